Background: an optimization exercise with open tools, aiming at a short achievable clock period and few clock cycles. Do not read the settings as production practice. RTL that was checked went through simulation tests only; none was proved equivalent to the original. The runs stand in the order in which they began. Some may have run side by side, so a run need not build on the results above it, and the first need not be the original design. Not every run is shown, and edits may drop behaviour that the tests do not exercise. Function not checked in runs 3 and 4: the RTL went through the layout flow alone. No activity file was given, so power comes from the tool's default toggle rates.

==> flow/design.v <==
module sign_extend(in, out);
  input [15:0] in;
  output [31:0] out;
  assign out = {{16{in[15]}}, in};
endmodule
module shl_2(in, out);
  input [31:0] in;
  output [31:0] out;
  assign out = {in[29:0], 2'b00};
endmodule
module adder(a, b, out);
  input [31:0] a, b;
  output [31:0] out;
  assign out = a + b;
endmodule
module mux2_32(d0, d1, a, out);
  input [31:0] d0, d1;
  input a;
  output [31:0] out;
  assign out = a ? d1 : d0;
endmodule
module mux2_5(d0, d1, a, out);
  input [4:0] d0, d1;
  input a;
  output [4:0] out;
  assign out = a ? d1 : d0;
endmodule
module register_file(clk, we3, a1, a2, a3, wd3, rd1, rd2);
  input clk, we3;
  input [4:0] a1, a2, a3;
  input [31:0] wd3;
  output [31:0] rd1, rd2;
  reg [31:0] mem[0:31];
  assign rd1 = mem[a1];
  assign rd2 = mem[a2];
  always @ (posedge clk) begin
    if (we3) mem[a3] <= wd3;
  end
endmodule
module d_flop(d, clk, rst, q);
  input [31:0] d;
  input clk;
  input rst;
  output reg [31:0] q;
  always @ (posedge clk)
    if (rst) q <= 32'b0;
    else q <= d;
endmodule
module control_unit(opc, fun, MRT, MWT, BNT, BET, AST, RDT, RWT, ACT, JPT, JLT, JRT);
input wire [5:0] opc, fun;
output wire MRT, MWT, BNT, BET, AST, RDT, RWT, JPT, JLT, JRT;
output reg [2:0] ACT;
reg mr, mw, bn, be, as, rd, rw, jp, jl, jr;
reg [1:0] ALUop;
reg a, c, d, e, f, na, nc, nd, ne, nf;
always @* begin
a = opc[5]; na = ~a;
c = opc[3]; nc = ~c;
d = opc[2]; nd = ~d;
e = opc[1]; ne = ~e;
f = opc[0]; nf = ~f;
rw = na & ne & nf & (nd | c & d) | e & f & nc & nd;
rd = na & nc & nd & ne & nf;
as = a & nd & e & f | na & c & ne & nf;
mr = a & nc & nd & e & f;
jl = na & nc & nd & e & f;
bn = na & nc & d & ne & f;
be = na & nc & d & ne & nf;
mw = a & c & nd & e & f;
jp = na & nc & nd & e;
ALUop[1] = na & nc & nd & e | na & ne & nf & (nc & nd | c & d);
ALUop[0] = na & d & ne & (nc | c & nf);
jr = 0;
ACT = 3'b010;
if (ALUop == 2'b10)
begin
  case (fun)
  6'b100000: begin ACT = 3'b010; end
  6'b100010: begin ACT = 3'b110; end
  6'b100100: begin ACT = 3'b000; end
  6'b100101: begin ACT = 3'b001; end
  6'b101010: begin ACT = 3'b111; end
  6'b001000: begin if (rd) begin jr = 1; rw = 0; end end
  endcase
end else begin
  ACT[2] = (~ALUop[1]) & ALUop[0];
  ACT[1] = ~ALUop[1];
  ACT[0] = 0;
end
end
assign MRT = mr; assign MWT = mw;
assign RDT = rd; assign RWT = rw;
assign BNT = bn; assign BET = be;
assign AST = as;
assign JPT = jp;
assign JLT = jl;
assign JRT = jr; 
endmodule
module mips_cpu(clk, pc, pc_new, instruction_memory_a, instruction_memory_rd, data_memory_a, data_memory_rd, data_memory_we, data_memory_wd,
                register_a1, register_a2, register_a3, register_we3, register_wd3, register_rd1, register_rd2);
  input clk;
  input [31:0] pc;
  output [31:0] pc_new;
  output data_memory_we;
  output [31:0] instruction_memory_a, data_memory_a, data_memory_wd;
  input [31:0] instruction_memory_rd, data_memory_rd;
  output register_we3;
  output [4:0] register_a1, register_a2, register_a3;
  output [31:0] register_wd3;
  input [31:0] register_rd1, register_rd2;
  wire [5:0] opcode = instruction_memory_rd[31:26], funct = instruction_memory_rd[5:0];
  wire [4:0] rs = instruction_memory_rd[25:21], rt = instruction_memory_rd[20:16], rd = instruction_memory_rd[15:11];
  wire [15:0] imm16 = instruction_memory_rd[15:0];
  wire [25:0] jumpAddr = instruction_memory_rd[25:0];
  wire MemtoReg, MemtoWrite, BN, BE, src, RegDst, Jump, Jal, Jr;
  wire [2:0] ctrl;
  wire [4:0] tempRegWrite;
  wire [31:0] imm32, reg2, res, value, pc0, pc1, tempPc1, tempPc2, tempJump, jmp, chetire;
  wire [31:0] reg1 = register_rd1;
  wire fobos, lol, kek, BranchChoose, notnol, rnol, PCSrc;
  control_unit CU(opcode, funct, MemtoReg, MemtoWrite, BN, BE, src, RegDst, register_we3, ctrl, Jump, Jal, Jr);
  mux2_5 mux243826342(rt, rd, RegDst, tempRegWrite);
  mux2_5 mux328423432(tempRegWrite, 5'b11111, Jal, register_a3);
  mux2_32 mux38273423(.d0(register_rd2), .d1(imm32), .a(src), .out(reg2));
  alu alu347242394322(reg1, reg2, ctrl, res, fobos);
  mux2_32 mux24382341(res, data_memory_rd, MemtoReg, value);
  mux2_32 mux38121921(value, pc0, Jal, register_wd3);
  shl_2 shl9474293231(imm32, chetire);
  alu alu929020002931(pc, 4, 3'b010, pc0, lol);
  alu alu192993476824(pc0, chetire, 3'b010, pc1, kek);
  mux2_1 mux923429213(BN, BE, fobos, BranchChoose);
  mux2_1 mux248919832(notnol, fobos, BE, rnol);
  and_gate and2382917(BranchChoose, rnol, PCSrc);
  mux2_32 mux92100646(pc0, pc1, PCSrc, tempPc1);
  shl_2 shl1287477777(tempJump, jmp);
  mux2_32 mux92347546(tempPc1, jmp, Jump, tempPc2);
  mux2_32 mux32742736(tempPc2, reg1, Jr, pc_new);
  assign tempJump = {6'b000000, jumpAddr};
  assign imm32 = {{16{imm16[15]}}, imm16};
  assign instruction_memory_a = pc;
  assign register_a1 = rs;
  assign register_a2 = rt;
  assign data_memory_a = res;
  assign data_memory_wd = register_rd2;
  assign data_memory_we = MemtoWrite;
  assign notnol = !fobos;
endmodule
module mux2_1(d0, d1, a, out);
  input d0, d1, a;
  output out;
  assign out = a ? d1 : d0;
endmodule
module and_gate(a, b, out);
  input a, b;
  output reg out;
  always @* begin
  out = a && b;
  end
endmodule
module alu(a, b, control, res, f);
  input signed [31:0] a, b;
  input [2:0] control;
  output reg [31:0] res;
  output reg f;
  reg [31:0] bb;
  always @* begin
    bb = (control[2] == 0) ? b : ~b;
    case (control[1:0])
      2'b00: res = a & bb;
      2'b01: res = a | bb;
      2'b10: res = a + bb + control[2];
      2'b11: begin
        if (control[2] == 1) begin
          if (a < b) res = 1;
          else res = 0;
        end else res = 0;
      end
    endcase
    f = (res == 0);
  end
endmodule
module mips_top(clk, rst, imem_addr, imem_rdata, dmem_addr, dmem_wdata, dmem_we, dmem_rdata);
  input clk;
  input rst;
  output [31:0] imem_addr;
  input [31:0] imem_rdata;
  output [31:0] dmem_addr, dmem_wdata;
  output dmem_we;
  input [31:0] dmem_rdata;
  wire [31:0] pc, pc_new;
  wire register_we3;
  wire [4:0] register_a1, register_a2, register_a3;
  wire [31:0] register_rd1, register_rd2, register_wd3;
  d_flop program_counter(.d(pc_new), .clk(clk), .rst(rst), .q(pc));
  register_file cpu_register(.clk(clk),
                             .we3(register_we3),
                             .a1(register_a1),
                             .a2(register_a2),
                             .a3(register_a3),
                             .wd3(register_wd3),
                             .rd1(register_rd1),
                             .rd2(register_rd2));
  mips_cpu cpu(.clk(clk),
               .pc(pc),
               .pc_new(pc_new),
               .instruction_memory_a(imem_addr),
               .instruction_memory_rd(imem_rdata),
               .data_memory_a(dmem_addr),
               .data_memory_rd(dmem_rdata),
               .data_memory_we(dmem_we),
               .data_memory_wd(dmem_wdata),
               .register_a1(register_a1),
               .register_a2(register_a2),
               .register_a3(register_a3),
               .register_we3(register_we3),
               .register_wd3(register_wd3),
               .register_rd1(register_rd1),
               .register_rd2(register_rd2));
endmodule
==> flow/run.sh <==
#!/bin/bash
# synth_recipe.tcl (not shown) runs the flow's synth.tcl, then flattens the netlist and writes it again
# the make line also repeats each setting of config.mk as NAME=value (left out here)
make -C /OpenROAD-flow-scripts/flow DESIGN_CONFIG=/design/flow/config.mk WORK_HOME=/design/flow/orfs CLKGATE_MAP_FILE= SYNTH_SCRIPT=/design/flow/synth_recipe.tcl finish
==> flow/config.mk <==
export PLATFORM = sky130hd
export DESIGN_NAME = mips_top
export DESIGN_NICKNAME = mips_top
export VERILOG_FILES = /design/flow/design.v
export SDC_FILE = /design/flow/constraint.sdc
export NUM_CORES = 4
export LEC_CHECK = 0
export CAP_MARGIN = 20
export CORE_MARGIN = 2
export CORE_UTILIZATION = 40
export SLEW_MARGIN = 20
==> flow/constraint.sdc <==
create_clock -name core_clock -period 11.0 [get_ports {clk}]
set_input_delay 2.2000 -clock core_clock [delete_from_list [all_inputs] [get_ports {clk}]]
set_output_delay 2.2000 -clock core_clock [all_outputs]
set_load 0.01 [all_outputs]
==> results of run 1 <==
## sequential cells by signal, summed over array words and instances (netlist names)
signal             cells
program_counter.q     32
cpu_register.mem    1024
## where the power goes
part           total, mW  leakage [nW]  switching (mW)  internal (mW)
sequential          5.15          9.47          0.0155           5.14
clock               3.93          1.84            1.62           2.31
combinational       2.73          9.85            1.80          0.925
total               11.8          21.2            3.44           8.37
## logic make-up (layout without fill, tap and decap cells)
logic type               count (synthesis)  count (layout)
AO/OA/AOI/OAI                          431             431
XOR/XNOR                               103             103
adder cells (fa/ha/maj)                128             128
buffers and inverters                  337             653
flip-flops                            1056            1056
multiplexers                           733             733
AND/OR/NAND/NOR                        465             465
## cell usage after synthesis (all sizes together), types with 14 or more instances
cell,number,area [um^2]
a21o,37,277.8
a211oi,14,110.1
mux2,54,608.1
a21oi,101,513.0
nand4,42,262.8
o21ai,87,435.4
xnor2,72,630.6
clkbuf,117,439.2
inv,116,435.4
edfxtp,1024,30750
ha,126,1577
mux2i,47,470.5
nand2,118,445.4
mux4,632,14230
o22ai,18,112.6
dfxtp,32,640.6
or3,14,87.58
nor2,133,499.2
nor3,27,151.4
a22oi,25,192.7
buf,104,440.4
xor2,31,271.5
o211ai,37,282.8
nand3,53,265.3
## worst min path at each step
stage,cells past startpoint,start,to
after CTS,2,program_counter.q[0],program_counter.q[0]
after global placement,2,program_counter.q[0],program_counter.q[0]
after floorplan,2,program_counter.q[0],program_counter.q[0]
final,2,program_counter.q[0],program_counter.q[0]
after global routing,2,program_counter.q[0],program_counter.q[0]
after detailed placement,2,program_counter.q[0],program_counter.q[0]
## layer usage
layer	global-route usage, %	vias up
li1	-	14100
met1	36.17	18610
met2	40.38	1752
met3	4.056	289
met4	8.340	2
met5	0	-
## worst register-to-register path: stages (launching register included)
cell and delay [ps]:
edfxtp_1 390, mux4_2 480, mux4_2 460, mux2_2 380, o21ai_0 490, xnor2_1 170, ha_1 420, nand2_1 130
o21a_1 230, o21ai_0 220, a31oi_1 220, nand3_1 130, o21ai_0 80, a22oi_1 160, nand3_1 390, or4_1 760
nor4_2 430, and4_1 340, a31oi_1 100, buf_4 220, nor2_1 350, buf_4 340, o211ai_1 160
## area by class of cell
type                    count  area, um^2  area share, %
inverters                 116       435.4         0.6762
flip-flops and latches   1056       31390          48.75
clock inverters            74       957.2          1.486
well taps                1794        2245          3.486
repair buffers            337        3153          4.896
clock buffers             126        2821          4.381
multi-input cells        1860       23390          36.33
## metrics by stage
stage,std cells,instance area [um^2]
after global routing,5363,64400
after CTS,5363,64390
after floorplan,3253,55720
after detailed placement,5163,60610
after global placement,5163,60600
final,5363,64400
==> impl_metrics.toml, run 1 <==
[hold_path]
hp-class = "flip-flop to flip-flop"

[layout]
final_common_cell = "edfxtp_1"
n_fill_cell = 11690
diodes = 0
drive_above_1_share_pct = 31.77
post-route-util_pct = 46.72
nets = 3672
areaGrowthSynthToFinish_pct = 15.56
final_cell_mix = "1024 x edfxtp_1, 632 x mux4_2, 161 x buf_4"

[synth]
syn_area_per_cell_um2 = 17.13
synth-simple-area-share_pct = 4.089
synth_top_family_by_area = "multiplexers"
yosys_warnings = 5
synthMuxAreaShare_pct = 27.48
ys_ff_latch = 1056
synth_xor_area_share_pct = 1.619
synth_cell_type_count = 85
synth_compound_area_share_pct = 5.220
syn_inst = 3253
synthFlopType = "edfxtp_1"
synth_edf_count = 1024
ys_seq_area_share_pct = 56.33
synth-adder-area-share_pct = 2.901
async_flop_share_pct = 0
syn_area_um2 = 55720

[critical_path]
endpoint = "dmem_addr[30]"
path_cells = "buf_8, buf_12, mux4_2, mux4_2, mux2_2, mux2i_1, xnor2_1, inv_1, fa_1, nor2b_1, o31a_1, o31ai_1, a21o_1, a21o_1, o31a_1, o21a_1, a21oi_1, a21oi_1, xnor2_1, a21oi_1, buf_4, inv_1, clkdlybuf4s50_1"
setup.worst_path.end_class = "output port"
worst_r2r_startpoint = "cpu_register.mem[16][15]"
critPathKind = "input port to output port"
path_buf_inv = 6
critPathRequiredTime_ps = 8800
critical_path_arrival_ps = 8240
slowest_delay_ps = 580
start_kind = "input port"
r2r_cells = 22
r2r_slack_ps = 3830
crit_family = "compound AO/OA/AOI/OAI gates"
crit_slowest_cell = "clkdlybuf4s50_1"
crit_cells = 23
crit_start = "imem_rdata[16]"
crit_top_cell = "a21oi_1"
r2r-end = "program_counter.q[19]"
crit_path_max_fanout = 26

[placed_design]
gp_congestion = 0.9729
port_buffers = 161
place_ws_ps = 640.9
hpwl_um = 117200

[floorplanning]
die_h_um = 377.2
fp.coreArea_um2 = 137800
io-pin-count = 163
start_util_pct = 40.43
die_area_um2 = 142300
rows = 136
die_w_um = 377.2

[routing]
viasPerCell = 6.480
wl_met2_um = 85310
drc_errors = 0
drt-wirelength-per-cell_um = 33.87
ant_nets = 0
route.top_layer_used = "met5"
wl_met3_um = 15850
firstDrtPassIters = 5
vias = 34750
drt-initial-drc-count = 4216
wl_met1_um = 74780
wl_um = 181700

[global_route]
track_usage_pct = 25.50
grt_pass1_vias = 34000
grt_pass1_wl_um = 255000
antenna_found_initial = 7
grt_start_max_net_pins = 57
gr-total-overflow = 0

[sta]
final.setup.worst_slack_ps = 561.1
hold_ws_ps = 524.5
finalHoldViolations = 0
clock_skew_ps = 33.04
relSlewSlack_pct = 24.71
fin_setup_tns_ps = 0
period_share_pct = 94.90
setup_viol_count_final = 0
rsz0062_at_grt = "no"
min_period_ps = 10440
fmax_mhz = 95.80
tightest_slew_ps = 1127
drv_slew = 0

[clocking]
ctsResizeCount = 0
clock_path_buffers = 3
cts_buffers = 107
cts_setup_buffers = 0
htreeDepth = 3
cts_tree = "built"
hold_buffers = 0
clk_pin_slew_worst_paths_ps = 70
cts.sinks = 1056
cts_root_buffer = "clkbuf_16"
clkLatencyLatePin_ps = 740

[pwr]
irDropWorstVdd_mv = 0.1212
p_total_mw = 11.81
cellPowerDensity_nw_per_um2 = 183.4
leakage_nw = 21.16

[flow_run]
cap_violations = 0

[outcome]
status = "no timing/DRC/antenna violations"
Testbench counts, summed over its fixed seeds: cycles 40,654.
==> run 2: changes to the inputs <==
==> flow/design.v (replaced) <==
module en_reg(clk, rst, en, d, q);
  parameter W = 32;
  input clk, rst, en;
  input [W-1:0] d;
  output reg [W-1:0] q;
  always @(posedge clk)
    if (rst) q <= {W{1'b0}};
    else if (en) q <= d;
endmodule
module register_file(clk, we3, a1, a2, a3, wd3, rd1, rd2);
  input clk, we3;
  input [4:0] a1, a2, a3;
  input [31:0] wd3;
  output [31:0] rd1, rd2;
  reg [31:0] mem[0:31];
  assign rd1 = mem[a1];
  assign rd2 = mem[a2];
  always @(posedge clk)
    if (we3) mem[a3] <= wd3;
endmodule
module d_flop(d, clk, rst, en, q);
  input [31:0] d;
  input clk;
  input rst;
  input en;
  output reg [31:0] q;
  always @(posedge clk)
    if (rst) q <= 32'b0;
    else if (en) q <= d;
endmodule
module mips_cpu(clk, rst, imem_addr, imem_rdata, dmem_addr, dmem_rdata, dmem_we, dmem_wdata,
                rf_ra1, rf_ra2, rf_rd1, rf_rd2, rf_we, rf_wa, rf_wd);
  input clk, rst;
  output [31:0] imem_addr;
  input [31:0] imem_rdata;
  output [31:0] dmem_addr, dmem_wdata;
  output dmem_we;
  input [31:0] dmem_rdata;
  output [4:0] rf_ra1, rf_ra2;
  input [31:0] rf_rd1, rf_rd2;
  output rf_we;
  output [4:0] rf_wa;
  output [31:0] rf_wd;
  wire [31:0] pc;
  wire [31:0] pc4 = pc + 32'd4;
  wire [31:0] ins = imem_rdata;
  wire [5:0] op = ins[31:26], fn = ins[5:0];
  wire [4:0] rs = ins[25:21], rt = ins[20:16], rd = ins[15:11];
  wire [15:0] imm = ins[15:0];
  wire [31:0] simm = {{16{imm[15]}}, imm};
  wire f_rtype = (op == 6'b000000);
  wire f_jr    = f_rtype & (fn == 6'b001000);
  wire f_addi  = (op == 6'b001000);
  wire f_andi  = (op == 6'b001100);
  wire f_lw    = (op == 6'b100011);
  wire f_sw    = (op == 6'b101011);
  wire f_beq   = (op == 6'b000100);
  wire f_bne   = (op == 6'b000101);
  wire f_j     = (op == 6'b000010);
  wire f_jal   = (op == 6'b000011);
  wire f_br    = f_beq | f_bne;
  wire f_wen   = (f_rtype & ~f_jr) | f_addi | f_andi | f_lw | f_jal;
  wire [4:0] f_dest = f_jal ? 5'd31 : (f_rtype ? rd : rt);
  wire f_use_rs = ~(f_j | f_jal);
  wire f_use_rt = f_rtype | f_sw | f_br;
  wire f_sub  = f_rtype & (fn == 6'b100010);
  wire f_and  = (f_rtype & (fn == 6'b100100)) | f_andi;
  wire f_or   = f_rtype & (fn == 6'b100101);
  wire f_slt  = f_rtype & (fn == 6'b101010);
  wire f_uimm = f_addi | f_andi | f_lw | f_sw;
  wire f_ptaken = f_br & (imm[15] | (f_beq & (rs == rt)) | (f_bne & (rs != rt)));
  wire [31:0] f_btarget = pc4 + {simm[29:0], 2'b00};
  wire [31:0] link;
  wire [31:0] f_pnpc = (f_j | f_jal) ? {4'b0000, ins[25:0], 2'b00} :
                       f_jr ? link :
                       f_ptaken ? f_btarget : pc4;
  reg e_valid, e_wen, e_lw, e_sw, e_beq, e_bne, e_jr, e_jal;
  reg e_sub, e_and, e_or, e_slt, e_uimm, e_fa, e_fb, e_ptaken, e_off0;
  reg [4:0] e_dest;
  reg [31:0] e_a, e_b, e_imm, e_pc4, e_btarget, e_pnpc;
  reg m_wen, m_lw, m_sw;
  reg [4:0] m_dest;
  reg [31:0] m_res, m_wdata;
  assign rf_ra1 = rs;
  assign rf_ra2 = rt;
  wire [31:0] f_a = (m_wen & (m_dest == rs)) ? rf_wd : rf_rd1;
  wire [31:0] f_b = (m_wen & (m_dest == rt)) ? rf_wd : rf_rd2;
  wire stall = e_valid & e_lw & ((f_use_rs & (rs == e_dest)) | (f_use_rt & (rt == e_dest)));
  wire [31:0] a = e_fa ? m_res : e_a;
  wire [31:0] b = e_fb ? m_res : e_b;
  wire [31:0] bi = e_uimm ? e_imm : b;
  wire [31:0] sum = a + bi;
  wire [31:0] diff = a - b;
  wire lt = (a[31] != b[31]) ? a[31] : diff[31];
  wire [31:0] res = e_jal ? e_pc4 :
                    e_and ? (a & bi) :
                    e_or  ? (a | bi) :
                    e_slt ? {31'b0, lt} :
                    e_sub ? diff : sum;
  wire eq = (a == b);
  wire taken = e_beq ? eq : ~eq;
  wire br_miss = (e_beq | e_bne) & ~e_off0 & (taken != e_ptaken);
  wire jr_miss = e_jr & (a != e_pnpc);
  wire redirect = e_valid & (br_miss | jr_miss);
  wire [31:0] rtarget = e_jr ? a : (taken ? e_btarget : e_pc4);
  wire [31:0] npc = redirect ? rtarget : f_pnpc;
  d_flop program_counter(.d(npc), .clk(clk), .rst(rst), .en(redirect | ~stall), .q(pc));
  en_reg link_reg(.clk(clk), .rst(rst), .en(f_jal & ~redirect), .d(pc4), .q(link));
  assign imem_addr = pc;
  always @(posedge clk) begin
    if (rst) begin
      e_valid <= 1'b0;
      m_wen <= 1'b0;
      m_sw <= 1'b0;
    end else begin
      e_valid <= ~redirect & ~stall;
      m_wen <= e_valid & e_wen;
      m_sw <= e_valid & e_sw;
    end
    e_wen <= f_wen;
    e_lw <= f_lw;
    e_sw <= f_sw;
    e_beq <= f_beq;
    e_bne <= f_bne;
    e_jr <= f_jr;
    e_jal <= f_jal;
    e_sub <= f_sub;
    e_and <= f_and;
    e_or <= f_or;
    e_slt <= f_slt;
    e_uimm <= f_uimm;
    e_dest <= f_dest;
    e_fa <= e_valid & e_wen & (e_dest == rs);
    e_fb <= e_valid & e_wen & (e_dest == rt);
    e_a <= f_a;
    e_b <= f_b;
    e_imm <= simm;
    e_pc4 <= pc4;
    e_btarget <= f_btarget;
    e_pnpc <= link;
    e_ptaken <= f_ptaken;
    e_off0 <= (imm == 16'b0);
    m_lw <= e_lw;
    m_dest <= e_dest;
    m_res <= res;
    m_wdata <= b;
  end
  assign dmem_addr = m_res;
  assign dmem_wdata = m_wdata;
  assign dmem_we = m_sw;
  assign rf_we = m_wen;
  assign rf_wa = m_dest;
  assign rf_wd = m_lw ? dmem_rdata : m_res;
endmodule
module mips_top(clk, rst, imem_addr, imem_rdata, dmem_addr, dmem_wdata, dmem_we, dmem_rdata);
  input clk;
  input rst;
  output [31:0] imem_addr;
  input [31:0] imem_rdata;
  output [31:0] dmem_addr, dmem_wdata;
  output dmem_we;
  input [31:0] dmem_rdata;
  wire [4:0] ra1, ra2, wa;
  wire [31:0] rd1, rd2, wd;
  wire we;
  register_file cpu_register(.clk(clk), .we3(we), .a1(ra1), .a2(ra2), .a3(wa),
                             .wd3(wd), .rd1(rd1), .rd2(rd2));
  mips_cpu cpu(.clk(clk), .rst(rst),
               .imem_addr(imem_addr), .imem_rdata(imem_rdata),
               .dmem_addr(dmem_addr), .dmem_rdata(dmem_rdata),
               .dmem_we(dmem_we), .dmem_wdata(dmem_wdata),
               .rf_ra1(ra1), .rf_ra2(ra2), .rf_rd1(rd1), .rf_rd2(rd2),
               .rf_we(we), .rf_wa(wa), .rf_wd(wd));
endmodule
==> run 2 against run 1 <==
Against the previous run:
- die area rose by 16%
- clock power grew 18%
- combinational power is 8.1% lower
- final area grew 14%
- register-to-register slack lost 1000 ps
- total power rose by 14%
- synthesized cell count is 35% higher
- non-clock buffer count decreased by 50
- maximum frequency increased by 28%
- critical endpoint is now cpu.m_res[31]
- highest routed layer unchanged
==> impl_metrics.toml, run 2 <==
[synth]
async_flop_share_pct = 0
yosys_warnings = 4
synth_most_common_cell = "edfxtp_1"
syn_inst = 4405
synth_top_area_share_pct = 47.62
syn_area_um2 = 64570
yosysTopAreaCell = "edfxtp_1"
syn_area_per_cell_um2 = 14.66
synth_cell_type_count = 80
synthFlopType = "edfxtp_1"
ys_seq_area_share_pct = 56.24
synth_edf_count = 1024
ys_ff_latch = 1302
synth_top_cells_by_count = "1024 x edfxtp_1, 485 x mux4_2, 334 x mux2i_1, 278 x dfxtp_1, 245 x nor2_1"
synthTopCellsByArea = "edfxtp_1 48%, mux4_2 17%, dfxtp_1 8.6%"

[pwr]
leakage_nw = 25.72
cellPowerDensity_nw_per_um2 = 182.4
p_total_mw = 13.42
irDropWorstVdd_mv = 0.1677

[critical_path]
setup.worst_path.end_class = "flip-flop"
critPathRequiredTime_ps = 11720
r2r-end = "cpu.m_res[31]"
crit_top_cell = "nor2_1"
crit_slowest_cell = "dfxtp_4"
critPathKind = "flip-flop to flip-flop"
crit_path_max_fanout = 118
r2r_cells = 23
slowest_delay_ps = 990
critical_path_arrival_ps = 8900
start_kind = "flip-flop"
path_buf_inv = 2
crit_family = "compound AO/OA/AOI/OAI gates"
r2r_slack_ps = 2820
path_cells = "buf_12, mux4_2, nor2_1, nor2_1, o221ai_1, nor2_1, a21oi_1, inv_1, ha_1, nor2b_1, o21a_1, o21ai_0, a21oi_1, o211ai_1, a31oi_1, nand4b_1, a211o_1, a31oi_1, nor2_1, a211oi_1, fa_1, or3b_2, nand3_1"

[floorplanning]
fp.coreArea_um2 = 160400
die_area_um2 = 164700
io-pin-count = 163
die_h_um = 405.8
die_w_um = 405.8
rows = 147
start_util_pct = 40.26

[sta]
fin_setup_tns_ps = 0
final.setup.worst_slack_ps = 2819
rsz0062_at_grt = "no"
drv_slew = 0
tightest_slew_ps = 1136
relSlewSlack_pct = 24.27
finalHoldViolations = 0
clock_skew_ps = 37.28
hold_ws_ps = 363.4
fmax_mhz = 122.2
period_share_pct = 74.38
setup_viol_count_final = 0
min_period_ps = 8181

[routing]
drc_errors = 0
drt-wirelength-per-cell_um = 34.42
ant_nets = 0
firstDrtPassIters = 7
drt-initial-drc-count = 5637
vias = 43560
viasPerCell = 6.376
wl_um = 235200

[layout]
final_common_cell = "edfxtp_1"
n_fill_cell = 13970
nets = 4763
top_register = "cpu_register.mem"
areaGrowthSynthToFinish_pct = 13.94
regArea_um2 = 36350
drive_above_1_share_pct = 20.29
multi_input_area_um2 = 26820
diodes = 0
largest_register_ffs = 1024
fin_cells = 6833
final_cell_mix = "1024 x edfxtp_1, 485 x mux4_2, 333 x mux2i_1"

[clocking]
cts_root_buffer = "clkbuf_16"
cts.sinks = 1302
clock_path_buffers = 3
cts_buffers = 138
htreeDepth = 4
cts_setup_buffers = 0
cts_tree = "built"
ctsResizeCount = 0
clk_pin_slew_worst_paths_ps = 60
hold_buffers = 0
clkLatencyLatePin_ps = 790

[global_route]
antenna_found_initial = 15
grt_start_max_net_pins = 119
grt_pass1_wl_um = 328100
grt_pass1_vias = 42490
gr-total-overflow = 0
track_usage_pct = 28.37

[placed_design]
place_ws_ps = 3028
gp_congestion = 1.031
placedCellCount = 6588
hpwl_um = 150000
port_buffers = 162

[outcome]
status = "no timing/DRC/antenna violations"

[hold_path]
holdPathEnd = "cpu.e_pnpc[20]"
hold_start = "cpu.link_reg.q[20]"
hold_path_depth = 0
hp-class = "flip-flop to flip-flop"

[flow_run]
cap_violations = 0
[run 2: cell types whose count changed in the layout (fill, tap and decap cells not counted), sizes merged, moves of 39 or more]
| cell | before | now |
|---|---|---|
| a21oi | 101 | 208 |
| nand3 | 53 | 93 |
| inv | 120 | 163 |
| dfxtp | 32 | 278 |
| mux2i | 47 | 334 |
| xor2 | 31 | 79 |
| buf | 186 | 127 |
| clkbuf | 126 | 165 |
| nand2 | 118 | 185 |
| a22oi | 25 | 116 |
| mux4 | 632 | 485 |
| nor2 | 133 | 247 |
[run 2: per-stage QoR]
step / area, um^2 / utilization, %
2_1_floorplan: 64570 / -
3_3_place_gp: 69130 / 43.10
3_5_place_dp: 69150 / 43.11
4_1_cts: 73570 / 45.87
5_1_grt: 73570 / 45.87
6_report: 73570 / 45.87
[run 2: cell families after synthesis]
group	Yosys count	share of synthesized area (%)
multiplexers	871	23.00
flip-flops	1302	56.24
XOR/XNOR	185	2.509
adder cells (fa/ha/maj)	129	2.546
AND/OR/NAND/NOR	751	5.476
buffers and inverters	424	2.691
AO/OA/AOI/OAI	743	7.536
[run 2: routing by layer]
layer / routed length, um / part of all wire (%) / up-vias / GRT usage [%]
met1: 90110 / 38 / 22610 / 36.93
met2: 108100 / 46 / 2532 / 44.68
met5: 88 / 0.037 / - / 0
li1: - / - / 17810 / -
met4: 14240 / 6.1 / 14 / 14.86
met3: 22660 / 9.6 / 598 / 6.103
[run 2: how the worst max path moves through the flow]
| stage | startpoint | end | slack [ps] | cells after the start |
|---|---|---|---|---|
| 4_1_cts | flip-flop | cpu.m_res[31] | 2980 | 23 |
| 2_1_floorplan | flip-flop | cpu.m_res[31] | 4730 | 24 |
| 3_5_place_dp | flip-flop | cpu.m_res[31] | 3030 | 23 |
| 5_1_grt | flip-flop | cpu.m_res[31] | 2420 | 23 |
| 6_report | flip-flop | cpu.m_res[31] | 2820 | 23 |
| 3_3_place_gp | flip-flop | cpu.m_res[31] | 2990 | 23 |
[run 2: report_power, final]
group	internal [mW]	total [mW]	switching, mW
clock	2.66	4.65	1.99
sequential	5.98	6.26	0.279
combinational	0.881	2.51	1.63
total	9.52	13.4	3.90
[run 2: final cells by class]
cell class	instances	share of cell area, %
sequential	1302	49.41
tap	2160	3.673
clock inverter	80	0.9745
timing repair buffer	287	3.636
clock buffer	165	5.030
inverter	160	0.8163
multi-input combinational	2679	36.46
Testbench counts for the RTL of run 2, summed over its fixed seeds: cycles 42,763.
==> run 3: changes to the inputs <==
--- a/flow/design.v
+++ b/flow/design.v
@@ -6,6 +6,33 @@
   always @(posedge clk)
     if (rst) q <= {W{1'b0}};
     else if (en) q <= d;
+endmodule
+module ks_add(a, b, cin, s);
+  parameter W = 32;
+  input [W-1:0] a, b;
+  input cin;
+  output [W-1:0] s;
+  localparam L = $clog2(W);
+  wire [W-1:0] g [0:L];
+  wire [W-1:0] p [0:L];
+  assign g[0] = (a & b) | {{(W-1){1'b0}}, cin & (a[0] ^ b[0])};
+  assign p[0] = a ^ b;
+  genvar i, k;
+  generate
+    for (k = 0; k < L; k = k + 1) begin : lvl
+      for (i = 0; i < W; i = i + 1) begin : bitk
+        if (i >= (1 << k)) begin : comb
+          assign g[k+1][i] = g[k][i] | (p[k][i] & g[k][i - (1 << k)]);
+          assign p[k+1][i] = p[k][i] & p[k][i - (1 << k)];
+        end else begin : pass
+          assign g[k+1][i] = g[k][i];
+          assign p[k+1][i] = p[k][i];
+        end
+      end
+    end
+  endgenerate
+  wire [W-1:0] c = {g[L][W-2:0], cin};
+  assign s = p[0] ^ c;
 endmodule
 module register_file(clk, we3, a1, a2, a3, wd3, rd1, rd2);
   input clk, we3;
@@ -42,7 +69,9 @@
   output [4:0] rf_wa;
   output [31:0] rf_wd;
   wire [31:0] pc;
-  wire [31:0] pc4 = pc + 32'd4;
+  wire [31:0] pc4;
+  ks_add #(30) pc_inc(.a(pc[31:2]), .b(30'd1), .cin(1'b0), .s(pc4[31:2]));
+  assign pc4[1:0] = pc[1:0];
   wire [31:0] ins = imem_rdata;
   wire [5:0] op = ins[31:26], fn = ins[5:0];
   wire [4:0] rs = ins[25:21], rt = ins[20:16], rd = ins[15:11];
@@ -69,7 +98,9 @@
   wire f_slt  = f_rtype & (fn == 6'b101010);
   wire f_uimm = f_addi | f_andi | f_lw | f_sw;
   wire f_ptaken = f_br & (imm[15] | (f_beq & (rs == rt)) | (f_bne & (rs != rt)));
-  wire [31:0] f_btarget = pc4 + {simm[29:0], 2'b00};
+  wire [31:0] f_btarget;
+  ks_add #(30) br_add(.a(pc4[31:2]), .b(simm[29:0]), .cin(1'b0), .s(f_btarget[31:2]));
+  assign f_btarget[1:0] = pc4[1:0];
   wire [31:0] link;
   wire [31:0] f_pnpc = (f_j | f_jal) ? {4'b0000, ins[25:0], 2'b00} :
                        f_jr ? link :
@@ -89,8 +120,9 @@
   wire [31:0] a = e_fa ? m_res : e_a;
   wire [31:0] b = e_fb ? m_res : e_b;
   wire [31:0] bi = e_uimm ? e_imm : b;
-  wire [31:0] sum = a + bi;
-  wire [31:0] diff = a - b;
+  wire [31:0] sum, diff;
+  ks_add #(32) alu_add(.a(a), .b(bi), .cin(1'b0), .s(sum));
+  ks_add #(32) alu_sub(.a(a), .b(~b), .cin(1'b1), .s(diff));
   wire lt = (a[31] != b[31]) ? a[31] : diff[31];
   wire [31:0] res = e_jal ? e_pc4 :
                     e_and ? (a & bi) :
--- a/flow/config.mk
+++ b/flow/config.mk
@@ -8,4 +8,5 @@
 export CAP_MARGIN = 20
 export CORE_MARGIN = 2
 export CORE_UTILIZATION = 40
+export SETUP_SLACK_MARGIN = 5
 export SLEW_MARGIN = 20
==> run 3 against run 2 <==
Against the previous run:
- maximum frequency grew 37%
- worst setup slack better by 2200 ps
- register-to-register slack improved by 2200 ps
- wire length rose by 6.1%
- total power grew 5.9%
- clock skew rose by 8.5 ps
- final area grew 6.2%
- critical path type unchanged
- highest routed layer unchanged
==> impl_metrics.toml, run 3 <==
[critical_path]
setup.worst_path.end_class = "flip-flop"
start_kind = "flip-flop"
r2r-end = "cpu.program_counter.q[19]"
critical_path_arrival_ps = 6680
r2r_cells = 21
crit_path_max_fanout = 8
r2r_slack_ps = 5020
critPathKind = "flip-flop to flip-flop"
critPathRequiredTime_ps = 11700

[global_route]
antenna_found_initial = 7
gr-total-overflow = 0
grt_pass1_vias = 44760
grt_start_max_net_pins = 68
track_usage_pct = 29.22
grt_pass1_wl_um = 344500

[layout]
n_fill_cell = 13800
final_common_cell = "edfxtp_1"
post-route-util_pct = 48.17
areaGrowthSynthToFinish_pct = 19.88
top_register = "cpu_register.mem"
drive_above_1_share_pct = 25.85
stdcell_area_um2 = 78140
nets = 5043
final_cell_mix = "1024 x edfxtp_1, 469 x mux4_2, 263 x dfxtp_1"
largest_register_ffs = 1024

[synth]
async_flop_share_pct = 0
syn_inst = 4526
synth_most_common_cell = "edfxtp_1"
synth_top_cells_by_count = "1024 x edfxtp_1, 469 x mux4_2, 286 x mux2i_1, 278 x dfxtp_1, 239 x nor2_1"
yosysTopAreaCell = "edfxtp_1"
yosys_warnings = 6
synth_edf_count = 1024
synth_top_area_share_pct = 47.17
synthFlopType = "edfxtp_1"
syn_area_um2 = 65190
syn_area_per_cell_um2 = 14.40
synthTopCellsByArea = "edfxtp_1 47%, mux4_2 16%, dfxtp_1 8.5%"
ys_seq_area_share_pct = 55.71
synth_cell_type_count = 85
ys_ff_latch = 1302

[routing]
drt-initial-drc-count = 6690
vias = 46490
firstDrtPassIters = 6
drc_errors = 0
viasPerCell = 6.512
ant_nets = 0
drt-wirelength-per-cell_um = 34.97
wl_um = 249600

[pwr]
irDropWorstVdd_mv = 0.1833
cellPowerDensity_nw_per_um2 = 181.8
leakage_nw = 27.18

[sta]
hold_ws_ps = 361.5
relSlewSlack_pct = 20.82
tightest_slew_ps = 1185
fin_setup_tns_ps = 0
rsz0062_at_grt = "yes"
drv_slew = 0
fmax_mhz = 167.1
clock_skew_ps = 45.79
finalHoldViolations = 0
min_period_ps = 5984
setup_viol_count_final = 0
period_share_pct = 54.40

[floorplanning]
io-pin-count = 163
rows = 148
die_area_um2 = 166200
start_util_pct = 40.18
die_h_um = 407.7
fp.coreArea_um2 = 162200
die_w_um = 407.7

[clocking]
cts.sinks = 1302
cts_root_buffer = "clkbuf_16"
cts_tree = "built"
htreeDepth = 4
clk_pin_slew_worst_paths_ps = 60
clkLatencyLatePin_ps = 810
cts_buffers = 140
clock_path_buffers = 3

[flow_run]
cap_violations = 0

[hold_path]
holdPathEnd = "cpu.m_lw"
hold_start = "cpu.e_lw"
hold_path_depth = 0
hp-class = "flip-flop to flip-flop"

[placed_design]
gp_congestion = 0.9854
port_buffers = 162
hpwl_um = 151200
placed_area_um2 = 69410

[outcome]
status = "no timing/DRC/antenna violations"
run 3: logic make-up (layout without fill, tap and decap cells):
logic type | after synthesis | in the layout | share of synthesized area (%)
xor+xnor | 176 | 176 | 2.365
flops | 1302 | 1302 | 55.71
simple gates | 797 | 801 | 5.881
compound gates | 836 | 837 | 8.572
buf+inv | 451 | 879 | 2.966
mux | 835 | 835 | 21.98
fa+ha+maj | 129 | 129 | 2.522
other cells | 0 | 4 | 0
run 3: through the flow:
stage	worst slack (ps)	std cells	total power, mW
finish	5016	7138	14.21
global route	4945	7134	14.61
CTS	4968	7083	14.07
detailed placement	2636	6678	8.990
global placement	2696	6678	8.963
floorplan	5179	4526	7.820
run 3: timing repair:
action	in CTS	in global routing
setup endpoints to repair	90	73
cloned	25	9
setup buffers	127	42
endpoints found under the hold margin	0	0
resized for setup	230	84
pin swaps	29	15
hold buffers	0	0
run 3: routing by layer:
| metal | routed length [um] | vias up | global-route usage (%) | share of wire, % |
|---|---|---|---|---|
| met1 | 92420 | 23780 | 37.93 | 37 |
| met3 | 28310 | 736 | 7.097 | 11 |
| met4 | 15920 | 2 | 15.49 | 6.4 |
| met5 | 13 | - | 0 | 0.0052 |
| li1 | - | 18740 | - | - |
| met2 | 113000 | 3230 | 45.38 | 45 |
run 3: worst max path at each step:
| stage | endpoint | start | slack (ps) | cells after the start |
|---|---|---|---|---|
| finish | cpu.program_counter.q[19] | flip-flop | 5020 | 21 |
| global route | cpu.m_res[30] | flip-flop | 4940 | 21 |
| CTS | cpu.m_res[0] | flip-flop | 4970 | 27 |
| detailed placement | cpu.link_reg.q[5] | flip-flop | 2640 | 21 |
| global placement | cpu.link_reg.q[4] | flip-flop | 2700 | 19 |
| floorplan | cpu.program_counter.q[28] | flip-flop | 5180 | 22 |
run 3: final cells by class:
class / count / area (um^2) / area share, %
multi-input cells: 2778 / 28420 / 36.36
well taps: 2175 / 2721 / 3.482
clock inverters: 76 / 988.4 / 1.265
flip-flops and latches: 1302 / 36360 / 46.52
inverters: 163 / 616.8 / 0.7894
diodes: 4 / 10.01 / 0.01281
clock buffers: 177 / 3784 / 4.842
repair buffers: 463 / 5251 / 6.720
run 3: critical path: stages (launching register included):
cell and delay (ps):
dfxtp_4 380, buf_4 230, nor2b_4 350, buf_4 290
buf_4 230, a22oi_1 90, nand3_1 120, nand4_1 100
buf_4 200, mux2_2 310, ha_1 390, nand4_1 200
or4_4 580, or3_4 410, or4_1 410, o2111a_2 300
and2_4 210, buf_4 150, mux2_1 310, nor2_1 190
a2111oi_4 80, a221o_1 290
run 3: power breakdown:
group / internal, mW / switching (mW)
registers: 6.01 / 0.373
clock network: 2.84 / 2.07
logic: 1.11 / 1.80
==> run 4: changes to the inputs <==
==> flow/flow/run.sh (new file) <==
#!/bin/bash
set -euo pipefail
bash standard.sh SETUP_SLACK_MARGIN=7.5 finish > make_finish.log 2>&1
==> flow/standard.sh (new file) <==
#!/bin/bash
# synth_recipe.tcl (not shown) runs the flow's synth.tcl, then flattens the netlist and writes it again
# the make line also repeats each setting of config.mk as NAME=value (left out here)
make -C /OpenROAD-flow-scripts/flow DESIGN_CONFIG=/design/flow/config.mk WORK_HOME=/design/flow/orfs CLKGATE_MAP_FILE= SYNTH_SCRIPT=/design/flow/synth_recipe.tcl "${@:-finish}"
--- a/flow/config.mk
+++ b/flow/config.mk
@@ -8,5 +8,4 @@
 export CAP_MARGIN = 20
 export CORE_MARGIN = 2
 export CORE_UTILIZATION = 40
-export SETUP_SLACK_MARGIN = 5
 export SLEW_MARGIN = 20
removed: flow/run.sh
==> run 4 against run 3 <==
Against the previous run:
- clock power shrank 2%
- non-clock buffer count grew 194
- maximum frequency grew 1.7%
- sequential power shrank 3%
- hold slack lost 9.5 ps
- critical path depth shrank 1
- sequential cell count is the same
- largest cell class unchanged
==> impl_metrics.toml, run 4 <==
[synth]
async_flop_share_pct = 0
synthTopCellsByArea = "edfxtp_1 47%, mux4_2 16%, dfxtp_1 8.5%"
yosysTopAreaCell = "edfxtp_1"
yosys_warnings = 6
syn_inst = 4526
synth_cell_type_count = 85
syn_area_um2 = 65190
ys_ff_latch = 1302
synth_top_area_share_pct = 47.17
synth_top_cells_by_count = "1024 x edfxtp_1, 469 x mux4_2, 286 x mux2i_1, 278 x dfxtp_1, 239 x nor2_1"
ys_seq_area_share_pct = 55.71
synth_most_common_cell = "edfxtp_1"
synth_edf_count = 1024
syn_area_per_cell_um2 = 14.40
synthFlopType = "edfxtp_1"

[routing]
vias = 47400
wl_um = 254400
viasPerCell = 6.460
drc_errors = 0
drt-initial-drc-count = 6569
route.top_layer_used = "met5"
drt-wirelength-per-cell_um = 34.67
firstDrtPassIters = 8
wl_met2_um = 113800
wl_met1_um = 96010
wl_met3_um = 29870
ant_nets = 0

[layout]
nets = 5242
largest_register_ffs = 1024
areaGrowthSynthToFinish_pct = 25.99
final_common_cell = "edfxtp_1"
top_register = "cpu_register.mem"
stdcell_area_um2 = 82120
final_cell_mix = "1024 x edfxtp_1, 469 x mux4_2, 306 x buf_4"
post-route-util_pct = 50.63
drive_above_1_share_pct = 36.44

[sta]
relSlewSlack_pct = 28.74
setup_viol_count_final = 0
min_period_ps = 5887
tightest_slew_ps = 1066
fmax_mhz = 169.9
final.setup.worst_slack_ps = 5113
drv_slew = 0
clock_skew_ps = 47.93
period_share_pct = 53.52
rsz0062_at_grt = "yes"
finalHoldViolations = 0
fin_setup_tns_ps = 0

[critical_path]
slowest_delay_ps = 440
critical_path_arrival_ps = 6580
crit_path_max_fanout = 28
critPathRequiredTime_ps = 11690
r2r_cells = 20
r2r_slack_ps = 5110
path_cells = "buf_12, buf_4, bufbuf_16, mux4_2, a22oi_1, nand4_1, mux2i_4, inv_1, ha_1, and4_4, nand4bb_4, or3_4, or4_1, o2111a_2, and2_4, buf_12, mux2_1, nor2_1, a2111oi_2, a211o_1"
crit_slowest_cell = "or3_4"
start_kind = "flip-flop"
r2r-end = "cpu.program_counter.q[10]"
setup.worst_path.end_class = "flip-flop"
crit_top_cell = "buf_12"
critPathKind = "flip-flop to flip-flop"

[floorplanning]
rows = 148
die_w_um = 407.7
die_h_um = 407.7
io-pin-count = 163
die_area_um2 = 166200
start_util_pct = 40.18
fp.coreArea_um2 = 162200

[placed_design]
gp_congestion = 0.9652
hpwl_um = 145900
port_buffers = 162
placed_area_um2 = 70080
place_ws_ps = 3379

[global_route]
antenna_found_initial = 8
grt_start_max_net_pins = 72
grt_pass1_vias = 45750
gr-total-overflow = 0
track_usage_pct = 29.67
grt_pass1_wl_um = 350200

[clocking]
hold_buffers = 0
clkLatencyLatePin_ps = 810
cts.sinks = 1302
cts_root_buffer = "clkbuf_16"
cts_buffers = 144
cts_tree = "built"
htreeDepth = 4
clk_pin_slew_worst_paths_ps = 60
clock_path_buffers = 3

[pwr]
p_total_mw = 14.88
irDropWorstVdd_mv = 0.1843
leakage_nw = 29.01
cellPowerDensity_nw_per_um2 = 181.2

[outcome]
status = "no timing/DRC/antenna violations"

[hold_path]
hold_path_depth = 0
holdPathEnd = "cpu.m_lw"
hp-class = "flip-flop to flip-flop"
hold_start = "cpu.e_lw"

[flow_run]
cap_violations = 0
## run 4: cell counts after synthesis
No cell type changed its count.
## run 4: where the power goes
| part | internal, mW | total (mW) | switching, mW |
|---|---|---|---|
| logic | 1.59 | 3.83 | 2.24 |
| clock network | 2.71 | 4.83 | 2.12 |
| registers | 6.05 | 6.22 | 0.177 |
## run 4: worst max-delay path, delay by kind of cell, from the launching register on
kind,cells,cell delay (ps)
adder cells (fa/ha/maj),1,420
buffers and inverters,5,1060
multiplexers,3,1060
AND/OR/NAND/NOR,7,2030
AO/OA/AOI/OAI,4,750
flip-flops,1,390
## run 4: timing repair
action / 4_1_cts / 5_1_grt
endpoints found under the setup margin: 248 / 183
pin swaps: 105 / 112
setup buffers: 286 / 69
gates cloned: 35 / 9
gates resized for setup: 1039 / 236
## run 4: per-stage QoR
stage / std cells / hold WS [ps]
6_report: 7338 / 352.0
5_1_grt: 7332 / 371.8
4_1_cts: 7253 / 348.1
3_5_place_dp: 6676 / 339.9
3_3_place_gp: 6676 / 343.7
2_1_floorplan: 4526 / 323.6
## run 4: area by class of cell
type,instances,area (um^2)
inverters,163,634.4
well taps,2175,2721
fillers,13610,80090
multi-input cells,2779,30040
clock inverters,71,810.8
clock buffers,185,3904
repair buffers,657,7416
diodes,6,15.01
flip-flops and latches,1302,36580
## run 4: logic make-up (layout without fill, tap and decap cells)
group,count (synthesis),in the layout,share of synthesized area [%]
DFF,1302,1302,55.71
AOI/OAI and AO/OA,836,836,8.572
muxes,835,835,21.98
and+or+nand+nor,797,803,5.881
buffers and inverters,451,1076,2.966
xor gates and xnor gates,176,176,2.365
adders and majority gates,129,129,2.522
other,0,6,0
## run 4: worst max-delay path by stage
stage / cells past startpoint / to / slack [ps]
6_report: 20 / cpu.program_counter.q[10] / 5110
3_3_place_gp: 19 / cpu.link_reg.q[10] / 3390
3_5_place_dp: 19 / cpu.link_reg.q[27] / 3380
4_1_cts: 20 / cpu.program_counter.q[27] / 5230
5_1_grt: 24 / cpu.program_counter.q[13] / 5050
2_1_floorplan: 22 / cpu.program_counter.q[28] / 5700
## run 4: layer usage
metal	vias up	track usage (%)
met5	-	0
met4	4	14.66
li1	19130	-
met3	671	7.591
met2	3310	45.29
met1	24290	39.40
==> run 5: changes to the inputs <==
==> flow/design.v (replaced) <==
module en_reg(clk, rst, en, d, q);
  parameter W = 32;
  input clk, rst, en;
  input [W-1:0] d;
  output reg [W-1:0] q;
  always @(posedge clk)
    if (rst) q <= {W{1'b0}};
    else if (en) q <= d;
endmodule
module ks_add(a, b, cin, s);
  parameter W = 32;
  input [W-1:0] a, b;
  input cin;
  output [W-1:0] s;
  localparam L = (W > 32) ? 6 : (W > 16) ? 5 : (W > 8) ? 4 : (W > 4) ? 3 : (W > 2) ? 2 : 1;
  wire [W-1:0] g [0:L];
  wire [W-1:0] p [0:L];
  assign g[0] = (a & b) | {{(W-1){1'b0}}, cin & (a[0] ^ b[0])};
  assign p[0] = a ^ b;
  genvar i, k;
  generate
    for (k = 0; k < L; k = k + 1) begin : lvl
      for (i = 0; i < W; i = i + 1) begin : bitk
        if (i >= (1 << k)) begin : comb
          assign g[k+1][i] = g[k][i] | (p[k][i] & g[k][i - (1 << k)]);
          assign p[k+1][i] = p[k][i] & p[k][i - (1 << k)];
        end else begin : pass
          assign g[k+1][i] = g[k][i];
          assign p[k+1][i] = p[k][i];
        end
      end
    end
  endgenerate
  wire [W-1:0] c = {g[L][W-2:0], cin};
  assign s = p[0] ^ c;
endmodule
module register_file(clk, we3, a1, a2, a3, wd3, rd1, rd2);
  input clk, we3;
  input [4:0] a1, a2, a3;
  input [31:0] wd3;
  output [31:0] rd1, rd2;
  reg [1023:0] regs;
  wire [31:0] sel1, sel2;
  genvar i;
  generate
    for (i = 0; i < 32; i = i + 1) begin : word
      always @(posedge clk)
        if (we3 & (a3 == i)) regs[i*32 +: 32] <= wd3;
      assign sel1[i] = (a1 == i);
      assign sel2[i] = (a2 == i);
    end
  endgenerate
  reg [31:0] r1, r2;
  integer k;
  always @* begin
    r1 = 32'b0;
    r2 = 32'b0;
    for (k = 0; k < 32; k = k + 1) begin
      r1 = r1 | (regs[k*32 +: 32] & {32{sel1[k]}});
      r2 = r2 | (regs[k*32 +: 32] & {32{sel2[k]}});
    end
  end
  assign rd1 = r1;
  assign rd2 = r2;
endmodule
module d_flop(d, clk, rst, en, q);
  input [31:0] d;
  input clk;
  input rst;
  input en;
  output reg [31:0] q;
  always @(posedge clk)
    if (rst) q <= 32'b0;
    else if (en) q <= d;
endmodule
module mips_cpu(clk, rst, imem_addr, imem_rdata, dmem_addr, dmem_rdata, dmem_we, dmem_wdata,
                rf_ra1, rf_ra2, rf_rd1, rf_rd2, rf_we, rf_wa, rf_wd);
  input clk, rst;
  output [31:0] imem_addr;
  input [31:0] imem_rdata;
  output [31:0] dmem_addr, dmem_wdata;
  output dmem_we;
  input [31:0] dmem_rdata;
  output [4:0] rf_ra1, rf_ra2;
  input [31:0] rf_rd1, rf_rd2;
  output rf_we;
  output [4:0] rf_wa;
  output [31:0] rf_wd;
  reg d_valid, d_ptaken, d_ptok;
  reg [31:0] d_ins, d_pc4, d_pnpc;
  reg e_valid, e_wen, e_lw, e_sw, e_beq, e_bne, e_jr, e_fl, e_ptaken, e_ptok, e_off0;
  reg e_s_sum, e_s_diff, e_s_and, e_s_or, e_s_slt, e_s_link;
  reg [4:0] e_dest;
  reg [31:0] e_a, e_b, e_bi, e_imm, e_pc4, e_pnpc;
  reg m_wen, m_lw, m_sw;
  reg [4:0] m_dest;
  reg [31:0] m_res, m_wdata;
  wire redirect, stall;
  wire [31:0] pc;
  wire [31:0] pc4;
  ks_add #(30) pc_inc(.a(pc[31:2]), .b(30'd1), .cin(1'b0), .s(pc4[31:2]));
  assign pc4[1:0] = pc[1:0];
  wire [31:0] ins = imem_rdata;
  wire [5:0] op = ins[31:26];
  wire [4:0] rs = ins[25:21], rt = ins[20:16];
  wire [15:0] imm = ins[15:0];
  wire f_jr    = (op == 6'b000000) & (ins[5:0] == 6'b001000);
  wire f_beq   = (op == 6'b000100);
  wire f_bne   = (op == 6'b000101);
  wire f_jal   = (op == 6'b000011);
  wire f_j     = (op == 6'b000010) | f_jal;
  wire f_ptaken = (f_beq | f_bne) & (imm[15] | (f_beq & (rs == rt)) | (f_bne & (rs != rt)));
  wire [10:0] bt_lo;
  ks_add #(11) lo_add(.a({1'b0, pc[11:2]}), .b({1'b0, imm[9:0]}), .cin(1'b1), .s(bt_lo));
  wire f_tgt_ok = ((imm[15:10] == 6'h00) & ~bt_lo[10]) | ((imm[15:10] == 6'h3f) & bt_lo[10]);
  wire [31:0] f_bpred = {pc[31:12], bt_lo[9:0], pc[1:0]};
  wire [31:0] link;
  wire [31:0] f_pnpc = f_j ? {4'b0000, ins[25:0], 2'b00} :
                       f_jr ? link :
                       f_ptaken ? f_bpred : pc4;
  wire [5:0] dop = d_ins[31:26], fn = d_ins[5:0];
  wire [4:0] drs = d_ins[25:21], drt = d_ins[20:16], drd = d_ins[15:11];
  wire [15:0] dimm = d_ins[15:0];
  wire [31:0] simm = {{16{dimm[15]}}, dimm};
  wire d_rtype = (dop == 6'b000000);
  wire d_jr    = d_rtype & (fn == 6'b001000);
  wire d_addi  = (dop == 6'b001000);
  wire d_andi  = (dop == 6'b001100);
  wire d_lw    = (dop == 6'b100011);
  wire d_sw    = (dop == 6'b101011);
  wire d_beq   = (dop == 6'b000100);
  wire d_bne   = (dop == 6'b000101);
  wire d_j     = (dop == 6'b000010);
  wire d_jal   = (dop == 6'b000011);
  wire d_br    = d_beq | d_bne;
  wire d_wen   = (d_rtype & ~d_jr) | d_addi | d_andi | d_lw | d_jal;
  wire [4:0] d_dest = d_jal ? 5'd31 : (d_rtype ? drd : drt);
  wire d_use_rs = ~(d_j | d_jal);
  wire d_use_rt = d_rtype | d_sw | d_br;
  wire d_s_diff = d_rtype & (fn == 6'b100010);
  wire d_s_and  = (d_rtype & (fn == 6'b100100)) | d_andi;
  wire d_s_or   = d_rtype & (fn == 6'b100101);
  wire d_s_slt  = d_rtype & (fn == 6'b101010);
  wire d_s_link = d_jal;
  wire d_s_sum  = ~(d_s_diff | d_s_and | d_s_or | d_s_slt | d_s_link);
  wire d_uimm   = d_addi | d_andi | d_lw | d_sw;
  assign rf_ra1 = drs;
  assign rf_ra2 = drt;
  wire e_fwd = e_valid & e_wen & ~e_lw;
  wire fa_e = e_fwd & (e_dest == drs);
  wire fb_e = e_fwd & (e_dest == drt);
  wire fa_m = m_wen & (m_dest == drs);
  wire fb_m = m_wen & (m_dest == drt);
  wire [31:0] res;
  wire [31:0] d_a_rf = fa_m ? rf_wd : rf_rd1;
  wire [31:0] d_b_rf = fb_m ? rf_wd : rf_rd2;
  wire [31:0] d_a = fa_e ? res : d_a_rf;
  wire [31:0] d_b = fb_e ? res : d_b_rf;
  wire [31:0] d_bi = (fb_e & ~d_uimm) ? res : (d_uimm ? simm : d_b_rf);
  wire d_sw_ld = d_sw & (drt == e_dest) & (drs != e_dest);
  assign stall = d_valid & e_valid & e_lw &
                 ((d_use_rs & (drs == e_dest)) | (d_use_rt & (drt == e_dest) & ~d_sw_ld));
  wire [31:0] sum, diff;
  ks_add #(32) alu_add(.a(e_a), .b(e_bi), .cin(1'b0), .s(sum));
  ks_add #(32) alu_sub(.a(e_a), .b(~e_b), .cin(1'b1), .s(diff));
  wire lt = (e_a[31] != e_b[31]) ? e_a[31] : diff[31];
  assign res = ({32{e_s_sum}} & sum) |
               ({32{e_s_diff}} & diff) |
               ({32{e_s_and}} & (e_a & e_bi)) |
               ({32{e_s_or}} & (e_a | e_bi)) |
               {31'b0, e_s_slt & lt} |
               ({32{e_s_link}} & e_pc4);
  wire [31:0] btarget;
  ks_add #(30) bt_add(.a(e_pc4[31:2]), .b(e_imm[29:0]), .cin(1'b0), .s(btarget[31:2]));
  assign btarget[1:0] = e_pc4[1:0];
  wire eq = (e_a == e_b);
  wire taken = e_beq ? eq : ~eq;
  wire br_miss = (e_beq | e_bne) & ~e_off0 & (taken ? ~e_ptok : e_ptaken);
  wire jr_miss = e_jr & (e_a != e_pnpc);
  assign redirect = e_valid & (br_miss | jr_miss);
  wire [31:0] rtarget = e_jr ? e_a : (taken ? btarget : e_pc4);
  wire [31:0] npc = redirect ? rtarget : f_pnpc;
  d_flop program_counter(.d(npc), .clk(clk), .rst(rst), .en(redirect | ~stall), .q(pc));
  en_reg link_reg(.clk(clk), .rst(rst), .en(f_jal & ~redirect & ~stall), .d(pc4), .q(link));
  assign imem_addr = pc;
  always @(posedge clk) begin
    if (rst) begin
      d_valid <= 1'b0;
      e_valid <= 1'b0;
      m_wen <= 1'b0;
      m_sw <= 1'b0;
    end else begin
      if (redirect | ~stall) d_valid <= ~redirect;
      e_valid <= d_valid & ~redirect & ~stall;
      m_wen <= e_valid & e_wen;
      m_sw <= e_valid & e_sw;
    end
    if (~stall) begin
      d_ins <= ins;
      d_pc4 <= pc4;
      d_pnpc <= link;
      d_ptaken <= f_ptaken;
      d_ptok <= f_ptaken & f_tgt_ok;
    end
    e_wen <= d_wen;
    e_lw <= d_lw;
    e_sw <= d_sw;
    e_beq <= d_beq;
    e_bne <= d_bne;
    e_jr <= d_jr;
    e_s_sum <= d_s_sum;
    e_s_diff <= d_s_diff;
    e_s_and <= d_s_and;
    e_s_or <= d_s_or;
    e_s_slt <= d_s_slt;
    e_s_link <= d_s_link;
    e_dest <= d_dest;
    e_fl <= e_valid & e_lw & d_sw_ld;
    e_a <= d_a;
    e_b <= d_b;
    e_bi <= d_bi;
    e_imm <= simm;
    e_pc4 <= d_pc4;
    e_pnpc <= d_pnpc;
    e_ptaken <= d_ptaken;
    e_ptok <= d_ptok;
    e_off0 <= (dimm == 16'b0);
    m_lw <= e_lw;
    m_dest <= e_dest;
    m_res <= res;
    m_wdata <= e_fl ? dmem_rdata : e_b;
  end
  assign dmem_addr = m_res;
  assign dmem_wdata = m_wdata;
  assign dmem_we = m_sw;
  assign rf_we = m_wen;
  assign rf_wa = m_dest;
  assign rf_wd = m_lw ? dmem_rdata : m_res;
endmodule
module mips_top(clk, rst, imem_addr, imem_rdata, dmem_addr, dmem_wdata, dmem_we, dmem_rdata);
  input clk;
  input rst;
  output [31:0] imem_addr;
  input [31:0] imem_rdata;
  output [31:0] dmem_addr, dmem_wdata;
  output dmem_we;
  input [31:0] dmem_rdata;
  wire [4:0] ra1, ra2, wa;
  wire [31:0] rd1, rd2, wd;
  wire we;
  register_file cpu_register(.clk(clk), .we3(we), .a1(ra1), .a2(ra2), .a3(wa),
                             .wd3(wd), .rd1(rd1), .rd2(rd2));
  mips_cpu cpu(.clk(clk), .rst(rst),
               .imem_addr(imem_addr), .imem_rdata(imem_rdata),
               .dmem_addr(dmem_addr), .dmem_rdata(dmem_rdata),
               .dmem_we(dmem_we), .dmem_wdata(dmem_wdata),
               .rf_ra1(ra1), .rf_ra2(ra2), .rf_rd1(rd1), .rf_rd2(rd2),
               .rf_we(we), .rf_wa(wa), .rf_wd(wd));
endmodule
==> flow/flow/run.sh (replaced) <==
#!/bin/bash
set -euo pipefail
bash standard.sh SETUP_SLACK_MARGIN=7.5 ADDER_MAP_FILE= finish > make_finish.log 2>&1
--- a/flow/config.mk
+++ b/flow/config.mk
@@ -8,4 +8,7 @@
 export CAP_MARGIN = 20
 export CORE_MARGIN = 2
 export CORE_UTILIZATION = 40
+export SETUP_SLACK_MARGIN = 5
 export SLEW_MARGIN = 20
+export SYNTH_HIERARCHICAL = 1
+export SYNTH_MINIMUM_KEEP_SIZE = 0
==> run 5 against run 4 <==
Against the previous run:
- sequential cell count rose by 155
- combinational power grew 52%
- utilization is 2.3 points lower
- critical path depth down 10
- synthesized cell count increased by 37%
- critical path type unchanged
- via count grew 33%
- sequential power up 21%
- clock power grew 12%
- final cell count grew 23%
- die area grew 12%
- worst setup slack better by 2200 ps
- count of clock-buffer cells in the layout up 29
==> impl_metrics.toml, run 5 <==
[outcome]
status = "no timing/DRC/antenna violations"

[synth]
synth_edf_count = 1122
synth_most_common_cell = "edfxtp_1"
async_flop_share_pct = 0
synth_top_cells_by_count = "1122 x edfxtp_1, 700 x a22oi_1, 335 x dfxtp_1, 309 x nor2_1, 298 x nand2_1"
ys_seq_area_share_pct = 55.39
synth_cell_type_count = 109
yosysTopAreaCell = "edfxtp_1"
syn_area_um2 = 72940
syn_inst = 6198
syn_area_per_cell_um2 = 11.77
synthTopCellsByArea = "edfxtp_1 46%, dfxtp_1 9.2%, a22oi_1 7.2%"
synth_top_area_share_pct = 46.19
yosys_warnings = 13
synthFlopType = "edfxtp_1"
ys_ff_latch = 1457

[flow_run]
cap_violations = 0

[pwr]
cellPowerDensity_nw_per_um2 = 214.8
p_sw_share_pct = 35.72
leakage_nw = 30.73
p_total_mw = 18.78
p_sw_mw = 6.707
pwr-share-seq_pct = 40.0
internal_power_mw = 12.07
p_clk_share_pct = 28.8
irDropWorstVdd_mv = 0.1461
pwr-share-comb_pct = 31.1

[sta]
fmax_mhz = 273.7
period_share_pct = 33.21
setup_viol_count_final = 0
min_period_ps = 3653
fin_setup_tns_ps = 0
rsz0062_at_grt = "yes"
final.setup.worst_slack_ps = 7347
finalHoldViolations = 0
clock_skew_ps = 60.09
hold_ws_ps = 319.2
drv_slew = 0
relSlewSlack_pct = 7.721
tightest_slew_ps = 1379

[floorplanning]
die_area_um2 = 185800
rows = 156
io-pin-count = 163
fp.coreArea_um2 = 180900
die_h_um = 431.0
start_util_pct = 40.31
die_w_um = 431.0

[layout]
top_register = "cpu_register.regs"
drive_above_1_share_pct = 22.05
stdcell_area_um2 = 87410
n_fill_cell = 16060
nets = 6580
largest_register_ffs = 1024
areaGrowthSynthToFinish_pct = 19.85
final_common_cell = "edfxtp_1"
final_cell_mix = "1122 x edfxtp_1, 691 x a22oi_1, 294 x nand2_1"

[critical_path]
crit_start = "cpu.d_ins[21]"
setup.worst_path.end_class = "flip-flop"
r2r_cells = 10
crit_path_max_fanout = 26
critPathKind = "flip-flop to flip-flop"
critical_path_arrival_ps = 4370
r2r_slack_ps = 7350
worst_r2r_startpoint = "cpu.d_ins[21]"
endpoint = "cpu.e_a[29]"
r2r-end = "cpu.e_a[29]"
start_kind = "flip-flop"
critPathRequiredTime_ps = 11720

[global_route]
grt_pass1_vias = 58360
antenna_found_initial = 22
track_usage_pct = 35.72
grt_pass1_wl_um = 464100
gr-total-overflow = 0
grt_start_max_net_pins = 99

[routing]
drt-wirelength-per-cell_um = 38.65
drt-initial-drc-count = 10860
firstDrtPassIters = 13
wl_um = 349300
drc_errors = 0
vias = 62970
ant_nets = 0
viasPerCell = 6.966

[clocking]
cts.sinks = 1457
clk_pin_slew_worst_paths_ps = 70
clock_path_buffers = 3
cts_root_buffer = "clkbuf_16"
cts_tree = "built"
clkLatencyLatePin_ps = 860
cts_buffers = 158
htreeDepth = 4

[placed_design]
place_ws_ps = 5211
gp_congestion = 0.9690
port_buffers = 162
placed_area_um2 = 77490
hpwl_um = 211400

[hold_path]
hp-class = "flip-flop to flip-flop"
==> run 5: cell count changes after synthesis, moves of 70 or more <==
cell      previous run  this run
a22oi_1            147       700
mux4_2             469         1
and3_1              17       264
nand2_1            153       298
xnor2_1            107       246
ha_1               125         0
clkbuf_1           162       286
mux2i_1            286       178
edfxtp_1          1024      1122
nand4_1             46       129
nor2_1             239       309
==> run 5: through the flow <==
stage                     util (%)  cells
after floorplan                  -   6301
after CTS                    47.24   8935
final                        48.31   9039
after global placement       42.83   8541
after global routing         48.28   9017
after detailed placement     42.83   8541
==> run 5: area by class of cell <==
type,instances,area [um^2],area share [%]
Antenna cell,24,60.06,0.06871
Timing Repair inverter,1,7.507,0.008588
Sequential cell,1457,40670,46.53
Multi-Input combinational cell,4293,32770,37.49
Inverter,97,386.6,0.4423
Clock inverter,77,803.3,0.9190
Tap cell,2370,2965,3.392
Timing Repair Buffer,506,5381,6.156
Clock buffer,214,4359,4.987
==> run 5: power groups by stage <==
stage	clock, mW	combinational (mW)	sequential (mW)
6_report	5.41	5.84	7.52
2_1_floorplan	0	3.15	7.30
5_1_grt	5.63	6.07	7.53
3_3_place_gp	0	4.99	7.63
3_5_place_dp	0	5.02	7.63
4_1_cts	5.41	5.43	7.50
==> run 5: modules after synthesis (local to each module, per instance), excerpt <==
module         cells inside  copies in the design  flip-flops and latches
d_flop                  103                     1                      32
mips_cpu               1515                     1                     369
register_file          3038                     1                    1024
en_reg                  103                     1                      32
==> run 5: critical path, cell delays in order (launching register included) <==
cell,delay [ps]
edfxtp_1,450
buf_12,180
buf_16,160
nand2_4,240
nor2_4,70
buf_4,400
a2111oi_1,770
nand4_1,160
or4_1,690
o211ai_1,260
o21ai_0,100
==> run 5: per-layer routing <==
layer	routed length, um	track usage [%]	vias to the layer above
met1	119800	42.40	30870
met2	152300	54.50	5498
met5	326	0	-
met3	48110	13.00	1561
li1	-	-	25030
met4	28830	23.38	14
==> run 5: how the worst min path moves through the flow <==
| stage | startpoint | end | slack, ps | cells after the start |
|---|---|---|---|---|
| 2_1_floorplan | cpu.d_pc4[0] | cpu.e_pc4[0] | 320 | 0 |
| 3_3_place_gp | cpu.d_pc4[14] | cpu.e_pc4[14] | 330 | 0 |
| 3_5_place_dp | cpu.d_pc4[14] | cpu.e_pc4[14] | 330 | 0 |
| 4_1_cts | cpu.d_ptaken | cpu.e_ptaken | 320 | 0 |
| 5_1_grt | cpu.d_ptaken | cpu.e_ptaken | 330 | 0 |
| 6_report | cpu.d_pc4[24] | cpu.e_pc4[24] | 320 | 0 |
==> run 5: cell families after synthesis <==
kind of cell	Yosys count	share of synthesized area [%]
AO/OA/AOI/OAI	1780	18.62
AND/OR/NAND/NOR	1643	12.15
flip-flops	1457	55.39
buffers and inverters	557	3.573
XOR/XNOR	369	4.472
multiplexers	335	5.006
adder cells (fa/ha/maj)	55	0.7737
other	2	0.01030
==> run 5: what timing repair did <==
item / CTS / global route
pin swaps: 36 / 68
gates resized for setup: 1087 / 256
setup buffers: 86 / 67
gates cloned: 17 / 13
endpoints found under the setup margin: 379 / 253
hold buffers: 0 / 0
Testbench counts for the RTL of run 5, summed over its fixed seeds: cycles 43,448.
==> run 6: changes to the inputs <==
--- a/flow/design.v
+++ b/flow/design.v
@@ -6,6 +6,12 @@
   always @(posedge clk)
     if (rst) q <= {W{1'b0}};
     else if (en) q <= d;
+endmodule
+module pg_dot(gh, ph, gl, pl, g, p);
+  input gh, ph, gl, pl;
+  output g, p;
+  assign g = gh | (ph & gl);
+  assign p = ph & pl;
 endmodule
 module ks_add(a, b, cin, s);
   parameter W = 32;
@@ -22,8 +28,8 @@
     for (k = 0; k < L; k = k + 1) begin : lvl
       for (i = 0; i < W; i = i + 1) begin : bitk
         if (i >= (1 << k)) begin : comb
-          assign g[k+1][i] = g[k][i] | (p[k][i] & g[k][i - (1 << k)]);
-          assign p[k+1][i] = p[k][i] & p[k][i - (1 << k)];
+          pg_dot dot(.gh(g[k][i]), .ph(p[k][i]), .gl(g[k][i - (1 << k)]), .pl(p[k][i - (1 << k)]),
+                     .g(g[k+1][i]), .p(p[k+1][i]));
         end else begin : pass
           assign g[k+1][i] = g[k][i];
           assign p[k+1][i] = p[k][i];
@@ -33,6 +39,41 @@
   endgenerate
   wire [W-1:0] c = {g[L][W-2:0], cin};
   assign s = p[0] ^ c;
+endmodule
+module next_pc(ins, pc_n, link, rst, redirect, rtarget, stall, pc_d, pc4, jal, ptaken, ptok);
+  input [31:0] ins, pc_n, link, rtarget;
+  input rst, redirect, stall;
+  output [31:0] pc_d, pc4;
+  output jal, ptaken, ptok;
+  wire [31:0] pc = ~pc_n;
+  ks_add #(30) pc_inc(.a(pc[31:2]), .b(30'd1), .cin(1'b0), .s(pc4[31:2]));
+  assign pc4[1:0] = pc[1:0];
+  wire [5:0] op = ins[31:26];
+  wire [4:0] rs = ins[25:21], rt = ins[20:16];
+  wire [15:0] imm = ins[15:0];
+  wire is_jr  = (op == 6'b000000) & (ins[5:0] == 6'b001000);
+  wire is_beq = (op == 6'b000100);
+  wire is_bne = (op == 6'b000101);
+  assign jal  = (op == 6'b000011);
+  wire is_j   = (op == 6'b000010) | jal;
+  assign ptaken = (is_beq | is_bne) & (imm[15] | (is_beq & (rs == rt)) | (is_bne & (rs != rt)));
+  wire [10:0] bt_lo;
+  ks_add #(11) lo_add(.a({1'b0, pc[11:2]}), .b({1'b0, imm[9:0]}), .cin(1'b1), .s(bt_lo));
+  assign ptok = ptaken & (((imm[15:10] == 6'h00) & ~bt_lo[10]) | ((imm[15:10] == 6'h3f) & bt_lo[10]));
+  wire [31:0] bpred = {pc[31:12], bt_lo[9:0], pc[1:0]};
+  wire go = ~rst & ~redirect & ~stall;
+  wire s_j  = go & is_j;
+  wire s_jr = go & ~is_j & is_jr;
+  wire s_bt = go & ~is_j & ~is_jr & ptaken;
+  wire s_p4 = go & ~is_j & ~is_jr & ~ptaken;
+  wire s_rd = ~rst & redirect;
+  wire s_hd = ~rst & ~redirect & stall;
+  assign pc_d = ({32{s_bt}} & bpred) |
+                ({32{s_j}}  & {4'b0000, ins[25:0], 2'b00}) |
+                ({32{s_jr}} & link) |
+                ({32{s_p4}} & pc4) |
+                ({32{s_rd}} & rtarget) |
+                ({32{s_hd}} & pc);
 endmodule
 module register_file(clk, we3, a1, a2, a3, wd3, rd1, rd2);
   input clk, we3;
@@ -63,15 +104,12 @@
   assign rd1 = r1;
   assign rd2 = r2;
 endmodule
-module d_flop(d, clk, rst, en, q);
+module d_flop(d, clk, q);
   input [31:0] d;
   input clk;
-  input rst;
-  input en;
   output reg [31:0] q;
   always @(posedge clk)
-    if (rst) q <= 32'b0;
-    else if (en) q <= d;
+    q <= d;
 endmodule
 module mips_cpu(clk, rst, imem_addr, imem_rdata, dmem_addr, dmem_rdata, dmem_we, dmem_wdata,
                 rf_ra1, rf_ra2, rf_rd1, rf_rd2, rf_we, rf_wa, rf_wd);
@@ -94,30 +132,32 @@
   reg [31:0] e_a, e_b, e_bi, e_imm, e_pc4, e_pnpc;
   reg m_wen, m_lw, m_sw;
   reg [4:0] m_dest;
-  reg [31:0] m_res, m_wdata;
+  reg [31:0] m_res, m_addr, m_wdata;
   wire redirect, stall;
-  wire [31:0] pc;
-  wire [31:0] pc4;
-  ks_add #(30) pc_inc(.a(pc[31:2]), .b(30'd1), .cin(1'b0), .s(pc4[31:2]));
-  assign pc4[1:0] = pc[1:0];
+  wire [31:0] pc, pc_n;
+  wire [31:0] pc_d, pc4, link;
   wire [31:0] ins = imem_rdata;
-  wire [5:0] op = ins[31:26];
-  wire [4:0] rs = ins[25:21], rt = ins[20:16];
-  wire [15:0] imm = ins[15:0];
-  wire f_jr    = (op == 6'b000000) & (ins[5:0] == 6'b001000);
-  wire f_beq   = (op == 6'b000100);
-  wire f_bne   = (op == 6'b000101);
-  wire f_jal   = (op == 6'b000011);
-  wire f_j     = (op == 6'b000010) | f_jal;
-  wire f_ptaken = (f_beq | f_bne) & (imm[15] | (f_beq & (rs == rt)) | (f_bne & (rs != rt)));
-  wire [10:0] bt_lo;
-  ks_add #(11) lo_add(.a({1'b0, pc[11:2]}), .b({1'b0, imm[9:0]}), .cin(1'b1), .s(bt_lo));
-  wire f_tgt_ok = ((imm[15:10] == 6'h00) & ~bt_lo[10]) | ((imm[15:10] == 6'h3f) & bt_lo[10]);
-  wire [31:0] f_bpred = {pc[31:12], bt_lo[9:0], pc[1:0]};
-  wire [31:0] link;
-  wire [31:0] f_pnpc = f_j ? {4'b0000, ins[25:0], 2'b00} :
-                       f_jr ? link :
-                       f_ptaken ? f_bpred : pc4;
+  wire f_jal, f_ptaken, f_ptok;
+  wire [31:0] rtarget;
+  wire [31:0] pc_d0, pc_d1, pc_d2, pc_d3, pc4_1, pc4_2, pc4_3;
+  wire jal_1, jal_2, jal_3, ptaken_1, ptaken_2, ptaken_3, ptok_1, ptok_2, ptok_3;
+  next_pc fetch0(.ins(ins), .pc_n(pc_n), .link(link), .rst(rst), .redirect(redirect),
+                 .rtarget(rtarget), .stall(stall), .pc_d(pc_d0), .pc4(pc4),
+                 .jal(f_jal), .ptaken(f_ptaken), .ptok(f_ptok));
+  next_pc fetch1(.ins(ins), .pc_n(pc_n), .link(link), .rst(rst), .redirect(redirect),
+                 .rtarget(rtarget), .stall(stall), .pc_d(pc_d1), .pc4(pc4_1),
+                 .jal(jal_1), .ptaken(ptaken_1), .ptok(ptok_1));
+  next_pc fetch2(.ins(ins), .pc_n(pc_n), .link(link), .rst(rst), .redirect(redirect),
+                 .rtarget(rtarget), .stall(stall), .pc_d(pc_d2), .pc4(pc4_2),
+                 .jal(jal_2), .ptaken(ptaken_2), .ptok(ptok_2));
+  next_pc fetch3(.ins(ins), .pc_n(pc_n), .link(link), .rst(rst), .redirect(redirect),
+                 .rtarget(rtarget), .stall(stall), .pc_d(pc_d3), .pc4(pc4_3),
+                 .jal(jal_3), .ptaken(ptaken_3), .ptok(ptok_3));
+  assign pc_d = {pc_d3[31:24], pc_d2[23:16], pc_d1[15:8], pc_d0[7:0]};
+  d_flop program_counter(.d(pc_d), .clk(clk), .q(pc));
+  d_flop program_counter_n(.d(~pc_d), .clk(clk), .q(pc_n));
+  en_reg link_reg(.clk(clk), .rst(rst), .en(f_jal & ~redirect & ~stall), .d(pc4), .q(link));
+  assign imem_addr = pc;
   wire [5:0] dop = d_ins[31:26], fn = d_ins[5:0];
   wire [4:0] drs = d_ins[25:21], drt = d_ins[20:16], drd = d_ins[15:11];
   wire [15:0] dimm = d_ins[15:0];
@@ -178,11 +218,7 @@
   wire br_miss = (e_beq | e_bne) & ~e_off0 & (taken ? ~e_ptok : e_ptaken);
   wire jr_miss = e_jr & (e_a != e_pnpc);
   assign redirect = e_valid & (br_miss | jr_miss);
-  wire [31:0] rtarget = e_jr ? e_a : (taken ? btarget : e_pc4);
-  wire [31:0] npc = redirect ? rtarget : f_pnpc;
-  d_flop program_counter(.d(npc), .clk(clk), .rst(rst), .en(redirect | ~stall), .q(pc));
-  en_reg link_reg(.clk(clk), .rst(rst), .en(f_jal & ~redirect & ~stall), .d(pc4), .q(link));
-  assign imem_addr = pc;
+  assign rtarget = e_jr ? e_a : (taken ? btarget : e_pc4);
   always @(posedge clk) begin
     if (rst) begin
       d_valid <= 1'b0;
@@ -200,7 +236,7 @@
       d_pc4 <= pc4;
       d_pnpc <= link;
       d_ptaken <= f_ptaken;
-      d_ptok <= f_ptaken & f_tgt_ok;
+      d_ptok <= f_ptok;
     end
     e_wen <= d_wen;
     e_lw <= d_lw;
@@ -227,10 +263,11 @@
     e_off0 <= (dimm == 16'b0);
     m_lw <= e_lw;
     m_dest <= e_dest;
-    m_res <= res;
+    if (e_valid & e_wen) m_res <= res;
+    m_addr <= res;
     m_wdata <= e_fl ? dmem_rdata : e_b;
   end
-  assign dmem_addr = m_res;
+  assign dmem_addr = m_addr;
   assign dmem_wdata = m_wdata;
   assign dmem_we = m_sw;
   assign rf_we = m_wen;
==> flow/flow/run.sh (replaced) <==
#!/bin/bash
set -euo pipefail
bash standard.sh SETUP_SLACK_MARGIN=7.5 ADDER_MAP_FILE= MATCH_CELL_FOOTPRINT=0 finish > make_finish.log 2>&1
==> run 6 against run 5 <==
Against the previous run:
- sequential cell count up 64
- critical endpoint is now cpu.e_bi[16]
- maximum frequency down 1.0%
- highest routed layer unchanged
- still clean
- sequential share of layout area down 1.2 points
==> impl_metrics.toml, run 6 <==
[floorplanning]
die_w_um = 449.1
io-pin-count = 163
die_area_um2 = 201700
die_h_um = 449.1
fp.coreArea_um2 = 197000
start_util_pct = 40.22
rows = 163

[synth]
syn_area_um2 = 79240
yosys_warnings = 13
syn_inst = 6895
syn_area_per_cell_um2 = 11.49

[pwr]
cellPowerDensity_nw_per_um2 = 197.9
pwr-share-seq_pct = 39.5
internal_power_mw = 11.90
irDropWorstVdd_mv = 0.1515
p_sw_share_pct = 35.34
p_clk_share_pct = 30.9
leakage_nw = 38.87
pwr-share-comb_pct = 29.6
p_sw_mw = 6.504

[placed_design]
hpwl_um = 239000
placedCellCount = 9593
port_buffers = 162
gp_congestion = 1.002

[clocking]
clkLatencyLatePin_ps = 860
cts.sinks = 1521
cts_root_buffer = "clkbuf_16"
cts_tree = "built"
hold_buffers = 0
htreeDepth = 4
clock_path_buffers = 3
cts_buffers = 165
clk_pin_slew_worst_paths_ps = 70

[critical_path]
crit_path_max_fanout = 46
critical_path_arrival_ps = 4450
critPathKind = "flip-flop to flip-flop"
setup.worst_path.end_class = "flip-flop"
crit_start = "cpu.d_ins[20]"
critPathRequiredTime_ps = 11760
worst_r2r_startpoint = "cpu.d_ins[20]"
start_kind = "flip-flop"

[hold_path]
hold_start = "cpu.d_pc4[23]"
hp-class = "flip-flop to flip-flop"

[sta]
fmax_mhz = 270.9
period_share_pct = 33.56
drv_slew = 0
min_period_ps = 3692
rsz0062_at_grt = "yes"
tightest_slew_ps = 1225
setup_viol_count_final = 0
clock_skew_ps = 54.27
finalHoldViolations = 0
fin_setup_tns_ps = 0
relSlewSlack_pct = 18.12

[global_route]
antenna_found_initial = 27
grt_start_max_net_pins = 71
grt_pass1_vias = 62140
gr-total-overflow = 0
track_usage_pct = 35.01
grt_pass1_wl_um = 494400

[outcome]
status = "no timing/DRC/antenna violations"

[routing]
drc_errors = 0
firstDrtPassIters = 10
vias = 66240
ant_nets = 0
viasPerCell = 6.621
wl_um = 369300
drt-wirelength-per-cell_um = 36.92
drt-initial-drc-count = 12490

[layout]
post-route-util_pct = 47.20
final_cell_mix = "1154 x edfxtp_1, 756 x a21o_1, 741 x and2_1"
top_register = "cpu_register.regs"
fin_cells = 10010
final_common_cell = "edfxtp_1"
largest_register_ffs = 1024
nets = 7280
areaGrowthSynthToFinish_pct = 17.35
drive_above_1_share_pct = 17.19

[flow_run]
cap_violations = 0
## run 6: area by class of cell
class	instances	area [um^2]
multi-input cells	4911	37110
diodes	17	42.54
repair buffers	407	4066
inverters	207	793.3
clock buffers	214	4523
repair inverters	1	8.758
clock inverters	87	944.7
flip-flops and latches	1521	42200
fillers	17940	104000
well taps	2640	3303
## run 6: power groups by stage
| stage | registers, mW | logic, mW | clock network, mW |
|---|---|---|---|
| final | 7.26 | 5.45 | 5.70 |
| after global routing | 7.25 | 5.72 | 5.91 |
| after CTS | 7.21 | 5.12 | 5.69 |
| after detailed placement | 7.28 | 5.03 | 0 |
| after global placement | 7.29 | 5.04 | 0 |
| after floorplan | 6.96 | 3.15 | 0 |
## run 6: worst max-delay path, cell delays in order (launching register included)
cell      delay [ps]
edfxtp_1         400
buf_6            220
nor2b_4          160
buf_8            450
and2_4           950
a22oi_1          270
and4_1           210
nand4_1          190
mux2i_1          190
mux2i_1          350
o21ba_1          170
## run 6: stage by stage
| stage | power (mW) | setup slack, ps | cell area (um^2) | hold WS (ps) |
|---|---|---|---|---|
| floorplan | 10.10 | 7262 | 80200 | 323.3 |
| global placement | 12.33 | 5901 | 84600 | 325.4 |
| detailed placement | 12.31 | 5839 | 84630 | 326.9 |
| CTS | 18.02 | 7428 | 91760 | 330.2 |
| global route | 18.89 | 7444 | 92950 | 333.2 |
| finish | 18.40 | 7308 | 92990 | 333.6 |
## run 6: final timing paths
path / depth (start not counted) / endpoint / slack, ps
worst min-delay path: 0 / cpu.e_pc4[23] / 330
worst max register to register: 10 / cpu.e_bi[16] / 7310
worst min register to register: 0 / cpu.e_pc4[23] / 330
worst max-delay path: 10 / cpu.e_bi[16] / 7310
## run 6: layer usage
metal	wire (um)	up-vias	global-route usage, %	share of wire [%]
li1	-	26710	-	-
met1	139200	32360	46.91	38
met2	149800	5823	49.37	41
met3	54620	1327	11.96	15
met4	25600	24	19.19	6.9
met5	190	-	0	0.051
## run 6: repair_timing
| item | 4_1_cts | 5_1_grt |
|---|---|---|
| gates cloned | 7 | 6 |
| pin swaps | 26 | 31 |
| setup buffers | 44 | 37 |
| endpoints found under the setup margin | 402 | 254 |
| gates resized for setup | 754 | 175 |
Testbench counts for the RTL of run 6, summed over its fixed seeds: cycles 43,448.
==> run 7: changes to the inputs <==
--- a/flow/design.v
+++ b/flow/design.v
@@ -61,34 +61,31 @@
   ks_add #(11) lo_add(.a({1'b0, pc[11:2]}), .b({1'b0, imm[9:0]}), .cin(1'b1), .s(bt_lo));
   assign ptok = ptaken & (((imm[15:10] == 6'h00) & ~bt_lo[10]) | ((imm[15:10] == 6'h3f) & bt_lo[10]));
   wire [31:0] bpred = {pc[31:12], bt_lo[9:0], pc[1:0]};
-  wire go = ~rst & ~redirect & ~stall;
+  wire go = ~rst & ~stall;
   wire s_j  = go & is_j;
   wire s_jr = go & ~is_j & is_jr;
   wire s_bt = go & ~is_j & ~is_jr & ptaken;
   wire s_p4 = go & ~is_j & ~is_jr & ~ptaken;
-  wire s_rd = ~rst & redirect;
-  wire s_hd = ~rst & ~redirect & stall;
-  assign pc_d = ({32{s_bt}} & bpred) |
-                ({32{s_j}}  & {4'b0000, ins[25:0], 2'b00}) |
-                ({32{s_jr}} & link) |
-                ({32{s_p4}} & pc4) |
-                ({32{s_rd}} & rtarget) |
-                ({32{s_hd}} & pc);
-endmodule
-module register_file(clk, we3, a1, a2, a3, wd3, rd1, rd2);
+  wire s_hd = ~rst & stall;
+  wire [31:0] pred = ({32{s_bt}} & bpred) |
+                     ({32{s_j}}  & {4'b0000, ins[25:0], 2'b00}) |
+                     ({32{s_jr}} & link) |
+                     ({32{s_p4}} & pc4) |
+                     ({32{s_hd}} & pc);
+  assign pc_d = (redirect & ~rst) ? rtarget : pred;
+endmodule
+module register_file(clk, we3, s1, s2, a3, wd3, rd1, rd2);
   input clk, we3;
-  input [4:0] a1, a2, a3;
+  input [31:0] s1, s2;
+  input [4:0] a3;
   input [31:0] wd3;
   output [31:0] rd1, rd2;
   reg [1023:0] regs;
-  wire [31:0] sel1, sel2;
   genvar i;
   generate
     for (i = 0; i < 32; i = i + 1) begin : word
       always @(posedge clk)
         if (we3 & (a3 == i)) regs[i*32 +: 32] <= wd3;
-      assign sel1[i] = (a1 == i);
-      assign sel2[i] = (a2 == i);
     end
   endgenerate
   reg [31:0] r1, r2;
@@ -97,8 +94,8 @@
     r1 = 32'b0;
     r2 = 32'b0;
     for (k = 0; k < 32; k = k + 1) begin
-      r1 = r1 | (regs[k*32 +: 32] & {32{sel1[k]}});
-      r2 = r2 | (regs[k*32 +: 32] & {32{sel2[k]}});
+      r1 = r1 | (regs[k*32 +: 32] & {32{s1[k]}});
+      r2 = r2 | (regs[k*32 +: 32] & {32{s2[k]}});
     end
   end
   assign rd1 = r1;
@@ -112,20 +109,20 @@
     q <= d;
 endmodule
 module mips_cpu(clk, rst, imem_addr, imem_rdata, dmem_addr, dmem_rdata, dmem_we, dmem_wdata,
-                rf_ra1, rf_ra2, rf_rd1, rf_rd2, rf_we, rf_wa, rf_wd);
+                rf_rs1, rf_rs2, rf_rd1, rf_rd2, rf_we, rf_wa, rf_wd);
   input clk, rst;
   output [31:0] imem_addr;
   input [31:0] imem_rdata;
   output [31:0] dmem_addr, dmem_wdata;
   output dmem_we;
   input [31:0] dmem_rdata;
-  output [4:0] rf_ra1, rf_ra2;
+  output [31:0] rf_rs1, rf_rs2;
   input [31:0] rf_rd1, rf_rd2;
   output rf_we;
   output [4:0] rf_wa;
   output [31:0] rf_wd;
   reg d_valid, d_ptaken, d_ptok;
-  reg [31:0] d_ins, d_pc4, d_pnpc;
+  reg [31:0] d_ins, d_pc4, d_pnpc, d_sel1, d_sel2;
   reg e_valid, e_wen, e_lw, e_sw, e_beq, e_bne, e_jr, e_fl, e_ptaken, e_ptok, e_off0;
   reg e_s_sum, e_s_diff, e_s_and, e_s_or, e_s_slt, e_s_link;
   reg [4:0] e_dest;
@@ -184,8 +181,8 @@
   wire d_s_link = d_jal;
   wire d_s_sum  = ~(d_s_diff | d_s_and | d_s_or | d_s_slt | d_s_link);
   wire d_uimm   = d_addi | d_andi | d_lw | d_sw;
-  assign rf_ra1 = drs;
-  assign rf_ra2 = drt;
+  assign rf_rs1 = d_sel1;
+  assign rf_rs2 = d_sel2;
   wire e_fwd = e_valid & e_wen & ~e_lw;
   wire fa_e = e_fwd & (e_dest == drs);
   wire fb_e = e_fwd & (e_dest == drt);
@@ -233,6 +230,8 @@
     end
     if (~stall) begin
       d_ins <= ins;
+      d_sel1 <= 32'b1 << ins[25:21];
+      d_sel2 <= 32'b1 << ins[20:16];
       d_pc4 <= pc4;
       d_pnpc <= link;
       d_ptaken <= f_ptaken;
@@ -282,15 +281,16 @@
   output [31:0] dmem_addr, dmem_wdata;
   output dmem_we;
   input [31:0] dmem_rdata;
-  wire [4:0] ra1, ra2, wa;
+  wire [31:0] rs1, rs2;
+  wire [4:0] wa;
   wire [31:0] rd1, rd2, wd;
   wire we;
-  register_file cpu_register(.clk(clk), .we3(we), .a1(ra1), .a2(ra2), .a3(wa),
+  register_file cpu_register(.clk(clk), .we3(we), .s1(rs1), .s2(rs2), .a3(wa),
                              .wd3(wd), .rd1(rd1), .rd2(rd2));
   mips_cpu cpu(.clk(clk), .rst(rst),
                .imem_addr(imem_addr), .imem_rdata(imem_rdata),
                .dmem_addr(dmem_addr), .dmem_rdata(dmem_rdata),
                .dmem_we(dmem_we), .dmem_wdata(dmem_wdata),
-               .rf_ra1(ra1), .rf_ra2(ra2), .rf_rd1(rd1), .rf_rd2(rd2),
+               .rf_rs1(rs1), .rf_rs2(rs2), .rf_rd1(rd1), .rf_rd2(rd2),
                .rf_we(we), .rf_wa(wa), .rf_wd(wd));
 endmodule
==> run 7 against run 6 <==
Against the previous run:
- global-route usage is 4.5 points lower
- via count fell by 6.7%
- non-clock buffer count down 82
- sequential power rose by 3.3%
- sequential cell count up 64
- count of clock-buffer cells in the layout unchanged
- final area down 2.1%
- combinational power increased by 3%
- wire length shrank 14%
- die area decreased by 0.25%
- critical path depth down 9
==> impl_metrics.toml, run 7 <==
[outcome]
status = "no timing/DRC/antenna violations"

[pwr]
leakage_nw = 36.75
cellPowerDensity_nw_per_um2 = 206.6
irDropWorstVdd_mv = 0.1603
p_total_mw = 18.81

[critical_path]
crit_family = "flip-flops"
critical_path_arrival_ps = 1370
critPathRequiredTime_ps = 8800
path_buf_inv = 1
setup.worst_path.end_class = "output port"
start_kind = "flip-flop"
slowest_delay_ps = 420
crit_path_max_fanout = 1
crit_slowest_cell = "dfxtp_4"
critPathKind = "flip-flop to output port"
path_cells = "buf_6"

[layout]
largest_register_ffs = 1024
areaGrowthSynthToFinish_pct = 15.18
top_register = "cpu_register.regs"
drive_above_1_share_pct = 12.95
n_fill_cell = 17920
final_common_cell = "edfxtp_1"
final_cell_mix = "1218 x edfxtp_1, 1087 x a22oi_1, 752 x a21o_1"
nets = 7094

[clocking]
cts_root_buffer = "clkbuf_16"
hold_buffers = 0
clkLatencyLatePin_ps = 850
cts_buffers = 165
htreeDepth = 4
clk_pin_slew_worst_paths_ps = 60
cts.sinks = 1585
clock_path_buffers = 3
cts_tree = "built"

[routing]
drt-initial-drc-count = 8839
drt-wirelength-per-cell_um = 32.42
ant_nets = 0
firstDrtPassIters = 7
drc_errors = 0
vias = 61820
wl_um = 318100
viasPerCell = 6.301

[global_route]
gr-total-overflow = 0
grt_start_max_net_pins = 76
grt_pass1_vias = 59050
track_usage_pct = 30.47
antenna_found_initial = 17
grt_pass1_wl_um = 439800

[sta]
fin_setup_tns_ps = 0
clock_skew_ps = 69.77
drv_slew = 0
rsz0062_at_grt = "yes"
period_share_pct = 32.42
min_period_ps = 3566
setup_viol_count_final = 0
tightest_slew_ps = 1091
finalHoldViolations = 0
fmax_mhz = 280.4
relSlewSlack_pct = 27.27

[floorplanning]
fp.coreArea_um2 = 196800
start_util_pct = 40.16
die_h_um = 448.5
die_w_um = 448.5
rows = 163
io-pin-count = 163
die_area_um2 = 201200

[placed_design]
hpwl_um = 206900
gp_congestion = 0.9622
port_buffers = 162

[synth]
syn_area_per_cell_um2 = 11.68
yosys_warnings = 13
syn_inst = 6768
syn_area_um2 = 79040

[hold_path]
hp-class = "flip-flop to flip-flop"

[flow_run]
cap_violations = 0
==> run 7: routing by layer <==
layer / track usage [%] / vias up / wire (um)
li1: - / 26170 / -
met1: 42.62 / 30450 / 129700
met2: 42.77 / 4343 / 129000
met3: 8.673 / 838 / 40460
met4: 15.49 / 14 / 18810
met5: 0 / - / 92
==> run 7: layout make-up <==
type                       count  area, um^2  share of cell area, %
antenna                        6       15.01                0.01649
clock buffer                 214        4488                  4.930
clock inverter                90        1001                  1.100
inverter                     207       799.5                 0.8782
multi-input combinational   4744       34460                  37.85
sequential                  1585       44120                  48.46
tap                         2640        3303                  3.628
timing repair buffer         325        2849                  3.130
==> run 7: path summary, 6_finish.rpt <==
kind	slack [ps]	cells after the start	end	from
setup reg to reg	7500	13	cpu.program_counter_n.q[23]	cpu.e_pc4[18]
setup / recovery	7430	1	dmem_addr[20]	cpu.m_addr[20]
hold / removal	320	0	cpu.e_pc4[3]	cpu.d_pc4[3]
hold reg to reg	320	0	cpu.e_pc4[3]	cpu.d_pc4[3]
==> run 7: timing repair <==
action	in CTS	in global routing
pin swaps	11	36
buffers inserted	17	16
gates resized for setup	566	197
gates cloned	1	3
endpoints found under the setup margin	245	135
==> run 7: power by group <==
part / leakage [nW] / switching, mW / internal [mW]
sequential: 14.5 / 0.639 / 6.87
clock: 2.65 / 2.44 / 3.25
combinational: 19.6 / 3.46 / 2.15
==> run 7: through the flow <==
stage	hold slack, ps	worst slack [ps]	std cells	area, um^2	utilization, %
3_3_place_gp	325.0	5781	9463	83750	42.56
2_1_floorplan	323.3	6688	6959	79810	-
5_1_grt	330.6	7421	9806	91020	46.25
6_report	322.9	7434	9811	91040	46.26
3_5_place_dp	326.9	5773	9464	83770	42.56
4_1_cts	325.0	7385	9786	89990	45.73
Testbench counts for the RTL of run 7, summed over its fixed seeds: cycles 43,448.
==> run 8: changes to the inputs <==
--- a/flow/design.v
+++ b/flow/design.v
@@ -123,6 +123,7 @@
   output [31:0] rf_wd;
   reg d_valid, d_ptaken, d_ptok;
   reg [31:0] d_ins, d_pc4, d_pnpc, d_sel1, d_sel2;
+  reg [4:0] d_rs, d_rt;
   reg e_valid, e_wen, e_lw, e_sw, e_beq, e_bne, e_jr, e_fl, e_ptaken, e_ptok, e_off0;
   reg e_s_sum, e_s_diff, e_s_and, e_s_or, e_s_slt, e_s_link;
   reg [4:0] e_dest;
@@ -156,7 +157,7 @@
   en_reg link_reg(.clk(clk), .rst(rst), .en(f_jal & ~redirect & ~stall), .d(pc4), .q(link));
   assign imem_addr = pc;
   wire [5:0] dop = d_ins[31:26], fn = d_ins[5:0];
-  wire [4:0] drs = d_ins[25:21], drt = d_ins[20:16], drd = d_ins[15:11];
+  wire [4:0] drs = d_rs, drt = d_rt, drd = d_ins[15:11];
   wire [15:0] dimm = d_ins[15:0];
   wire [31:0] simm = {{16{dimm[15]}}, dimm};
   wire d_rtype = (dop == 6'b000000);
@@ -230,13 +231,15 @@
     end
     if (~stall) begin
       d_ins <= ins;
-      d_sel1 <= 32'b1 << ins[25:21];
-      d_sel2 <= 32'b1 << ins[20:16];
       d_pc4 <= pc4;
       d_pnpc <= link;
       d_ptaken <= f_ptaken;
       d_ptok <= f_ptok;
     end
+    d_rs <= stall ? d_ins[25:21] : ins[25:21];
+    d_rt <= stall ? d_ins[20:16] : ins[20:16];
+    d_sel1 <= 32'b1 << (stall ? d_ins[25:21] : ins[25:21]);
+    d_sel2 <= 32'b1 << (stall ? d_ins[20:16] : ins[20:16]);
     e_wen <= d_wen;
     e_lw <= d_lw;
     e_sw <= d_sw;
==> run 8 against run 7 <==
Against the previous run:
- register-to-register slack worse by 90 ps
- synthesized cell count increased by 1.8%
- synthesized area rose by 0.40%
- sequential share of layout area shrank 0.67 points
- still clean
- wire length grew 1.6%
- total power up 0.33%
- combinational power is 0.9% higher
- largest power group unchanged
- hold slack improved by 0.97 ps
- final cell count grew 1.1%
- count of clock-buffer cells in the layout down 4
==> impl_metrics.toml, run 8 <==
[outcome]
status = "no timing/DRC/antenna violations"

[hold_path]
hp-class = "flip-flop to flip-flop"

[placed_design]
gp_congestion = 0.9987
hpwl_um = 208400
port_buffers = 162

[global_route]
gr-total-overflow = 0
grt_pass1_vias = 60060
antenna_found_initial = 22
track_usage_pct = 30.86
grt_pass1_wl_um = 447300
grt_start_max_net_pins = 69

[clocking]
clkLatencyLatePin_ps = 860
hold_buffers = 0
cts_tree = "built"
clk_pin_slew_worst_paths_ps = 70
clock_path_buffers = 3
htreeDepth = 4
cts.sinks = 1595
cts_buffers = 164
cts_root_buffer = "clkbuf_16"

[sta]
fin_setup_tns_ps = 0
setup_viol_count_final = 0
tightest_slew_ps = 1243
period_share_pct = 32.66
drv_slew = 0
clock_skew_ps = 81.95
fmax_mhz = 278.4
hold_ws_ps = 323.8
finalHoldViolations = 0
min_period_ps = 3592
rsz0062_at_grt = "yes"
relSlewSlack_pct = 16.24

[floorplanning]
die_area_um2 = 202000
fp.coreArea_um2 = 197200
rows = 163
io-pin-count = 163
die_w_um = 449.4
die_h_um = 449.4
start_util_pct = 40.24

[routing]
firstDrtPassIters = 6
wl_um = 323200
viasPerCell = 6.339
ant_nets = 0
drc_errors = 0
vias = 62900
drt-initial-drc-count = 9676
drt-wirelength-per-cell_um = 32.57

[layout]
top_register = "cpu_register.regs"
drive_above_1_share_pct = 13.72
final_cell_mix = "1154 x edfxtp_1, 1086 x a22oi_1, 754 x a21o_1"
largest_register_ffs = 1024
nets = 7205
post-route-util_pct = 46.40
n_fill_cell = 17970
areaGrowthSynthToFinish_pct = 15.32
final_common_cell = "edfxtp_1"

[synth]
syn_area_per_cell_um2 = 11.52
yosys_warnings = 13
syn_area_um2 = 79350
syn_inst = 6889

[flow_run]
cap_violations = 0

[pwr]
p_total_mw = 18.87
irDropWorstVdd_mv = 0.1293
p_sw_share_pct = 35.33
cellPowerDensity_nw_per_um2 = 206.2
pwr-share-seq_pct = 40.1
pwr-share-comb_pct = 30.0
p_sw_mw = 6.668
leakage_nw = 36.88
internal_power_mw = 12.21
p_clk_share_pct = 29.9

[critical_path]
crit_path_max_fanout = 30
critPathRequiredTime_ps = 11720
setup.worst_path.end_class = "flip-flop"
critical_path_arrival_ps = 4310
critPathKind = "flip-flop to flip-flop"
start_kind = "flip-flop"
run 8: worst paths after layout:
check / from / end / slack, ps / cells past startpoint
worst min register to register: cpu.d_pc4[13] / cpu.e_pc4[13] / 320 / 0
worst max-delay path: cpu.e_a[8] / cpu.program_counter_n.q[30] / 7410 / 12
worst min-delay path: cpu.d_pc4[13] / cpu.e_pc4[13] / 320 / 0
worst max register to register: cpu.e_a[8] / cpu.program_counter_n.q[30] / 7410 / 12
run 8: metal layers:
| metal | vias to the layer above | wire length, um | track usage [%] |
|---|---|---|---|
| li1 | 26590 | - | - |
| met1 | 30780 | 125600 | 41.17 |
| met2 | 4577 | 132700 | 43.55 |
| met3 | 942 | 44410 | 10.51 |
| met4 | 14 | 20220 | 17.25 |
| met5 | - | 229 | 0.6155 |
run 8: critical path, stage by stage (launching register included):
cell and delay, ps:
dfxtp_2 530, xor2_1 610, nor4_1 120, and4_1 270
nand3_1 90, buf_4 400, nand3_1 380, a31oi_4 410
o21ai_0 160, a211oi_1 240, o21ai_1 100, nand3b_1 120
inv_1 50
run 8: stage by stage:
stage	cells	setup WS, ps	instance area (um^2)
2_1_floorplan	7080	7177	80170
3_3_place_gp	9564	5966	84080
4_1_cts	9891	7381	90650
3_5_place_dp	9564	5938	84090
6_report	9923	7408	91510
5_1_grt	9913	7408	91480
run 8: what timing repair did:
item | CTS | global route
pin swaps | 10 | 27
setup endpoints to repair | 249 | 153
gates cloned | 5 | 5
setup buffers | 22 | 15
resized for setup | 617 | 162
run 8: power groups by stage:
stage	Clock [mW]	Sequential, mW	Combinational [mW]
floorplan	0	7.25	3.14
global placement	0	7.58	5.01
detailed placement	0	7.57	5.01
CTS	5.67	7.51	5.24
global route	5.90	7.58	5.99
finish	5.64	7.57	5.66
run 8: final cells by class:
cell class	count	area, um^2	area share, %
diodes	10	25.02	0.02735
clock inverters	90	915.9	1.001
repair buffers	334	2978	3.254
clock buffers	210	4483	4.899
flip-flops and latches	1595	43740	47.80
well taps	2640	3303	3.610
inverters	208	814.5	0.8901
multi-input cells	4836	35250	38.52
Testbench counts for the RTL of run 8, summed over its fixed seeds: cycles 43,448.
==> run 9: changes to the inputs <==
--- a/flow/design.v
+++ b/flow/design.v
@@ -127,7 +127,7 @@
   reg e_valid, e_wen, e_lw, e_sw, e_beq, e_bne, e_jr, e_fl, e_ptaken, e_ptok, e_off0;
   reg e_s_sum, e_s_diff, e_s_and, e_s_or, e_s_slt, e_s_link;
   reg [4:0] e_dest;
-  reg [31:0] e_a, e_b, e_bi, e_imm, e_pc4, e_pnpc;
+  reg [31:0] e_a, e_b, e_bi, e_pc4, e_pnpc, e_btarget;
   reg m_wen, m_lw, m_sw;
   reg [4:0] m_dest;
   reg [31:0] m_res, m_addr, m_wdata;
@@ -182,6 +182,9 @@
   wire d_s_link = d_jal;
   wire d_s_sum  = ~(d_s_diff | d_s_and | d_s_or | d_s_slt | d_s_link);
   wire d_uimm   = d_addi | d_andi | d_lw | d_sw;
+  wire [31:0] d_btarget;
+  ks_add #(30) bt_add(.a(d_pc4[31:2]), .b(simm[29:0]), .cin(1'b0), .s(d_btarget[31:2]));
+  assign d_btarget[1:0] = d_pc4[1:0];
   assign rf_rs1 = d_sel1;
   assign rf_rs2 = d_sel2;
   wire e_fwd = e_valid & e_wen & ~e_lw;
@@ -208,15 +211,13 @@
                ({32{e_s_or}} & (e_a | e_bi)) |
                {31'b0, e_s_slt & lt} |
                ({32{e_s_link}} & e_pc4);
-  wire [31:0] btarget;
-  ks_add #(30) bt_add(.a(e_pc4[31:2]), .b(e_imm[29:0]), .cin(1'b0), .s(btarget[31:2]));
-  assign btarget[1:0] = e_pc4[1:0];
   wire eq = (e_a == e_b);
   wire taken = e_beq ? eq : ~eq;
-  wire br_miss = (e_beq | e_bne) & ~e_off0 & (taken ? ~e_ptok : e_ptaken);
+  wire br_miss = (e_beq | e_bne) &
+                 ((e_ptaken & ~e_ptok) | (~e_off0 & (taken ? ~e_ptaken : e_ptaken)));
   wire jr_miss = e_jr & (e_a != e_pnpc);
   assign redirect = e_valid & (br_miss | jr_miss);
-  assign rtarget = e_jr ? e_a : (taken ? btarget : e_pc4);
+  assign rtarget = e_jr ? e_a : (taken ? e_btarget : e_pc4);
   always @(posedge clk) begin
     if (rst) begin
       d_valid <= 1'b0;
@@ -257,8 +258,8 @@
     e_a <= d_a;
     e_b <= d_b;
     e_bi <= d_bi;
-    e_imm <= simm;
     e_pc4 <= d_pc4;
+    e_btarget <= d_btarget;
     e_pnpc <= d_pnpc;
     e_ptaken <= d_ptaken;
     e_ptok <= d_ptok;
==> flow/flow/run.sh (replaced) <==
#!/bin/bash
set -euo pipefail
bash standard.sh SETUP_SLACK_MARGIN=7.5 ADDER_MAP_FILE= MATCH_CELL_FOOTPRINT=0 \
  "BUFFER_PORTS_ARGS=-buffer_cell sky130_fd_sc_hd__buf_4" finish > make_finish.log 2>&1
==> run 9 against run 8 <==
Against the previous run:
- synthesized cell count up 0.70%
- sequential power down 0.5%
- still clean
- sequential share of layout area up 0.28 points
- clock skew down 26 ps
- count of clock-buffer cells in the layout up 17
==> impl_metrics.toml, run 9 <==
[outcome]
status = "no timing/DRC/antenna violations"

[routing]
wl_met2_um = 133000
wl_met3_um = 40580
firstDrtPassIters = 7
wl_met1_um = 128500
route.top_layer_used = "met5"
drc_errors = 0
ant_nets = 0
vias = 63560
drt-initial-drc-count = 9110
viasPerCell = 6.375
wl_um = 322400
drt-wirelength-per-cell_um = 32.33

[clocking]
cts_buffers = 169
hold_buffers = 0
clk_pin_slew_worst_paths_ps = 60
clock_path_buffers = 3
htreeDepth = 4
clkLatencyLatePin_ps = 870
cts.sinks = 1609
cts_tree = "built"
cts_root_buffer = "clkbuf_16"

[floorplanning]
die_w_um = 450.5
die_area_um2 = 202900
die_h_um = 450.5
io-pin-count = 163
rows = 163
fp.coreArea_um2 = 197600
start_util_pct = 40.35

[layout]
largest_register_ffs = 1024
top_register = "cpu_register.regs"
nets = 7245
drive_above_1_share_pct = 14.19
final_cell_mix = "1154 x edfxtp_1, 1084 x a22oi_1, 756 x a21o_1"
final_common_cell = "edfxtp_1"
areaGrowthSynthToFinish_pct = 14.76

[global_route]
gr-total-overflow = 0
grt_pass1_vias = 60240
grt_start_max_net_pins = 83
track_usage_pct = 30.64
antenna_found_initial = 19
grt_pass1_wl_um = 446400

[sta]
drv_slew = 0
tightest_slew_ps = 1059
rsz0062_at_grt = "yes"
relSlewSlack_pct = 28.79
min_period_ps = 3579
setup_viol_count_final = 0
final.setup.worst_slack_ps = 7421
fin_setup_tns_ps = 0
finalHoldViolations = 0
clock_skew_ps = 55.87
hold_ws_ps = 303.9
period_share_pct = 32.53
fmax_mhz = 279.4

[critical_path]
slowest_delay_ps = 410
critical_path_arrival_ps = 1380
path_buf_inv = 1
crit_slowest_cell = "dfxtp_4"
path_cells = "buf_6"
start_kind = "flip-flop"
crit_start = "cpu.m_addr[21]"
worst_r2r_startpoint = "cpu.e_a[29]"
critPathKind = "flip-flop to output port"
crit_family = "flip-flops"
critPathRequiredTime_ps = 8800
crit_path_max_fanout = 1
setup.worst_path.end_class = "output port"

[placed_design]
gp_congestion = 0.9797
port_buffers = 162
place_ws_ps = 6139
hpwl_um = 208700

[pwr]
cellPowerDensity_nw_per_um2 = 201.3
p_sw_share_pct = 33.63
p_sw_mw = 6.195
pwr-share-seq_pct = 40.9
p_clk_share_pct = 31.0
irDropWorstVdd_mv = 0.1863
pwr-share-comb_pct = 28.2
internal_power_mw = 12.22
leakage_nw = 36.79

[flow_run]
cap_violations = 0

[hold_path]
hold_start = "cpu.d_pnpc[2]"
hp-class = "flip-flop to flip-flop"

[synth]
syn_area_um2 = 79740
syn_area_per_cell_um2 = 11.49
yosys_warnings = 13
syn_inst = 6937
run 9: cell types whose count changed in the layout (fill, tap and decap cells not counted), moves of 28 or more:
cell / previous run / this run
buf_6: 60 / 95
buf_4: 155 / 228
nand3_1: 93 / 141
clkdlybuf4s50_1: 37 / 0
dfxtp_2: 93 / 154
o21ai_1: 56 / 28
o21ai_0: 185 / 213
buf_2: 30 / 0
run 9: area by class of cell:
type / instances / area [um^2]
Clock buffer: 227 / 4633
Multi-Input combinational cell: 4855 / 34880
Inverter: 210 / 814.5
Antenna cell: 16 / 40.04
Timing Repair Buffer: 334 / 3002
Sequential cell: 1609 / 43990
Fill cell: 17980 / 106100
Clock inverter: 80 / 840.8
Tap cell: 2640 / 3303
run 9: power groups by stage:
stage	Clock, mW	Sequential [mW]	Combinational, mW
floorplan	0	7.38	3.05
global placement	0	7.57	4.69
detailed placement	0	7.57	4.70
CTS	5.75	7.50	4.89
global route	5.98	7.56	5.52
finish	5.70	7.53	5.19
run 9: what timing repair did:
item	4_1_cts	5_1_grt
gates resized for setup	276	107
buffers inserted	17	20
pin swaps	11	17
endpoints found under the setup margin	236	184
gates cloned	1	3
run 9: final timing paths:
check | to | slack [ps] | depth (start not counted)
worst min register to register | cpu.e_pnpc[2] | 300 | 0
worst min-delay path | cpu.e_pnpc[2] | 300 | 0
worst max register to register | cpu.program_counter.q[10] | 7500 | 13
worst max-delay path | dmem_addr[21] | 7420 | 1
run 9: stage by stage:
step | utilization, % | std cells | total power, mW | instance area (um^2)
floorplan | - | 7128 | 10.43 | 80540
global placement | 42.59 | 9607 | 12.26 | 84170
detailed placement | 42.59 | 9607 | 12.27 | 84180
CTS | 45.94 | 9932 | 18.14 | 90780
global route | 46.29 | 9956 | 19.06 | 91470
finish | 46.30 | 9971 | 18.42 | 91510
run 9: per-layer routing:
layer,vias up,global-route usage [%]
li1,26830,-
met1,31230,41.25
met2,4559,43.63
met3,938,9.397
met4,6,17.02
met5,-,0.1894
Testbench counts for the RTL of run 9, summed over its fixed seeds: cycles 43,448.
==> run 10: changes to the inputs <==
--- a/flow/design.v
+++ b/flow/design.v
@@ -123,11 +123,10 @@
   output [31:0] rf_wd;
   reg d_valid, d_ptaken, d_ptok;
   reg [31:0] d_ins, d_pc4, d_pnpc, d_sel1, d_sel2;
-  reg [4:0] d_rs, d_rt;
   reg e_valid, e_wen, e_lw, e_sw, e_beq, e_bne, e_jr, e_fl, e_ptaken, e_ptok, e_off0;
   reg e_s_sum, e_s_diff, e_s_and, e_s_or, e_s_slt, e_s_link;
   reg [4:0] e_dest;
-  reg [31:0] e_a, e_b, e_bi, e_pc4, e_pnpc, e_btarget;
+  reg [31:0] e_a, e_b, e_bi, e_imm, e_pc4, e_pnpc;
   reg m_wen, m_lw, m_sw;
   reg [4:0] m_dest;
   reg [31:0] m_res, m_addr, m_wdata;
@@ -157,7 +156,7 @@
   en_reg link_reg(.clk(clk), .rst(rst), .en(f_jal & ~redirect & ~stall), .d(pc4), .q(link));
   assign imem_addr = pc;
   wire [5:0] dop = d_ins[31:26], fn = d_ins[5:0];
-  wire [4:0] drs = d_rs, drt = d_rt, drd = d_ins[15:11];
+  wire [4:0] drs = d_ins[25:21], drt = d_ins[20:16], drd = d_ins[15:11];
   wire [15:0] dimm = d_ins[15:0];
   wire [31:0] simm = {{16{dimm[15]}}, dimm};
   wire d_rtype = (dop == 6'b000000);
@@ -182,9 +181,6 @@
   wire d_s_link = d_jal;
   wire d_s_sum  = ~(d_s_diff | d_s_and | d_s_or | d_s_slt | d_s_link);
   wire d_uimm   = d_addi | d_andi | d_lw | d_sw;
-  wire [31:0] d_btarget;
-  ks_add #(30) bt_add(.a(d_pc4[31:2]), .b(simm[29:0]), .cin(1'b0), .s(d_btarget[31:2]));
-  assign d_btarget[1:0] = d_pc4[1:0];
   assign rf_rs1 = d_sel1;
   assign rf_rs2 = d_sel2;
   wire e_fwd = e_valid & e_wen & ~e_lw;
@@ -211,13 +207,16 @@
                ({32{e_s_or}} & (e_a | e_bi)) |
                {31'b0, e_s_slt & lt} |
                ({32{e_s_link}} & e_pc4);
+  wire [31:0] btarget;
+  ks_add #(30) bt_add(.a(e_pc4[31:2]), .b(e_imm[29:0]), .cin(1'b0), .s(btarget[31:2]));
+  assign btarget[1:0] = e_pc4[1:0];
   wire eq = (e_a == e_b);
   wire taken = e_beq ? eq : ~eq;
   wire br_miss = (e_beq | e_bne) &
                  ((e_ptaken & ~e_ptok) | (~e_off0 & (taken ? ~e_ptaken : e_ptaken)));
   wire jr_miss = e_jr & (e_a != e_pnpc);
   assign redirect = e_valid & (br_miss | jr_miss);
-  assign rtarget = e_jr ? e_a : (taken ? e_btarget : e_pc4);
+  assign rtarget = e_jr ? e_a : (taken ? btarget : e_pc4);
   always @(posedge clk) begin
     if (rst) begin
       d_valid <= 1'b0;
@@ -232,15 +231,13 @@
     end
     if (~stall) begin
       d_ins <= ins;
+      d_sel1 <= 32'b1 << ins[25:21];
+      d_sel2 <= 32'b1 << ins[20:16];
       d_pc4 <= pc4;
       d_pnpc <= link;
       d_ptaken <= f_ptaken;
       d_ptok <= f_ptok;
     end
-    d_rs <= stall ? d_ins[25:21] : ins[25:21];
-    d_rt <= stall ? d_ins[20:16] : ins[20:16];
-    d_sel1 <= 32'b1 << (stall ? d_ins[25:21] : ins[25:21]);
-    d_sel2 <= 32'b1 << (stall ? d_ins[20:16] : ins[20:16]);
     e_wen <= d_wen;
     e_lw <= d_lw;
     e_sw <= d_sw;
@@ -258,8 +255,8 @@
     e_a <= d_a;
     e_b <= d_b;
     e_bi <= d_bi;
+    e_imm <= simm;
     e_pc4 <= d_pc4;
-    e_btarget <= d_btarget;
     e_pnpc <= d_pnpc;
     e_ptaken <= d_ptaken;
     e_ptok <= d_ptok;
==> flow/flow/run.sh (replaced) <==
#!/bin/bash
set -euo pipefail
bash standard.sh SETUP_SLACK_MARGIN=7.5 ADDER_MAP_FILE= MATCH_CELL_FOOTPRINT=0 finish > make_finish.log 2>&1
==> run 10 against run 9 <==
Against the previous run:
- maximum frequency is essentially flat
- largest cell class unchanged
- critical endpoint is now dmem_addr[19]
- global-route usage is 0.40 points lower
- via count shrank 2.9%
- highest routed layer unchanged
- worst setup slack got worse by 3.5 ps
- still clean
==> impl_metrics.toml, run 10 <==
[critical_path]
slowest_delay_ps = 420
critical_path_arrival_ps = 1380
critPathKind = "flip-flop to output port"
crit_path_max_fanout = 1
crit_slowest_cell = "dfxtp_4"
path_cells = "buf_6"
start_kind = "flip-flop"
crit_family = "flip-flops"
critPathRequiredTime_ps = 8800
path_buf_inv = 1
setup.worst_path.end_class = "output port"

[sta]
rsz0062_at_grt = "yes"
clock_skew_ps = 69.60
drv_slew = 0
min_period_ps = 3582
relSlewSlack_pct = 30.93
period_share_pct = 32.56
tightest_slew_ps = 1036
hold_ws_ps = 327.3
setup_viol_count_final = 0
fin_setup_tns_ps = 0
finalHoldViolations = 0
fmax_mhz = 279.2

[synth]
syn_area_per_cell_um2 = 11.65
syn_inst = 6779
yosys_warnings = 13
syn_area_um2 = 78980

[pwr]
leakage_nw = 36.66
p_total_mw = 18.62
cellPowerDensity_nw_per_um2 = 205.3
irDropWorstVdd_mv = 0.1696

[layout]
drive_above_1_share_pct = 12.71
largest_register_ffs = 1024
top_register = "cpu_register.regs"
nets = 7099
final_cell_mix = "1218 x edfxtp_1, 1087 x a22oi_1, 754 x a21o_1"
areaGrowthSynthToFinish_pct = 14.87
fin_cells = 9817
final_common_cell = "edfxtp_1"

[global_route]
grt_pass1_vias = 58850
top_usage_layer = "met2"
grt_start_max_net_pins = 76
track_usage_pct = 30.24
antenna_found_initial = 20
met2_usage_pct = 44.62
grt_use_met1_pct = 41.62
grt_pass1_wl_um = 433700
gr-total-overflow = 0
grt_util_met3_pct = 7.754

[clocking]
clk_pin_slew_worst_paths_ps = 60
clock_path_buffers = 3
cts.sinks = 1585
cts_tree = "built"
cts_root_buffer = "clkbuf_16"
htreeDepth = 4
clkLatencyLatePin_ps = 870
hold_buffers = 0
cts_buffers = 167

[routing]
firstDrtPassIters = 6
vias = 61740
ant_nets = 0
wl_um = 312100
viasPerCell = 6.289
drt-initial-drc-count = 9440
drt-wirelength-per-cell_um = 31.79
drc_errors = 0

[floorplanning]
die_w_um = 448.4
io-pin-count = 163
fp.coreArea_um2 = 196800
die_h_um = 448.4
rows = 163
die_area_um2 = 201000
start_util_pct = 40.13

[placed_design]
port_buffers = 162
placedCellCount = 9470
gp_congestion = 0.9599
hpwl_um = 204300

[flow_run]
cap_violations = 0

[hold_path]
hp-class = "flip-flop to flip-flop"

[outcome]
status = "no timing/DRC/antenna violations"
[run 10: what timing repair did]
action | 4_1_cts | 5_1_grt
gates cloned | 1 | 3
endpoints found under the setup margin | 371 | 162
pin swaps | 11 | 11
setup buffers | 14 | 15
gates resized for setup | 563 | 134
[run 10: report_power, final]
group / switching (mW) / leakage [nW] / internal, mW
logic: 3.35 / 19.5 / 2.05
clock network: 2.54 / 2.71 / 3.27
registers: 0.530 / 14.5 / 6.90
total: 6.41 / 36.7 / 12.2
[run 10: worst paths after layout]
| check | depth (start not counted) | slack [ps] | endpoint | start |
|---|---|---|---|---|
| max reg2reg | 10 | 7440 | cpu.program_counter_n.q[6] | cpu.program_counter_n.q[2] |
| min | 0 | 330 | cpu.e_pnpc[27] | cpu.d_pnpc[27] |
| max | 1 | 7420 | dmem_addr[19] | cpu.m_addr[19] |
| min reg2reg | 0 | 330 | cpu.e_pnpc[27] | cpu.d_pnpc[27] |
[run 10: per-stage QoR]
stage | setup slack, ps | instance area, um^2 | utilization [%]
2_1_floorplan | 7157 | 79760 | -
3_3_place_gp | 5677 | 83770 | 42.57
3_5_place_dp | 5609 | 83770 | 42.57
4_1_cts | 7375 | 90060 | 45.76
5_1_grt | 7390 | 90720 | 46.09
6_report | 7418 | 90720 | 46.10
[run 10: final cells by class]
class / instances / area (um^2)
fillers: 17820 / 106100
flip-flops and latches: 1585 / 44100
multi-input cells: 4754 / 34240
clock buffers: 206 / 4417
well taps: 2640 / 3303
repair buffers: 319 / 2683
clock inverters: 104 / 1194
inverters: 206 / 784.5
diodes: 3 / 7.507
[run 10: routing by layer]
metal	vias up	wire length [um]
li1	26200	-
met1	30550	126400
met2	4179	133600
met4	16	15460
met3	804	36390
met5	-	264
Testbench counts for the RTL of run 10, summed over its fixed seeds: cycles 43,448.
==> run 11: changes to the inputs <==
--- a/flow/design.v
+++ b/flow/design.v
@@ -40,10 +40,10 @@
   wire [W-1:0] c = {g[L][W-2:0], cin};
   assign s = p[0] ^ c;
 endmodule
-module next_pc(ins, pc_n, link, rst, redirect, rtarget, stall, pc_d, pc4, jal, ptaken, ptok);
+module next_pc(ins, pc_n, link, rst, redirect, rtarget, stall, pc_d, pc_dn, pc4, jal, ptaken, ptok);
   input [31:0] ins, pc_n, link, rtarget;
   input rst, redirect, stall;
-  output [31:0] pc_d, pc4;
+  output [31:0] pc_d, pc_dn, pc4;
   output jal, ptaken, ptok;
   wire [31:0] pc = ~pc_n;
   ks_add #(30) pc_inc(.a(pc[31:2]), .b(30'd1), .cin(1'b0), .s(pc4[31:2]));
@@ -67,12 +67,14 @@
   wire s_bt = go & ~is_j & ~is_jr & ptaken;
   wire s_p4 = go & ~is_j & ~is_jr & ~ptaken;
   wire s_hd = ~rst & stall;
-  wire [31:0] pred = ({32{s_bt}} & bpred) |
-                     ({32{s_j}}  & {4'b0000, ins[25:0], 2'b00}) |
-                     ({32{s_jr}} & link) |
-                     ({32{s_p4}} & pc4) |
-                     ({32{s_hd}} & pc);
-  assign pc_d = (redirect & ~rst) ? rtarget : pred;
+  wire [31:0] pred_other = ({32{s_j}}  & {4'b0000, ins[25:0], 2'b00}) |
+                           ({32{s_jr}} & link) |
+                           ({32{s_p4}} & pc4) |
+                           ({32{s_hd}} & pc);
+  wire [31:0] pred = ({32{s_bt}} & bpred) | pred_other;
+  wire rd = redirect & ~rst;
+  assign pc_d = rd ? rtarget : pred;
+  assign pc_dn = rd ? ~rtarget : ~pred;
 endmodule
 module register_file(clk, we3, s1, s2, a3, wd3, rd1, rd2);
   input clk, we3;
@@ -123,10 +125,11 @@
   output [31:0] rf_wd;
   reg d_valid, d_ptaken, d_ptok;
   reg [31:0] d_ins, d_pc4, d_pnpc, d_sel1, d_sel2;
+  reg [4:0] d_rs, d_rt;
   reg e_valid, e_wen, e_lw, e_sw, e_beq, e_bne, e_jr, e_fl, e_ptaken, e_ptok, e_off0;
   reg e_s_sum, e_s_diff, e_s_and, e_s_or, e_s_slt, e_s_link;
   reg [4:0] e_dest;
-  reg [31:0] e_a, e_b, e_bi, e_imm, e_pc4, e_pnpc;
+  reg [31:0] e_a, e_b, e_bi, e_pc4, e_pnpc, e_btarget;
   reg m_wen, m_lw, m_sw;
   reg [4:0] m_dest;
   reg [31:0] m_res, m_addr, m_wdata;
@@ -137,26 +140,28 @@
   wire f_jal, f_ptaken, f_ptok;
   wire [31:0] rtarget;
   wire [31:0] pc_d0, pc_d1, pc_d2, pc_d3, pc4_1, pc4_2, pc4_3;
+  wire [31:0] pc_dn0, pc_dn1, pc_dn2, pc_dn3, pc_dn;
   wire jal_1, jal_2, jal_3, ptaken_1, ptaken_2, ptaken_3, ptok_1, ptok_2, ptok_3;
   next_pc fetch0(.ins(ins), .pc_n(pc_n), .link(link), .rst(rst), .redirect(redirect),
-                 .rtarget(rtarget), .stall(stall), .pc_d(pc_d0), .pc4(pc4),
+                 .rtarget(rtarget), .stall(stall), .pc_d(pc_d0), .pc_dn(pc_dn0), .pc4(pc4),
                  .jal(f_jal), .ptaken(f_ptaken), .ptok(f_ptok));
   next_pc fetch1(.ins(ins), .pc_n(pc_n), .link(link), .rst(rst), .redirect(redirect),
-                 .rtarget(rtarget), .stall(stall), .pc_d(pc_d1), .pc4(pc4_1),
+                 .rtarget(rtarget), .stall(stall), .pc_d(pc_d1), .pc_dn(pc_dn1), .pc4(pc4_1),
                  .jal(jal_1), .ptaken(ptaken_1), .ptok(ptok_1));
   next_pc fetch2(.ins(ins), .pc_n(pc_n), .link(link), .rst(rst), .redirect(redirect),
-                 .rtarget(rtarget), .stall(stall), .pc_d(pc_d2), .pc4(pc4_2),
+                 .rtarget(rtarget), .stall(stall), .pc_d(pc_d2), .pc_dn(pc_dn2), .pc4(pc4_2),
                  .jal(jal_2), .ptaken(ptaken_2), .ptok(ptok_2));
   next_pc fetch3(.ins(ins), .pc_n(pc_n), .link(link), .rst(rst), .redirect(redirect),
-                 .rtarget(rtarget), .stall(stall), .pc_d(pc_d3), .pc4(pc4_3),
+                 .rtarget(rtarget), .stall(stall), .pc_d(pc_d3), .pc_dn(pc_dn3), .pc4(pc4_3),
                  .jal(jal_3), .ptaken(ptaken_3), .ptok(ptok_3));
   assign pc_d = {pc_d3[31:24], pc_d2[23:16], pc_d1[15:8], pc_d0[7:0]};
+  assign pc_dn = {pc_dn3[31:24], pc_dn2[23:16], pc_dn1[15:8], pc_dn0[7:0]};
   d_flop program_counter(.d(pc_d), .clk(clk), .q(pc));
-  d_flop program_counter_n(.d(~pc_d), .clk(clk), .q(pc_n));
+  d_flop program_counter_n(.d(pc_dn), .clk(clk), .q(pc_n));
   en_reg link_reg(.clk(clk), .rst(rst), .en(f_jal & ~redirect & ~stall), .d(pc4), .q(link));
   assign imem_addr = pc;
   wire [5:0] dop = d_ins[31:26], fn = d_ins[5:0];
-  wire [4:0] drs = d_ins[25:21], drt = d_ins[20:16], drd = d_ins[15:11];
+  wire [4:0] drs = d_rs, drt = d_rt, drd = d_ins[15:11];
   wire [15:0] dimm = d_ins[15:0];
   wire [31:0] simm = {{16{dimm[15]}}, dimm};
   wire d_rtype = (dop == 6'b000000);
@@ -181,6 +186,9 @@
   wire d_s_link = d_jal;
   wire d_s_sum  = ~(d_s_diff | d_s_and | d_s_or | d_s_slt | d_s_link);
   wire d_uimm   = d_addi | d_andi | d_lw | d_sw;
+  wire [31:0] d_btarget;
+  ks_add #(30) bt_add(.a(d_pc4[31:2]), .b(simm[29:0]), .cin(1'b0), .s(d_btarget[31:2]));
+  assign d_btarget[1:0] = d_pc4[1:0];
   assign rf_rs1 = d_sel1;
   assign rf_rs2 = d_sel2;
   wire e_fwd = e_valid & e_wen & ~e_lw;
@@ -207,16 +215,13 @@
                ({32{e_s_or}} & (e_a | e_bi)) |
                {31'b0, e_s_slt & lt} |
                ({32{e_s_link}} & e_pc4);
-  wire [31:0] btarget;
-  ks_add #(30) bt_add(.a(e_pc4[31:2]), .b(e_imm[29:0]), .cin(1'b0), .s(btarget[31:2]));
-  assign btarget[1:0] = e_pc4[1:0];
   wire eq = (e_a == e_b);
   wire taken = e_beq ? eq : ~eq;
   wire br_miss = (e_beq | e_bne) &
                  ((e_ptaken & ~e_ptok) | (~e_off0 & (taken ? ~e_ptaken : e_ptaken)));
   wire jr_miss = e_jr & (e_a != e_pnpc);
   assign redirect = e_valid & (br_miss | jr_miss);
-  assign rtarget = e_jr ? e_a : (taken ? btarget : e_pc4);
+  assign rtarget = e_jr ? e_a : (taken ? e_btarget : e_pc4);
   always @(posedge clk) begin
     if (rst) begin
       d_valid <= 1'b0;
@@ -231,13 +236,15 @@
     end
     if (~stall) begin
       d_ins <= ins;
-      d_sel1 <= 32'b1 << ins[25:21];
-      d_sel2 <= 32'b1 << ins[20:16];
       d_pc4 <= pc4;
       d_pnpc <= link;
       d_ptaken <= f_ptaken;
       d_ptok <= f_ptok;
     end
+    d_rs <= stall ? d_ins[25:21] : ins[25:21];
+    d_rt <= stall ? d_ins[20:16] : ins[20:16];
+    d_sel1 <= 32'b1 << (stall ? d_ins[25:21] : ins[25:21]);
+    d_sel2 <= 32'b1 << (stall ? d_ins[20:16] : ins[20:16]);
     e_wen <= d_wen;
     e_lw <= d_lw;
     e_sw <= d_sw;
@@ -255,8 +262,8 @@
     e_a <= d_a;
     e_b <= d_b;
     e_bi <= d_bi;
-    e_imm <= simm;
     e_pc4 <= d_pc4;
+    e_btarget <= d_btarget;
     e_pnpc <= d_pnpc;
     e_ptaken <= d_ptaken;
     e_ptok <= d_ptok;
==> flow/flow/run.sh (replaced) <==
#!/bin/bash
set -euo pipefail
bash standard.sh SETUP_SLACK_MARGIN=7.5 ADDER_MAP_FILE= MATCH_CELL_FOOTPRINT=0 \
  "BUFFER_PORTS_ARGS=-buffer_cell sky130_fd_sc_hd__buf_4" finish > make_finish.log 2>&1
==> run 11 against run 10 <==
Against the previous run:
- worst setup slack better by 38 ps
- utilization is 0.11 points higher
- synthesized cell count is 0.15% lower
- maximum frequency is 1.1% higher
- critical path type is now flip-flop to flip-flop
- critical endpoint is now cpu.program_counter_n.q[18]
==> impl_metrics.toml, run 11 <==
[clocking]
clkLatencyLatePin_ps = 860
clock_path_buffers = 3
clk_pin_slew_worst_paths_ps = 60
cts.sinks = 1609
cts_root_buffer = "clkbuf_16"
cts_buffers = 171
htreeDepth = 4
cts_tree = "built"
hold_buffers = 0

[sta]
hold_ws_ps = 322.1
fin_setup_tns_ps = 0
setup_viol_count_final = 0
drv_slew = 0
period_share_pct = 32.22
clock_skew_ps = 67.82
tightest_slew_ps = 1251
finalHoldViolations = 0
rsz0062_at_grt = "yes"
fmax_mhz = 282.1
min_period_ps = 3545
relSlewSlack_pct = 16.60

[pwr]
cellPowerDensity_nw_per_um2 = 203.6
leakage_nw = 36.61
p_total_mw = 18.52
irDropWorstVdd_mv = 0.1919

[layout]
n_fill_cell = 17960
nets = 7135
largest_register_ffs = 1024
top_register = "cpu_register.regs"
drive_above_1_share_pct = 13.38
fin_cells = 9863
final_cell_mix = "1154 x edfxtp_1, 1088 x a22oi_1, 750 x and2_1"
final_common_cell = "edfxtp_1"
areaGrowthSynthToFinish_pct = 15.03

[global_route]
grt_pass1_wl_um = 422600
grt_pass1_vias = 57560
antenna_found_initial = 16
track_usage_pct = 28.76
grt_start_max_net_pins = 98
gr-total-overflow = 0

[critical_path]
endpoint = "cpu.program_counter_n.q[18]"
crit_slowest_cell = "or4_4"
critPathKind = "flip-flop to flip-flop"
worst_r2r_startpoint = "cpu.e_a[20]"
setup.worst_path.end_class = "flip-flop"
crit_top_cell = "buf_12"
start_kind = "flip-flop"
path_cells = "xnor2_1, nand4_1, or4_4, buf_4, buf_12, nor3_4, buf_12, o21ai_0, a31oi_2, nor2_1, nor3_1, nand2_1, o21a_1"
r2r_slack_ps = 7460
critical_path_arrival_ps = 4280
r2r_cells = 13
r2r-end = "cpu.program_counter_n.q[18]"
crit_start = "cpu.e_a[20]"
critPathRequiredTime_ps = 11740
slowest_delay_ps = 670
crit_path_max_fanout = 10

[placed_design]
port_buffers = 162
placedCellCount = 9507
gp_congestion = 1.042
hpwl_um = 212000

[routing]
drt-initial-drc-count = 8611
vias = 60920
viasPerCell = 6.176
drc_errors = 0
drt-wirelength-per-cell_um = 30.58
firstDrtPassIters = 6
wl_um = 301600
ant_nets = 0

[floorplanning]
die_h_um = 448.6
die_area_um2 = 201200
rows = 163
io-pin-count = 163
start_util_pct = 40.17
fp.coreArea_um2 = 196800
die_w_um = 448.6

[flow_run]
cap_violations = 0

[synth]
syn_inst = 6769
syn_area_per_cell_um2 = 11.68
syn_area_um2 = 79060
yosys_warnings = 13

[hold_path]
hp-class = "flip-flop to flip-flop"
hold_path_depth = 0

[outcome]
status = "no timing/DRC/antenna violations"
==> run 11: cell types whose count changed in the layout (fill, tap and decap cells not counted), moves of 40 or more <==
| cell | change |
|---|---|
| a21oi_1 | +40 |
| buf_4 | +78 |
| dfxtp_1 | +89 |
| edfxtp_1 | -64 |
| o21ai_0 | -71 |
| o21ai_1 | -51 |
| o31ai_1 | +68 |
==> run 11: critical path: cells and delay by family, from the launching register on <==
kind / cells / cell delay [ps]
AND/OR/NAND/NOR: 6 / 1610
AO/OA/AOI/OAI: 3 / 730
buffers and inverters: 3 / 460
flip-flops: 1 / 440
XOR/XNOR: 1 / 190
==> run 11: how the worst min path moves through the flow <==
stage	end	slack, ps	from
floorplan	cpu.e_btarget[0]	320	cpu.d_pc4[0]
global placement	cpu.e_pnpc[16]	330	cpu.d_pnpc[16]
detailed placement	cpu.e_pnpc[31]	330	cpu.d_pnpc[31]
CTS	cpu.e_pnpc[31]	330	cpu.d_pnpc[31]
global route	cpu.e_pnpc[31]	340	cpu.d_pnpc[31]
finish	cpu.e_pnpc[31]	320	cpu.d_pnpc[31]
==> run 11: metal layers <==
metal	GRT usage, %	part of all wire, %
met1	40.53	41
met2	44.23	44
met3	4.113	9.6
met4	12.19	5.0
met5	0	0.015
==> run 11: metrics by stage <==
step                worst slack [ps]  cell area, um^2  utilization (%)
global route                    7429            90920            46.20
detailed placement              6344            83640            42.50
finish                          7455            90940            46.21
global placement                6383            83640            42.50
floorplan                       7371            79810                -
CTS                             7412            90250            45.86
==> run 11: cell type report <==
class | count | area [um^2] | share of cell area (%)
Tap cell | 2640 | 3303 | 3.632
Inverter | 177 | 669.4 | 0.7360
Multi-Input combinational cell | 4799 | 34610 | 38.06
Clock buffer | 222 | 4572 | 5.027
Clock inverter | 96 | 1135 | 1.248
Timing Repair Buffer | 311 | 2716 | 2.987
Antenna cell | 9 | 22.52 | 0.02476
Sequential cell | 1609 | 43910 | 48.29
==> run 11: where the power goes <==
group / internal [mW] / switching, mW
combinational: 1.96 / 3.10
clock: 3.34 / 2.53
sequential: 7.01 / 0.569
==> run 11: timing repair <==
action | 4_1_cts | 5_1_grt
pin swaps | 8 | 10
resized for setup | 227 | 104
endpoints found under the setup margin | 310 | 243
buffers inserted | 11 | 15
endpoints found under the hold margin | 0 | 0
cloned | 1 | 2
Testbench counts for the RTL of run 11, summed over its fixed seeds: cycles 43,448.
==> run 12: changes to the inputs <==
--- a/flow/design.v
+++ b/flow/design.v
@@ -126,7 +126,7 @@
   reg d_valid, d_ptaken, d_ptok;
   reg [31:0] d_ins, d_pc4, d_pnpc, d_sel1, d_sel2;
   reg [4:0] d_rs, d_rt;
-  reg e_valid, e_wen, e_lw, e_sw, e_beq, e_bne, e_jr, e_fl, e_ptaken, e_ptok, e_off0;
+  reg e_valid, e_wen, e_lw, e_sw, e_beq, e_bne, e_jr, e_fl, e_la, e_lb, e_ptaken, e_ptok, e_off0;
   reg e_s_sum, e_s_diff, e_s_and, e_s_or, e_s_slt, e_s_link;
   reg [4:0] e_dest;
   reg [31:0] e_a, e_b, e_bi, e_pc4, e_pnpc, e_btarget;
@@ -203,16 +203,19 @@
   wire [31:0] d_b = fb_e ? res : d_b_rf;
   wire [31:0] d_bi = (fb_e & ~d_uimm) ? res : (d_uimm ? simm : d_b_rf);
   wire d_sw_ld = d_sw & (drt == e_dest) & (drs != e_dest);
-  assign stall = d_valid & e_valid & e_lw &
+  wire d_logic = d_s_and | d_s_or;
+  assign stall = d_valid & e_valid & e_lw & ~d_logic &
                  ((d_use_rs & (drs == e_dest)) | (d_use_rt & (drt == e_dest) & ~d_sw_ld));
   wire [31:0] sum, diff;
   ks_add #(32) alu_add(.a(e_a), .b(e_bi), .cin(1'b0), .s(sum));
   ks_add #(32) alu_sub(.a(e_a), .b(~e_b), .cin(1'b1), .s(diff));
   wire lt = (e_a[31] != e_b[31]) ? e_a[31] : diff[31];
+  wire [31:0] la = e_la ? dmem_rdata : e_a;
+  wire [31:0] lb = e_lb ? dmem_rdata : e_bi;
   assign res = ({32{e_s_sum}} & sum) |
                ({32{e_s_diff}} & diff) |
-               ({32{e_s_and}} & (e_a & e_bi)) |
-               ({32{e_s_or}} & (e_a | e_bi)) |
+               ({32{e_s_and}} & (la & lb)) |
+               ({32{e_s_or}} & (la | lb)) |
                {31'b0, e_s_slt & lt} |
                ({32{e_s_link}} & e_pc4);
   wire eq = (e_a == e_b);
@@ -259,6 +262,8 @@
     e_s_link <= d_s_link;
     e_dest <= d_dest;
     e_fl <= e_valid & e_lw & d_sw_ld;
+    e_la <= e_valid & e_lw & d_logic & d_use_rs & (drs == e_dest);
+    e_lb <= e_valid & e_lw & d_logic & d_use_rt & (drt == e_dest);
     e_a <= d_a;
     e_b <= d_b;
     e_bi <= d_bi;
==> run 12 against run 11 <==
Against the previous run:
- via count rose by 4.8%
- sequential cell count grew 2
- synthesized area grew 0.66%
- critical path depth shrank 12
- die area rose by 0.65%
- maximum frequency fell by 1.5%
- clock skew up 12 ps
- wire length is 12% higher
- global-route usage up 3.3 points
- register-to-register slack lost 50 ps
==> impl_metrics.toml, run 12 <==
[placed_design]
place_ws_ps = 6292
hpwl_um = 224200
port_buffers = 162
gp_congestion = 1.028

[global_route]
track_usage_pct = 32.08
gr-total-overflow = 0
grt_pass1_wl_um = 462100
grt_start_max_net_pins = 120
antenna_found_initial = 35
grt_pass1_vias = 60230

[sta]
drv_slew = 0
fin_setup_tns_ps = 0
period_share_pct = 32.71
relSlewSlack_pct = 22.51
setup_viol_count_final = 0
fmax_mhz = 277.9
tightest_slew_ps = 1162
clock_skew_ps = 79.46
final.setup.worst_slack_ps = 7401
min_period_ps = 3599
rsz0062_at_grt = "yes"
finalHoldViolations = 0

[critical_path]
crit_cells = 1
crit_slowest_cell = "dfxtp_4"
crit_family = "flip-flops"
critPathKind = "flip-flop to output port"
worst_r2r_startpoint = "cpu.e_b[0]"
path_buf_inv = 1
crit_start = "cpu.m_addr[1]"
critical_path_arrival_ps = 1400
critPathRequiredTime_ps = 8800
setup.worst_path.end_class = "output port"
r2r_cells = 10
crit_path_max_fanout = 1
path_cells = "buf_6"
slowest_delay_ps = 450
start_kind = "flip-flop"

[pwr]
p_clk_share_pct = 30.4
p_sw_mw = 6.514
leakage_nw = 36.42
irDropWorstVdd_mv = 0.1680
internal_power_mw = 12.27
pwr-share-seq_pct = 41.1
cellPowerDensity_nw_per_um2 = 205.2
p_sw_share_pct = 34.68
pwr-share-comb_pct = 28.5

[synth]
syn_inst = 6821
syn_area_per_cell_um2 = 11.67
yosys_warnings = 13
syn_area_um2 = 79580

[routing]
drt-initial-drc-count = 9740
viasPerCell = 6.425
vias = 63820
firstDrtPassIters = 9
drt-wirelength-per-cell_um = 33.92
drc_errors = 0
wl_um = 336900
ant_nets = 0

[clocking]
cts_buffers = 165
cts.sinks = 1611
hold_buffers = 0
clkLatencyLatePin_ps = 840
cts_root_buffer = "clkbuf_16"
cts_tree = "built"
clock_path_buffers = 3
htreeDepth = 4
clk_pin_slew_worst_paths_ps = 70

[layout]
top_register = "cpu_register.regs"
areaGrowthSynthToFinish_pct = 14.98
nets = 7206
final_common_cell = "edfxtp_1"
drive_above_1_share_pct = 14.95
final_cell_mix = "1154 x edfxtp_1, 1024 x a22oi_1, 756 x and2_1"
largest_register_ffs = 1024

[hold_path]
hold_start = "cpu.d_pnpc[27]"
hold_path_depth = 0
hp-class = "flip-flop to flip-flop"

[outcome]
status = "no timing/DRC/antenna violations"

[flow_run]
cap_violations = 0

[floorplanning]
die_w_um = 450.0
die_h_um = 450.0
fp.coreArea_um2 = 197600
io-pin-count = 163
die_area_um2 = 202500
rows = 163
start_util_pct = 40.27
run 12: worst reg2reg max path: stages (launching register included):
cell and delay (ps):
dfxtp_2 340, inv_1 90, maj3_2 440, a21o_4 290
a21o_1 270, xor2_1 240, a222oi_1 900, nand3_2 340
nand2_1 120, o21ai_0 120, mux2_2 310
run 12: final cells by class:
| class | count | area (um^2) |
|---|---|---|
| multi-input combinational | 4879 | 35100 |
| timing repair buffer | 340 | 2952 |
| sequential | 1611 | 44060 |
| clock inverter | 84 | 929.6 |
| fill | 17890 | 106100 |
| antenna | 14 | 35.03 |
| inverter | 143 | 536.8 |
| tap | 2640 | 3303 |
| clock buffer | 222 | 4589 |
run 12: power groups by stage:
stage          registers [mW]  logic (mW)  clock network [mW]
6_report                 7.71        5.36                5.71
5_1_grt                  7.71        5.63                5.96
4_1_cts                  7.67        5.06                5.73
3_5_place_dp             7.73        4.84                   0
3_3_place_gp             7.74        4.86                   0
2_1_floorplan            7.38        3.00                   0
run 12: per-layer routing:
layer  vias to the layer above  track usage (%)  routed length [um]
met3                      1002            8.951               44590
met4                        26            19.12               23040
met1                     31350            43.26              129800
met5                         -           0.6629                 329
li1                      26650                -                   -
met2                      4786            45.71              139100
run 12: final timing paths:
path	to	slack, ps
worst min-delay path	cpu.e_pnpc[27]	310
worst max-delay path	dmem_addr[1]	7400
worst min register to register	cpu.e_pnpc[27]	310
worst max register to register	cpu.e_bi[6]	7400
run 12: metrics by stage:
stage	hold WS, ps	cells	cell area, um^2	utilization (%)	power, mW
2_1_floorplan	323.3	7012	80330	-	10.38
3_5_place_dp	326.9	9561	84220	42.62	12.57
6_report	309.5	9933	91510	46.30	18.78
4_1_cts	313.5	9900	90980	46.04	18.46
3_3_place_gp	325.8	9560	84210	42.61	12.60
5_1_grt	330.6	9925	91490	46.29	19.30
run 12: what timing repair did:
action,4_1_cts,5_1_grt
cloned,3,1
resized for setup,298,81
endpoints found under the hold margin,0,0
endpoints found under the setup margin,302,133
buffers inserted,30,18
pin swaps,39,26
Testbench counts for the RTL of run 12, summed over its fixed seeds: cycles 43,285.

## re-timing with driven ports
How much do the figures lean on ideal ports? The routed layouts below were timed once more, with nothing changed but the port constraints.
Step 1 assumes that a clkbuf_16 drives the clock port and a buf_2 every other input.
Step 2 times the ports against the registers' clock, not the clock port: input delays grow and output delays shrink by t, the midpoint of the rising clock arrivals with the driver on.
Three values: ideal ports, drivers, drivers and shift; two values: the first two.
run	shift t [ns]	setup slack, ns	worst register clock-pin slew, ns	worst data-port slew with drivers (ns)	pins driven straight from the clock port
run 1	0.804	0.561 / 0.418 / 0.418	0.07 / 0.07	0.14	1
run 2	0.861	2.819 / 2.819 / 2.819	0.07 / 0.07	0.08	1
run 3	0.881	5.016 / 5.016 / 4.489	0.07 / 0.07	0.05	1
run 4	0.863	5.113 / 5.113 / 5.113	0.07 / 0.07	0.07	1
run 5	0.908	7.347 / 7.327 / 6.521	0.07 / 0.07	0.15	1
run 6	0.923	7.308 / 7.308 / 6.671	0.07 / 0.07	0.05	1
run 7	0.893	7.434 / 7.353 / 6.642	0.07 / 0.07	0.12	1
run 8	0.901	7.408 / 7.342 / 6.648	0.07 / 0.07	0.19	1
run 9	0.915	7.421 / 7.340 / 6.598	0.07 / 0.07	0.06	1
run 10	0.917	7.418 / 7.337 / 6.579	0.08 / 0.08	0.11	1
run 11	0.914	7.455 / 7.379 / 6.796	0.07 / 0.07	0.08	1
run 12	0.910	7.401 / 7.306 / 6.711	0.07 / 0.07	0.10	1
After both steps every run listed still meets setup and hold. The setup slack of run 10, which loses most, moves by -0.081 ns with the drivers and by -0.839 ns with both steps.
